Background: an optimization exercise with open tools, aiming at small area and a short achievable clock period. Do not read the settings as production practice.
RTL that was checked went through simulation tests only; none was proved equivalent to the original.
The runs stand in the order in which they began. Some may have run side by side, so a run need not build on the results above it, and the first need not be the original design.
The series may have gaps, and a smaller design here may also do less where the tests do not look.
Only the layout flow was run in runs 2 to 10; the RTL was not checked for function there.
Power is estimated from default activity; no workload was simulated.

==> flow/config.mk <==
export PLATFORM = sky130hd
export DESIGN_NAME = reciprocal_divider
export DESIGN_NICKNAME = reciprocal_divider
export VERILOG_FILES = /design/flow/design.v
export SDC_FILE = /design/flow/constraint.sdc
export NUM_CORES = 4
export LEC_CHECK = 0
export CAP_MARGIN = 20
export CORE_MARGIN = 2
export CORE_UTILIZATION = 40
export SLEW_MARGIN = 20
==> flow/constraint.sdc <==
create_clock -name core_clock -period 55.0 [get_ports {clk}]
set_input_delay 11.0000 -clock core_clock [delete_from_list [all_inputs] [get_ports {clk}]]
set_output_delay 11.0000 -clock core_clock [all_outputs]
set_load 0.01 [all_outputs]
==> flow/design.v <==
module reciprocal_divider (
    input  clk,
    input  rst,
    input  [15:0] u,
    input  [15:0] v,
    output reg [15:0] q
);
    function [7:0] recip_lut;
        input [2:0] idx;
        begin
            case (idx)
                3'd0: recip_lut = 8'hFF;
                3'd1: recip_lut = 8'hE3;
                3'd2: recip_lut = 8'hCC;
                3'd3: recip_lut = 8'hBA;
                3'd4: recip_lut = 8'hAA;
                3'd5: recip_lut = 8'h9D;
                3'd6: recip_lut = 8'h92;
                default: recip_lut = 8'h88;
            endcase
        end
    endfunction
    reg [15:0] q_reg, u_reg, v_reg, r, v_shifted, temp;
    reg [4:0] n;
    reg [15:0] i, mul1, mul2, correction;
    function [4:0] clz16;
        input [15:0] x;
        integer j;
        reg found;
        begin
            clz16 = 16;
            found = 0;
            for (j = 15; j >= 0; j = j - 1) begin
                if (!found && x[j]) begin
                    clz16 = 15 - j;
                    found = 1;
                end
            end
            if (!found)
                clz16 = 16;   
        end
    endfunction
    function [15:0] MulHi_U16_U16;
        input [15:0] a, b;
        reg [31:0] product;
        begin
            product = a * b;
            MulHi_U16_U16 = product[31:16];
        end
    endfunction
    always @(posedge clk or posedge rst) begin
        if (rst) begin
            q <= 0;
        end else begin
            u_reg <= u;
            v_reg <= v;
            n = clz16(v);
            v_shifted = v << n;
            i = (v << n) >> 12;   
            r = {recip_lut(i[2:0]), 8'b00000000};   
            mul1 = MulHi_U16_U16(r, v_shifted);
            mul2 = MulHi_U16_U16(~mul1 + 1, r);
            r = mul2 << 1;
            mul1 = MulHi_U16_U16(r, v_shifted);
            mul2 = MulHi_U16_U16(~mul1 + 1, r);
            r = mul2 << 1;
            q_reg = MulHi_U16_U16(u, r);
            q_reg = q_reg >> (15 - n);
            if (q_reg > 0)
                q_reg = q_reg - 1;
            temp = u - q_reg * v;
            correction = 0;
            if (temp >= v) begin
                correction = correction + 1;
                temp = temp - v;
                if (temp >= v) begin
                    correction = correction + 1;
                    temp = temp - v;
                    if (temp >= v) begin
                        correction = correction + 1;
                    end
                end
            end
            q <= q_reg + correction;
        end
    end
endmodule
==> flow/run.sh <==
#!/bin/bash
# synth_recipe.tcl (not shown) runs the flow's synth.tcl, then flattens the netlist and writes it again
# the make line also repeats each setting of config.mk as NAME=value (left out here)
make -C /OpenROAD-flow-scripts/flow DESIGN_CONFIG=/design/flow/config.mk WORK_HOME=/design/flow/orfs CLKGATE_MAP_FILE= SYNTH_SCRIPT=/design/flow/synth_recipe.tcl finish
==> metrics.csv, run 1 <==
metric,value,unit
number of global-route vias before repair,34600,
Final GP Congestion,0.970,
WL met1,52.6,mm
"Largest stage delay, worst path",0.56,ns
row cnt,115,
Pre-antenna DRT Iters,8,
Starting Density,0.403,
I/O pin cnt,50,
post-synthesis sequential area ratio,0.0101,
Final ANT Viol Nets,0,
filler cell count,9874,
Slew headroom,0.356,
Final nets,6220,
clock tree buffer depth,2,
TritonCTS clock tree,done,
CTS sink count,16,
Post-Place Cells,6172,
Hold Buf Count CTS,0,
final core utilization,0.446,
share of the synthesized area in the top cell type,0.404,
"Data arrival, critical path",53.07,ns
Crit path top cell by count,fa_1,
clk root buf,clkbuf_16,
worst hold slack,11.13,ns
share of cells above drive strength 1,0.0943,
Yosys reg bits,16,
met3 WL,8.53,mm
die width,319,µm
Crit Path Class,in2reg,
Syn Inst Count,4797,
asr flop ratio synth,1.00,
Syn. warnings,1,
ys flop type,dfrtp_1,
largest net degree at the start of global routing,27,
"most common cell after layout, fill and taps aside",inv_1,
"Reg clk slew, reported paths",0.05,ns
"Slowest-stage cell, CP",fa_1,
leading area contributor after synthesis,fa_1,
die area,102000,µm²
DR WL/cell,19.8,µm
"commonest cells after routing, fill and taps aside","996 x inv_1, 799 x fa_1, 537 x nor2_1",
Top Metal Used,met5,
"EDFF count, synth",0,
pre-CTS setup slack,-0.767,ns
Setup-failing EPs final,0,
Finished Layout Cells,6227,
main area contributors after synthesis,"fa_1 40%, ha_1 14%, inv_1 9.5%",
max reg flops,16,
CP Capture Type,register,
Worst Max-Slew Pin Slew,0.960,ns
first-pass GRT wire length,197,mm
H-Tree Depth,1,
Synth Cell Area,39600,µm²
WP data required,55.16,ns
min-delay worst type,in2async,
syn_area_per_cell,8.25,µm²
max cap viols,0,
CTS buffer count,3,
GRT Total Usage,0.246,
via count,33200,
post-synth cell types,112,
PortBufs,49,
status,no timing/DRC/antenna violations,
initial antenna violation count,14,
setup ws final,2.09,ns
dpl hpwl,103,mm
drt total wl,123,mm
grt total ovfl,0,
minimum clock period,52.91,ns
period utilisation layout,0.962,
"CP delay by family, top",adder cells,
DR DRC count,0,
Met2 Wirelength,58.5,mm
startpoint types,input pin,
Bufs and invs on worst path,34,
final slew viol count,0,
initial detailed-routing violation count,2298,
Core Region,98300,µm²
Die Span Y,319,µm
endpoints failing hold,0,
maximum clock frequency,18.9,MHz
Synth-to-Final Area Change,10.7,%
"critical path fanouts, max",15,
Vias/cell,5.34,
==> cell families (layout without fill, tap and decap cells) <==
family          Yosys count  after routing  share of synthesized area
mux                      27             27                    0.00727
fa+ha+maj              1254           1254                      0.548
other cells               1             11                  0.0000947
xor+xnor                218            218                     0.0493
flops                    16             16                     0.0101
simple gates           1572           1572                      0.183
buf+inv                1185           1318                      0.113
compound gates          524            524                     0.0893
==> synth_stat cells (60+ instances only) <==
master	n
ha_1	455
nor2_1	543
xor2_1	70
a21oi_1	157
nand2_1	525
and2_1	185
o21ai_0	90
nor3_1	60
clkbuf_1	161
inv_1	998
xnor2_1	145
fa_1	799
==> cell type report <==
class / instances / area, µm² / area share
Multi-Input combinational cell: 3597 / 35400 / 0.808
Sequential cell: 16 / 400 / 0.00913
Inverter: 1004 / 3770 / 0.0860
Timing Repair Buffer: 310 / 2510 / 0.0574
Antenna cell: 9 / 22.5 / 0.000514
Tap cell: 1287 / 1610 / 0.0367
Clock buffer: 4 / 88.8 / 0.00203
==> final timing paths <==
kind	start	end	slack [ns]	cells after the start
min	rst	q[2]$_DFF_PP0_	11.13	2
max in group asynchronous	rst	q[0]$_DFF_PP0_	43.48	2
max	v[3]	q[15]$_DFF_PP0_	2.09	196
min in group core_clock	v[8]	q[11]$_DFF_PP0_	11.87	6
==> stage by stage <==
| stage | setup TNS (ns) | instance area, µm² |
|---|---|---|
| floorplan | 0 | 39600 |
| global placement | 0 | 42700 |
| detailed placement | -7.17 | 42800 |
| CTS | 0 | 42900 |
| global route | -0.890 | 43800 |
| finish | 0 | 43800 |
==> what timing repair did <==
item / CTS / global route
setup buffers: 4 / 38
endpoints found under the setup margin: 13 / 16
gates resized for setup: 9 / 133
pin swaps: 2 / 44
==> routing by layer <==
metal / up-vias / track usage
li1: 15000 / -
met1: 16800 / 0.333
met2: 1219 / 0.416
met3: 207 / 0.0285
met4: 2 / 0.0655
met5: - / 0
Power of run 1 is left out: the tool's default activity adds up to more than one toggle a clock period on the data nets, which glitch-free logic cannot reach.
==> inputs of run 2 (changes only) <==
==> flow/design.v (replaced) <==
module reciprocal_divider (
    input  clk,
    input  rst,
    input  [15:0] u,
    input  [15:0] v,
    output reg [15:0] q
);
    wire [16:0] hz;
    assign hz[16] = 1'b1;
    genvar k;
    generate
        for (k = 15; k >= 0; k = k - 1) begin : g_hz
            assign hz[k] = hz[k+1] & ~v[k];
        end
    endgenerate
    wire [15:0] rem [0:16];
    wire [15:0] qr;
    assign rem[16] = 16'd0;
    genvar j, b;
    generate
        for (j = 15; j >= 0; j = j - 1) begin : g_row
            localparam W = 16 - j;
            wire [W-1:0] p;
            wire [W:0]   br;
            wire [W-1:0] d;
            if (W > 1) begin : g_p
                assign p = {rem[j+1][W-2:0], u[j]};
            end else begin : g_p1
                assign p = u[j];
            end
            assign br[0] = 1'b0;
            for (b = 0; b < W; b = b + 1) begin : g_bit
                assign d[b]    = p[b] ^ v[b] ^ br[b];
                assign br[b+1] = (~p[b] & v[b]) | (~(p[b] ^ v[b]) & br[b]);
            end
            assign qr[j] = ~br[W] & hz[W];
            if (j > 0) begin : g_r
                assign rem[j] = {{(16-W){1'b0}}, (qr[j] ? d : p)};
            end
        end
    endgenerate
    assign rem[0] = 16'd0;
    wire vz = hz[0];
    always @(posedge clk or posedge rst) begin
        if (rst)
            q <= 16'd0;
        else
            q <= {qr[15:2] & {14{~vz}}, qr[1:0]};
    end
endmodule
==> metrics.csv, run 2 <==
metric,value,unit,change
worst hold slack,11.10,ns,was 11.13 ns
PortBufs,49,,unchanged
max reg flops,16,,unchanged
Bufs and invs on worst path,27,,was 34
"Largest stage delay, worst path",0.59,ns,was 0.56 ns
WP data required,55.14,ns,was 55.16 ns
Largest Register,q,,
status,failed layout checks,,was no timing/DRC/antenna violations
"Slowest-stage cell, CP",or4_4,,was fa_1
commonest cells in the netlist,"105 x fa_1, 91 x inv_1, 78 x nor2_1, 66 x nand2_1, 40 x o21ai_0",,"was 998 x inv_1, 799 x fa_1, 543 x nor2_1, 525 x nand2_1, 455 x ha_1"
Starting Density,0.412,,was 0.403
grt total ovfl,0,,unchanged
Yosys reg bits,16,,unchanged
SO Viols,setup timing,,
Final ANT Viol Nets,0,,unchanged
endpoints failing hold,0,,unchanged
crit path launch,v[5],,was v[3]
Internal Power,0.0624,mW,
"Data arrival, critical path",55.82,ns,was 53.07 ns
Crit path top cell by count,fa_2,,was fa_1
setup ws final,-0.678,ns,was 2.09 ns
main area contributors after synthesis,"fa_1 37%, dfrtp_1 7.0%, ha_1 6.3%",,"was fa_1 40%, ha_1 14%, inv_1 9.5%"
Core Region,13900,µm²,was 98300 µm²
drt total wl,17.9,mm,was 123 mm
"Reg clk slew, reported paths",0.05,ns,about the same
Final nets,1024,,was 6220
Hold Buf Count CTS,0,,unchanged
CP Capture Type,register,,unchanged
Crit Path Class,in2reg,,unchanged
P_sw,0.0464,mW,
share of cells above drive strength 1,0.418,,was 0.0943
via count,5682,,was 33200
I/O pin cnt,50,,unchanged
placed cell area,7810,µm²,was 42800 µm²
clock tree buffer depth,2,,unchanged
"CP delay by family, top",adder cells,,unchanged
final slew viol count,0,,unchanged
Levels on crit path,177,,was 196
share of the synthesized area in the top cell type,0.366,,was 0.404
"critical path fanouts, max",11,,was 15
post-synth cell types,60,,was 112
# diodes,0,,was 9
Power Density,13.2,nW/µm²,
GRT Total Usage,0.248,,was 0.246
CTS buffer count,3,,unchanged
period utilisation layout,1.01,,was 0.962
post-synthesis sequential area ratio,0.0698,,was 0.0101
Slew headroom,0.548,,was 0.356
power share of the combinational group,0.746,,
initial antenna violation count,0,,was 14
Syn. warnings,1,,unchanged
row cnt,43,,was 115
"EDFF count, synth",0,,unchanged
pre-CTS setup slack,-1.95,ns,was -0.767 ns
dpl hpwl,14.9,mm,was 103 mm
maximum clock frequency,18.0,MHz,was 18.9 MHz
maximum vdd drop,0.00796,mV,
Synth-to-Final Area Change,44.0,%,was 10.7%
syn_area_per_cell,8.44,µm²,was 8.25 µm²
Syn Inst Count,680,,was 4797
Synth Cell Area,5740,µm²,was 39600 µm²
min-delay worst type,in2async,,unchanged
Pre-antenna DRT Iters,5,,was 8
"count leader, synth",fa_1,,was inv_1
Sw Ratio,0.427,,
die area,15300,µm²,was 102000 µm²
Die Span Y,124,µm,was 319 µm
Worst Max-Slew Pin Slew,0.673,ns,was 0.960 ns
ys flop type,dfrtp_1,,unchanged
die width,124,µm,was 319 µm
Finished Layout Cells,1035,,was 6227
largest net degree at the start of global routing,26,,was 27
clk root buf,clkbuf_16,,unchanged
Seq pwr share,0.114,,
Power Total,0.109,mW,
number of global-route vias before repair,5938,,was 34600
biggest regs,q: 16 flops,,
H-Tree Depth,1,,unchanged
TritonCTS clock tree,done,,unchanged
DR WL/cell,17.3,µm,was 19.8 µm
first-pass GRT wire length,29.6,mm,was 197 mm
Post-Place Cells,1021,,was 6172
minimum clock period,55.68,ns,was 52.91 ns
Final GP Congestion,0.904,,was 0.970
Clock Power Share,0.140,,
CTS sink count,16,,unchanged
"commonest cells after routing, fill and taps aside","146 x buf_4, 104 x fa_2, 77 x nor2_1",,"was 996 x inv_1, 799 x fa_1, 537 x nor2_1"
RSZ-0062 raised after global routing,true,,
Vias/cell,5.49,,was 5.34
max cap viols,0,,unchanged
leading area contributor after synthesis,fa_1,,unchanged
CP endpoint,q[0]$_DFF_PP0_,,was q[15]$_DFF_PP0_
Finished Cell Area,8260,µm²,was 43800 µm²
asr flop ratio synth,1.00,,unchanged
"most common cell after layout, fill and taps aside",buf_4,,was inv_1
initial detailed-routing violation count,259,,was 2298
Leakage Power,3.64,nW,
Setup-failing EPs final,1,,was 0
DR DRC count,0,,unchanged
startpoint types,input pin,,unchanged
[run 2: changes by cell type in the layout (fill, tap and decap cells not counted), sizes merged, moves of 145 or more]
cell	change
ha	-426
nand2	-461
and2	-180
xnor2	-145
inv	-910
nor2	-466
fa	-694
[run 2: logic make-up (layout without fill, tap and decap cells)]
logic type | Yosys count | count (layout) | synth area share
buf+inv | 117 | 292 | 0.0792
flops | 16 | 16 | 0.0698
simple gates | 236 | 236 | 0.199
fa+ha+maj | 134 | 134 | 0.430
mux | 31 | 31 | 0.0602
compound gates | 146 | 146 | 0.162
[run 2: layout make-up]
type,count,area (µm²)
Clock buffer,4,88.8
Fill cell,1200,5670
Inverter,91,344
Multi-Input combinational cell,547,5590
Sequential cell,16,400
Tap cell,180,225
Timing Repair Buffer,197,1610
[run 2: per-stage QoR]
step / setup TNS, ns / utilization
floorplan: -0.634 / -
global placement: -1.18 / 0.560
detailed placement: -2.02 / 0.560
CTS: -0.882 / 0.579
global route: -2.64 / 0.593
finish: -0.678 / 0.593
[run 2: what timing repair did]
item / CTS / global route
setup endpoints to repair: 1 / 2
pin swaps: 32 / 58
setup buffers: 8 / 3
endpoints found under the hold margin: 0 / 0
resized for setup: 30 / 55
[run 2: power by group through the flow]
stage / Combinational [mW] / Sequential [mW] / Clock (mW)
detailed placement: 0.0747 / 0.0126 / 0
finish: 0.0812 / 0.0124 / 0.0153
global route: 0.0920 / 0.0124 / 0.0160
floorplan: 0.0471 / 0.0128 / 0
CTS: 0.0775 / 0.0124 / 0.0157
global placement: 0.0712 / 0.0126 / 0
[run 2: routing by layer]
layer / routed length [µm] / track usage / vias up
met1: 7770 / 0.334 / 2865
met5: 0 / 0 / -
li1: - / - / 2661
met2: 9000 / 0.431 / 133
met3: 870 / 0.0266 / 23
met4: 231 / 0.0540 / 0
[run 2: worst min-delay path by stage]
stage,from,endpoint,slack (ns)
2_1_floorplan,rst,q[0]$_DFF_PP0_,10.91
3_3_place_gp,rst,q[4]$_DFF_PP0_,11.38
3_5_place_dp,rst,q[4]$_DFF_PP0_,11.38
4_1_cts,rst,q[6]$_DFF_PP0_,11.12
5_1_grt,rst,q[4]$_DFF_PP0_,11.17
6_report,rst,q[4]$_DFF_PP0_,11.10
==> inputs of run 3 (changes only) <==
--- a/flow/design.v
+++ b/flow/design.v
@@ -16,26 +16,21 @@
     wire [15:0] rem [0:16];
     wire [15:0] qr;
     assign rem[16] = 16'd0;
-    genvar j, b;
+    genvar j;
     generate
         for (j = 15; j >= 0; j = j - 1) begin : g_row
             localparam W = 16 - j;
             wire [W-1:0] p;
-            wire [W:0]   br;
-            wire [W-1:0] d;
+            wire [W:0]   d;
             if (W > 1) begin : g_p
                 assign p = {rem[j+1][W-2:0], u[j]};
             end else begin : g_p1
                 assign p = u[j];
             end
-            assign br[0] = 1'b0;
-            for (b = 0; b < W; b = b + 1) begin : g_bit
-                assign d[b]    = p[b] ^ v[b] ^ br[b];
-                assign br[b+1] = (~p[b] & v[b]) | (~(p[b] ^ v[b]) & br[b]);
-            end
-            assign qr[j] = ~br[W] & hz[W];
+            assign d = {1'b0, p} - {1'b0, v[W-1:0]};
+            assign qr[j] = ~d[W] & hz[W];
             if (j > 0) begin : g_r
-                assign rem[j] = {{(16-W){1'b0}}, (qr[j] ? d : p)};
+                assign rem[j] = {{(16-W){1'b0}}, (qr[j] ? d[W-1:0] : p)};
             end
         end
     endgenerate
==> metrics.csv, run 3 <==
metric,value,unit,change
Slew headroom,0.386,,was 0.548
Synth Cell Area,7920,µm²,was 5740 µm²
Worst Max-Slew Pin Slew,0.914,ns,was 0.673 ns
setup ws final,12.40,ns,was -0.678 ns
post-synthesis sequential area ratio,0.0506,,was 0.0698
largest net degree at the start of global routing,25,,was 26
"Data arrival, critical path",42.72,ns,was 55.82 ns
TritonCTS clock tree,done,,unchanged
RSZ-0062 raised after global routing,false,,was true
CTS buffer count,3,,unchanged
ys flop type,dfrtp_1,,unchanged
endpoints failing hold,0,,unchanged
Power Total,0.142,mW,was 0.109 mW
"most common cell after layout, fill and taps aside",ha_1,,was buf_4
commonest cells in the netlist,"134 x ha_1, 110 x nor2_1, 75 x a21oi_1, 75 x o21ai_0, 73 x inv_1",,"was 105 x fa_1, 91 x inv_1, 78 x nor2_1, 66 x nand2_1, 40 x o21ai_0"
clock tree buffer depth,2,,unchanged
initial detailed-routing violation count,659,,was 259
Starting Density,0.407,,was 0.412
Final ANT Viol Nets,0,,unchanged
leading area contributor after synthesis,ha_1,,was fa_1
maximum vdd drop,0.00899,mV,was 0.00796 mV
placed cell area,8760,µm²,was 7810 µm²
Leakage Power,3.99,nW,was 3.64 nW
met3 WL,1.72,mm,was 870 µm
period utilisation layout,0.775,,was 1.01
Crit path top cell by count,ha_1,,was fa_2
main area contributors after synthesis,"ha_1 21%, nor2_1 5.2%, dfrtp_1 5.1%",,"was fa_1 37%, dfrtp_1 7.0%, ha_1 6.3%"
syn_area_per_cell,7.35,µm²,was 8.44 µm²
H-Tree Depth,1,,unchanged
Crit Path Class,in2reg,,unchanged
PortBufs,49,,unchanged
min-delay worst type,in2async,,unchanged
clk root buf,clkbuf_16,,unchanged
initial antenna violation count,0,,unchanged
Finished Cell Area,8850,µm²,was 8260 µm²
"Reg clk slew, reported paths",0.06,ns,was 0.05 ns
"count leader, synth",ha_1,,was fa_1
via count,8441,,was 5682
Yosys reg bits,16,,unchanged
Met2 Wirelength,12.0,mm,was 9.00 mm
grt total ovfl,0,,unchanged
biggest regs,q: 16 flops,,unchanged
startpoint types,input pin,,unchanged
maximum clock frequency,23.5,MHz,was 18.0 MHz
Vias/cell,6.10,,was 5.49
CTS sink count,16,,unchanged
"EDFF count, synth",0,,unchanged
setup TNS,0,ns,was -0.678 ns
GRT Total Usage,0.251,,was 0.248
die width,145,µm,was 124 µm
dpl hpwl,21.4,mm,was 14.9 mm
Setup-failing EPs final,0,,was 1
setup bufs post-CTS,0,,was 8
DR DRC count,0,,unchanged
post-synth cell types,75,,was 60
Syn Inst Count,1078,,was 680
asr flop ratio synth,1.00,,unchanged
DR WL/cell,19.1,µm,was 17.3 µm
# diodes,0,,unchanged
I/O pin cnt,50,,unchanged
"commonest cells after routing, fill and taps aside","134 x ha_1, 110 x nor2_1, 75 x o21ai_0, 75 x a21oi_1, 73 x inv_1",,"was 146 x buf_4, 104 x fa_2, 77 x nor2_1"
Hold Buf Count CTS,0,,unchanged
max reg flops,16,,unchanged
number of global-route vias before repair,7806,,was 5938
Syn. warnings,1,,unchanged
final slew viol count,0,,unchanged
Largest Register,q,,unchanged
share of cells above drive strength 1,0.0643,,was 0.418
"critical path fanouts, max",21,,was 11
row cnt,51,,was 43
Final nets,1302,,was 1024
WP data required,55.12,ns,was 55.14 ns
Synth-to-Final Area Change,11.7,%,was 44.0%
first-pass GRT wire length,41.5,mm,was 29.6 mm
Power Density,16.0,nW/µm²,was 13.2 nW/µm²
"Largest stage delay, worst path",0.78,ns,was 0.59 ns
Final GP Congestion,0.954,,was 0.904
Die Span Y,145,µm,was 124 µm
"CP delay by family, top",compound AO/OA/AOI/OAI gates,,was adder cells
Levels on crit path,110,,was 177
minimum clock period,42.60,ns,was 55.68 ns
"Slowest-stage cell, CP",nor3_1,,was or4_4
final core utilization,0.455,,was 0.593
Top Metal Used,met4,,unchanged
WL met1,12.2,mm,was 7.77 mm
die area,20900,µm²,was 15300 µm²
status,no timing/DRC/antenna violations,,was failed layout checks
Core Region,19500,µm²,was 13900 µm²
max cap viols,0,,unchanged
share of the synthesized area in the top cell type,0.212,,was 0.366
Pre-antenna DRT Iters,6,,was 5
Bufs and invs on worst path,8,,was 27
drt total wl,26.4,mm,was 17.9 mm
CP Capture Type,register,,unchanged
pre-CTS setup slack,12.99,ns,was -1.95 ns
post_cts resized,0,,was 30
==> run 3: changes by cell type in the layout (fill, tap and decap cells not counted), sizes merged, moves of 17 or more <==
cell,change
buf,-137
ha,+105
a21oi,+41
o21ai,+35
fa,-91
a211oi,+17
nor2,+32
nor2b,+17
o21a,+31
xnor2,+35
a21o,+28
nor3,+18
xor2,+20
inv,-18
==> run 3: per-layer routing <==
layer	track usage	vias to the layer above
met4	0.0470	0
met5	0	-
met1	0.359	3954
li1	-	4153
met2	0.421	296
met3	0.0141	38
==> run 3: worst paths after layout <==
path / from / end
min in group core_clock: v[2] / q[14]$_DFF_PP0_
max in group asynchronous: rst / q[3]$_DFF_PP0_
worst min-delay path: rst / q[11]$_DFF_PP0_
worst max-delay path: v[11] / q[0]$_DFF_PP0_
==> run 3: where the power goes <==
part | total, mW | switching, mW | internal [mW] | leakage (nW)
Sequential | 0.0127 | 0.000269 | 0.0124 | 0.220
Clock | 0.0163 | 0.00519 | 0.0111 | 0.0442
Combinational | 0.113 | 0.0637 | 0.0491 | 3.73
Total | 0.142 | 0.0692 | 0.0726 | 3.99
==> run 3: per-stage QoR <==
stage	std cells	hold slack, ns
floorplan	1078	10.91
global placement	1380	11.44
detailed placement	1380	11.44
CTS	1384	11.18
global route	1384	11.24
finish	1384	11.15
==> run 3: cell type report <==
type | instances | area, µm²
fill | 1968 | 10600
multi-input combinational | 965 | 7180
inverter | 74 | 278
timing repair buffer | 60 | 573
clock buffer | 4 | 88.8
sequential | 16 | 400
tap | 265 | 332
==> run 3: kinds of logic after synthesis <==
| kind of cell | Yosys count | share of synthesized area |
|---|---|---|
| AOI/OAI and AO/OA | 370 | 0.322 |
| xor gates and xnor gates | 55 | 0.0608 |
| adders and majority gates | 148 | 0.247 |
| buffers and inverters | 97 | 0.0468 |
| DFF | 16 | 0.0506 |
| muxes | 41 | 0.0564 |
| and+or+nand+nor | 351 | 0.216 |
==> inputs of run 4 (changes only) <==
--- a/flow/config.mk
+++ b/flow/config.mk
@@ -5,6 +5,7 @@
 export SDC_FILE = /design/flow/constraint.sdc
 export NUM_CORES = 4
 export LEC_CHECK = 0
+export ABC_AREA = 1
 export CAP_MARGIN = 20
 export CORE_MARGIN = 2
 export CORE_UTILIZATION = 40
==> metrics.csv, run 4 <==
metric,value,unit,change
status,no timing/DRC/antenna violations,,unchanged
maximum clock frequency,24.0,MHz,was 23.5 MHz
min-delay worst type,in2async,,unchanged
met2 layer usage reported by global route,0.324,,was 0.421
leading area contributor after synthesis,ha_1,,unchanged
Yosys reg bits,16,,unchanged
clk root buf,clkbuf_16,,unchanged
"Slowest-stage cell, CP",o21ai_0,,was nor3_1
Final ANT Viol Nets,0,,unchanged
Core Region,17100,µm²,was 19500 µm²
Syn. warnings,1,,unchanged
"Data arrival, critical path",41.74,ns,was 42.72 ns
CP Capture Type,register,,unchanged
Seq pwr share,0.112,,was 0.089
setup TNS,0,ns,unchanged
"Reg clk slew, reported paths",0.06,ns,about the same
met1 Use GR,0.258,,was 0.359
DR DRC count,0,,unchanged
worst hold slack,11.15,ns,about the same
asr flop ratio synth,1.00,,unchanged
"Largest stage delay, worst path",0.56,ns,was 0.78 ns
Synth-to-Final Area Change,11.8,%,was 11.7%
Crit Path Class,in2reg,,unchanged
DR WL/cell,12.7,µm,was 19.1 µm
biggest regs,q: 16 flops,,unchanged
initial detailed-routing violation count,229,,was 659
period utilisation layout,0.757,,was 0.775
die area,18300,µm²,was 20900 µm²
main area contributors after synthesis,"ha_1 24%, nand2_1 12%, inv_1 8.6%",,"was ha_1 21%, nor2_1 5.2%, dfrtp_1 5.1%"
power share of the combinational group,0.737,,was 0.796
GR Util met3,0.0123,,was 0.0141
placed cell area,7630,µm²,was 8760 µm²
max reg flops,16,,unchanged
grt total ovfl,0,,unchanged
GRT Total Usage,0.187,,was 0.251
I/O pin cnt,50,,unchanged
Largest Register,q,,unchanged
Clock Power Share,0.151,,was 0.115
Hold Buf Count CTS,0,,unchanged
Vias/cell,4.90,,was 6.10
PortBufs,49,,unchanged
post-synthesis sequential area ratio,0.0580,,was 0.0506
# diodes,0,,unchanged
post_cts resized,0,,unchanged
"count leader, synth",nand2_1,,was ha_1
TritonCTS clock tree,done,,unchanged
dpl hpwl,13.8,mm,was 21.4 mm
ys flop type,dfrtp_1,,unchanged
P_sw,0.0533,mW,was 0.0692 mW
Finished Layout Cells,1299,,was 1384
die width,135,µm,was 145 µm
via count,6371,,was 8441
Bufs and invs on worst path,22,,was 8
"most common cell after layout, fill and taps aside",nand2_1,,was ha_1
maximum vdd drop,0.0103,mV,was 0.00899 mV
Final GP Congestion,0.861,,was 0.954
drt total wl,16.5,mm,was 26.4 mm
setup bufs post-CTS,0,,unchanged
WP data required,55.12,ns,about the same
final slew viol count,0,,unchanged
CTS buffer count,3,,unchanged
Syn Inst Count,1030,,was 1078
Internal Power,0.0578,mW,was 0.0726 mW
Leakage Power,4.26,nW,was 3.99 nW
startpoint types,input pin,,unchanged
gr busiest metal,met2,,unchanged
Power Density,14.4,nW/µm²,was 16.0 nW/µm²
Starting Density,0.405,,was 0.407
post-synth cell types,40,,was 75
clock tree buffer depth,2,,unchanged
Setup-failing EPs final,0,,unchanged
H-Tree Depth,1,,unchanged
syn_area_per_cell,6.70,µm²,was 7.35 µm²
first-pass GRT wire length,28.2,mm,was 41.5 mm
RSZ-0062 raised after global routing,false,,unchanged
"EDFF count, synth",0,,unchanged
Final nets,1257,,was 1302
final core utilization,0.452,,was 0.455
"critical path fanouts, max",22,,was 21
Die Span Y,135,µm,was 145 µm
number of global-route vias before repair,6032,,was 7806
Pre-antenna DRT Iters,4,,was 6
CTS sink count,16,,unchanged
Post-Place Cells,1295,,was 1380
filler cell count,1805,,was 1968
share of cells above drive strength 1,0.0940,,was 0.0643
endpoints failing hold,0,,unchanged
largest net degree at the start of global routing,23,,was 25
"CP delay by family, top",compound AO/OA/AOI/OAI gates,,unchanged
row cnt,48,,was 51
Synth Cell Area,6900,µm²,was 7920 µm²
Worst Max-Slew Pin Slew,0.809,ns,was 0.914 ns
max cap viols,0,,unchanged
"commonest cells after routing, fill and taps aside","221 x nand2_1, 158 x inv_1, 134 x ha_1",,"was 134 x ha_1, 110 x nor2_1, 75 x o21ai_0, 75 x a21oi_1, 73 x inv_1"
share of the synthesized area in the top cell type,0.243,,was 0.212
Crit path top cell by count,a21oi_1,,was ha_1
initial antenna violation count,0,,unchanged
Sw Ratio,0.480,,was 0.488
commonest cells in the netlist,"221 x nand2_1, 158 x inv_1, 134 x ha_1, 93 x a21oi_1, 59 x nand3_1",,"was 134 x ha_1, 110 x nor2_1, 75 x a21oi_1, 75 x o21ai_0, 73 x inv_1"
minimum clock period,41.62,ns,was 42.60 ns
Slew headroom,0.460,,was 0.386
Finished Cell Area,7720,µm²,was 8850 µm²
[run 4: cell types whose count changed after synthesis, moves of 28 or more]
cell     before  now
nand2_1      67  221
inv_1        73  158
nor2_1      110   32
o21ai_0      75   31
o21ai_2       0   38
o21a_1       37    0
xor2_1       20   52
nand3_1      28   59
a21o_1       34    4
o21ai_1       3   31
[run 4: per-stage QoR]
stage,setup WS (ns),power (mW)
CTS,13.28,0.112
detailed placement,13.17,0.0945
floorplan,19.14,0.0773
global placement,13.77,0.0935
global route,9.76,0.125
finish,13.38,0.111
[run 4: final cells by class]
cell class              count  area, µm²  area share
multi-input cells         838       5810       0.752
inverters                 161        604      0.0783
repair buffers             55        536      0.0694
flip-flops and latches     16        400      0.0519
well taps                 225        282      0.0365
clock buffers               4       88.8      0.0115
[run 4: cell families after synthesis]
logic type | count (synthesis) | share of synthesized area
AOI/OAI and AO/OA | 237 | 0.210
buffers and inverters | 176 | 0.101
xor gates and xnor gates | 72 | 0.0914
and+or+nand+nor | 381 | 0.256
adders and majority gates | 148 | 0.284
DFF | 16 | 0.0580
[run 4: power groups by stage]
| stage | Sequential (mW) | Clock [mW] | Combinational (mW) |
|---|---|---|---|
| 2_1_floorplan | 0.0129 | 0 | 0.0644 |
| 3_3_place_gp | 0.0126 | 0 | 0.0809 |
| 3_5_place_dp | 0.0126 | 0 | 0.0819 |
| 4_1_cts | 0.0124 | 0.0171 | 0.0823 |
| 5_1_grt | 0.0124 | 0.0175 | 0.0948 |
| 6_report | 0.0124 | 0.0168 | 0.0819 |
[run 4: per-layer routing]
layer	up-vias	wire (µm)
li1	3510	-
met1	2782	8400
met2	66	7560
met3	13	320
met4	0	227
met5	-	0
[run 4: path summary, 6_finish.rpt]
kind	start	to	slack, ns	cells after the start
hold / removal	rst	q[11]$_DFF_PP0_	11.15	2
setup / recovery	v[11]	q[0]$_DFF_PP0_	13.38	189
max in group asynchronous	rst	q[15]$_DFF_PP0_	43.41	2
min in group core_clock	v[2]	q[14]$_DFF_PP0_	11.50	4
==> inputs of run 5 (changes only) <==
==> flow/design.v (replaced) <==
module reciprocal_divider (
    input  clk,
    input  rst,
    input  [15:0] u,
    input  [15:0] v,
    output reg [15:0] q
);
    wire [16:0] hz;
    assign hz[16] = 1'b1;
    assign hz[15] = hz[16] & ~v[15];
    assign hz[14] = hz[15] & ~v[14];
    assign hz[13] = hz[14] & ~v[13];
    assign hz[12] = hz[13] & ~v[12];
    assign hz[11] = hz[12] & ~v[11];
    assign hz[10] = hz[11] & ~v[10];
    assign hz[9] = hz[10] & ~v[9];
    assign hz[8] = hz[9] & ~v[8];
    assign hz[7] = hz[8] & ~v[7];
    assign hz[6] = hz[7] & ~v[6];
    assign hz[5] = hz[6] & ~v[5];
    assign hz[4] = hz[5] & ~v[4];
    assign hz[3] = hz[4] & ~v[3];
    assign hz[2] = hz[3] & ~v[2];
    assign hz[1] = hz[2] & ~v[1];
    assign hz[0] = hz[1] & ~v[0];
    wire [15:0] nv = ~v;
    wire [15:0] qr;
    wire [0:0] r15_a, r15_t, r15_g, r15_c;
    assign r15_a = u[15];
    assign r15_t = r15_a ^ nv[0:0];
    assign r15_g = r15_a & nv[0:0];
    wire r15_G0_0 = r15_a[0] | nv[0];
    assign r15_c[0] = r15_G0_0;
    assign qr[15] = hz[1] & r15_c[0];
    wire [0:0] r15_d = ~r15_t;
    wire [0:0] rm15 = qr[15] ? r15_d : r15_a;
    wire [1:0] r14_a, r14_t, r14_g, r14_c;
    assign r14_a = {rm15[0:0], u[14]};
    assign r14_t = r14_a ^ nv[1:0];
    assign r14_g = r14_a & nv[1:0];
    wire r14_G0_0 = r14_a[0] | nv[0];
    wire r14_G1_1 = r14_g[1] | (r14_t[1] & r14_G0_0);
    assign r14_c[0] = r14_G0_0;
    assign r14_c[1] = r14_G1_1;
    assign qr[14] = hz[2] & r14_c[1];
    wire [1:0] r14_d = r14_t ^ {r14_c[0:0], 1'b1};
    wire [1:0] rm14 = qr[14] ? r14_d : r14_a;
    wire [2:0] r13_a, r13_t, r13_g, r13_c;
    assign r13_a = {rm14[1:0], u[13]};
    assign r13_t = r13_a ^ nv[2:0];
    assign r13_g = r13_a & nv[2:0];
    wire r13_G0_0 = r13_a[0] | nv[0];
    wire r13_G1_1 = r13_g[1] | (r13_t[1] & r13_G0_0);
    wire r13_G2_2 = r13_g[2] | (r13_t[2] & r13_G1_1);
    assign r13_c[0] = r13_G0_0;
    assign r13_c[1] = r13_G1_1;
    assign r13_c[2] = r13_G2_2;
    assign qr[13] = hz[3] & r13_c[2];
    wire [2:0] r13_d = r13_t ^ {r13_c[1:0], 1'b1};
    wire [2:0] rm13 = qr[13] ? r13_d : r13_a;
    wire [3:0] r12_a, r12_t, r12_g, r12_c;
    assign r12_a = {rm13[2:0], u[12]};
    assign r12_t = r12_a ^ nv[3:0];
    assign r12_g = r12_a & nv[3:0];
    wire r12_G0_0 = r12_a[0] | nv[0];
    wire r12_G1_1 = r12_g[1] | (r12_t[1] & r12_G0_0);
    wire r12_G1_3 = r12_g[3] | (r12_t[3] & r12_g[2]);
    wire r12_P1_3 = r12_t[3] & r12_t[2];
    wire r12_G2_2 = r12_g[2] | (r12_t[2] & r12_G1_1);
    wire r12_G2_3 = r12_G1_3 | (r12_P1_3 & r12_G1_1);
    assign r12_c[0] = r12_G0_0;
    assign r12_c[1] = r12_G1_1;
    assign r12_c[2] = r12_G2_2;
    assign r12_c[3] = r12_G2_3;
    assign qr[12] = hz[4] & r12_c[3];
    wire [3:0] r12_d = r12_t ^ {r12_c[2:0], 1'b1};
    wire [3:0] rm12 = qr[12] ? r12_d : r12_a;
    wire [4:0] r11_a, r11_t, r11_g, r11_c;
    assign r11_a = {rm12[3:0], u[11]};
    assign r11_t = r11_a ^ nv[4:0];
    assign r11_g = r11_a & nv[4:0];
    wire r11_G0_0 = r11_a[0] | nv[0];
    wire r11_G1_1 = r11_g[1] | (r11_t[1] & r11_G0_0);
    wire r11_G1_3 = r11_g[3] | (r11_t[3] & r11_g[2]);
    wire r11_P1_3 = r11_t[3] & r11_t[2];
    wire r11_G2_2 = r11_g[2] | (r11_t[2] & r11_G1_1);
    wire r11_G2_3 = r11_G1_3 | (r11_P1_3 & r11_G1_1);
    wire r11_G3_4 = r11_g[4] | (r11_t[4] & r11_G2_3);
    assign r11_c[0] = r11_G0_0;
    assign r11_c[1] = r11_G1_1;
    assign r11_c[2] = r11_G2_2;
    assign r11_c[3] = r11_G2_3;
    assign r11_c[4] = r11_G3_4;
    assign qr[11] = hz[5] & r11_c[4];
    wire [4:0] r11_d = r11_t ^ {r11_c[3:0], 1'b1};
    wire [4:0] rm11 = qr[11] ? r11_d : r11_a;
    wire [5:0] r10_a, r10_t, r10_g, r10_c;
    assign r10_a = {rm11[4:0], u[10]};
    assign r10_t = r10_a ^ nv[5:0];
    assign r10_g = r10_a & nv[5:0];
    wire r10_G0_0 = r10_a[0] | nv[0];
    wire r10_G1_1 = r10_g[1] | (r10_t[1] & r10_G0_0);
    wire r10_G1_3 = r10_g[3] | (r10_t[3] & r10_g[2]);
    wire r10_P1_3 = r10_t[3] & r10_t[2];
    wire r10_G1_5 = r10_g[5] | (r10_t[5] & r10_g[4]);
    wire r10_P1_5 = r10_t[5] & r10_t[4];
    wire r10_G2_2 = r10_g[2] | (r10_t[2] & r10_G1_1);
    wire r10_G2_3 = r10_G1_3 | (r10_P1_3 & r10_G1_1);
    wire r10_G3_4 = r10_g[4] | (r10_t[4] & r10_G2_3);
    wire r10_G3_5 = r10_G1_5 | (r10_P1_5 & r10_G2_3);
    assign r10_c[0] = r10_G0_0;
    assign r10_c[1] = r10_G1_1;
    assign r10_c[2] = r10_G2_2;
    assign r10_c[3] = r10_G2_3;
    assign r10_c[4] = r10_G3_4;
    assign r10_c[5] = r10_G3_5;
    assign qr[10] = hz[6] & r10_c[5];
    wire [5:0] r10_d = r10_t ^ {r10_c[4:0], 1'b1};
    wire [5:0] rm10 = qr[10] ? r10_d : r10_a;
    wire [6:0] r9_a, r9_t, r9_g, r9_c;
    assign r9_a = {rm10[5:0], u[9]};
    assign r9_t = r9_a ^ nv[6:0];
    assign r9_g = r9_a & nv[6:0];
    wire r9_G0_0 = r9_a[0] | nv[0];
    wire r9_G1_1 = r9_g[1] | (r9_t[1] & r9_G0_0);
    wire r9_G1_3 = r9_g[3] | (r9_t[3] & r9_g[2]);
    wire r9_P1_3 = r9_t[3] & r9_t[2];
    wire r9_G1_5 = r9_g[5] | (r9_t[5] & r9_g[4]);
    wire r9_P1_5 = r9_t[5] & r9_t[4];
    wire r9_G2_2 = r9_g[2] | (r9_t[2] & r9_G1_1);
    wire r9_G2_3 = r9_G1_3 | (r9_P1_3 & r9_G1_1);
    wire r9_G2_6 = r9_g[6] | (r9_t[6] & r9_G1_5);
    wire r9_P2_6 = r9_t[6] & r9_P1_5;
    wire r9_G3_4 = r9_g[4] | (r9_t[4] & r9_G2_3);
    wire r9_G3_5 = r9_G1_5 | (r9_P1_5 & r9_G2_3);
    wire r9_G3_6 = r9_G2_6 | (r9_P2_6 & r9_G2_3);
    assign r9_c[0] = r9_G0_0;
    assign r9_c[1] = r9_G1_1;
    assign r9_c[2] = r9_G2_2;
    assign r9_c[3] = r9_G2_3;
    assign r9_c[4] = r9_G3_4;
    assign r9_c[5] = r9_G3_5;
    assign r9_c[6] = r9_G3_6;
    assign qr[9] = hz[7] & r9_c[6];
    wire [6:0] r9_d = r9_t ^ {r9_c[5:0], 1'b1};
    wire [6:0] rm9 = qr[9] ? r9_d : r9_a;
    wire [7:0] r8_a, r8_t, r8_g, r8_c;
    assign r8_a = {rm9[6:0], u[8]};
    assign r8_t = r8_a ^ nv[7:0];
    assign r8_g = r8_a & nv[7:0];
    wire r8_G0_0 = r8_a[0] | nv[0];
    wire r8_G1_1 = r8_g[1] | (r8_t[1] & r8_G0_0);
    wire r8_G1_3 = r8_g[3] | (r8_t[3] & r8_g[2]);
    wire r8_P1_3 = r8_t[3] & r8_t[2];
    wire r8_G1_5 = r8_g[5] | (r8_t[5] & r8_g[4]);
    wire r8_P1_5 = r8_t[5] & r8_t[4];
    wire r8_G1_7 = r8_g[7] | (r8_t[7] & r8_g[6]);
    wire r8_P1_7 = r8_t[7] & r8_t[6];
    wire r8_G2_2 = r8_g[2] | (r8_t[2] & r8_G1_1);
    wire r8_G2_3 = r8_G1_3 | (r8_P1_3 & r8_G1_1);
    wire r8_G2_6 = r8_g[6] | (r8_t[6] & r8_G1_5);
    wire r8_P2_6 = r8_t[6] & r8_P1_5;
    wire r8_G2_7 = r8_G1_7 | (r8_P1_7 & r8_G1_5);
    wire r8_P2_7 = r8_P1_7 & r8_P1_5;
    wire r8_G3_4 = r8_g[4] | (r8_t[4] & r8_G2_3);
    wire r8_G3_5 = r8_G1_5 | (r8_P1_5 & r8_G2_3);
    wire r8_G3_6 = r8_G2_6 | (r8_P2_6 & r8_G2_3);
    wire r8_G3_7 = r8_G2_7 | (r8_P2_7 & r8_G2_3);
    assign r8_c[0] = r8_G0_0;
    assign r8_c[1] = r8_G1_1;
    assign r8_c[2] = r8_G2_2;
    assign r8_c[3] = r8_G2_3;
    assign r8_c[4] = r8_G3_4;
    assign r8_c[5] = r8_G3_5;
    assign r8_c[6] = r8_G3_6;
    assign r8_c[7] = r8_G3_7;
    assign qr[8] = hz[8] & r8_c[7];
    wire [7:0] r8_d = r8_t ^ {r8_c[6:0], 1'b1};
    wire [7:0] rm8 = qr[8] ? r8_d : r8_a;
    wire [8:0] r7_a, r7_t, r7_g, r7_c;
    assign r7_a = {rm8[7:0], u[7]};
    assign r7_t = r7_a ^ nv[8:0];
    assign r7_g = r7_a & nv[8:0];
    wire r7_G0_0 = r7_a[0] | nv[0];
    wire r7_G1_1 = r7_g[1] | (r7_t[1] & r7_G0_0);
    wire r7_G1_3 = r7_g[3] | (r7_t[3] & r7_g[2]);
    wire r7_P1_3 = r7_t[3] & r7_t[2];
    wire r7_G1_5 = r7_g[5] | (r7_t[5] & r7_g[4]);
    wire r7_P1_5 = r7_t[5] & r7_t[4];
    wire r7_G1_7 = r7_g[7] | (r7_t[7] & r7_g[6]);
    wire r7_P1_7 = r7_t[7] & r7_t[6];
    wire r7_G2_2 = r7_g[2] | (r7_t[2] & r7_G1_1);
    wire r7_G2_3 = r7_G1_3 | (r7_P1_3 & r7_G1_1);
    wire r7_G2_6 = r7_g[6] | (r7_t[6] & r7_G1_5);
    wire r7_P2_6 = r7_t[6] & r7_P1_5;
    wire r7_G2_7 = r7_G1_7 | (r7_P1_7 & r7_G1_5);
    wire r7_P2_7 = r7_P1_7 & r7_P1_5;
    wire r7_G3_4 = r7_g[4] | (r7_t[4] & r7_G2_3);
    wire r7_G3_5 = r7_G1_5 | (r7_P1_5 & r7_G2_3);
    wire r7_G3_6 = r7_G2_6 | (r7_P2_6 & r7_G2_3);
    wire r7_G3_7 = r7_G2_7 | (r7_P2_7 & r7_G2_3);
    wire r7_G4_8 = r7_g[8] | (r7_t[8] & r7_G3_7);
    assign r7_c[0] = r7_G0_0;
    assign r7_c[1] = r7_G1_1;
    assign r7_c[2] = r7_G2_2;
    assign r7_c[3] = r7_G2_3;
    assign r7_c[4] = r7_G3_4;
    assign r7_c[5] = r7_G3_5;
    assign r7_c[6] = r7_G3_6;
    assign r7_c[7] = r7_G3_7;
    assign r7_c[8] = r7_G4_8;
    assign qr[7] = hz[9] & r7_c[8];
    wire [8:0] r7_d = r7_t ^ {r7_c[7:0], 1'b1};
    wire [8:0] rm7 = qr[7] ? r7_d : r7_a;
    wire [9:0] r6_a, r6_t, r6_g, r6_c;
    assign r6_a = {rm7[8:0], u[6]};
    assign r6_t = r6_a ^ nv[9:0];
    assign r6_g = r6_a & nv[9:0];
    wire r6_G0_0 = r6_a[0] | nv[0];
    wire r6_G1_1 = r6_g[1] | (r6_t[1] & r6_G0_0);
    wire r6_G1_3 = r6_g[3] | (r6_t[3] & r6_g[2]);
    wire r6_P1_3 = r6_t[3] & r6_t[2];
    wire r6_G1_5 = r6_g[5] | (r6_t[5] & r6_g[4]);
    wire r6_P1_5 = r6_t[5] & r6_t[4];
    wire r6_G1_7 = r6_g[7] | (r6_t[7] & r6_g[6]);
    wire r6_P1_7 = r6_t[7] & r6_t[6];
    wire r6_G1_9 = r6_g[9] | (r6_t[9] & r6_g[8]);
    wire r6_P1_9 = r6_t[9] & r6_t[8];
    wire r6_G2_2 = r6_g[2] | (r6_t[2] & r6_G1_1);
    wire r6_G2_3 = r6_G1_3 | (r6_P1_3 & r6_G1_1);
    wire r6_G2_6 = r6_g[6] | (r6_t[6] & r6_G1_5);
    wire r6_P2_6 = r6_t[6] & r6_P1_5;
    wire r6_G2_7 = r6_G1_7 | (r6_P1_7 & r6_G1_5);
    wire r6_P2_7 = r6_P1_7 & r6_P1_5;
    wire r6_G3_4 = r6_g[4] | (r6_t[4] & r6_G2_3);
    wire r6_G3_5 = r6_G1_5 | (r6_P1_5 & r6_G2_3);
    wire r6_G3_6 = r6_G2_6 | (r6_P2_6 & r6_G2_3);
    wire r6_G3_7 = r6_G2_7 | (r6_P2_7 & r6_G2_3);
    wire r6_G4_8 = r6_g[8] | (r6_t[8] & r6_G3_7);
    wire r6_G4_9 = r6_G1_9 | (r6_P1_9 & r6_G3_7);
    assign r6_c[0] = r6_G0_0;
    assign r6_c[1] = r6_G1_1;
    assign r6_c[2] = r6_G2_2;
    assign r6_c[3] = r6_G2_3;
    assign r6_c[4] = r6_G3_4;
    assign r6_c[5] = r6_G3_5;
    assign r6_c[6] = r6_G3_6;
    assign r6_c[7] = r6_G3_7;
    assign r6_c[8] = r6_G4_8;
    assign r6_c[9] = r6_G4_9;
    assign qr[6] = hz[10] & r6_c[9];
    wire [9:0] r6_d = r6_t ^ {r6_c[8:0], 1'b1};
    wire [9:0] rm6 = qr[6] ? r6_d : r6_a;
    wire [10:0] r5_a, r5_t, r5_g, r5_c;
    assign r5_a = {rm6[9:0], u[5]};
    assign r5_t = r5_a ^ nv[10:0];
    assign r5_g = r5_a & nv[10:0];
    wire r5_G0_0 = r5_a[0] | nv[0];
    wire r5_G1_1 = r5_g[1] | (r5_t[1] & r5_G0_0);
    wire r5_G1_3 = r5_g[3] | (r5_t[3] & r5_g[2]);
    wire r5_P1_3 = r5_t[3] & r5_t[2];
    wire r5_G1_5 = r5_g[5] | (r5_t[5] & r5_g[4]);
    wire r5_P1_5 = r5_t[5] & r5_t[4];
    wire r5_G1_7 = r5_g[7] | (r5_t[7] & r5_g[6]);
    wire r5_P1_7 = r5_t[7] & r5_t[6];
    wire r5_G1_9 = r5_g[9] | (r5_t[9] & r5_g[8]);
    wire r5_P1_9 = r5_t[9] & r5_t[8];
    wire r5_G2_2 = r5_g[2] | (r5_t[2] & r5_G1_1);
    wire r5_G2_3 = r5_G1_3 | (r5_P1_3 & r5_G1_1);
    wire r5_G2_6 = r5_g[6] | (r5_t[6] & r5_G1_5);
    wire r5_P2_6 = r5_t[6] & r5_P1_5;
    wire r5_G2_7 = r5_G1_7 | (r5_P1_7 & r5_G1_5);
    wire r5_P2_7 = r5_P1_7 & r5_P1_5;
    wire r5_G2_10 = r5_g[10] | (r5_t[10] & r5_G1_9);
    wire r5_P2_10 = r5_t[10] & r5_P1_9;
    wire r5_G3_4 = r5_g[4] | (r5_t[4] & r5_G2_3);
    wire r5_G3_5 = r5_G1_5 | (r5_P1_5 & r5_G2_3);
    wire r5_G3_6 = r5_G2_6 | (r5_P2_6 & r5_G2_3);
    wire r5_G3_7 = r5_G2_7 | (r5_P2_7 & r5_G2_3);
    wire r5_G4_8 = r5_g[8] | (r5_t[8] & r5_G3_7);
    wire r5_G4_9 = r5_G1_9 | (r5_P1_9 & r5_G3_7);
    wire r5_G4_10 = r5_G2_10 | (r5_P2_10 & r5_G3_7);
    assign r5_c[0] = r5_G0_0;
    assign r5_c[1] = r5_G1_1;
    assign r5_c[2] = r5_G2_2;
    assign r5_c[3] = r5_G2_3;
    assign r5_c[4] = r5_G3_4;
    assign r5_c[5] = r5_G3_5;
    assign r5_c[6] = r5_G3_6;
    assign r5_c[7] = r5_G3_7;
    assign r5_c[8] = r5_G4_8;
    assign r5_c[9] = r5_G4_9;
    assign r5_c[10] = r5_G4_10;
    assign qr[5] = hz[11] & r5_c[10];
    wire [10:0] r5_d = r5_t ^ {r5_c[9:0], 1'b1};
    wire [10:0] rm5 = qr[5] ? r5_d : r5_a;
    wire [11:0] r4_a, r4_t, r4_g, r4_c;
    assign r4_a = {rm5[10:0], u[4]};
    assign r4_t = r4_a ^ nv[11:0];
    assign r4_g = r4_a & nv[11:0];
    wire r4_G0_0 = r4_a[0] | nv[0];
    wire r4_G1_1 = r4_g[1] | (r4_t[1] & r4_G0_0);
    wire r4_G1_3 = r4_g[3] | (r4_t[3] & r4_g[2]);
    wire r4_P1_3 = r4_t[3] & r4_t[2];
    wire r4_G1_5 = r4_g[5] | (r4_t[5] & r4_g[4]);
    wire r4_P1_5 = r4_t[5] & r4_t[4];
    wire r4_G1_7 = r4_g[7] | (r4_t[7] & r4_g[6]);
    wire r4_P1_7 = r4_t[7] & r4_t[6];
    wire r4_G1_9 = r4_g[9] | (r4_t[9] & r4_g[8]);
    wire r4_P1_9 = r4_t[9] & r4_t[8];
    wire r4_G1_11 = r4_g[11] | (r4_t[11] & r4_g[10]);
    wire r4_P1_11 = r4_t[11] & r4_t[10];
    wire r4_G2_2 = r4_g[2] | (r4_t[2] & r4_G1_1);
    wire r4_G2_3 = r4_G1_3 | (r4_P1_3 & r4_G1_1);
    wire r4_G2_6 = r4_g[6] | (r4_t[6] & r4_G1_5);
    wire r4_P2_6 = r4_t[6] & r4_P1_5;
    wire r4_G2_7 = r4_G1_7 | (r4_P1_7 & r4_G1_5);
    wire r4_P2_7 = r4_P1_7 & r4_P1_5;
    wire r4_G2_10 = r4_g[10] | (r4_t[10] & r4_G1_9);
    wire r4_P2_10 = r4_t[10] & r4_P1_9;
    wire r4_G2_11 = r4_G1_11 | (r4_P1_11 & r4_G1_9);
    wire r4_P2_11 = r4_P1_11 & r4_P1_9;
    wire r4_G3_4 = r4_g[4] | (r4_t[4] & r4_G2_3);
    wire r4_G3_5 = r4_G1_5 | (r4_P1_5 & r4_G2_3);
    wire r4_G3_6 = r4_G2_6 | (r4_P2_6 & r4_G2_3);
    wire r4_G3_7 = r4_G2_7 | (r4_P2_7 & r4_G2_3);
    wire r4_G4_8 = r4_g[8] | (r4_t[8] & r4_G3_7);
    wire r4_G4_9 = r4_G1_9 | (r4_P1_9 & r4_G3_7);
    wire r4_G4_10 = r4_G2_10 | (r4_P2_10 & r4_G3_7);
    wire r4_G4_11 = r4_G2_11 | (r4_P2_11 & r4_G3_7);
    assign r4_c[0] = r4_G0_0;
    assign r4_c[1] = r4_G1_1;
    assign r4_c[2] = r4_G2_2;
    assign r4_c[3] = r4_G2_3;
    assign r4_c[4] = r4_G3_4;
    assign r4_c[5] = r4_G3_5;
    assign r4_c[6] = r4_G3_6;
    assign r4_c[7] = r4_G3_7;
    assign r4_c[8] = r4_G4_8;
    assign r4_c[9] = r4_G4_9;
    assign r4_c[10] = r4_G4_10;
    assign r4_c[11] = r4_G4_11;
    assign qr[4] = hz[12] & r4_c[11];
    wire [11:0] r4_d = r4_t ^ {r4_c[10:0], 1'b1};
    wire [11:0] rm4 = qr[4] ? r4_d : r4_a;
    wire [12:0] r3_a, r3_t, r3_g, r3_c;
    assign r3_a = {rm4[11:0], u[3]};
    assign r3_t = r3_a ^ nv[12:0];
    assign r3_g = r3_a & nv[12:0];
    wire r3_G0_0 = r3_a[0] | nv[0];
    wire r3_G1_1 = r3_g[1] | (r3_t[1] & r3_G0_0);
    wire r3_G1_3 = r3_g[3] | (r3_t[3] & r3_g[2]);
    wire r3_P1_3 = r3_t[3] & r3_t[2];
    wire r3_G1_5 = r3_g[5] | (r3_t[5] & r3_g[4]);
    wire r3_P1_5 = r3_t[5] & r3_t[4];
    wire r3_G1_7 = r3_g[7] | (r3_t[7] & r3_g[6]);
    wire r3_P1_7 = r3_t[7] & r3_t[6];
    wire r3_G1_9 = r3_g[9] | (r3_t[9] & r3_g[8]);
    wire r3_P1_9 = r3_t[9] & r3_t[8];
    wire r3_G1_11 = r3_g[11] | (r3_t[11] & r3_g[10]);
    wire r3_P1_11 = r3_t[11] & r3_t[10];
    wire r3_G2_2 = r3_g[2] | (r3_t[2] & r3_G1_1);
    wire r3_G2_3 = r3_G1_3 | (r3_P1_3 & r3_G1_1);
    wire r3_G2_6 = r3_g[6] | (r3_t[6] & r3_G1_5);
    wire r3_P2_6 = r3_t[6] & r3_P1_5;
    wire r3_G2_7 = r3_G1_7 | (r3_P1_7 & r3_G1_5);
    wire r3_P2_7 = r3_P1_7 & r3_P1_5;
    wire r3_G2_10 = r3_g[10] | (r3_t[10] & r3_G1_9);
    wire r3_P2_10 = r3_t[10] & r3_P1_9;
    wire r3_G2_11 = r3_G1_11 | (r3_P1_11 & r3_G1_9);
    wire r3_P2_11 = r3_P1_11 & r3_P1_9;
    wire r3_G3_4 = r3_g[4] | (r3_t[4] & r3_G2_3);
    wire r3_G3_5 = r3_G1_5 | (r3_P1_5 & r3_G2_3);
    wire r3_G3_6 = r3_G2_6 | (r3_P2_6 & r3_G2_3);
    wire r3_G3_7 = r3_G2_7 | (r3_P2_7 & r3_G2_3);
    wire r3_G3_12 = r3_g[12] | (r3_t[12] & r3_G2_11);
    wire r3_P3_12 = r3_t[12] & r3_P2_11;
    wire r3_G4_8 = r3_g[8] | (r3_t[8] & r3_G3_7);
    wire r3_G4_9 = r3_G1_9 | (r3_P1_9 & r3_G3_7);
    wire r3_G4_10 = r3_G2_10 | (r3_P2_10 & r3_G3_7);
    wire r3_G4_11 = r3_G2_11 | (r3_P2_11 & r3_G3_7);
    wire r3_G4_12 = r3_G3_12 | (r3_P3_12 & r3_G3_7);
    assign r3_c[0] = r3_G0_0;
    assign r3_c[1] = r3_G1_1;
    assign r3_c[2] = r3_G2_2;
    assign r3_c[3] = r3_G2_3;
    assign r3_c[4] = r3_G3_4;
    assign r3_c[5] = r3_G3_5;
    assign r3_c[6] = r3_G3_6;
    assign r3_c[7] = r3_G3_7;
    assign r3_c[8] = r3_G4_8;
    assign r3_c[9] = r3_G4_9;
    assign r3_c[10] = r3_G4_10;
    assign r3_c[11] = r3_G4_11;
    assign r3_c[12] = r3_G4_12;
    assign qr[3] = hz[13] & r3_c[12];
    wire [12:0] r3_d = r3_t ^ {r3_c[11:0], 1'b1};
    wire [12:0] rm3 = qr[3] ? r3_d : r3_a;
    wire [13:0] r2_a, r2_t, r2_g, r2_c;
    assign r2_a = {rm3[12:0], u[2]};
    assign r2_t = r2_a ^ nv[13:0];
    assign r2_g = r2_a & nv[13:0];
    wire r2_G0_0 = r2_a[0] | nv[0];
    wire r2_G1_1 = r2_g[1] | (r2_t[1] & r2_G0_0);
    wire r2_G1_3 = r2_g[3] | (r2_t[3] & r2_g[2]);
    wire r2_P1_3 = r2_t[3] & r2_t[2];
    wire r2_G1_5 = r2_g[5] | (r2_t[5] & r2_g[4]);
    wire r2_P1_5 = r2_t[5] & r2_t[4];
    wire r2_G1_7 = r2_g[7] | (r2_t[7] & r2_g[6]);
    wire r2_P1_7 = r2_t[7] & r2_t[6];
    wire r2_G1_9 = r2_g[9] | (r2_t[9] & r2_g[8]);
    wire r2_P1_9 = r2_t[9] & r2_t[8];
    wire r2_G1_11 = r2_g[11] | (r2_t[11] & r2_g[10]);
    wire r2_P1_11 = r2_t[11] & r2_t[10];
    wire r2_G1_13 = r2_g[13] | (r2_t[13] & r2_g[12]);
    wire r2_P1_13 = r2_t[13] & r2_t[12];
    wire r2_G2_2 = r2_g[2] | (r2_t[2] & r2_G1_1);
    wire r2_G2_3 = r2_G1_3 | (r2_P1_3 & r2_G1_1);
    wire r2_G2_6 = r2_g[6] | (r2_t[6] & r2_G1_5);
    wire r2_P2_6 = r2_t[6] & r2_P1_5;
    wire r2_G2_7 = r2_G1_7 | (r2_P1_7 & r2_G1_5);
    wire r2_P2_7 = r2_P1_7 & r2_P1_5;
    wire r2_G2_10 = r2_g[10] | (r2_t[10] & r2_G1_9);
    wire r2_P2_10 = r2_t[10] & r2_P1_9;
    wire r2_G2_11 = r2_G1_11 | (r2_P1_11 & r2_G1_9);
    wire r2_P2_11 = r2_P1_11 & r2_P1_9;
    wire r2_G3_4 = r2_g[4] | (r2_t[4] & r2_G2_3);
    wire r2_G3_5 = r2_G1_5 | (r2_P1_5 & r2_G2_3);
    wire r2_G3_6 = r2_G2_6 | (r2_P2_6 & r2_G2_3);
    wire r2_G3_7 = r2_G2_7 | (r2_P2_7 & r2_G2_3);
    wire r2_G3_12 = r2_g[12] | (r2_t[12] & r2_G2_11);
    wire r2_P3_12 = r2_t[12] & r2_P2_11;
    wire r2_G3_13 = r2_G1_13 | (r2_P1_13 & r2_G2_11);
    wire r2_P3_13 = r2_P1_13 & r2_P2_11;
    wire r2_G4_8 = r2_g[8] | (r2_t[8] & r2_G3_7);
    wire r2_G4_9 = r2_G1_9 | (r2_P1_9 & r2_G3_7);
    wire r2_G4_10 = r2_G2_10 | (r2_P2_10 & r2_G3_7);
    wire r2_G4_11 = r2_G2_11 | (r2_P2_11 & r2_G3_7);
    wire r2_G4_12 = r2_G3_12 | (r2_P3_12 & r2_G3_7);
    wire r2_G4_13 = r2_G3_13 | (r2_P3_13 & r2_G3_7);
    assign r2_c[0] = r2_G0_0;
    assign r2_c[1] = r2_G1_1;
    assign r2_c[2] = r2_G2_2;
    assign r2_c[3] = r2_G2_3;
    assign r2_c[4] = r2_G3_4;
    assign r2_c[5] = r2_G3_5;
    assign r2_c[6] = r2_G3_6;
    assign r2_c[7] = r2_G3_7;
    assign r2_c[8] = r2_G4_8;
    assign r2_c[9] = r2_G4_9;
    assign r2_c[10] = r2_G4_10;
    assign r2_c[11] = r2_G4_11;
    assign r2_c[12] = r2_G4_12;
    assign r2_c[13] = r2_G4_13;
    assign qr[2] = hz[14] & r2_c[13];
    wire [13:0] r2_d = r2_t ^ {r2_c[12:0], 1'b1};
    wire [13:0] rm2 = qr[2] ? r2_d : r2_a;
    wire [14:0] r1_a, r1_t, r1_g, r1_c;
    assign r1_a = {rm2[13:0], u[1]};
    assign r1_t = r1_a ^ nv[14:0];
    assign r1_g = r1_a & nv[14:0];
    wire r1_G0_0 = r1_a[0] | nv[0];
    wire r1_G1_1 = r1_g[1] | (r1_t[1] & r1_G0_0);
    wire r1_G1_3 = r1_g[3] | (r1_t[3] & r1_g[2]);
    wire r1_P1_3 = r1_t[3] & r1_t[2];
    wire r1_G1_5 = r1_g[5] | (r1_t[5] & r1_g[4]);
    wire r1_P1_5 = r1_t[5] & r1_t[4];
    wire r1_G1_7 = r1_g[7] | (r1_t[7] & r1_g[6]);
    wire r1_P1_7 = r1_t[7] & r1_t[6];
    wire r1_G1_9 = r1_g[9] | (r1_t[9] & r1_g[8]);
    wire r1_P1_9 = r1_t[9] & r1_t[8];
    wire r1_G1_11 = r1_g[11] | (r1_t[11] & r1_g[10]);
    wire r1_P1_11 = r1_t[11] & r1_t[10];
    wire r1_G1_13 = r1_g[13] | (r1_t[13] & r1_g[12]);
    wire r1_P1_13 = r1_t[13] & r1_t[12];
    wire r1_G2_2 = r1_g[2] | (r1_t[2] & r1_G1_1);
    wire r1_G2_3 = r1_G1_3 | (r1_P1_3 & r1_G1_1);
    wire r1_G2_6 = r1_g[6] | (r1_t[6] & r1_G1_5);
    wire r1_P2_6 = r1_t[6] & r1_P1_5;
    wire r1_G2_7 = r1_G1_7 | (r1_P1_7 & r1_G1_5);
    wire r1_P2_7 = r1_P1_7 & r1_P1_5;
    wire r1_G2_10 = r1_g[10] | (r1_t[10] & r1_G1_9);
    wire r1_P2_10 = r1_t[10] & r1_P1_9;
    wire r1_G2_11 = r1_G1_11 | (r1_P1_11 & r1_G1_9);
    wire r1_P2_11 = r1_P1_11 & r1_P1_9;
    wire r1_G2_14 = r1_g[14] | (r1_t[14] & r1_G1_13);
    wire r1_P2_14 = r1_t[14] & r1_P1_13;
    wire r1_G3_4 = r1_g[4] | (r1_t[4] & r1_G2_3);
    wire r1_G3_5 = r1_G1_5 | (r1_P1_5 & r1_G2_3);
    wire r1_G3_6 = r1_G2_6 | (r1_P2_6 & r1_G2_3);
    wire r1_G3_7 = r1_G2_7 | (r1_P2_7 & r1_G2_3);
    wire r1_G3_12 = r1_g[12] | (r1_t[12] & r1_G2_11);
    wire r1_P3_12 = r1_t[12] & r1_P2_11;
    wire r1_G3_13 = r1_G1_13 | (r1_P1_13 & r1_G2_11);
    wire r1_P3_13 = r1_P1_13 & r1_P2_11;
    wire r1_G3_14 = r1_G2_14 | (r1_P2_14 & r1_G2_11);
    wire r1_P3_14 = r1_P2_14 & r1_P2_11;
    wire r1_G4_8 = r1_g[8] | (r1_t[8] & r1_G3_7);
    wire r1_G4_9 = r1_G1_9 | (r1_P1_9 & r1_G3_7);
    wire r1_G4_10 = r1_G2_10 | (r1_P2_10 & r1_G3_7);
    wire r1_G4_11 = r1_G2_11 | (r1_P2_11 & r1_G3_7);
    wire r1_G4_12 = r1_G3_12 | (r1_P3_12 & r1_G3_7);
    wire r1_G4_13 = r1_G3_13 | (r1_P3_13 & r1_G3_7);
    wire r1_G4_14 = r1_G3_14 | (r1_P3_14 & r1_G3_7);
    assign r1_c[0] = r1_G0_0;
    assign r1_c[1] = r1_G1_1;
    assign r1_c[2] = r1_G2_2;
    assign r1_c[3] = r1_G2_3;
    assign r1_c[4] = r1_G3_4;
    assign r1_c[5] = r1_G3_5;
    assign r1_c[6] = r1_G3_6;
    assign r1_c[7] = r1_G3_7;
    assign r1_c[8] = r1_G4_8;
    assign r1_c[9] = r1_G4_9;
    assign r1_c[10] = r1_G4_10;
    assign r1_c[11] = r1_G4_11;
    assign r1_c[12] = r1_G4_12;
    assign r1_c[13] = r1_G4_13;
    assign r1_c[14] = r1_G4_14;
    assign qr[1] = hz[15] & r1_c[14];
    wire [14:0] r1_d = r1_t ^ {r1_c[13:0], 1'b1};
    wire [14:0] rm1 = qr[1] ? r1_d : r1_a;
    wire [15:0] r0_a, r0_t, r0_g, r0_c;
    assign r0_a = {rm1[14:0], u[0]};
    assign r0_t = r0_a ^ nv[15:0];
    assign r0_g = r0_a & nv[15:0];
    wire r0_G0_0 = r0_a[0] | nv[0];
    wire r0_G1_1 = r0_g[1] | (r0_t[1] & r0_G0_0);
    wire r0_G1_3 = r0_g[3] | (r0_t[3] & r0_g[2]);
    wire r0_P1_3 = r0_t[3] & r0_t[2];
    wire r0_G1_5 = r0_g[5] | (r0_t[5] & r0_g[4]);
    wire r0_P1_5 = r0_t[5] & r0_t[4];
    wire r0_G1_7 = r0_g[7] | (r0_t[7] & r0_g[6]);
    wire r0_P1_7 = r0_t[7] & r0_t[6];
    wire r0_G1_9 = r0_g[9] | (r0_t[9] & r0_g[8]);
    wire r0_P1_9 = r0_t[9] & r0_t[8];
    wire r0_G1_11 = r0_g[11] | (r0_t[11] & r0_g[10]);
    wire r0_P1_11 = r0_t[11] & r0_t[10];
    wire r0_G1_13 = r0_g[13] | (r0_t[13] & r0_g[12]);
    wire r0_P1_13 = r0_t[13] & r0_t[12];
    wire r0_G1_15 = r0_g[15] | (r0_t[15] & r0_g[14]);
    wire r0_P1_15 = r0_t[15] & r0_t[14];
    wire r0_G2_2 = r0_g[2] | (r0_t[2] & r0_G1_1);
    wire r0_G2_3 = r0_G1_3 | (r0_P1_3 & r0_G1_1);
    wire r0_G2_6 = r0_g[6] | (r0_t[6] & r0_G1_5);
    wire r0_P2_6 = r0_t[6] & r0_P1_5;
    wire r0_G2_7 = r0_G1_7 | (r0_P1_7 & r0_G1_5);
    wire r0_P2_7 = r0_P1_7 & r0_P1_5;
    wire r0_G2_10 = r0_g[10] | (r0_t[10] & r0_G1_9);
    wire r0_P2_10 = r0_t[10] & r0_P1_9;
    wire r0_G2_11 = r0_G1_11 | (r0_P1_11 & r0_G1_9);
    wire r0_P2_11 = r0_P1_11 & r0_P1_9;
    wire r0_G2_14 = r0_g[14] | (r0_t[14] & r0_G1_13);
    wire r0_P2_14 = r0_t[14] & r0_P1_13;
    wire r0_G2_15 = r0_G1_15 | (r0_P1_15 & r0_G1_13);
    wire r0_P2_15 = r0_P1_15 & r0_P1_13;
    wire r0_G3_4 = r0_g[4] | (r0_t[4] & r0_G2_3);
    wire r0_G3_5 = r0_G1_5 | (r0_P1_5 & r0_G2_3);
    wire r0_G3_6 = r0_G2_6 | (r0_P2_6 & r0_G2_3);
    wire r0_G3_7 = r0_G2_7 | (r0_P2_7 & r0_G2_3);
    wire r0_G3_12 = r0_g[12] | (r0_t[12] & r0_G2_11);
    wire r0_P3_12 = r0_t[12] & r0_P2_11;
    wire r0_G3_13 = r0_G1_13 | (r0_P1_13 & r0_G2_11);
    wire r0_P3_13 = r0_P1_13 & r0_P2_11;
    wire r0_G3_14 = r0_G2_14 | (r0_P2_14 & r0_G2_11);
    wire r0_P3_14 = r0_P2_14 & r0_P2_11;
    wire r0_G3_15 = r0_G2_15 | (r0_P2_15 & r0_G2_11);
    wire r0_P3_15 = r0_P2_15 & r0_P2_11;
    wire r0_G4_8 = r0_g[8] | (r0_t[8] & r0_G3_7);
    wire r0_G4_9 = r0_G1_9 | (r0_P1_9 & r0_G3_7);
    wire r0_G4_10 = r0_G2_10 | (r0_P2_10 & r0_G3_7);
    wire r0_G4_11 = r0_G2_11 | (r0_P2_11 & r0_G3_7);
    wire r0_G4_12 = r0_G3_12 | (r0_P3_12 & r0_G3_7);
    wire r0_G4_13 = r0_G3_13 | (r0_P3_13 & r0_G3_7);
    wire r0_G4_14 = r0_G3_14 | (r0_P3_14 & r0_G3_7);
    wire r0_G4_15 = r0_G3_15 | (r0_P3_15 & r0_G3_7);
    assign r0_c[0] = r0_G0_0;
    assign r0_c[1] = r0_G1_1;
    assign r0_c[2] = r0_G2_2;
    assign r0_c[3] = r0_G2_3;
    assign r0_c[4] = r0_G3_4;
    assign r0_c[5] = r0_G3_5;
    assign r0_c[6] = r0_G3_6;
    assign r0_c[7] = r0_G3_7;
    assign r0_c[8] = r0_G4_8;
    assign r0_c[9] = r0_G4_9;
    assign r0_c[10] = r0_G4_10;
    assign r0_c[11] = r0_G4_11;
    assign r0_c[12] = r0_G4_12;
    assign r0_c[13] = r0_G4_13;
    assign r0_c[14] = r0_G4_14;
    assign r0_c[15] = r0_G4_15;
    assign qr[0] = hz[16] & r0_c[15];
    always @(posedge clk or posedge rst) begin
        if (rst)
            q <= 16'd0;
        else
            q <= {qr[15:2] & {14{~hz[0]}}, qr[1:0]};
    end
endmodule
==> metrics.csv, run 5 <==
metric,value,unit,change
status,no timing/DRC/antenna violations,,unchanged
Core Region,15700,µm²,was 17100 µm²
grt total ovfl,0,,unchanged
CTS buffer count,3,,unchanged
TritonCTS clock tree,done,,unchanged
max reg flops,16,,unchanged
dpl hpwl,12.6,mm,was 13.8 mm
"count leader, synth",nand2_1,,unchanged
largest net degree at the start of global routing,25,,was 23
period utilisation layout,0.749,,was 0.757
DR WL/cell,13.2,µm,was 12.7 µm
H-Tree Depth,1,,unchanged
final slew viol count,0,,unchanged
Bufs and invs on worst path,17,,was 22
Finished Cell Area,7170,µm²,was 7720 µm²
DR DRC count,0,,unchanged
syn_area_per_cell,7.55,µm²,was 6.70 µm²
Levels on crit path,166,,was 189
filler cell count,1615,,was 1805
Largest Register,q,,unchanged
max cap viols,0,,unchanged
biggest regs,q: 16 flops,,unchanged
min-delay worst type,in2async,,unchanged
Leakage Power,3.80,nW,was 4.26 nW
Worst Max-Slew Pin Slew,0.874,ns,was 0.809 ns
Final nets,1089,,was 1257
die width,130,µm,was 135 µm
post_cts resized,0,,unchanged
placed cell area,7090,µm²,was 7630 µm²
drt total wl,14.6,mm,was 16.5 mm
asr flop ratio synth,1.00,,unchanged
"Data arrival, critical path",41.32,ns,was 41.74 ns
WP data required,55.11,ns,was 55.12 ns
ys flop type,dfrtp_1,,unchanged
RSZ-0062 raised after global routing,false,,unchanged
initial antenna violation count,0,,unchanged
setup TNS,0,ns,unchanged
via count,5371,,was 6371
Slew headroom,0.417,,was 0.460
# diodes,0,,unchanged
row cnt,46,,was 48
Crit path top cell by count,nand2_1,,was a21oi_1
PortBufs,49,,unchanged
post-synthesis sequential area ratio,0.0628,,was 0.0580
setup bufs post-CTS,0,,unchanged
Final GP Congestion,0.839,,was 0.861
Crit Path Class,in2reg,,unchanged
minimum clock period,41.21,ns,was 41.62 ns
Syn Inst Count,845,,was 1030
Final ANT Viol Nets,0,,unchanged
"Slowest-stage cell, CP",inv_1,,was o21ai_0
post-synth cell types,46,,was 40
Synth Cell Area,6380,µm²,was 6900 µm²
Syn. warnings,1,,unchanged
Vias/cell,4.86,,was 4.90
Setup-failing EPs final,0,,unchanged
Yosys reg bits,16,,unchanged
endpoints failing hold,0,,unchanged
leading area contributor after synthesis,ha_1,,unchanged
Pre-antenna DRT Iters,5,,was 4
"Reg clk slew, reported paths",0.05,ns,was 0.06 ns
die area,17000,µm²,was 18300 µm²
main area contributors after synthesis,"ha_1 23%, fa_1 14%, nand2_1 11%",,"was ha_1 24%, nand2_1 12%, inv_1 8.6%"
Power Density,13.5,nW/µm²,was 14.4 nW/µm²
"critical path fanouts, max",24,,was 22
CP Capture Type,register,,unchanged
"Largest stage delay, worst path",0.66,ns,was 0.56 ns
startpoint types,input pin,,unchanged
clock tree buffer depth,2,,unchanged
maximum vdd drop,0.00794,mV,was 0.0103 mV
Hold Buf Count CTS,0,,unchanged
initial detailed-routing violation count,245,,was 229
"EDFF count, synth",0,,unchanged
Synth-to-Final Area Change,12.4,%,was 11.8%
share of the synthesized area in the top cell type,0.231,,was 0.243
"most common cell after layout, fill and taps aside",nand2_1,,unchanged
first-pass GRT wire length,25.9,mm,was 28.2 mm
CTS sink count,16,,unchanged
Die Span Y,130,µm,was 135 µm
GRT Total Usage,0.187,,about the same
maximum clock frequency,24.3,MHz,was 24.0 MHz
number of global-route vias before repair,5323,,was 6032
share of cells above drive strength 1,0.144,,was 0.0940
"CP delay by family, top",compound AO/OA/AOI/OAI gates,,unchanged
commonest cells in the netlist,"192 x nand2_1, 118 x ha_1, 97 x inv_1, 52 x nand3_1, 45 x fa_1",,"was 221 x nand2_1, 158 x inv_1, 134 x ha_1, 93 x a21oi_1, 59 x nand3_1"
clk root buf,clkbuf_16,,unchanged
I/O pin cnt,50,,unchanged
"commonest cells after routing, fill and taps aside","192 x nand2_1, 118 x ha_1, 97 x inv_1",,"was 221 x nand2_1, 158 x inv_1, 134 x ha_1"
Starting Density,0.406,,was 0.405
[run 5: cell count changes after synthesis, sizes merged, moves of 22 or more]
cell    before  now
a21oi       94   33
inv        161  113
nand2      240  218
fa          14   45
o21bai      32    0
xor2        52   20
[run 5: per-stage QoR]
stage	hold slack, ns	total power, mW	setup slack [ns]	utilization	instances
finish	11.15	0.0968	13.79	0.456	1106
global route	11.22	0.110	10.28	0.456	1106
CTS	11.17	0.0982	13.43	0.456	1106
detailed placement	11.44	0.0835	13.23	0.451	1103
global placement	11.42	0.0825	13.60	0.451	1103
floorplan	10.91	0.0672	18.92	-	845
[run 5: layout make-up]
type                       instances  area (µm²)  area share
clock buffer                       3        75.1      0.0105
tap                              216         270      0.0377
sequential                        16         400      0.0559
inverter                         117         443      0.0618
timing repair buffer              53         520      0.0726
multi-input combinational        701        5460       0.762
[run 5: logic make-up (layout without fill, tap and decap cells)]
family,count (synthesis),in the layout,share of synthesized area
buffers and inverters,128,173,0.0816
adders and majority gates,163,163,0.373
muxes,1,1,0.00157
AOI/OAI and AO/OA,150,150,0.156
DFF,16,16,0.0628
xor gates and xnor gates,45,45,0.0618
and+or+nand+nor,342,342,0.263
[run 5: path summary, 6_finish.rpt]
path / endpoint / startpoint
worst max-delay path: q[0]$_DFF_PP0_ / v[8]
worst min-delay path: q[2]$_DFF_PP0_ / rst
max in group asynchronous: q[12]$_DFF_PP0_ / rst
min in group core_clock: q[1]$_DFF_PP0_ / v[15]
[run 5: layer usage]
layer	GRT usage	vias to the layer above	share of wire
met2	0.325	61	0.47
met4	0.00569	0	0.0014
met1	0.270	2418	0.51
met3	0.0127	2	0.020
met5	0	-	0
li1	-	2890	-
[run 5: power breakdown]
part	switching [mW]	internal (mW)
Sequential	0.000104	0.0123
Clock	0.00446	0.00955
Combinational	0.0395	0.0310
Total	0.0440	0.0528
==> inputs of run 6 (changes only) <==
==> flow/flow/run.sh (new file) <==
#!/bin/bash
# Standard ORFS layout, with repair_timing aiming for 20 ns of setup slack
# at the design's clock period and constraints.
set -euo pipefail
bash standard.sh SETUP_SLACK_MARGIN=20 finish > standard.log 2>&1
==> flow/standard.sh (new file) <==
#!/bin/bash
# synth_recipe.tcl (not shown) runs the flow's synth.tcl, then flattens the netlist and writes it again
# the make line also repeats each setting of config.mk as NAME=value (left out here)
make -C /OpenROAD-flow-scripts/flow DESIGN_CONFIG=/design/flow/config.mk WORK_HOME=/design/flow/orfs CLKGATE_MAP_FILE= SYNTH_SCRIPT=/design/flow/synth_recipe.tcl "${@:-finish}"
removed: flow/run.sh
==> metrics.csv, run 6 <==
metric,value,unit,change
"commonest cells after routing, fill and taps aside","183 x buf_4, 138 x nand2_1, 92 x ha_1",,"was 192 x nand2_1, 118 x ha_1, 97 x inv_1"
H-Tree Depth,1,,unchanged
Slew headroom,0.247,,was 0.417
Setup-failing EPs final,0,,unchanged
Register Area,400,µm²,unchanged
"count leader, synth",nand2_1,,unchanged
startpoint types,input pin,,unchanged
clock tree buffer depth,2,,unchanged
max reg flops,16,,unchanged
pre-CTS setup slack,15.40,ns,was 13.23 ns
Largest Register,q,,unchanged
CP Capture Type,register,,unchanged
RSZ-0062 raised after global routing,true,,was false
Finished Cell Area,10000,µm²,was 7170 µm²
"Slowest-stage cell, CP",dlygate4sd2_1,,was inv_1
number of global-route vias before repair,6249,,was 5323
Crit Path Class,in2reg,,unchanged
I/O pin cnt,50,,unchanged
Worst Max-Slew Pin Slew,1.13,ns,was 0.874 ns
Synth-to-Final Area Change,56.9,%,was 12.4%
biggest regs,q: 16 flops,,unchanged
die width,130,µm,unchanged
Adder-Cell Fraction of Synth Area,0.373,,unchanged
post-synth cell types,46,,unchanged
main area contributors after synthesis,"ha_1 23%, fa_1 14%, nand2_1 11%",,unchanged
complex-gate fraction of the synthesized area,0.156,,unchanged
DR WL/cell,15.2,µm,was 13.2 µm
final slew viol count,0,,unchanged
share of cells above drive strength 1,0.478,,was 0.144
DR DRC count,0,,unchanged
Leakage Power,4.96,nW,was 3.80 nW
Syn Inst Count,845,,unchanged
setup TNS,0,ns,unchanged
ys flop type,dfrtp_1,,unchanged
post-synthesis sequential area ratio,0.0628,,unchanged
die area,17000,µm²,unchanged
Vias/cell,5.04,,was 4.86
status,no timing/DRC/antenna violations,,unchanged
leading area contributor after synthesis,ha_1,,unchanged
grt total ovfl,0,,unchanged
syn_area_per_cell,7.55,µm²,unchanged
Final GP Congestion,0.806,,was 0.839
clk root buf,clkbuf_16,,unchanged
"Reg clk slew, reported paths",0.05,ns,about the same
"Data arrival, critical path",35.59,ns,was 41.32 ns
Core Region,15700,µm²,unchanged
CTS sink count,16,,unchanged
Final nets,1285,,was 1089
filler cell count,1287,,was 1615
mux cell area share after synthesis,0.00157,,unchanged
Die Span Y,130,µm,unchanged
period utilisation layout,0.645,,was 0.749
Post-Synth Simple-Gate Area,0.263,,unchanged
setup ws final,19.52,ns,was 13.79 ns
main combinational cell family by area after synthesis,adder cells,,unchanged
TritonCTS clock tree,done,,unchanged
minimum clock period,35.48,ns,was 41.21 ns
"EDFF count, synth",0,,unchanged
maximum vdd drop,0.00940,mV,was 0.00794 mV
maximum clock frequency,28.2,MHz,was 24.3 MHz
GRT Total Usage,0.220,,was 0.187
drt total wl,19.8,mm,was 14.6 mm
WP data required,55.11,ns,about the same
Crit path top cell by count,buf_4,,was nand2_1
dpl hpwl,12.4,mm,was 12.6 mm
worst hold slack,11.13,ns,was 11.15 ns
CTS buffer count,3,,unchanged
initial detailed-routing violation count,245,,unchanged
Final ANT Viol Nets,0,,unchanged
area occupied by multi-input gates,6680,µm²,was 5460 µm²
"most common cell after layout, fill and taps aside",buf_4,,was nand2_1
Pre-antenna DRT Iters,4,,was 5
max cap viols,0,,unchanged
min-delay worst type,in2async,,unchanged
Synth Cell Area,6380,µm²,unchanged
Syn. warnings,1,,unchanged
row cnt,46,,unchanged
initial antenna violation count,0,,unchanged
asr flop ratio synth,1.00,,unchanged
# diodes,0,,unchanged
post-synthesis xor/xnor area fraction,0.0618,,unchanged
PortBufs,49,,unchanged
share of the synthesized area in the top cell type,0.231,,unchanged
via count,6566,,was 5371
Yosys reg bits,16,,unchanged
largest net degree at the start of global routing,17,,was 25
first-pass GRT wire length,29.9,mm,was 25.9 mm
commonest cells in the netlist,"192 x nand2_1, 118 x ha_1, 97 x inv_1, 52 x nand3_1, 45 x fa_1",,unchanged
endpoints failing hold,0,,unchanged
Starting Density,0.406,,unchanged
Power Density,13.8,nW/µm²,was 13.5 nW/µm²
placed cell area,7230,µm²,was 7090 µm²
"critical path fanouts, max",8,,was 24
"Largest stage delay, worst path",0.48,ns,was 0.66 ns
==> run 6: changes by cell type in the layout (fill, tap and decap cells not counted), moves of 22 or more <==
cell,change
nand2_4,+22
nand2_2,+32
o21ai_1,-28
o21ai_4,+24
buf_4,+179
ha_1,-26
nand2_1,-54
ha_4,+26
==> run 6: path summary, 6_finish.rpt <==
path / start / to / slack, ns / cells after the start
max in group asynchronous: rst / q[8]$_DFF_PP0_ / 43.47 / 2
hold / removal: rst / q[1]$_DFF_PP0_ / 11.13 / 2
min in group core_clock: v[15] / q[1]$_DFF_PP0_ / 11.18 / 4
setup / recovery: v[8] / q[0]$_DFF_PP0_ / 19.52 / 174
==> run 6: layer usage <==
layer  vias to the layer above  track usage  wire, µm
met4                         0       0.0474       628
met2                       125        0.403     10300
li1                       3293            -         -
met5                         -            0         0
met3                        46       0.0168       509
met1                      3102        0.283      8380
==> run 6: area by class of cell <==
type / count / share of cell area
timing repair inverter: 1 / 0.000375
sequential: 16 / 0.0400
timing repair buffer: 246 / 0.204
multi-input combinational: 703 / 0.667
clock buffer: 4 / 0.00888
inverter: 117 / 0.0527
tap: 216 / 0.0270
==> run 6: critical path: cells and delay by family <==
kind,cells,cell delay [ns]
AND/OR/NAND/NOR,61,5.76
XOR/XNOR,1,0.16
buffers and inverters,47,5.97
adder cells (fa/ha/maj),19,6.02
AO/OA/AOI/OAI,46,6.58
==> run 6: cells by family (layout without fill, tap and decap cells) <==
group / Yosys count / after routing
mux: 1 / 1
buf+inv: 128 / 368
simple gates: 342 / 344
compound gates: 150 / 150
fa+ha+maj: 163 / 163
flops: 16 / 16
xor+xnor: 45 / 45
==> run 6: repair_timing <==
| item | CTS | global route |
|---|---|---|
| gates cloned | 3 | 0 |
| hold buffers | 0 | 0 |
| pin swaps | 103 | 143 |
| gates resized for setup | 130 | 157 |
| endpoints found under the setup margin | 3 | 2 |
| setup buffers | 125 | 67 |
==> run 6: stage by stage <==
step | power, mW | util | instances
floorplan | 0.0688 | - | 845
global placement | 0.0840 | 0.460 | 1104
detailed placement | 0.0853 | 0.460 | 1104
CTS | 0.121 | 0.559 | 1236
global route | 0.151 | 0.637 | 1303
finish | 0.139 | 0.637 | 1303
==> run 6: power breakdown <==
group	internal (mW)	leakage (nW)	total [mW]	switching, mW
logic	0.0548	4.69	0.110	0.0552
registers	0.0123	0.220	0.0124	0.000106
clock network	0.0111	0.0442	0.0162	0.00513
total	0.0781	4.96	0.139	0.0604
==> inputs of run 7 (changes only) <==
==> flow/flow/run.sh (replaced) <==
#!/bin/bash
# Standard ORFS layout, with repair_timing aiming for 10 ns of setup slack
# at the design's clock period and constraints.
set -euo pipefail
bash standard.sh SETUP_SLACK_MARGIN=10 finish > standard.log 2>&1
==> metrics.csv, run 7 <==
metric,value,unit,change
Seq pwr share,0.128,,was 0.089
drt total wl,14.6,mm,was 19.8 mm
"Reg clk slew, reported paths",0.05,ns,about the same
Final nets,1089,,was 1285
Finished Layout Cells,1106,,was 1303
min-delay worst type,in2async,,unchanged
period utilisation layout,0.749,,was 0.645
number of global-route vias before repair,5323,,was 6249
biggest regs,q: 16 flops,,unchanged
area occupied by multi-input gates,5460,µm²,was 6680 µm²
Setup-failing EPs final,0,,unchanged
Power Total,0.0968,mW,was 0.139 mW
Hold Buf Count CTS,0,,unchanged
"Largest stage delay, worst path",0.66,ns,was 0.48 ns
worst hold slack,11.15,ns,was 11.13 ns
Largest Register,q,,unchanged
die area,17000,µm²,unchanged
share of the synthesized area in the top cell type,0.231,,unchanged
share of cells above drive strength 1,0.144,,was 0.478
RSZ-0062 raised after global routing,false,,was true
post-synth cell types,46,,unchanged
DR WL/cell,13.2,µm,was 15.2 µm
syn_area_per_cell,7.55,µm²,unchanged
"count leader, synth",nand2_1,,unchanged
Worst Max-Slew Pin Slew,0.874,ns,was 1.13 ns
Register Area,400,µm²,unchanged
minimum clock period,41.21,ns,was 35.48 ns
# diodes,0,,unchanged
DR DRC count,0,,unchanged
Slew headroom,0.417,,was 0.247
dpl hpwl,12.6,mm,was 12.4 mm
maximum clock frequency,24.3,MHz,was 28.2 MHz
"commonest cells after routing, fill and taps aside","192 x nand2_1, 118 x ha_1, 97 x inv_1",,"was 183 x buf_4, 138 x nand2_1, 92 x ha_1"
status,no timing/DRC/antenna violations,,unchanged
Finished Cell Area,7170,µm²,was 10000 µm²
Internal Power,0.0528,mW,was 0.0781 mW
TritonCTS clock tree,done,,unchanged
Core Region,15700,µm²,unchanged
Pre-antenna DRT Iters,5,,was 4
PortBufs,49,,unchanged
H-Tree Depth,1,,unchanged
final slew viol count,0,,unchanged
startpoint types,input pin,,unchanged
Bufs and invs on worst path,17,,was 47
Synth Cell Area,6380,µm²,unchanged
Post-Place Cells,1103,,was 1104
CTS sink count,16,,unchanged
grt total ovfl,0,,unchanged
max cap viols,0,,unchanged
"critical path fanouts, max",24,,was 8
Crit Path Class,in2reg,,unchanged
Syn. warnings,1,,unchanged
Final GP Congestion,0.839,,was 0.806
via count,5371,,was 6566
leading area contributor after synthesis,ha_1,,unchanged
placed cell area,7090,µm²,was 7230 µm²
Syn Inst Count,845,,unchanged
Starting Density,0.406,,unchanged
max reg flops,16,,unchanged
Crit path top cell by count,nand2_1,,was buf_4
initial antenna violation count,0,,unchanged
crit path launch,v[8],,unchanged
filler cell count,1615,,was 1287
clock tree buffer depth,2,,unchanged
initial detailed-routing violation count,245,,unchanged
CTS buffer count,3,,unchanged
"Slowest-stage cell, CP",inv_1,,was dlygate4sd2_1
"Data arrival, critical path",41.32,ns,was 35.59 ns
endpoints failing hold,0,,unchanged
ys flop type,dfrtp_1,,unchanged
"most common cell after layout, fill and taps aside",nand2_1,,was buf_4
clk root buf,clkbuf_16,,unchanged
Power Density,13.5,nW/µm²,was 13.8 nW/µm²
Final ANT Viol Nets,0,,unchanged
Sw Ratio,0.455,,was 0.436
main area contributors after synthesis,"ha_1 23%, fa_1 14%, nand2_1 11%",,unchanged
post-synthesis sequential area ratio,0.0628,,unchanged
setup bufs post-CTS,0,,was 125
WP data required,55.11,ns,about the same
P_sw,0.0440,mW,was 0.0604 mW
Die Span Y,130,µm,unchanged
I/O pin cnt,50,,unchanged
power share of the combinational group,0.727,,was 0.794
commonest cells in the netlist,"192 x nand2_1, 118 x ha_1, 97 x inv_1, 52 x nand3_1, 45 x fa_1",,unchanged
row cnt,46,,unchanged
asr flop ratio synth,1.00,,unchanged
Vias/cell,4.86,,was 5.04
"EDFF count, synth",0,,unchanged
largest net degree at the start of global routing,25,,was 17
die width,130,µm,unchanged
post_cts resized,0,,was 130
setup TNS,0,ns,unchanged
GRT Total Usage,0.187,,was 0.220
Synth-to-Final Area Change,12.4,%,was 56.9%
Leakage Power,3.80,nW,was 4.96 nW
maximum vdd drop,0.00794,mV,was 0.00940 mV
first-pass GRT wire length,25.9,mm,was 29.9 mm
Clock Power Share,0.145,,was 0.117
"CP delay by family, top",compound AO/OA/AOI/OAI gates,,unchanged
Yosys reg bits,16,,unchanged
CP Capture Type,register,,unchanged
## run 7: logic make-up (layout without fill, tap and decap cells)
family                     Yosys count  in the layout  share of synthesized area
and+or+nand+nor                    342            342                      0.263
AOI/OAI and AO/OA                  150            150                      0.156
adders and majority gates          163            163                      0.373
muxes                                1              1                    0.00157
DFF                                 16             16                     0.0628
buffers and inverters              128            173                     0.0816
xor gates and xnor gates            45             45                     0.0618
## run 7: per-stage QoR
stage                     setup WS (ns)   util
final                             13.79  0.456
after floorplan                   18.92      -
after detailed placement          13.23  0.451
after CTS                         13.43  0.456
after global routing              10.28  0.456
after global placement            13.60  0.451
## run 7: power groups by stage
stage,logic [mW],registers (mW),clock network [mW]
final,0.0704,0.0124,0.0140
after global routing,0.0824,0.0124,0.0150
after CTS,0.0713,0.0124,0.0145
after detailed placement,0.0709,0.0126,0
after global placement,0.0699,0.0126,0
after floorplan,0.0543,0.0129,0
## run 7: worst paths after layout
| kind | to | slack (ns) | cells past startpoint |
|---|---|---|---|
| max | q[0]$_DFF_PP0_ | 13.79 | 166 |
| min | q[2]$_DFF_PP0_ | 11.15 | 2 |
| max in group asynchronous | q[12]$_DFF_PP0_ | 43.43 | 2 |
| min in group core_clock | q[1]$_DFF_PP0_ | 11.56 | 2 |
## run 7: cell type report
class,instances,share of cell area
Timing Repair Buffer,53,0.0726
Inverter,117,0.0618
Sequential cell,16,0.0559
Multi-Input combinational cell,701,0.762
Tap cell,216,0.0377
Clock buffer,3,0.0105
## run 7: routing by layer
| metal | global-route usage | share of wire |
|---|---|---|
| met1 | 0.270 | 0.51 |
| met2 | 0.325 | 0.47 |
| met3 | 0.0127 | 0.020 |
| met4 | 0.00569 | 0.0014 |
| met5 | 0 | 0 |
==> inputs of run 8 (changes only) <==
==> flow/design.v (replaced) <==
module reciprocal_divider (
    input  clk,
    input  rst,
    input  [15:0] u,
    input  [15:0] v,
    output reg [15:0] q
);
    wire [16:0] hz;
    assign hz[16] = 1'b1;
    assign hz[15] = hz[16] & ~v[15];
    assign hz[14] = hz[15] & ~v[14];
    assign hz[13] = hz[14] & ~v[13];
    assign hz[12] = hz[13] & ~v[12];
    assign hz[11] = hz[12] & ~v[11];
    assign hz[10] = hz[11] & ~v[10];
    assign hz[9] = hz[10] & ~v[9];
    assign hz[8] = hz[9] & ~v[8];
    assign hz[7] = hz[8] & ~v[7];
    assign hz[6] = hz[7] & ~v[6];
    assign hz[5] = hz[6] & ~v[5];
    assign hz[4] = hz[5] & ~v[4];
    assign hz[3] = hz[4] & ~v[3];
    assign hz[2] = hz[3] & ~v[2];
    assign hz[1] = hz[2] & ~v[1];
    assign hz[0] = hz[1] & ~v[0];
    wire [17:0] v3 = {2'b00, v} + {1'b0, v, 1'b0};
    wire [15:0] qr;
    wire [1:0] p7 = {u[15], u[14]};
    wire [1:0] r7a_a = p7;
    wire [1:0] r7a_b = ~(v[1:0]);
    wire [1:0] r7a_t = r7a_a ^ r7a_b;
    wire [1:0] r7a_g = r7a_a & r7a_b;
    wire [1:0] r7a_c;
    wire r7a_G1_1 = r7a_g[1] | (r7a_t[1] & (r7a_a[0] | r7a_b[0]));
    assign r7a_c[0] = (r7a_a[0] | r7a_b[0]);
    assign r7a_c[1] = r7a_G1_1;
    wire [1:0] r7a_d = r7a_t ^ {r7a_c[0:0], 1'b1};
    wire [0:0] r7b_a = p7[1:1];
    wire [0:0] r7b_b = ~(v[0:0]);
    wire [0:0] r7b_t = r7b_a ^ r7b_b;
    wire [0:0] r7b_g = r7b_a & r7b_b;
    wire [0:0] r7b_c;
    assign r7b_c[0] = (r7b_a[0] | r7b_b[0]);
    wire [0:0] r7b_d = ~r7b_t;
    wire [1:0] r7c_a = p7;
    wire [1:0] r7c_b = ~(v3[1:0]);
    wire [1:0] r7c_t = r7c_a ^ r7c_b;
    wire [1:0] r7c_g = r7c_a & r7c_b;
    wire [1:0] r7c_c;
    wire r7c_G1_1 = r7c_g[1] | (r7c_t[1] & (r7c_a[0] | r7c_b[0]));
    assign r7c_c[0] = (r7c_a[0] | r7c_b[0]);
    assign r7c_c[1] = r7c_G1_1;
    wire [1:0] r7c_d = r7c_t ^ {r7c_c[0:0], 1'b1};
    wire h3_7 = (v <= 16'd1);
    wire ge1_7 = hz[2] & r7a_c[1];
    wire ge2_7 = hz[1] & r7b_c[0];
    wire ge3_7 = h3_7 & r7c_c[1];
    assign qr[15] = ge2_7;
    assign qr[14] = ge3_7 | (ge1_7 & ~ge2_7);
    wire [1:0] s2_7 = {r7b_d, p7[0]};
    wire [1:0] rm7 = ge2_7 ? (ge3_7 ? r7c_d : s2_7) : (ge1_7 ? r7a_d : p7);
    wire [3:0] p6 = {rm7[1:0], u[13], u[12]};
    wire [3:0] r6a_a = p6;
    wire [3:0] r6a_b = ~(v[3:0]);
    wire [3:0] r6a_t = r6a_a ^ r6a_b;
    wire [3:0] r6a_g = r6a_a & r6a_b;
    wire [3:0] r6a_c;
    wire r6a_G1_1 = r6a_g[1] | (r6a_t[1] & (r6a_a[0] | r6a_b[0]));
    wire r6a_G1_3 = r6a_g[3] | (r6a_t[3] & r6a_g[2]);
    wire r6a_P1_3 = r6a_t[3] & r6a_t[2];
    wire r6a_G2_2 = r6a_g[2] | (r6a_t[2] & r6a_G1_1);
    wire r6a_G2_3 = r6a_G1_3 | (r6a_P1_3 & r6a_G1_1);
    assign r6a_c[0] = (r6a_a[0] | r6a_b[0]);
    assign r6a_c[1] = r6a_G1_1;
    assign r6a_c[2] = r6a_G2_2;
    assign r6a_c[3] = r6a_G2_3;
    wire [3:0] r6a_d = r6a_t ^ {r6a_c[2:0], 1'b1};
    wire [2:0] r6b_a = p6[3:1];
    wire [2:0] r6b_b = ~(v[2:0]);
    wire [2:0] r6b_t = r6b_a ^ r6b_b;
    wire [2:0] r6b_g = r6b_a & r6b_b;
    wire [2:0] r6b_c;
    wire r6b_G1_1 = r6b_g[1] | (r6b_t[1] & (r6b_a[0] | r6b_b[0]));
    wire r6b_G2_2 = r6b_g[2] | (r6b_t[2] & r6b_G1_1);
    assign r6b_c[0] = (r6b_a[0] | r6b_b[0]);
    assign r6b_c[1] = r6b_G1_1;
    assign r6b_c[2] = r6b_G2_2;
    wire [2:0] r6b_d = r6b_t ^ {r6b_c[1:0], 1'b1};
    wire [3:0] r6c_a = p6;
    wire [3:0] r6c_b = ~(v3[3:0]);
    wire [3:0] r6c_t = r6c_a ^ r6c_b;
    wire [3:0] r6c_g = r6c_a & r6c_b;
    wire [3:0] r6c_c;
    wire r6c_G1_1 = r6c_g[1] | (r6c_t[1] & (r6c_a[0] | r6c_b[0]));
    wire r6c_G1_3 = r6c_g[3] | (r6c_t[3] & r6c_g[2]);
    wire r6c_P1_3 = r6c_t[3] & r6c_t[2];
    wire r6c_G2_2 = r6c_g[2] | (r6c_t[2] & r6c_G1_1);
    wire r6c_G2_3 = r6c_G1_3 | (r6c_P1_3 & r6c_G1_1);
    assign r6c_c[0] = (r6c_a[0] | r6c_b[0]);
    assign r6c_c[1] = r6c_G1_1;
    assign r6c_c[2] = r6c_G2_2;
    assign r6c_c[3] = r6c_G2_3;
    wire [3:0] r6c_d = r6c_t ^ {r6c_c[2:0], 1'b1};
    wire h3_6 = (v <= 16'd5);
    wire ge1_6 = hz[4] & r6a_c[3];
    wire ge2_6 = hz[3] & r6b_c[2];
    wire ge3_6 = h3_6 & r6c_c[3];
    assign qr[13] = ge2_6;
    assign qr[12] = ge3_6 | (ge1_6 & ~ge2_6);
    wire [3:0] s2_6 = {r6b_d, p6[0]};
    wire [3:0] rm6 = ge2_6 ? (ge3_6 ? r6c_d : s2_6) : (ge1_6 ? r6a_d : p6);
    wire [5:0] p5 = {rm6[3:0], u[11], u[10]};
    wire [5:0] r5a_a = p5;
    wire [5:0] r5a_b = ~(v[5:0]);
    wire [5:0] r5a_t = r5a_a ^ r5a_b;
    wire [5:0] r5a_g = r5a_a & r5a_b;
    wire [5:0] r5a_c;
    wire r5a_G1_1 = r5a_g[1] | (r5a_t[1] & (r5a_a[0] | r5a_b[0]));
    wire r5a_G1_3 = r5a_g[3] | (r5a_t[3] & r5a_g[2]);
    wire r5a_P1_3 = r5a_t[3] & r5a_t[2];
    wire r5a_G1_5 = r5a_g[5] | (r5a_t[5] & r5a_g[4]);
    wire r5a_P1_5 = r5a_t[5] & r5a_t[4];
    wire r5a_G2_2 = r5a_g[2] | (r5a_t[2] & r5a_G1_1);
    wire r5a_G2_3 = r5a_G1_3 | (r5a_P1_3 & r5a_G1_1);
    wire r5a_G3_4 = r5a_g[4] | (r5a_t[4] & r5a_G2_3);
    wire r5a_G3_5 = r5a_G1_5 | (r5a_P1_5 & r5a_G2_3);
    assign r5a_c[0] = (r5a_a[0] | r5a_b[0]);
    assign r5a_c[1] = r5a_G1_1;
    assign r5a_c[2] = r5a_G2_2;
    assign r5a_c[3] = r5a_G2_3;
    assign r5a_c[4] = r5a_G3_4;
    assign r5a_c[5] = r5a_G3_5;
    wire [5:0] r5a_d = r5a_t ^ {r5a_c[4:0], 1'b1};
    wire [4:0] r5b_a = p5[5:1];
    wire [4:0] r5b_b = ~(v[4:0]);
    wire [4:0] r5b_t = r5b_a ^ r5b_b;
    wire [4:0] r5b_g = r5b_a & r5b_b;
    wire [4:0] r5b_c;
    wire r5b_G1_1 = r5b_g[1] | (r5b_t[1] & (r5b_a[0] | r5b_b[0]));
    wire r5b_G1_3 = r5b_g[3] | (r5b_t[3] & r5b_g[2]);
    wire r5b_P1_3 = r5b_t[3] & r5b_t[2];
    wire r5b_G2_2 = r5b_g[2] | (r5b_t[2] & r5b_G1_1);
    wire r5b_G2_3 = r5b_G1_3 | (r5b_P1_3 & r5b_G1_1);
    wire r5b_G3_4 = r5b_g[4] | (r5b_t[4] & r5b_G2_3);
    assign r5b_c[0] = (r5b_a[0] | r5b_b[0]);
    assign r5b_c[1] = r5b_G1_1;
    assign r5b_c[2] = r5b_G2_2;
    assign r5b_c[3] = r5b_G2_3;
    assign r5b_c[4] = r5b_G3_4;
    wire [4:0] r5b_d = r5b_t ^ {r5b_c[3:0], 1'b1};
    wire [5:0] r5c_a = p5;
    wire [5:0] r5c_b = ~(v3[5:0]);
    wire [5:0] r5c_t = r5c_a ^ r5c_b;
    wire [5:0] r5c_g = r5c_a & r5c_b;
    wire [5:0] r5c_c;
    wire r5c_G1_1 = r5c_g[1] | (r5c_t[1] & (r5c_a[0] | r5c_b[0]));
    wire r5c_G1_3 = r5c_g[3] | (r5c_t[3] & r5c_g[2]);
    wire r5c_P1_3 = r5c_t[3] & r5c_t[2];
    wire r5c_G1_5 = r5c_g[5] | (r5c_t[5] & r5c_g[4]);
    wire r5c_P1_5 = r5c_t[5] & r5c_t[4];
    wire r5c_G2_2 = r5c_g[2] | (r5c_t[2] & r5c_G1_1);
    wire r5c_G2_3 = r5c_G1_3 | (r5c_P1_3 & r5c_G1_1);
    wire r5c_G3_4 = r5c_g[4] | (r5c_t[4] & r5c_G2_3);
    wire r5c_G3_5 = r5c_G1_5 | (r5c_P1_5 & r5c_G2_3);
    assign r5c_c[0] = (r5c_a[0] | r5c_b[0]);
    assign r5c_c[1] = r5c_G1_1;
    assign r5c_c[2] = r5c_G2_2;
    assign r5c_c[3] = r5c_G2_3;
    assign r5c_c[4] = r5c_G3_4;
    assign r5c_c[5] = r5c_G3_5;
    wire [5:0] r5c_d = r5c_t ^ {r5c_c[4:0], 1'b1};
    wire h3_5 = (v <= 16'd21);
    wire ge1_5 = hz[6] & r5a_c[5];
    wire ge2_5 = hz[5] & r5b_c[4];
    wire ge3_5 = h3_5 & r5c_c[5];
    assign qr[11] = ge2_5;
    assign qr[10] = ge3_5 | (ge1_5 & ~ge2_5);
    wire [5:0] s2_5 = {r5b_d, p5[0]};
    wire [5:0] rm5 = ge2_5 ? (ge3_5 ? r5c_d : s2_5) : (ge1_5 ? r5a_d : p5);
    wire [7:0] p4 = {rm5[5:0], u[9], u[8]};
    wire [7:0] r4a_a = p4;
    wire [7:0] r4a_b = ~(v[7:0]);
    wire [7:0] r4a_t = r4a_a ^ r4a_b;
    wire [7:0] r4a_g = r4a_a & r4a_b;
    wire [7:0] r4a_c;
    wire r4a_G1_1 = r4a_g[1] | (r4a_t[1] & (r4a_a[0] | r4a_b[0]));
    wire r4a_G1_3 = r4a_g[3] | (r4a_t[3] & r4a_g[2]);
    wire r4a_P1_3 = r4a_t[3] & r4a_t[2];
    wire r4a_G1_5 = r4a_g[5] | (r4a_t[5] & r4a_g[4]);
    wire r4a_P1_5 = r4a_t[5] & r4a_t[4];
    wire r4a_G1_7 = r4a_g[7] | (r4a_t[7] & r4a_g[6]);
    wire r4a_P1_7 = r4a_t[7] & r4a_t[6];
    wire r4a_G2_2 = r4a_g[2] | (r4a_t[2] & r4a_G1_1);
    wire r4a_G2_3 = r4a_G1_3 | (r4a_P1_3 & r4a_G1_1);
    wire r4a_G2_6 = r4a_g[6] | (r4a_t[6] & r4a_G1_5);
    wire r4a_P2_6 = r4a_t[6] & r4a_P1_5;
    wire r4a_G2_7 = r4a_G1_7 | (r4a_P1_7 & r4a_G1_5);
    wire r4a_P2_7 = r4a_P1_7 & r4a_P1_5;
    wire r4a_G3_4 = r4a_g[4] | (r4a_t[4] & r4a_G2_3);
    wire r4a_G3_5 = r4a_G1_5 | (r4a_P1_5 & r4a_G2_3);
    wire r4a_G3_6 = r4a_G2_6 | (r4a_P2_6 & r4a_G2_3);
    wire r4a_G3_7 = r4a_G2_7 | (r4a_P2_7 & r4a_G2_3);
    assign r4a_c[0] = (r4a_a[0] | r4a_b[0]);
    assign r4a_c[1] = r4a_G1_1;
    assign r4a_c[2] = r4a_G2_2;
    assign r4a_c[3] = r4a_G2_3;
    assign r4a_c[4] = r4a_G3_4;
    assign r4a_c[5] = r4a_G3_5;
    assign r4a_c[6] = r4a_G3_6;
    assign r4a_c[7] = r4a_G3_7;
    wire [7:0] r4a_d = r4a_t ^ {r4a_c[6:0], 1'b1};
    wire [6:0] r4b_a = p4[7:1];
    wire [6:0] r4b_b = ~(v[6:0]);
    wire [6:0] r4b_t = r4b_a ^ r4b_b;
    wire [6:0] r4b_g = r4b_a & r4b_b;
    wire [6:0] r4b_c;
    wire r4b_G1_1 = r4b_g[1] | (r4b_t[1] & (r4b_a[0] | r4b_b[0]));
    wire r4b_G1_3 = r4b_g[3] | (r4b_t[3] & r4b_g[2]);
    wire r4b_P1_3 = r4b_t[3] & r4b_t[2];
    wire r4b_G1_5 = r4b_g[5] | (r4b_t[5] & r4b_g[4]);
    wire r4b_P1_5 = r4b_t[5] & r4b_t[4];
    wire r4b_G2_2 = r4b_g[2] | (r4b_t[2] & r4b_G1_1);
    wire r4b_G2_3 = r4b_G1_3 | (r4b_P1_3 & r4b_G1_1);
    wire r4b_G2_6 = r4b_g[6] | (r4b_t[6] & r4b_G1_5);
    wire r4b_P2_6 = r4b_t[6] & r4b_P1_5;
    wire r4b_G3_4 = r4b_g[4] | (r4b_t[4] & r4b_G2_3);
    wire r4b_G3_5 = r4b_G1_5 | (r4b_P1_5 & r4b_G2_3);
    wire r4b_G3_6 = r4b_G2_6 | (r4b_P2_6 & r4b_G2_3);
    assign r4b_c[0] = (r4b_a[0] | r4b_b[0]);
    assign r4b_c[1] = r4b_G1_1;
    assign r4b_c[2] = r4b_G2_2;
    assign r4b_c[3] = r4b_G2_3;
    assign r4b_c[4] = r4b_G3_4;
    assign r4b_c[5] = r4b_G3_5;
    assign r4b_c[6] = r4b_G3_6;
    wire [6:0] r4b_d = r4b_t ^ {r4b_c[5:0], 1'b1};
    wire [7:0] r4c_a = p4;
    wire [7:0] r4c_b = ~(v3[7:0]);
    wire [7:0] r4c_t = r4c_a ^ r4c_b;
    wire [7:0] r4c_g = r4c_a & r4c_b;
    wire [7:0] r4c_c;
    wire r4c_G1_1 = r4c_g[1] | (r4c_t[1] & (r4c_a[0] | r4c_b[0]));
    wire r4c_G1_3 = r4c_g[3] | (r4c_t[3] & r4c_g[2]);
    wire r4c_P1_3 = r4c_t[3] & r4c_t[2];
    wire r4c_G1_5 = r4c_g[5] | (r4c_t[5] & r4c_g[4]);
    wire r4c_P1_5 = r4c_t[5] & r4c_t[4];
    wire r4c_G1_7 = r4c_g[7] | (r4c_t[7] & r4c_g[6]);
    wire r4c_P1_7 = r4c_t[7] & r4c_t[6];
    wire r4c_G2_2 = r4c_g[2] | (r4c_t[2] & r4c_G1_1);
    wire r4c_G2_3 = r4c_G1_3 | (r4c_P1_3 & r4c_G1_1);
    wire r4c_G2_6 = r4c_g[6] | (r4c_t[6] & r4c_G1_5);
    wire r4c_P2_6 = r4c_t[6] & r4c_P1_5;
    wire r4c_G2_7 = r4c_G1_7 | (r4c_P1_7 & r4c_G1_5);
    wire r4c_P2_7 = r4c_P1_7 & r4c_P1_5;
    wire r4c_G3_4 = r4c_g[4] | (r4c_t[4] & r4c_G2_3);
    wire r4c_G3_5 = r4c_G1_5 | (r4c_P1_5 & r4c_G2_3);
    wire r4c_G3_6 = r4c_G2_6 | (r4c_P2_6 & r4c_G2_3);
    wire r4c_G3_7 = r4c_G2_7 | (r4c_P2_7 & r4c_G2_3);
    assign r4c_c[0] = (r4c_a[0] | r4c_b[0]);
    assign r4c_c[1] = r4c_G1_1;
    assign r4c_c[2] = r4c_G2_2;
    assign r4c_c[3] = r4c_G2_3;
    assign r4c_c[4] = r4c_G3_4;
    assign r4c_c[5] = r4c_G3_5;
    assign r4c_c[6] = r4c_G3_6;
    assign r4c_c[7] = r4c_G3_7;
    wire [7:0] r4c_d = r4c_t ^ {r4c_c[6:0], 1'b1};
    wire h3_4 = (v <= 16'd85);
    wire ge1_4 = hz[8] & r4a_c[7];
    wire ge2_4 = hz[7] & r4b_c[6];
    wire ge3_4 = h3_4 & r4c_c[7];
    assign qr[9] = ge2_4;
    assign qr[8] = ge3_4 | (ge1_4 & ~ge2_4);
    wire [7:0] s2_4 = {r4b_d, p4[0]};
    wire [7:0] rm4 = ge2_4 ? (ge3_4 ? r4c_d : s2_4) : (ge1_4 ? r4a_d : p4);
    wire [9:0] p3 = {rm4[7:0], u[7], u[6]};
    wire [9:0] r3a_a = p3;
    wire [9:0] r3a_b = ~(v[9:0]);
    wire [9:0] r3a_t = r3a_a ^ r3a_b;
    wire [9:0] r3a_g = r3a_a & r3a_b;
    wire [9:0] r3a_c;
    wire r3a_G1_1 = r3a_g[1] | (r3a_t[1] & (r3a_a[0] | r3a_b[0]));
    wire r3a_G1_3 = r3a_g[3] | (r3a_t[3] & r3a_g[2]);
    wire r3a_P1_3 = r3a_t[3] & r3a_t[2];
    wire r3a_G1_5 = r3a_g[5] | (r3a_t[5] & r3a_g[4]);
    wire r3a_P1_5 = r3a_t[5] & r3a_t[4];
    wire r3a_G1_7 = r3a_g[7] | (r3a_t[7] & r3a_g[6]);
    wire r3a_P1_7 = r3a_t[7] & r3a_t[6];
    wire r3a_G1_9 = r3a_g[9] | (r3a_t[9] & r3a_g[8]);
    wire r3a_P1_9 = r3a_t[9] & r3a_t[8];
    wire r3a_G2_2 = r3a_g[2] | (r3a_t[2] & r3a_G1_1);
    wire r3a_G2_3 = r3a_G1_3 | (r3a_P1_3 & r3a_G1_1);
    wire r3a_G2_6 = r3a_g[6] | (r3a_t[6] & r3a_G1_5);
    wire r3a_P2_6 = r3a_t[6] & r3a_P1_5;
    wire r3a_G2_7 = r3a_G1_7 | (r3a_P1_7 & r3a_G1_5);
    wire r3a_P2_7 = r3a_P1_7 & r3a_P1_5;
    wire r3a_G3_4 = r3a_g[4] | (r3a_t[4] & r3a_G2_3);
    wire r3a_G3_5 = r3a_G1_5 | (r3a_P1_5 & r3a_G2_3);
    wire r3a_G3_6 = r3a_G2_6 | (r3a_P2_6 & r3a_G2_3);
    wire r3a_G3_7 = r3a_G2_7 | (r3a_P2_7 & r3a_G2_3);
    wire r3a_G4_8 = r3a_g[8] | (r3a_t[8] & r3a_G3_7);
    wire r3a_G4_9 = r3a_G1_9 | (r3a_P1_9 & r3a_G3_7);
    assign r3a_c[0] = (r3a_a[0] | r3a_b[0]);
    assign r3a_c[1] = r3a_G1_1;
    assign r3a_c[2] = r3a_G2_2;
    assign r3a_c[3] = r3a_G2_3;
    assign r3a_c[4] = r3a_G3_4;
    assign r3a_c[5] = r3a_G3_5;
    assign r3a_c[6] = r3a_G3_6;
    assign r3a_c[7] = r3a_G3_7;
    assign r3a_c[8] = r3a_G4_8;
    assign r3a_c[9] = r3a_G4_9;
    wire [9:0] r3a_d = r3a_t ^ {r3a_c[8:0], 1'b1};
    wire [8:0] r3b_a = p3[9:1];
    wire [8:0] r3b_b = ~(v[8:0]);
    wire [8:0] r3b_t = r3b_a ^ r3b_b;
    wire [8:0] r3b_g = r3b_a & r3b_b;
    wire [8:0] r3b_c;
    wire r3b_G1_1 = r3b_g[1] | (r3b_t[1] & (r3b_a[0] | r3b_b[0]));
    wire r3b_G1_3 = r3b_g[3] | (r3b_t[3] & r3b_g[2]);
    wire r3b_P1_3 = r3b_t[3] & r3b_t[2];
    wire r3b_G1_5 = r3b_g[5] | (r3b_t[5] & r3b_g[4]);
    wire r3b_P1_5 = r3b_t[5] & r3b_t[4];
    wire r3b_G1_7 = r3b_g[7] | (r3b_t[7] & r3b_g[6]);
    wire r3b_P1_7 = r3b_t[7] & r3b_t[6];
    wire r3b_G2_2 = r3b_g[2] | (r3b_t[2] & r3b_G1_1);
    wire r3b_G2_3 = r3b_G1_3 | (r3b_P1_3 & r3b_G1_1);
    wire r3b_G2_6 = r3b_g[6] | (r3b_t[6] & r3b_G1_5);
    wire r3b_P2_6 = r3b_t[6] & r3b_P1_5;
    wire r3b_G2_7 = r3b_G1_7 | (r3b_P1_7 & r3b_G1_5);
    wire r3b_P2_7 = r3b_P1_7 & r3b_P1_5;
    wire r3b_G3_4 = r3b_g[4] | (r3b_t[4] & r3b_G2_3);
    wire r3b_G3_5 = r3b_G1_5 | (r3b_P1_5 & r3b_G2_3);
    wire r3b_G3_6 = r3b_G2_6 | (r3b_P2_6 & r3b_G2_3);
    wire r3b_G3_7 = r3b_G2_7 | (r3b_P2_7 & r3b_G2_3);
    wire r3b_G4_8 = r3b_g[8] | (r3b_t[8] & r3b_G3_7);
    assign r3b_c[0] = (r3b_a[0] | r3b_b[0]);
    assign r3b_c[1] = r3b_G1_1;
    assign r3b_c[2] = r3b_G2_2;
    assign r3b_c[3] = r3b_G2_3;
    assign r3b_c[4] = r3b_G3_4;
    assign r3b_c[5] = r3b_G3_5;
    assign r3b_c[6] = r3b_G3_6;
    assign r3b_c[7] = r3b_G3_7;
    assign r3b_c[8] = r3b_G4_8;
    wire [8:0] r3b_d = r3b_t ^ {r3b_c[7:0], 1'b1};
    wire [9:0] r3c_a = p3;
    wire [9:0] r3c_b = ~(v3[9:0]);
    wire [9:0] r3c_t = r3c_a ^ r3c_b;
    wire [9:0] r3c_g = r3c_a & r3c_b;
    wire [9:0] r3c_c;
    wire r3c_G1_1 = r3c_g[1] | (r3c_t[1] & (r3c_a[0] | r3c_b[0]));
    wire r3c_G1_3 = r3c_g[3] | (r3c_t[3] & r3c_g[2]);
    wire r3c_P1_3 = r3c_t[3] & r3c_t[2];
    wire r3c_G1_5 = r3c_g[5] | (r3c_t[5] & r3c_g[4]);
    wire r3c_P1_5 = r3c_t[5] & r3c_t[4];
    wire r3c_G1_7 = r3c_g[7] | (r3c_t[7] & r3c_g[6]);
    wire r3c_P1_7 = r3c_t[7] & r3c_t[6];
    wire r3c_G1_9 = r3c_g[9] | (r3c_t[9] & r3c_g[8]);
    wire r3c_P1_9 = r3c_t[9] & r3c_t[8];
    wire r3c_G2_2 = r3c_g[2] | (r3c_t[2] & r3c_G1_1);
    wire r3c_G2_3 = r3c_G1_3 | (r3c_P1_3 & r3c_G1_1);
    wire r3c_G2_6 = r3c_g[6] | (r3c_t[6] & r3c_G1_5);
    wire r3c_P2_6 = r3c_t[6] & r3c_P1_5;
    wire r3c_G2_7 = r3c_G1_7 | (r3c_P1_7 & r3c_G1_5);
    wire r3c_P2_7 = r3c_P1_7 & r3c_P1_5;
    wire r3c_G3_4 = r3c_g[4] | (r3c_t[4] & r3c_G2_3);
    wire r3c_G3_5 = r3c_G1_5 | (r3c_P1_5 & r3c_G2_3);
    wire r3c_G3_6 = r3c_G2_6 | (r3c_P2_6 & r3c_G2_3);
    wire r3c_G3_7 = r3c_G2_7 | (r3c_P2_7 & r3c_G2_3);
    wire r3c_G4_8 = r3c_g[8] | (r3c_t[8] & r3c_G3_7);
    wire r3c_G4_9 = r3c_G1_9 | (r3c_P1_9 & r3c_G3_7);
    assign r3c_c[0] = (r3c_a[0] | r3c_b[0]);
    assign r3c_c[1] = r3c_G1_1;
    assign r3c_c[2] = r3c_G2_2;
    assign r3c_c[3] = r3c_G2_3;
    assign r3c_c[4] = r3c_G3_4;
    assign r3c_c[5] = r3c_G3_5;
    assign r3c_c[6] = r3c_G3_6;
    assign r3c_c[7] = r3c_G3_7;
    assign r3c_c[8] = r3c_G4_8;
    assign r3c_c[9] = r3c_G4_9;
    wire [9:0] r3c_d = r3c_t ^ {r3c_c[8:0], 1'b1};
    wire h3_3 = (v <= 16'd341);
    wire ge1_3 = hz[10] & r3a_c[9];
    wire ge2_3 = hz[9] & r3b_c[8];
    wire ge3_3 = h3_3 & r3c_c[9];
    assign qr[7] = ge2_3;
    assign qr[6] = ge3_3 | (ge1_3 & ~ge2_3);
    wire [9:0] s2_3 = {r3b_d, p3[0]};
    wire [9:0] rm3 = ge2_3 ? (ge3_3 ? r3c_d : s2_3) : (ge1_3 ? r3a_d : p3);
    wire [11:0] p2 = {rm3[9:0], u[5], u[4]};
    wire [11:0] r2a_a = p2;
    wire [11:0] r2a_b = ~(v[11:0]);
    wire [11:0] r2a_t = r2a_a ^ r2a_b;
    wire [11:0] r2a_g = r2a_a & r2a_b;
    wire [11:0] r2a_c;
    wire r2a_G1_1 = r2a_g[1] | (r2a_t[1] & (r2a_a[0] | r2a_b[0]));
    wire r2a_G1_3 = r2a_g[3] | (r2a_t[3] & r2a_g[2]);
    wire r2a_P1_3 = r2a_t[3] & r2a_t[2];
    wire r2a_G1_5 = r2a_g[5] | (r2a_t[5] & r2a_g[4]);
    wire r2a_P1_5 = r2a_t[5] & r2a_t[4];
    wire r2a_G1_7 = r2a_g[7] | (r2a_t[7] & r2a_g[6]);
    wire r2a_P1_7 = r2a_t[7] & r2a_t[6];
    wire r2a_G1_9 = r2a_g[9] | (r2a_t[9] & r2a_g[8]);
    wire r2a_P1_9 = r2a_t[9] & r2a_t[8];
    wire r2a_G1_11 = r2a_g[11] | (r2a_t[11] & r2a_g[10]);
    wire r2a_P1_11 = r2a_t[11] & r2a_t[10];
    wire r2a_G2_2 = r2a_g[2] | (r2a_t[2] & r2a_G1_1);
    wire r2a_G2_3 = r2a_G1_3 | (r2a_P1_3 & r2a_G1_1);
    wire r2a_G2_6 = r2a_g[6] | (r2a_t[6] & r2a_G1_5);
    wire r2a_P2_6 = r2a_t[6] & r2a_P1_5;
    wire r2a_G2_7 = r2a_G1_7 | (r2a_P1_7 & r2a_G1_5);
    wire r2a_P2_7 = r2a_P1_7 & r2a_P1_5;
    wire r2a_G2_10 = r2a_g[10] | (r2a_t[10] & r2a_G1_9);
    wire r2a_P2_10 = r2a_t[10] & r2a_P1_9;
    wire r2a_G2_11 = r2a_G1_11 | (r2a_P1_11 & r2a_G1_9);
    wire r2a_P2_11 = r2a_P1_11 & r2a_P1_9;
    wire r2a_G3_4 = r2a_g[4] | (r2a_t[4] & r2a_G2_3);
    wire r2a_G3_5 = r2a_G1_5 | (r2a_P1_5 & r2a_G2_3);
    wire r2a_G3_6 = r2a_G2_6 | (r2a_P2_6 & r2a_G2_3);
    wire r2a_G3_7 = r2a_G2_7 | (r2a_P2_7 & r2a_G2_3);
    wire r2a_G4_8 = r2a_g[8] | (r2a_t[8] & r2a_G3_7);
    wire r2a_G4_9 = r2a_G1_9 | (r2a_P1_9 & r2a_G3_7);
    wire r2a_G4_10 = r2a_G2_10 | (r2a_P2_10 & r2a_G3_7);
    wire r2a_G4_11 = r2a_G2_11 | (r2a_P2_11 & r2a_G3_7);
    assign r2a_c[0] = (r2a_a[0] | r2a_b[0]);
    assign r2a_c[1] = r2a_G1_1;
    assign r2a_c[2] = r2a_G2_2;
    assign r2a_c[3] = r2a_G2_3;
    assign r2a_c[4] = r2a_G3_4;
    assign r2a_c[5] = r2a_G3_5;
    assign r2a_c[6] = r2a_G3_6;
    assign r2a_c[7] = r2a_G3_7;
    assign r2a_c[8] = r2a_G4_8;
    assign r2a_c[9] = r2a_G4_9;
    assign r2a_c[10] = r2a_G4_10;
    assign r2a_c[11] = r2a_G4_11;
    wire [11:0] r2a_d = r2a_t ^ {r2a_c[10:0], 1'b1};
    wire [10:0] r2b_a = p2[11:1];
    wire [10:0] r2b_b = ~(v[10:0]);
    wire [10:0] r2b_t = r2b_a ^ r2b_b;
    wire [10:0] r2b_g = r2b_a & r2b_b;
    wire [10:0] r2b_c;
    wire r2b_G1_1 = r2b_g[1] | (r2b_t[1] & (r2b_a[0] | r2b_b[0]));
    wire r2b_G1_3 = r2b_g[3] | (r2b_t[3] & r2b_g[2]);
    wire r2b_P1_3 = r2b_t[3] & r2b_t[2];
    wire r2b_G1_5 = r2b_g[5] | (r2b_t[5] & r2b_g[4]);
    wire r2b_P1_5 = r2b_t[5] & r2b_t[4];
    wire r2b_G1_7 = r2b_g[7] | (r2b_t[7] & r2b_g[6]);
    wire r2b_P1_7 = r2b_t[7] & r2b_t[6];
    wire r2b_G1_9 = r2b_g[9] | (r2b_t[9] & r2b_g[8]);
    wire r2b_P1_9 = r2b_t[9] & r2b_t[8];
    wire r2b_G2_2 = r2b_g[2] | (r2b_t[2] & r2b_G1_1);
    wire r2b_G2_3 = r2b_G1_3 | (r2b_P1_3 & r2b_G1_1);
    wire r2b_G2_6 = r2b_g[6] | (r2b_t[6] & r2b_G1_5);
    wire r2b_P2_6 = r2b_t[6] & r2b_P1_5;
    wire r2b_G2_7 = r2b_G1_7 | (r2b_P1_7 & r2b_G1_5);
    wire r2b_P2_7 = r2b_P1_7 & r2b_P1_5;
    wire r2b_G2_10 = r2b_g[10] | (r2b_t[10] & r2b_G1_9);
    wire r2b_P2_10 = r2b_t[10] & r2b_P1_9;
    wire r2b_G3_4 = r2b_g[4] | (r2b_t[4] & r2b_G2_3);
    wire r2b_G3_5 = r2b_G1_5 | (r2b_P1_5 & r2b_G2_3);
    wire r2b_G3_6 = r2b_G2_6 | (r2b_P2_6 & r2b_G2_3);
    wire r2b_G3_7 = r2b_G2_7 | (r2b_P2_7 & r2b_G2_3);
    wire r2b_G4_8 = r2b_g[8] | (r2b_t[8] & r2b_G3_7);
    wire r2b_G4_9 = r2b_G1_9 | (r2b_P1_9 & r2b_G3_7);
    wire r2b_G4_10 = r2b_G2_10 | (r2b_P2_10 & r2b_G3_7);
    assign r2b_c[0] = (r2b_a[0] | r2b_b[0]);
    assign r2b_c[1] = r2b_G1_1;
    assign r2b_c[2] = r2b_G2_2;
    assign r2b_c[3] = r2b_G2_3;
    assign r2b_c[4] = r2b_G3_4;
    assign r2b_c[5] = r2b_G3_5;
    assign r2b_c[6] = r2b_G3_6;
    assign r2b_c[7] = r2b_G3_7;
    assign r2b_c[8] = r2b_G4_8;
    assign r2b_c[9] = r2b_G4_9;
    assign r2b_c[10] = r2b_G4_10;
    wire [10:0] r2b_d = r2b_t ^ {r2b_c[9:0], 1'b1};
    wire [11:0] r2c_a = p2;
    wire [11:0] r2c_b = ~(v3[11:0]);
    wire [11:0] r2c_t = r2c_a ^ r2c_b;
    wire [11:0] r2c_g = r2c_a & r2c_b;
    wire [11:0] r2c_c;
    wire r2c_G1_1 = r2c_g[1] | (r2c_t[1] & (r2c_a[0] | r2c_b[0]));
    wire r2c_G1_3 = r2c_g[3] | (r2c_t[3] & r2c_g[2]);
    wire r2c_P1_3 = r2c_t[3] & r2c_t[2];
    wire r2c_G1_5 = r2c_g[5] | (r2c_t[5] & r2c_g[4]);
    wire r2c_P1_5 = r2c_t[5] & r2c_t[4];
    wire r2c_G1_7 = r2c_g[7] | (r2c_t[7] & r2c_g[6]);
    wire r2c_P1_7 = r2c_t[7] & r2c_t[6];
    wire r2c_G1_9 = r2c_g[9] | (r2c_t[9] & r2c_g[8]);
    wire r2c_P1_9 = r2c_t[9] & r2c_t[8];
    wire r2c_G1_11 = r2c_g[11] | (r2c_t[11] & r2c_g[10]);
    wire r2c_P1_11 = r2c_t[11] & r2c_t[10];
    wire r2c_G2_2 = r2c_g[2] | (r2c_t[2] & r2c_G1_1);
    wire r2c_G2_3 = r2c_G1_3 | (r2c_P1_3 & r2c_G1_1);
    wire r2c_G2_6 = r2c_g[6] | (r2c_t[6] & r2c_G1_5);
    wire r2c_P2_6 = r2c_t[6] & r2c_P1_5;
    wire r2c_G2_7 = r2c_G1_7 | (r2c_P1_7 & r2c_G1_5);
    wire r2c_P2_7 = r2c_P1_7 & r2c_P1_5;
    wire r2c_G2_10 = r2c_g[10] | (r2c_t[10] & r2c_G1_9);
    wire r2c_P2_10 = r2c_t[10] & r2c_P1_9;
    wire r2c_G2_11 = r2c_G1_11 | (r2c_P1_11 & r2c_G1_9);
    wire r2c_P2_11 = r2c_P1_11 & r2c_P1_9;
    wire r2c_G3_4 = r2c_g[4] | (r2c_t[4] & r2c_G2_3);
    wire r2c_G3_5 = r2c_G1_5 | (r2c_P1_5 & r2c_G2_3);
    wire r2c_G3_6 = r2c_G2_6 | (r2c_P2_6 & r2c_G2_3);
    wire r2c_G3_7 = r2c_G2_7 | (r2c_P2_7 & r2c_G2_3);
    wire r2c_G4_8 = r2c_g[8] | (r2c_t[8] & r2c_G3_7);
    wire r2c_G4_9 = r2c_G1_9 | (r2c_P1_9 & r2c_G3_7);
    wire r2c_G4_10 = r2c_G2_10 | (r2c_P2_10 & r2c_G3_7);
    wire r2c_G4_11 = r2c_G2_11 | (r2c_P2_11 & r2c_G3_7);
    assign r2c_c[0] = (r2c_a[0] | r2c_b[0]);
    assign r2c_c[1] = r2c_G1_1;
    assign r2c_c[2] = r2c_G2_2;
    assign r2c_c[3] = r2c_G2_3;
    assign r2c_c[4] = r2c_G3_4;
    assign r2c_c[5] = r2c_G3_5;
    assign r2c_c[6] = r2c_G3_6;
    assign r2c_c[7] = r2c_G3_7;
    assign r2c_c[8] = r2c_G4_8;
    assign r2c_c[9] = r2c_G4_9;
    assign r2c_c[10] = r2c_G4_10;
    assign r2c_c[11] = r2c_G4_11;
    wire [11:0] r2c_d = r2c_t ^ {r2c_c[10:0], 1'b1};
    wire h3_2 = (v <= 16'd1365);
    wire ge1_2 = hz[12] & r2a_c[11];
    wire ge2_2 = hz[11] & r2b_c[10];
    wire ge3_2 = h3_2 & r2c_c[11];
    assign qr[5] = ge2_2;
    assign qr[4] = ge3_2 | (ge1_2 & ~ge2_2);
    wire [11:0] s2_2 = {r2b_d, p2[0]};
    wire [11:0] rm2 = ge2_2 ? (ge3_2 ? r2c_d : s2_2) : (ge1_2 ? r2a_d : p2);
    wire [13:0] p1 = {rm2[11:0], u[3], u[2]};
    wire [13:0] r1a_a = p1;
    wire [13:0] r1a_b = ~(v[13:0]);
    wire [13:0] r1a_t = r1a_a ^ r1a_b;
    wire [13:0] r1a_g = r1a_a & r1a_b;
    wire [13:0] r1a_c;
    wire r1a_G1_1 = r1a_g[1] | (r1a_t[1] & (r1a_a[0] | r1a_b[0]));
    wire r1a_G1_3 = r1a_g[3] | (r1a_t[3] & r1a_g[2]);
    wire r1a_P1_3 = r1a_t[3] & r1a_t[2];
    wire r1a_G1_5 = r1a_g[5] | (r1a_t[5] & r1a_g[4]);
    wire r1a_P1_5 = r1a_t[5] & r1a_t[4];
    wire r1a_G1_7 = r1a_g[7] | (r1a_t[7] & r1a_g[6]);
    wire r1a_P1_7 = r1a_t[7] & r1a_t[6];
    wire r1a_G1_9 = r1a_g[9] | (r1a_t[9] & r1a_g[8]);
    wire r1a_P1_9 = r1a_t[9] & r1a_t[8];
    wire r1a_G1_11 = r1a_g[11] | (r1a_t[11] & r1a_g[10]);
    wire r1a_P1_11 = r1a_t[11] & r1a_t[10];
    wire r1a_G1_13 = r1a_g[13] | (r1a_t[13] & r1a_g[12]);
    wire r1a_P1_13 = r1a_t[13] & r1a_t[12];
    wire r1a_G2_2 = r1a_g[2] | (r1a_t[2] & r1a_G1_1);
    wire r1a_G2_3 = r1a_G1_3 | (r1a_P1_3 & r1a_G1_1);
    wire r1a_G2_6 = r1a_g[6] | (r1a_t[6] & r1a_G1_5);
    wire r1a_P2_6 = r1a_t[6] & r1a_P1_5;
    wire r1a_G2_7 = r1a_G1_7 | (r1a_P1_7 & r1a_G1_5);
    wire r1a_P2_7 = r1a_P1_7 & r1a_P1_5;
    wire r1a_G2_10 = r1a_g[10] | (r1a_t[10] & r1a_G1_9);
    wire r1a_P2_10 = r1a_t[10] & r1a_P1_9;
    wire r1a_G2_11 = r1a_G1_11 | (r1a_P1_11 & r1a_G1_9);
    wire r1a_P2_11 = r1a_P1_11 & r1a_P1_9;
    wire r1a_G3_4 = r1a_g[4] | (r1a_t[4] & r1a_G2_3);
    wire r1a_G3_5 = r1a_G1_5 | (r1a_P1_5 & r1a_G2_3);
    wire r1a_G3_6 = r1a_G2_6 | (r1a_P2_6 & r1a_G2_3);
    wire r1a_G3_7 = r1a_G2_7 | (r1a_P2_7 & r1a_G2_3);
    wire r1a_G3_12 = r1a_g[12] | (r1a_t[12] & r1a_G2_11);
    wire r1a_P3_12 = r1a_t[12] & r1a_P2_11;
    wire r1a_G3_13 = r1a_G1_13 | (r1a_P1_13 & r1a_G2_11);
    wire r1a_P3_13 = r1a_P1_13 & r1a_P2_11;
    wire r1a_G4_8 = r1a_g[8] | (r1a_t[8] & r1a_G3_7);
    wire r1a_G4_9 = r1a_G1_9 | (r1a_P1_9 & r1a_G3_7);
    wire r1a_G4_10 = r1a_G2_10 | (r1a_P2_10 & r1a_G3_7);
    wire r1a_G4_11 = r1a_G2_11 | (r1a_P2_11 & r1a_G3_7);
    wire r1a_G4_12 = r1a_G3_12 | (r1a_P3_12 & r1a_G3_7);
    wire r1a_G4_13 = r1a_G3_13 | (r1a_P3_13 & r1a_G3_7);
    assign r1a_c[0] = (r1a_a[0] | r1a_b[0]);
    assign r1a_c[1] = r1a_G1_1;
    assign r1a_c[2] = r1a_G2_2;
    assign r1a_c[3] = r1a_G2_3;
    assign r1a_c[4] = r1a_G3_4;
    assign r1a_c[5] = r1a_G3_5;
    assign r1a_c[6] = r1a_G3_6;
    assign r1a_c[7] = r1a_G3_7;
    assign r1a_c[8] = r1a_G4_8;
    assign r1a_c[9] = r1a_G4_9;
    assign r1a_c[10] = r1a_G4_10;
    assign r1a_c[11] = r1a_G4_11;
    assign r1a_c[12] = r1a_G4_12;
    assign r1a_c[13] = r1a_G4_13;
    wire [13:0] r1a_d = r1a_t ^ {r1a_c[12:0], 1'b1};
    wire [12:0] r1b_a = p1[13:1];
    wire [12:0] r1b_b = ~(v[12:0]);
    wire [12:0] r1b_t = r1b_a ^ r1b_b;
    wire [12:0] r1b_g = r1b_a & r1b_b;
    wire [12:0] r1b_c;
    wire r1b_G1_1 = r1b_g[1] | (r1b_t[1] & (r1b_a[0] | r1b_b[0]));
    wire r1b_G1_3 = r1b_g[3] | (r1b_t[3] & r1b_g[2]);
    wire r1b_P1_3 = r1b_t[3] & r1b_t[2];
    wire r1b_G1_5 = r1b_g[5] | (r1b_t[5] & r1b_g[4]);
    wire r1b_P1_5 = r1b_t[5] & r1b_t[4];
    wire r1b_G1_7 = r1b_g[7] | (r1b_t[7] & r1b_g[6]);
    wire r1b_P1_7 = r1b_t[7] & r1b_t[6];
    wire r1b_G1_9 = r1b_g[9] | (r1b_t[9] & r1b_g[8]);
    wire r1b_P1_9 = r1b_t[9] & r1b_t[8];
    wire r1b_G1_11 = r1b_g[11] | (r1b_t[11] & r1b_g[10]);
    wire r1b_P1_11 = r1b_t[11] & r1b_t[10];
    wire r1b_G2_2 = r1b_g[2] | (r1b_t[2] & r1b_G1_1);
    wire r1b_G2_3 = r1b_G1_3 | (r1b_P1_3 & r1b_G1_1);
    wire r1b_G2_6 = r1b_g[6] | (r1b_t[6] & r1b_G1_5);
    wire r1b_P2_6 = r1b_t[6] & r1b_P1_5;
    wire r1b_G2_7 = r1b_G1_7 | (r1b_P1_7 & r1b_G1_5);
    wire r1b_P2_7 = r1b_P1_7 & r1b_P1_5;
    wire r1b_G2_10 = r1b_g[10] | (r1b_t[10] & r1b_G1_9);
    wire r1b_P2_10 = r1b_t[10] & r1b_P1_9;
    wire r1b_G2_11 = r1b_G1_11 | (r1b_P1_11 & r1b_G1_9);
    wire r1b_P2_11 = r1b_P1_11 & r1b_P1_9;
    wire r1b_G3_4 = r1b_g[4] | (r1b_t[4] & r1b_G2_3);
    wire r1b_G3_5 = r1b_G1_5 | (r1b_P1_5 & r1b_G2_3);
    wire r1b_G3_6 = r1b_G2_6 | (r1b_P2_6 & r1b_G2_3);
    wire r1b_G3_7 = r1b_G2_7 | (r1b_P2_7 & r1b_G2_3);
    wire r1b_G3_12 = r1b_g[12] | (r1b_t[12] & r1b_G2_11);
    wire r1b_P3_12 = r1b_t[12] & r1b_P2_11;
    wire r1b_G4_8 = r1b_g[8] | (r1b_t[8] & r1b_G3_7);
    wire r1b_G4_9 = r1b_G1_9 | (r1b_P1_9 & r1b_G3_7);
    wire r1b_G4_10 = r1b_G2_10 | (r1b_P2_10 & r1b_G3_7);
    wire r1b_G4_11 = r1b_G2_11 | (r1b_P2_11 & r1b_G3_7);
    wire r1b_G4_12 = r1b_G3_12 | (r1b_P3_12 & r1b_G3_7);
    assign r1b_c[0] = (r1b_a[0] | r1b_b[0]);
    assign r1b_c[1] = r1b_G1_1;
    assign r1b_c[2] = r1b_G2_2;
    assign r1b_c[3] = r1b_G2_3;
    assign r1b_c[4] = r1b_G3_4;
    assign r1b_c[5] = r1b_G3_5;
    assign r1b_c[6] = r1b_G3_6;
    assign r1b_c[7] = r1b_G3_7;
    assign r1b_c[8] = r1b_G4_8;
    assign r1b_c[9] = r1b_G4_9;
    assign r1b_c[10] = r1b_G4_10;
    assign r1b_c[11] = r1b_G4_11;
    assign r1b_c[12] = r1b_G4_12;
    wire [12:0] r1b_d = r1b_t ^ {r1b_c[11:0], 1'b1};
    wire [13:0] r1c_a = p1;
    wire [13:0] r1c_b = ~(v3[13:0]);
    wire [13:0] r1c_t = r1c_a ^ r1c_b;
    wire [13:0] r1c_g = r1c_a & r1c_b;
    wire [13:0] r1c_c;
    wire r1c_G1_1 = r1c_g[1] | (r1c_t[1] & (r1c_a[0] | r1c_b[0]));
    wire r1c_G1_3 = r1c_g[3] | (r1c_t[3] & r1c_g[2]);
    wire r1c_P1_3 = r1c_t[3] & r1c_t[2];
    wire r1c_G1_5 = r1c_g[5] | (r1c_t[5] & r1c_g[4]);
    wire r1c_P1_5 = r1c_t[5] & r1c_t[4];
    wire r1c_G1_7 = r1c_g[7] | (r1c_t[7] & r1c_g[6]);
    wire r1c_P1_7 = r1c_t[7] & r1c_t[6];
    wire r1c_G1_9 = r1c_g[9] | (r1c_t[9] & r1c_g[8]);
    wire r1c_P1_9 = r1c_t[9] & r1c_t[8];
    wire r1c_G1_11 = r1c_g[11] | (r1c_t[11] & r1c_g[10]);
    wire r1c_P1_11 = r1c_t[11] & r1c_t[10];
    wire r1c_G1_13 = r1c_g[13] | (r1c_t[13] & r1c_g[12]);
    wire r1c_P1_13 = r1c_t[13] & r1c_t[12];
    wire r1c_G2_2 = r1c_g[2] | (r1c_t[2] & r1c_G1_1);
    wire r1c_G2_3 = r1c_G1_3 | (r1c_P1_3 & r1c_G1_1);
    wire r1c_G2_6 = r1c_g[6] | (r1c_t[6] & r1c_G1_5);
    wire r1c_P2_6 = r1c_t[6] & r1c_P1_5;
    wire r1c_G2_7 = r1c_G1_7 | (r1c_P1_7 & r1c_G1_5);
    wire r1c_P2_7 = r1c_P1_7 & r1c_P1_5;
    wire r1c_G2_10 = r1c_g[10] | (r1c_t[10] & r1c_G1_9);
    wire r1c_P2_10 = r1c_t[10] & r1c_P1_9;
    wire r1c_G2_11 = r1c_G1_11 | (r1c_P1_11 & r1c_G1_9);
    wire r1c_P2_11 = r1c_P1_11 & r1c_P1_9;
    wire r1c_G3_4 = r1c_g[4] | (r1c_t[4] & r1c_G2_3);
    wire r1c_G3_5 = r1c_G1_5 | (r1c_P1_5 & r1c_G2_3);
    wire r1c_G3_6 = r1c_G2_6 | (r1c_P2_6 & r1c_G2_3);
    wire r1c_G3_7 = r1c_G2_7 | (r1c_P2_7 & r1c_G2_3);
    wire r1c_G3_12 = r1c_g[12] | (r1c_t[12] & r1c_G2_11);
    wire r1c_P3_12 = r1c_t[12] & r1c_P2_11;
    wire r1c_G3_13 = r1c_G1_13 | (r1c_P1_13 & r1c_G2_11);
    wire r1c_P3_13 = r1c_P1_13 & r1c_P2_11;
    wire r1c_G4_8 = r1c_g[8] | (r1c_t[8] & r1c_G3_7);
    wire r1c_G4_9 = r1c_G1_9 | (r1c_P1_9 & r1c_G3_7);
    wire r1c_G4_10 = r1c_G2_10 | (r1c_P2_10 & r1c_G3_7);
    wire r1c_G4_11 = r1c_G2_11 | (r1c_P2_11 & r1c_G3_7);
    wire r1c_G4_12 = r1c_G3_12 | (r1c_P3_12 & r1c_G3_7);
    wire r1c_G4_13 = r1c_G3_13 | (r1c_P3_13 & r1c_G3_7);
    assign r1c_c[0] = (r1c_a[0] | r1c_b[0]);
    assign r1c_c[1] = r1c_G1_1;
    assign r1c_c[2] = r1c_G2_2;
    assign r1c_c[3] = r1c_G2_3;
    assign r1c_c[4] = r1c_G3_4;
    assign r1c_c[5] = r1c_G3_5;
    assign r1c_c[6] = r1c_G3_6;
    assign r1c_c[7] = r1c_G3_7;
    assign r1c_c[8] = r1c_G4_8;
    assign r1c_c[9] = r1c_G4_9;
    assign r1c_c[10] = r1c_G4_10;
    assign r1c_c[11] = r1c_G4_11;
    assign r1c_c[12] = r1c_G4_12;
    assign r1c_c[13] = r1c_G4_13;
    wire [13:0] r1c_d = r1c_t ^ {r1c_c[12:0], 1'b1};
    wire h3_1 = (v <= 16'd5461);
    wire ge1_1 = hz[14] & r1a_c[13];
    wire ge2_1 = hz[13] & r1b_c[12];
    wire ge3_1 = h3_1 & r1c_c[13];
    assign qr[3] = ge2_1;
    assign qr[2] = ge3_1 | (ge1_1 & ~ge2_1);
    wire [13:0] s2_1 = {r1b_d, p1[0]};
    wire [13:0] rm1 = ge2_1 ? (ge3_1 ? r1c_d : s2_1) : (ge1_1 ? r1a_d : p1);
    wire [15:0] p0 = {rm1[13:0], u[1], u[0]};
    wire [15:0] r0a_a = p0;
    wire [15:0] r0a_b = ~(v[15:0]);
    wire [15:0] r0a_t = r0a_a ^ r0a_b;
    wire [15:0] r0a_g = r0a_a & r0a_b;
    wire [15:0] r0a_c;
    wire r0a_G1_1 = r0a_g[1] | (r0a_t[1] & (r0a_a[0] | r0a_b[0]));
    wire r0a_G1_3 = r0a_g[3] | (r0a_t[3] & r0a_g[2]);
    wire r0a_P1_3 = r0a_t[3] & r0a_t[2];
    wire r0a_G1_5 = r0a_g[5] | (r0a_t[5] & r0a_g[4]);
    wire r0a_P1_5 = r0a_t[5] & r0a_t[4];
    wire r0a_G1_7 = r0a_g[7] | (r0a_t[7] & r0a_g[6]);
    wire r0a_P1_7 = r0a_t[7] & r0a_t[6];
    wire r0a_G1_9 = r0a_g[9] | (r0a_t[9] & r0a_g[8]);
    wire r0a_P1_9 = r0a_t[9] & r0a_t[8];
    wire r0a_G1_11 = r0a_g[11] | (r0a_t[11] & r0a_g[10]);
    wire r0a_P1_11 = r0a_t[11] & r0a_t[10];
    wire r0a_G1_13 = r0a_g[13] | (r0a_t[13] & r0a_g[12]);
    wire r0a_P1_13 = r0a_t[13] & r0a_t[12];
    wire r0a_G1_15 = r0a_g[15] | (r0a_t[15] & r0a_g[14]);
    wire r0a_P1_15 = r0a_t[15] & r0a_t[14];
    wire r0a_G2_2 = r0a_g[2] | (r0a_t[2] & r0a_G1_1);
    wire r0a_G2_3 = r0a_G1_3 | (r0a_P1_3 & r0a_G1_1);
    wire r0a_G2_6 = r0a_g[6] | (r0a_t[6] & r0a_G1_5);
    wire r0a_P2_6 = r0a_t[6] & r0a_P1_5;
    wire r0a_G2_7 = r0a_G1_7 | (r0a_P1_7 & r0a_G1_5);
    wire r0a_P2_7 = r0a_P1_7 & r0a_P1_5;
    wire r0a_G2_10 = r0a_g[10] | (r0a_t[10] & r0a_G1_9);
    wire r0a_P2_10 = r0a_t[10] & r0a_P1_9;
    wire r0a_G2_11 = r0a_G1_11 | (r0a_P1_11 & r0a_G1_9);
    wire r0a_P2_11 = r0a_P1_11 & r0a_P1_9;
    wire r0a_G2_14 = r0a_g[14] | (r0a_t[14] & r0a_G1_13);
    wire r0a_P2_14 = r0a_t[14] & r0a_P1_13;
    wire r0a_G2_15 = r0a_G1_15 | (r0a_P1_15 & r0a_G1_13);
    wire r0a_P2_15 = r0a_P1_15 & r0a_P1_13;
    wire r0a_G3_4 = r0a_g[4] | (r0a_t[4] & r0a_G2_3);
    wire r0a_G3_5 = r0a_G1_5 | (r0a_P1_5 & r0a_G2_3);
    wire r0a_G3_6 = r0a_G2_6 | (r0a_P2_6 & r0a_G2_3);
    wire r0a_G3_7 = r0a_G2_7 | (r0a_P2_7 & r0a_G2_3);
    wire r0a_G3_12 = r0a_g[12] | (r0a_t[12] & r0a_G2_11);
    wire r0a_P3_12 = r0a_t[12] & r0a_P2_11;
    wire r0a_G3_13 = r0a_G1_13 | (r0a_P1_13 & r0a_G2_11);
    wire r0a_P3_13 = r0a_P1_13 & r0a_P2_11;
    wire r0a_G3_14 = r0a_G2_14 | (r0a_P2_14 & r0a_G2_11);
    wire r0a_P3_14 = r0a_P2_14 & r0a_P2_11;
    wire r0a_G3_15 = r0a_G2_15 | (r0a_P2_15 & r0a_G2_11);
    wire r0a_P3_15 = r0a_P2_15 & r0a_P2_11;
    wire r0a_G4_8 = r0a_g[8] | (r0a_t[8] & r0a_G3_7);
    wire r0a_G4_9 = r0a_G1_9 | (r0a_P1_9 & r0a_G3_7);
    wire r0a_G4_10 = r0a_G2_10 | (r0a_P2_10 & r0a_G3_7);
    wire r0a_G4_11 = r0a_G2_11 | (r0a_P2_11 & r0a_G3_7);
    wire r0a_G4_12 = r0a_G3_12 | (r0a_P3_12 & r0a_G3_7);
    wire r0a_G4_13 = r0a_G3_13 | (r0a_P3_13 & r0a_G3_7);
    wire r0a_G4_14 = r0a_G3_14 | (r0a_P3_14 & r0a_G3_7);
    wire r0a_G4_15 = r0a_G3_15 | (r0a_P3_15 & r0a_G3_7);
    assign r0a_c[0] = (r0a_a[0] | r0a_b[0]);
    assign r0a_c[1] = r0a_G1_1;
    assign r0a_c[2] = r0a_G2_2;
    assign r0a_c[3] = r0a_G2_3;
    assign r0a_c[4] = r0a_G3_4;
    assign r0a_c[5] = r0a_G3_5;
    assign r0a_c[6] = r0a_G3_6;
    assign r0a_c[7] = r0a_G3_7;
    assign r0a_c[8] = r0a_G4_8;
    assign r0a_c[9] = r0a_G4_9;
    assign r0a_c[10] = r0a_G4_10;
    assign r0a_c[11] = r0a_G4_11;
    assign r0a_c[12] = r0a_G4_12;
    assign r0a_c[13] = r0a_G4_13;
    assign r0a_c[14] = r0a_G4_14;
    assign r0a_c[15] = r0a_G4_15;
    wire [15:0] r0a_d = r0a_t ^ {r0a_c[14:0], 1'b1};
    wire [14:0] r0b_a = p0[15:1];
    wire [14:0] r0b_b = ~(v[14:0]);
    wire [14:0] r0b_t = r0b_a ^ r0b_b;
    wire [14:0] r0b_g = r0b_a & r0b_b;
    wire [14:0] r0b_c;
    wire r0b_G1_1 = r0b_g[1] | (r0b_t[1] & (r0b_a[0] | r0b_b[0]));
    wire r0b_G1_3 = r0b_g[3] | (r0b_t[3] & r0b_g[2]);
    wire r0b_P1_3 = r0b_t[3] & r0b_t[2];
    wire r0b_G1_5 = r0b_g[5] | (r0b_t[5] & r0b_g[4]);
    wire r0b_P1_5 = r0b_t[5] & r0b_t[4];
    wire r0b_G1_7 = r0b_g[7] | (r0b_t[7] & r0b_g[6]);
    wire r0b_P1_7 = r0b_t[7] & r0b_t[6];
    wire r0b_G1_9 = r0b_g[9] | (r0b_t[9] & r0b_g[8]);
    wire r0b_P1_9 = r0b_t[9] & r0b_t[8];
    wire r0b_G1_11 = r0b_g[11] | (r0b_t[11] & r0b_g[10]);
    wire r0b_P1_11 = r0b_t[11] & r0b_t[10];
    wire r0b_G1_13 = r0b_g[13] | (r0b_t[13] & r0b_g[12]);
    wire r0b_P1_13 = r0b_t[13] & r0b_t[12];
    wire r0b_G2_2 = r0b_g[2] | (r0b_t[2] & r0b_G1_1);
    wire r0b_G2_3 = r0b_G1_3 | (r0b_P1_3 & r0b_G1_1);
    wire r0b_G2_6 = r0b_g[6] | (r0b_t[6] & r0b_G1_5);
    wire r0b_P2_6 = r0b_t[6] & r0b_P1_5;
    wire r0b_G2_7 = r0b_G1_7 | (r0b_P1_7 & r0b_G1_5);
    wire r0b_P2_7 = r0b_P1_7 & r0b_P1_5;
    wire r0b_G2_10 = r0b_g[10] | (r0b_t[10] & r0b_G1_9);
    wire r0b_P2_10 = r0b_t[10] & r0b_P1_9;
    wire r0b_G2_11 = r0b_G1_11 | (r0b_P1_11 & r0b_G1_9);
    wire r0b_P2_11 = r0b_P1_11 & r0b_P1_9;
    wire r0b_G2_14 = r0b_g[14] | (r0b_t[14] & r0b_G1_13);
    wire r0b_P2_14 = r0b_t[14] & r0b_P1_13;
    wire r0b_G3_4 = r0b_g[4] | (r0b_t[4] & r0b_G2_3);
    wire r0b_G3_5 = r0b_G1_5 | (r0b_P1_5 & r0b_G2_3);
    wire r0b_G3_6 = r0b_G2_6 | (r0b_P2_6 & r0b_G2_3);
    wire r0b_G3_7 = r0b_G2_7 | (r0b_P2_7 & r0b_G2_3);
    wire r0b_G3_12 = r0b_g[12] | (r0b_t[12] & r0b_G2_11);
    wire r0b_P3_12 = r0b_t[12] & r0b_P2_11;
    wire r0b_G3_13 = r0b_G1_13 | (r0b_P1_13 & r0b_G2_11);
    wire r0b_P3_13 = r0b_P1_13 & r0b_P2_11;
    wire r0b_G3_14 = r0b_G2_14 | (r0b_P2_14 & r0b_G2_11);
    wire r0b_P3_14 = r0b_P2_14 & r0b_P2_11;
    wire r0b_G4_8 = r0b_g[8] | (r0b_t[8] & r0b_G3_7);
    wire r0b_G4_9 = r0b_G1_9 | (r0b_P1_9 & r0b_G3_7);
    wire r0b_G4_10 = r0b_G2_10 | (r0b_P2_10 & r0b_G3_7);
    wire r0b_G4_11 = r0b_G2_11 | (r0b_P2_11 & r0b_G3_7);
    wire r0b_G4_12 = r0b_G3_12 | (r0b_P3_12 & r0b_G3_7);
    wire r0b_G4_13 = r0b_G3_13 | (r0b_P3_13 & r0b_G3_7);
    wire r0b_G4_14 = r0b_G3_14 | (r0b_P3_14 & r0b_G3_7);
    assign r0b_c[0] = (r0b_a[0] | r0b_b[0]);
    assign r0b_c[1] = r0b_G1_1;
    assign r0b_c[2] = r0b_G2_2;
    assign r0b_c[3] = r0b_G2_3;
    assign r0b_c[4] = r0b_G3_4;
    assign r0b_c[5] = r0b_G3_5;
    assign r0b_c[6] = r0b_G3_6;
    assign r0b_c[7] = r0b_G3_7;
    assign r0b_c[8] = r0b_G4_8;
    assign r0b_c[9] = r0b_G4_9;
    assign r0b_c[10] = r0b_G4_10;
    assign r0b_c[11] = r0b_G4_11;
    assign r0b_c[12] = r0b_G4_12;
    assign r0b_c[13] = r0b_G4_13;
    assign r0b_c[14] = r0b_G4_14;
    wire [14:0] r0b_d = r0b_t ^ {r0b_c[13:0], 1'b1};
    wire [15:0] r0c_a = p0;
    wire [15:0] r0c_b = ~(v3[15:0]);
    wire [15:0] r0c_t = r0c_a ^ r0c_b;
    wire [15:0] r0c_g = r0c_a & r0c_b;
    wire [15:0] r0c_c;
    wire r0c_G1_1 = r0c_g[1] | (r0c_t[1] & (r0c_a[0] | r0c_b[0]));
    wire r0c_G1_3 = r0c_g[3] | (r0c_t[3] & r0c_g[2]);
    wire r0c_P1_3 = r0c_t[3] & r0c_t[2];
    wire r0c_G1_5 = r0c_g[5] | (r0c_t[5] & r0c_g[4]);
    wire r0c_P1_5 = r0c_t[5] & r0c_t[4];
    wire r0c_G1_7 = r0c_g[7] | (r0c_t[7] & r0c_g[6]);
    wire r0c_P1_7 = r0c_t[7] & r0c_t[6];
    wire r0c_G1_9 = r0c_g[9] | (r0c_t[9] & r0c_g[8]);
    wire r0c_P1_9 = r0c_t[9] & r0c_t[8];
    wire r0c_G1_11 = r0c_g[11] | (r0c_t[11] & r0c_g[10]);
    wire r0c_P1_11 = r0c_t[11] & r0c_t[10];
    wire r0c_G1_13 = r0c_g[13] | (r0c_t[13] & r0c_g[12]);
    wire r0c_P1_13 = r0c_t[13] & r0c_t[12];
    wire r0c_G1_15 = r0c_g[15] | (r0c_t[15] & r0c_g[14]);
    wire r0c_P1_15 = r0c_t[15] & r0c_t[14];
    wire r0c_G2_2 = r0c_g[2] | (r0c_t[2] & r0c_G1_1);
    wire r0c_G2_3 = r0c_G1_3 | (r0c_P1_3 & r0c_G1_1);
    wire r0c_G2_6 = r0c_g[6] | (r0c_t[6] & r0c_G1_5);
    wire r0c_P2_6 = r0c_t[6] & r0c_P1_5;
    wire r0c_G2_7 = r0c_G1_7 | (r0c_P1_7 & r0c_G1_5);
    wire r0c_P2_7 = r0c_P1_7 & r0c_P1_5;
    wire r0c_G2_10 = r0c_g[10] | (r0c_t[10] & r0c_G1_9);
    wire r0c_P2_10 = r0c_t[10] & r0c_P1_9;
    wire r0c_G2_11 = r0c_G1_11 | (r0c_P1_11 & r0c_G1_9);
    wire r0c_P2_11 = r0c_P1_11 & r0c_P1_9;
    wire r0c_G2_14 = r0c_g[14] | (r0c_t[14] & r0c_G1_13);
    wire r0c_P2_14 = r0c_t[14] & r0c_P1_13;
    wire r0c_G2_15 = r0c_G1_15 | (r0c_P1_15 & r0c_G1_13);
    wire r0c_P2_15 = r0c_P1_15 & r0c_P1_13;
    wire r0c_G3_4 = r0c_g[4] | (r0c_t[4] & r0c_G2_3);
    wire r0c_G3_5 = r0c_G1_5 | (r0c_P1_5 & r0c_G2_3);
    wire r0c_G3_6 = r0c_G2_6 | (r0c_P2_6 & r0c_G2_3);
    wire r0c_G3_7 = r0c_G2_7 | (r0c_P2_7 & r0c_G2_3);
    wire r0c_G3_12 = r0c_g[12] | (r0c_t[12] & r0c_G2_11);
    wire r0c_P3_12 = r0c_t[12] & r0c_P2_11;
    wire r0c_G3_13 = r0c_G1_13 | (r0c_P1_13 & r0c_G2_11);
    wire r0c_P3_13 = r0c_P1_13 & r0c_P2_11;
    wire r0c_G3_14 = r0c_G2_14 | (r0c_P2_14 & r0c_G2_11);
    wire r0c_P3_14 = r0c_P2_14 & r0c_P2_11;
    wire r0c_G3_15 = r0c_G2_15 | (r0c_P2_15 & r0c_G2_11);
    wire r0c_P3_15 = r0c_P2_15 & r0c_P2_11;
    wire r0c_G4_8 = r0c_g[8] | (r0c_t[8] & r0c_G3_7);
    wire r0c_G4_9 = r0c_G1_9 | (r0c_P1_9 & r0c_G3_7);
    wire r0c_G4_10 = r0c_G2_10 | (r0c_P2_10 & r0c_G3_7);
    wire r0c_G4_11 = r0c_G2_11 | (r0c_P2_11 & r0c_G3_7);
    wire r0c_G4_12 = r0c_G3_12 | (r0c_P3_12 & r0c_G3_7);
    wire r0c_G4_13 = r0c_G3_13 | (r0c_P3_13 & r0c_G3_7);
    wire r0c_G4_14 = r0c_G3_14 | (r0c_P3_14 & r0c_G3_7);
    wire r0c_G4_15 = r0c_G3_15 | (r0c_P3_15 & r0c_G3_7);
    assign r0c_c[0] = (r0c_a[0] | r0c_b[0]);
    assign r0c_c[1] = r0c_G1_1;
    assign r0c_c[2] = r0c_G2_2;
    assign r0c_c[3] = r0c_G2_3;
    assign r0c_c[4] = r0c_G3_4;
    assign r0c_c[5] = r0c_G3_5;
    assign r0c_c[6] = r0c_G3_6;
    assign r0c_c[7] = r0c_G3_7;
    assign r0c_c[8] = r0c_G4_8;
    assign r0c_c[9] = r0c_G4_9;
    assign r0c_c[10] = r0c_G4_10;
    assign r0c_c[11] = r0c_G4_11;
    assign r0c_c[12] = r0c_G4_12;
    assign r0c_c[13] = r0c_G4_13;
    assign r0c_c[14] = r0c_G4_14;
    assign r0c_c[15] = r0c_G4_15;
    wire [15:0] r0c_d = r0c_t ^ {r0c_c[14:0], 1'b1};
    wire h3_0 = (v <= 16'd21845);
    wire ge1_0 = hz[16] & r0a_c[15];
    wire ge2_0 = hz[15] & r0b_c[14];
    wire ge3_0 = h3_0 & r0c_c[15];
    assign qr[1] = ge2_0;
    assign qr[0] = ge3_0 | (ge1_0 & ~ge2_0);
    always @(posedge clk or posedge rst) begin
        if (rst)
            q <= 16'd0;
        else
            q <= {qr[15:2] & {14{~hz[0]}}, qr[1:0]};
    end
endmodule
==> flow/run.sh (new file) <==
#!/bin/bash
# synth_recipe.tcl (not shown) runs the flow's synth.tcl, then flattens the netlist and writes it again
# the make line also repeats each setting of config.mk as NAME=value (left out here)
make -C /OpenROAD-flow-scripts/flow DESIGN_CONFIG=/design/flow/config.mk WORK_HOME=/design/flow/orfs CLKGATE_MAP_FILE= SYNTH_SCRIPT=/design/flow/synth_recipe.tcl finish
removed: flow/flow/run.sh
removed: flow/standard.sh
==> metrics.csv, run 8 <==
metric,value,unit,change
status,no timing/DRC/antenna violations,,unchanged
Syn Inst Count,1280,,was 845
clock tree buffer depth,2,,unchanged
Core Region,22600,µm²,was 15700 µm²
"Reg clk slew, reported paths",0.08,ns,was 0.05 ns
Vias/cell,5.39,,was 4.86
largest net degree at the start of global routing,20,,was 25
Power Total,0.161,mW,was 0.0968 mW
Sw Ratio,0.535,,was 0.455
Synth-to-Final Area Change,10.7,%,was 12.4%
Die Span Y,156,µm,was 130 µm
endpoints failing hold,0,,unchanged
"EDFF count, synth",0,,unchanged
CTS sink count,16,,unchanged
pre-CTS setup slack,24.85,ns,was 13.23 ns
crit path launch,v[1],,was v[8]
Pre-antenna DRT Iters,5,,unchanged
"Slowest-stage cell, CP",a21oi_2,,was inv_1
post-synthesis xor/xnor area fraction,0.0782,,was 0.0618
WP data required,55.17,ns,was 55.11 ns
maximum clock frequency,33.3,MHz,was 24.3 MHz
share of the synthesized area in the top cell type,0.282,,was 0.231
Final GP Congestion,0.986,,was 0.839
via count,8755,,was 5371
minimum clock period,30.01,ns,was 41.21 ns
"most common cell after layout, fill and taps aside",nand2_1,,unchanged
complex-gate fraction of the synthesized area,0.163,,was 0.156
Starting Density,0.407,,was 0.406
min-delay worst type,in2async,,unchanged
# diodes,0,,unchanged
Finished Cell Area,10200,µm²,was 7170 µm²
commonest cells in the netlist,"264 x nand2_1, 207 x ha_1, 193 x inv_1, 118 x a21oi_1, 68 x nor2_1",,"was 192 x nand2_1, 118 x ha_1, 97 x inv_1, 52 x nand3_1, 45 x fa_1"
"commonest cells after routing, fill and taps aside","264 x nand2_1, 207 x ha_1, 193 x inv_1",,"was 192 x nand2_1, 118 x ha_1, 97 x inv_1"
Seq pwr share,0.080,,was 0.128
post-synth cell types,50,,was 46
CTS buffer count,3,,unchanged
Syn. warnings,1,,unchanged
post_cts resized,0,,unchanged
Power Density,15.8,nW/µm²,was 13.5 nW/µm²
Yosys reg bits,16,,unchanged
maximum vdd drop,0.0109,mV,was 0.00794 mV
number of global-route vias before repair,8347,,was 5323
main area contributors after synthesis,"ha_1 28%, fa_1 14%, nand2_1 11%",,"was ha_1 23%, fa_1 14%, nand2_1 11%"
Crit Path Class,in2reg,,unchanged
"Largest stage delay, worst path",0.55,ns,was 0.66 ns
DR WL/cell,17.9,µm,was 13.2 µm
setup bufs post-CTS,0,,unchanged
ys flop type,dfrtp_1,,unchanged
DR DRC count,0,,unchanged
clk root buf,clkbuf_16,,unchanged
Levels on crit path,106,,was 166
biggest regs,q: 16 flops,,unchanged
CP endpoint,q[0]$_DFF_PP0_,,unchanged
TritonCTS clock tree,done,,unchanged
Bufs and invs on worst path,18,,was 17
filler cell count,2337,,was 1615
Slew headroom,0.372,,was 0.417
die width,156,µm,was 130 µm
Final ANT Viol Nets,0,,unchanged
dpl hpwl,24.1,mm,was 12.6 mm
first-pass GRT wire length,46.0,mm,was 25.9 mm
row cnt,55,,was 46
"Data arrival, critical path",30.18,ns,was 41.32 ns
CP Capture Type,register,,unchanged
worst hold slack,11.24,ns,was 11.15 ns
setup TNS,0,ns,unchanged
drt total wl,29.1,mm,was 14.6 mm
setup ws final,24.99,ns,was 13.79 ns
RSZ-0062 raised after global routing,false,,unchanged
mux cell area share after synthesis,0,,was 0.00157
initial antenna violation count,0,,unchanged
Clock Power Share,0.108,,was 0.145
Adder-Cell Fraction of Synth Area,0.419,,was 0.373
grt total ovfl,0,,unchanged
final slew viol count,0,,unchanged
Post-Synth Simple-Gate Area,0.211,,was 0.263
"count leader, synth",nand2_1,,unchanged
"CP delay by family, top",simple AND/OR/NAND/NOR gates,,was compound AO/OA/AOI/OAI gates
die area,24200,µm²,was 17000 µm²
Hold Buf Count CTS,0,,unchanged
Largest Register,q,,unchanged
Internal Power,0.0748,mW,was 0.0528 mW
Final nets,1644,,was 1089
PortBufs,49,,unchanged
Leakage Power,5.34,nW,was 3.80 nW
Synth Cell Area,9190,µm²,was 6380 µm²
post-synthesis sequential area ratio,0.0436,,was 0.0628
Setup-failing EPs final,0,,unchanged
syn_area_per_cell,7.18,µm²,was 7.55 µm²
asr flop ratio synth,1.00,,unchanged
H-Tree Depth,1,,unchanged
main combinational cell family by area after synthesis,adder cells,,unchanged
startpoint types,input pin,,unchanged
share of cells above drive strength 1,0.0374,,was 0.144
GRT Total Usage,0.243,,was 0.187
Worst Max-Slew Pin Slew,0.941,ns,was 0.874 ns
max cap viols,0,,unchanged
P_sw,0.0861,mW,was 0.0440 mW
period utilisation layout,0.546,,was 0.749
placed cell area,10100,µm²,was 7090 µm²
I/O pin cnt,50,,unchanged
max reg flops,16,,unchanged
initial detailed-routing violation count,622,,was 245
leading area contributor after synthesis,ha_1,,unchanged
"critical path fanouts, max",18,,was 24
power share of the combinational group,0.812,,was 0.727
Crit path top cell by count,nand2_1,,unchanged
run 8: changes by cell type in the layout (fill, tap and decap cells not counted), moves of 20 or more:
cell     change
nor2_1      +56
a21oi_1     +86
ha_1        +89
nand2_1     +72
nand2_2     -20
inv_1       +96
o21ai_1     -32
o21ai_0     +50
o21ai_2     -25
run 8: worst min-delay path by stage:
stage,endpoint,slack (ns),startpoint,depth (start not counted)
2_1_floorplan,q[0]$_DFF_PP0_,10.91,rst,1
3_3_place_gp,q[1]$_DFF_PP0_,11.60,v[15],2
3_5_place_dp,q[1]$_DFF_PP0_,11.60,v[15],2
4_1_cts,q[2]$_DFF_PP0_,11.31,rst,2
5_1_grt,q[1]$_DFF_PP0_,11.34,rst,2
6_report,q[2]$_DFF_PP0_,11.24,rst,2
run 8: routing by layer:
layer	wire [µm]	share of wire	vias to the layer above	track usage
met3	1570	0.054	36	0.0214
met5	0	0	-	0
met4	643	0.022	0	0.0533
li1	-	-	4393	-
met1	14000	0.48	4088	0.356
met2	12900	0.44	238	0.390
run 8: kinds of logic (layout without fill, tap and decap cells):
group,count (synthesis),in the layout
xor gates and xnor gates,82,82
AOI/OAI and AO/OA,261,261
DFF,16,16
adders and majority gates,270,270
buffers and inverters,207,265
and+or+nand+nor,444,444
run 8: stage by stage:
stage                     instances  utilization
final                          1623        0.451
after detailed placement       1620        0.447
after global placement         1620        0.447
after floorplan                1280            -
after global routing           1623        0.451
after CTS                      1623        0.451
run 8: area by class of cell:
cell class              count  area [µm²]  share of cell area
repair buffers             60         573              0.0563
clock buffers               3        75.1             0.00738
well taps                 285         357              0.0351
flip-flops and latches     16         400              0.0394
inverters                 202         758              0.0746
multi-input cells        1057        8010               0.787
run 8: power groups by stage:
stage	logic (mW)	clock network, mW	registers [mW]
after detailed placement	0.129	0	0.0132
after global placement	0.128	0	0.0132
after CTS	0.130	0.0175	0.0129
after global routing	0.148	0.0180	0.0130
after floorplan	0.0905	0	0.0136
final	0.131	0.0173	0.0129
==> inputs of run 9 (changes only) <==
==> flow/design.v: back to that of run 5 <==
==> flow/flow/run.sh (new file) <==
#!/bin/bash
# Standard ORFS layout; the ports are buffered with the smallest buffer
# (buf_1) instead of the resizer's default choice.
set -euo pipefail
bash standard.sh "BUFFER_PORTS_ARGS=-buffer_cell sky130_fd_sc_hd__buf_1" finish > standard.log 2>&1
==> flow/standard.sh (new file) <==
#!/bin/bash
# synth_recipe.tcl (not shown) runs the flow's synth.tcl, then flattens the netlist and writes it again
# the make line also repeats each setting of config.mk as NAME=value (left out here)
make -C /OpenROAD-flow-scripts/flow DESIGN_CONFIG=/design/flow/config.mk WORK_HOME=/design/flow/orfs CLKGATE_MAP_FILE= SYNTH_SCRIPT=/design/flow/synth_recipe.tcl "${@:-finish}"
--- a/flow/config.mk
+++ b/flow/config.mk
@@ -8,5 +8,5 @@
 export ABC_AREA = 1
 export CAP_MARGIN = 20
 export CORE_MARGIN = 2
-export CORE_UTILIZATION = 40
+export CORE_UTILIZATION = 70
 export SLEW_MARGIN = 20
removed: flow/run.sh
==> metrics.csv, run 9 <==
metric,value,unit,change
row cnt,34,,was 55
WL met1,6.71,mm,was 14.0 mm
"commonest cells after routing, fill and taps aside","192 x nand2_1, 118 x ha_1, 97 x inv_1",,"was 264 x nand2_1, 207 x ha_1, 193 x inv_1"
Setup-failing EPs final,0,,unchanged
Crit Path Class,in2reg,,unchanged
syn_area_per_cell,7.55,µm²,was 7.18 µm²
Top Metal Used,met4,,unchanged
drt total wl,14.6,mm,was 29.1 mm
initial detailed-routing violation count,212,,was 622
mux cell area share after synthesis,0.00157,,was 0
Finished Layout Cells,1000,,was 1623
initial antenna violation count,0,,unchanged
grt total ovfl,0,,unchanged
max cap viols,0,,unchanged
Syn. warnings,1,,unchanged
commonest cells in the netlist,"192 x nand2_1, 118 x ha_1, 97 x inv_1, 52 x nand3_1, 45 x fa_1",,"was 264 x nand2_1, 207 x ha_1, 193 x inv_1, 118 x a21oi_1, 68 x nor2_1"
main combinational cell family by area after synthesis,adder cells,,unchanged
Final GP Congestion,0.908,,was 0.986
"critical path fanouts, max",24,,was 18
DR WL/cell,14.6,µm,was 17.9 µm
CTS buffer count,3,,unchanged
Starting Density,0.728,,was 0.407
worst hold slack,10.79,ns,was 11.24 ns
H-Tree Depth,1,,unchanged
Adder-Cell Fraction of Synth Area,0.373,,was 0.419
Pre-antenna DRT Iters,5,,unchanged
setup bufs post-CTS,0,,unchanged
status,no timing/DRC/antenna violations,,unchanged
Largest Register,q,,unchanged
post-synth cell types,46,,was 50
Worst Max-Slew Pin Slew,0.858,ns,was 0.941 ns
post-synthesis sequential area ratio,0.0628,,was 0.0436
I/O pin cnt,50,,unchanged
filler cell count,681,,was 2337
max reg flops,16,,unchanged
dpl hpwl,12.3,mm,was 24.1 mm
"Slowest-stage cell, CP",inv_1,,was a21oi_2
period utilisation layout,0.748,,was 0.546
PortBufs,49,,unchanged
# diodes,0,,unchanged
Crit path top cell by count,nand2_1,,unchanged
RSZ-0062 raised after global routing,false,,unchanged
complex-gate fraction of the synthesized area,0.156,,was 0.163
Syn Inst Count,845,,was 1280
endpoints failing hold,0,,unchanged
WP data required,55.11,ns,was 55.17 ns
main area contributors after synthesis,"ha_1 23%, fa_1 14%, nand2_1 11%",,"was ha_1 28%, fa_1 14%, nand2_1 11%"
Post-Synth Simple-Gate Area,0.263,,was 0.211
Synth Cell Area,6380,µm²,was 9190 µm²
post-synthesis xor/xnor area fraction,0.0618,,was 0.0782
CP Capture Type,register,,unchanged
first-pass GRT wire length,26.2,mm,was 46.0 mm
asr flop ratio synth,1.00,,unchanged
met3 WL,519,µm,was 1.57 mm
Core Region,8760,µm²,was 22600 µm²
"count leader, synth",nand2_1,,unchanged
share of cells above drive strength 1,0.146,,was 0.0374
TritonCTS clock tree,done,,unchanged
final slew viol count,0,,unchanged
"most common cell after layout, fill and taps aside",nand2_1,,unchanged
Yosys reg bits,16,,unchanged
largest net degree at the start of global routing,25,,was 20
GRT Total Usage,0.322,,was 0.243
post_cts resized,0,,unchanged
clock tree buffer depth,2,,unchanged
die area,9890,µm²,was 24200 µm²
minimum clock period,41.13,ns,was 30.01 ns
Vias/cell,5.66,,was 5.39
"Reg clk slew, reported paths",0.07,ns,was 0.08 ns
clk root buf,clkbuf_8,,was clkbuf_16
"Data arrival, critical path",41.24,ns,was 30.18 ns
Hold Buf Count CTS,0,,unchanged
"Largest stage delay, worst path",0.54,ns,was 0.55 ns
maximum clock frequency,24.3,MHz,was 33.3 MHz
DR DRC count,0,,unchanged
Power Density,13.8,nW/µm²,was 15.8 nW/µm²
share of the synthesized area in the top cell type,0.231,,was 0.282
startpoint types,input pin,,unchanged
ys flop type,dfrtp_1,,unchanged
via count,5660,,was 8755
Synth-to-Final Area Change,5.24,%,was 10.7%
maximum vdd drop,0.00807,mV,was 0.0109 mV
Met2 Wirelength,7.07,mm,was 12.9 mm
Die Span Y,99.5,µm,was 156 µm
biggest regs,q: 16 flops,,unchanged
"EDFF count, synth",0,,unchanged
min-delay worst type,in2async,,unchanged
Slew headroom,0.427,,was 0.372
Post-Place Cells,996,,was 1620
setup TNS,0,ns,unchanged
Final ANT Viol Nets,0,,unchanged
CTS sink count,16,,unchanged
die width,99.5,µm,was 156 µm
Leakage Power,3.67,nW,was 5.34 nW
Final nets,1090,,was 1644
number of global-route vias before repair,5815,,was 8347
leading area contributor after synthesis,ha_1,,unchanged
-- run 9: cell types whose count changed in the layout (fill, tap and decap cells not counted), moves of 25 or more --
cell | previous run | this run
nor2_1 | 68 | 12
ha_1 | 207 | 118
o21ai_0 | 61 | 11
nand2_1 | 264 | 192
buf_1 | 0 | 49
o21ai_1 | 12 | 44
o21ai_2 | 0 | 25
a21oi_1 | 118 | 32
inv_1 | 193 | 97
clkdlybuf4s50_1 | 49 | 0
-- run 9: report_power, final --
group	leakage [nW]	internal, mW	total (mW)	switching (mW)
logic	3.42	0.0291	0.0695	0.0404
clock network	0.0288	0.00636	0.0107	0.00438
registers	0.220	0.0123	0.0124	0.000111
-- run 9: final cells by class --
cell class,instances,area (µm²),area share
Multi-Input combinational cell,701,5460,0.813
Inverter,117,443,0.0660
Sequential cell,16,400,0.0596
Clock buffer,4,55.1,0.00820
Tap cell,108,135,0.0201
Timing Repair Buffer,54,221,0.0330
-- run 9: logic make-up after synthesis --
family                     Yosys count
and+or+nand+nor                    342
adders and majority gates          163
AOI/OAI and AO/OA                  150
buffers and inverters              128
xor gates and xnor gates            45
DFF                                 16
muxes                                1
-- run 9: layer usage --
metal  track usage  vias up
met3        0.0387       27
met5             0        -
met1         0.417     2639
li1              -     2888
met4        0.0843        0
met2         0.569      106
-- run 9: worst paths after layout --
| path | cells past startpoint | slack, ns | to | start |
|---|---|---|---|---|
| setup / recovery | 167 | 13.87 | q[0]$_DFF_PP0_ | v[8] |
| hold / removal | 2 | 10.79 | q[1]$_DFF_PP0_ | rst |
| max in group asynchronous | 2 | 43.79 | q[10]$_DFF_PP0_ | rst |
| min in group core_clock | 2 | 11.18 | q[1]$_DFF_PP0_ | v[15] |
-- run 9: metrics by stage --
stage                     setup WS, ns   util  instance area (µm²)  power (mW)
final                            13.87  0.766                 6710      0.0926
after global routing             10.52  0.766                 6710       0.104
after CTS                        13.93  0.766                 6710      0.0928
after detailed placement         13.80  0.760                 6660      0.0817
after global placement           14.75  0.760                 6660      0.0776
after floorplan                  18.92      -                 6380      0.0672
-- run 9: worst max-delay path: cells and delay by family --
kind / cells / cell delay [ns]
and+or+nand+nor: 67 / 8.88
buffers and inverters: 18 / 3.17
adders and majority gates: 18 / 6.44
AOI/OAI and AO/OA: 64 / 11.71
==> inputs of run 10 (changes only) <==
==> flow/run.sh (new file) <==
#!/bin/bash
# synth_recipe.tcl (not shown) runs the flow's synth.tcl, then flattens the netlist and writes it again
# the make line also repeats each setting of config.mk as NAME=value (left out here)
make -C /OpenROAD-flow-scripts/flow DESIGN_CONFIG=/design/flow/config.mk WORK_HOME=/design/flow/orfs CLKGATE_MAP_FILE= SYNTH_SCRIPT=/design/flow/synth_recipe.tcl finish
removed: flow/flow/run.sh
removed: flow/standard.sh
==> metrics.csv, run 10 <==
metric,value,unit,change
Worst Max-Slew Pin Slew,0.867,ns,was 0.858 ns
Starting Density,0.728,,unchanged
RSZ-0062 raised after global routing,false,,unchanged
Finished Layout Cells,999,,was 1000
CP Capture Type,register,,unchanged
Slew headroom,0.421,,was 0.427
biggest regs,q: 16 flops,,unchanged
Yosys reg bits,16,,unchanged
I/O pin cnt,50,,unchanged
die width,99.5,µm,unchanged
startpoint types,input pin,,unchanged
"Slowest-stage cell, CP",inv_1,,unchanged
"Data arrival, critical path",42.00,ns,was 41.24 ns
pre-CTS setup slack,13.02,ns,was 13.80 ns
Synth Cell Area,6380,µm²,unchanged
share of the synthesized area in the top cell type,0.231,,unchanged
# diodes,0,,unchanged
"critical path fanouts, max",24,,unchanged
clk root buf,clkbuf_8,,unchanged
Setup-failing EPs final,0,,unchanged
"most common cell after layout, fill and taps aside",nand2_1,,unchanged
Final nets,1089,,was 1090
Syn Inst Count,845,,unchanged
via count,5736,,was 5660
die area,9890,µm²,unchanged
share of cells above drive strength 1,0.145,,was 0.146
drt total wl,15.2,mm,was 14.6 mm
initial detailed-routing violation count,291,,was 212
Final GP Congestion,0.928,,was 0.908
DR WL/cell,15.2,µm,was 14.6 µm
"Largest stage delay, worst path",0.67,ns,was 0.54 ns
dpl hpwl,12.9,mm,was 12.3 mm
post_cts resized,0,,unchanged
"count leader, synth",nand2_1,,unchanged
CTS sink count,16,,unchanged
setup bufs post-CTS,0,,unchanged
maximum clock frequency,23.9,MHz,was 24.3 MHz
mux cell area share after synthesis,0.00157,,unchanged
CTS buffer count,3,,unchanged
final slew viol count,0,,unchanged
Vias/cell,5.74,,was 5.66
number of global-route vias before repair,5849,,was 5815
post-synth cell types,46,,unchanged
main combinational cell family by area after synthesis,adder cells,,unchanged
Largest Register,q,,unchanged
min-delay worst type,in2async,,unchanged
DR DRC count,0,,unchanged
H-Tree Depth,1,,unchanged
PortBufs,49,,unchanged
Final ANT Viol Nets,0,,unchanged
row cnt,34,,unchanged
largest net degree at the start of global routing,25,,unchanged
post-synthesis sequential area ratio,0.0628,,unchanged
endpoints failing hold,0,,unchanged
Post-Synth Simple-Gate Area,0.263,,unchanged
ys flop type,dfrtp_1,,unchanged
minimum clock period,41.88,ns,was 41.13 ns
Syn. warnings,1,,unchanged
setup TNS,0,ns,unchanged
initial antenna violation count,0,,unchanged
setup ws final,13.12,ns,was 13.87 ns
Die Span Y,99.5,µm,unchanged
clock tree buffer depth,2,,unchanged
"EDFF count, synth",0,,unchanged
Adder-Cell Fraction of Synth Area,0.373,,unchanged
maximum vdd drop,0.00812,mV,was 0.00807 mV
Pre-antenna DRT Iters,5,,unchanged
leading area contributor after synthesis,ha_1,,unchanged
syn_area_per_cell,7.55,µm²,unchanged
commonest cells in the netlist,"192 x nand2_1, 118 x ha_1, 97 x inv_1, 52 x nand3_1, 45 x fa_1",,unchanged
Crit path top cell by count,nand2_1,,unchanged
Bufs and invs on worst path,16,,was 18
asr flop ratio synth,1.00,,unchanged
max reg flops,16,,unchanged
Hold Buf Count CTS,0,,unchanged
WP data required,55.12,ns,was 55.11 ns
Leakage Power,3.79,nW,was 3.67 nW
post-synthesis xor/xnor area fraction,0.0618,,unchanged
Synth-to-Final Area Change,9.93,%,was 5.24%
complex-gate fraction of the synthesized area,0.156,,unchanged
Post-Place Cells,995,,was 996
period utilisation layout,0.762,,was 0.748
main area contributors after synthesis,"ha_1 23%, fa_1 14%, nand2_1 11%",,unchanged
Power Density,13.6,nW/µm²,was 13.8 nW/µm²
status,no timing/DRC/antenna violations,,unchanged
worst hold slack,11.14,ns,was 10.79 ns
max cap viols,0,,unchanged
Crit Path Class,in2reg,,unchanged
"commonest cells after routing, fill and taps aside","192 x nand2_1, 118 x ha_1, 97 x inv_1",,unchanged
"CP delay by family, top",compound AO/OA/AOI/OAI gates,,unchanged
GRT Total Usage,0.326,,was 0.322
grt total ovfl,0,,unchanged
first-pass GRT wire length,26.7,mm,was 26.2 mm
Core Region,8760,µm²,unchanged
TritonCTS clock tree,done,,unchanged
"Reg clk slew, reported paths",0.07,ns,about the same
run 10: area by class of cell:
class	instances	area, µm²
multi-input cells	701	5460
clock buffers	4	55.1
fillers	655	1750
inverters	117	443
repair buffers	53	520
flip-flops and latches	16	400
well taps	108	135
run 10: metrics by stage:
stage / instance area [µm²] / total power, mW / utilization
global route: 7010 / 0.106 / 0.800
detailed placement: 6960 / 0.0844 / 0.794
floorplan: 6380 / 0.0672 / -
global placement: 6960 / 0.0801 / 0.794
CTS: 7010 / 0.0954 / 0.800
finish: 7010 / 0.0954 / 0.800
run 10: kinds of logic (layout without fill, tap and decap cells):
group | Yosys count | count (layout)
simple gates | 342 | 342
fa+ha+maj | 163 | 163
compound gates | 150 | 150
buf+inv | 128 | 174
xor+xnor | 45 | 45
flops | 16 | 16
mux | 1 | 1
run 10: how the worst max path moves through the flow:
| stage | slack (ns) | depth (start not counted) | from | endpoint |
|---|---|---|---|---|
| after floorplan | 18.92 | 168 | v[8] | q[0]$_DFF_PP0_ |
| after global routing | 9.76 | 168 | v[8] | q[0]$_DFF_PP0_ |
| after CTS | 13.23 | 168 | v[8] | q[0]$_DFF_PP0_ |
| after global placement | 14.28 | 168 | v[8] | q[0]$_DFF_PP0_ |
| final | 13.12 | 165 | v[8] | q[0]$_DFF_PP0_ |
| after detailed placement | 13.02 | 165 | v[8] | q[0]$_DFF_PP0_ |
run 10: power breakdown:
part	switching (mW)	internal [mW]	leakage, nW	total (mW)
registers	0.000150	0.0123	0.220	0.0124
logic	0.0410	0.0313	3.54	0.0723
clock network	0.00436	0.00636	0.0288	0.0107
run 10: per-layer routing:
layer | up-vias | track usage | wire length [µm]
met3 | 40 | 0.0302 | 488
li1 | 2893 | - | -
met5 | - | 0 | 0
met4 | 0 | 0.111 | 515
met1 | 2671 | 0.422 | 6770
met2 | 132 | 0.573 | 7440

-- afterwards: timing with drivers on the ports --
In the flow no input, the clock included, has a driving cell. The finished layouts below were timed again as built, in two steps. Step 1: set_driving_cell puts a clkbuf_16 on clk and a buf_2 on each other input, an assumption about the parent block. Step 2 moves the port delays by t, midway between the first and last clock arrival at a register: inputs arrive t later, outputs are due t later. That takes back most of the time a late clock gives input paths. Three values: ideal ports, drivers, drivers and shift; two values: the first two.
run | t, ns | setup WS [ns] | slew at the worst register clock pin (ns)
run 1 | 0.274 | 2.091 / 2.076 / 1.802 | 0.05 / 0.05
run 2 | 0.273 | -0.678 / -0.671 / -0.944 | 0.05 / 0.05
run 3 | 0.283 | 12.397 / 12.408 / 12.125 | 0.06 / 0.06
run 4 | 0.287 | 13.377 / 13.391 / 13.104 | 0.06 / 0.06
run 5 | 0.276 | 13.790 / 13.797 / 13.521 | 0.05 / 0.05
run 6 | 0.280 | 19.524 / 19.532 / 19.252 | 0.05 / 0.05
run 7 | 0.276 | 13.790 / 13.797 / 13.521 | 0.05 / 0.05
run 8 | 0.308 | 24.985 / 25.000 / 24.692 | 0.08 / 0.08
run 9 | 0.278 | 13.865 / 13.869 / 13.591 | 0.07 / 0.07
run 10 | 0.276 | 13.118 / 13.113 / 12.837 | 0.07 / 0.07
For run 8, which loses most, drivers alone change the setup slack by +0.015 ns; drivers and shift together by -0.293 ns.
